What follows belongs to an exercise in optimizing a design on an open flow for small area, a short achievable clock period and few clock cycles; a production flow would make more cautious choices. Function was checked by simulation only, so behaviour that the tests miss may differ from the original. The runs stand in the order in which they began. Some may have run side by side, so a run need not build on the results above it, and the first need not be the original design. Not every run is shown, and edits may drop behaviour that the tests do not exercise. Power and IR drop assume default switching activity.

==> design.v <==
module MUX2(
	input [15:0] Ain,  
	input [15:0] Bin,
	input Select,  
	output [15:0] Output  
	);
	assign Output = (Select == 1'b0)? Ain : Bin;
endmodule
module MUX3(
	input [15:0] Ain,  
	input [15:0] Bin,
	input [15:0] Cin,
	input [1:0] Select,  
	output reg [15:0] Output
	);
	always @(*)
	begin
		case (Select)
		2'b00: Output = Ain;
		2'b01: Output = Bin;
		2'b10: Output = Cin;
		2'b11: Output = 16'd0;  
		endcase
	end
endmodule
module MUX4(
	input [15:0] Ain,  
	input [15:0] Bin,
	input [15:0] Cin,
	input [15:0] Din,
	input [1:0] Select,  
	output reg [15:0] Output
	);
	always @(*)
	begin
		case (Select)
		2'b00: Output = Ain;
		2'b01: Output = Bin;
		2'b10: Output = Cin;
		2'b11: Output = Din;
		endcase
	end
endmodule
module ALU(
	input [15:0] Ain,  
	input [15:0] Bin,  
	input [3:0] MODE,  
	output reg [15:0] ALUout,  
	output FLAGzero  
	);
	always @(*)  
	begin
		case (MODE)  
			4'b0000: ALUout = 16'd0;		 
			4'b0001: ALUout = Ain + Bin;	 
			4'b0010: ALUout = Ain - Bin;	 
			4'b0011: ALUout = Ain & Bin;	 
			4'b0100: ALUout = Ain | Bin;	 
			4'b0101: ALUout = Ain ^ Bin;	 
			4'b0110: ALUout = ~Ain;			 
			4'b0111: ALUout = Ain * Bin;	 
			4'b1000: ALUout = (Bin == 16'd0) ? 16'hFFFF : Ain / Bin;	 
			4'b1001: ALUout = (Bin == 16'd0) ? Ain : Ain % Bin;	 
			4'b1010: ALUout = Ain<<Bin;	 
			4'b1011: ALUout = Ain>>Bin;	 
			4'b1100: ALUout = Ain;			 
			4'b1101: ALUout = Bin;			 
			4'b1110: begin if (Ain != Bin) ALUout = 16'd1;	 
							else ALUout = 16'd0;
							end
			4'b1111: begin if (Ain < Bin) ALUout = 16'd1;		 
							else ALUout = 16'd0;
							end
		endcase
	end
	assign FLAGzero = (ALUout == 16'd0) ? 1'b1: 1'b0;	 
endmodule
module CTRLUNIT(
	input [15:0] Instruction,  
	input ZFlag,  
	output reg JFlag,  
	output reg RamWriteEN,  
	output reg [9:0] RamAddr,
	output reg [3:0] ALUCtrl,  
	output reg RegWriteEN,
	output reg [4:0] RegWriteAddr,
	output reg [4:0] RegAddrA,  
	output reg [4:0] RegAddrB,
	output reg [9:0] Immediate,  
	output reg [1:0] MuxA,  
	output reg [1:0] MuxB,
	output reg [1:0] MuxC
	);
	wire [5:0] Opcode;
	wire [9:0] Address;
	wire [4:0] AddressA, AddressB;
	assign Opcode = Instruction[15:10];  
	assign Address = Instruction[9:0];  
	assign AddressA = Address[9:5];  
	assign AddressB = Address[4:0];  
	always @(*)
	begin
		case (Opcode)
		6'b000000: begin  
					RamWriteEN 		= 1'b0;
					RegWriteEN 		= 1'b0;
					MuxA 				= 1'b00;
					MuxB 				= 2'b00;
					MuxC				= 2'b00;
					RamAddr 			= 10'b0000000000;
					RegWriteAddr 	= 5'b00000;
					RegAddrA 		= 5'b00000;
					RegAddrB 		= 5'b00000;
					JFlag				= 1'b0;
					ALUCtrl			= 4'b0000;
					Immediate		= 10'b0000000000;
					end
		6'b000001: begin  
					RamWriteEN 		= 1'b0;
					RegWriteEN 		= 1'b1;
					MuxA 				= 1'b00;
					MuxB 				= 2'b01;
					MuxC				= 2'b01;
					RamAddr 			= Address;
					RegWriteAddr 	= 5'b00001;
					RegAddrA 		= 5'b00000;
					RegAddrB 		= 5'b00000;
					JFlag				= 1'b0;
					ALUCtrl			= 4'b1101;
					Immediate		= 10'b0000000000;
					end
		6'b000010: begin  
					RamWriteEN 		= 1'b1;
					RegWriteEN 		= 1'b0;
					MuxA 				= 1'b00;
					MuxB 				= 2'b00;
					MuxC				= 2'b01;
					RamAddr 			= Address;
					RegWriteAddr 	= 5'b00000;
					RegAddrA 		= 5'b00000;
					RegAddrB 		= 5'b00001;
					JFlag				= 1'b0;
					ALUCtrl			= 4'b0000;
					Immediate		= 10'b0000000000;
					end
		6'b000011: begin  
					RamWriteEN 		= 1'b0;
					RegWriteEN 		= 1'b1;
					MuxA 				= 1'b00;
					MuxB 				= 2'b00;
					MuxC				= 2'b00;
					RamAddr 			= 10'b0000000000;
					RegWriteAddr 	= AddressB;
					RegAddrA 		= AddressA;
					RegAddrB 		= 5'b00000;
					JFlag				= 1'b0;
					ALUCtrl			= 4'b1100;
					Immediate		= 10'b0000000000;
					end
		6'b000100: begin  
					RamWriteEN 		= 1'b0;
					RegWriteEN 		= 1'b0;
					MuxA 				= 1'b00;
					MuxB 				= 2'b10;  
					MuxC				= 2'b00;
					RamAddr 			= 10'b0000000000;
					RegWriteAddr 	= 5'b00000;
					RegAddrA 		= 5'b00001;  
					RegAddrB 		= 5'b00000;
					JFlag				= ~ZFlag;  
					ALUCtrl			= 4'b1100;  
					Immediate		= Address;  
					end
		6'b000101: begin  
					RamWriteEN 		= 1'b0;
					RegWriteEN 		= 1'b0;
					MuxA 				= 1'b00;
					MuxB 				= 2'b10;
					MuxC				= 2'b00;
					RamAddr 			= 10'b0000000000;
					RegWriteAddr 	= 5'b00000;
					RegAddrA 		= 5'b00001;
					RegAddrB 		= 5'b00000;
					JFlag				= ZFlag;
					ALUCtrl			= 4'b1100;
					Immediate		= Address;
					end
		6'b000110: begin  
					RamWriteEN 		= 1'b0;
					RegWriteEN 		= 1'b0;
					MuxA 				= 1'b00;
					MuxB 				= 2'b10;
					MuxC				= 2'b00;
					RamAddr 			= 10'b0000000000;
					RegWriteAddr 	= 5'b00000;
					RegAddrA 		= 5'b00000;
					RegAddrB 		= 5'b00000;
					JFlag				= 1'b1;
					ALUCtrl			= 4'b0000;
					Immediate		= Address;
					end
		6'b000111: begin  
					RamWriteEN 		= 1'b0;
					RegWriteEN 		= 1'b1;	 
					MuxA 				= 1'b01;	 
					MuxB 				= 2'b10;  
					MuxC				= 2'b00;
					RamAddr 			= 10'b0000000000;
					RegWriteAddr 	= AddressA;
					RegAddrA 		= 5'b00000;
					RegAddrB 		= 5'b00000;
					JFlag				= 1'b0;  
					ALUCtrl			= 4'b1100;	 
					Immediate		= 10'b0000000000;
					end
		6'b001000: begin  
					RamWriteEN 		= 1'b0;
					RegWriteEN 		= 1'b0;
					MuxA 				= 1'b00;
					MuxB 				= 2'b00;  
					MuxC				= 2'b00;
					RamAddr 			= 10'b0000000000;
					RegWriteAddr 	= 5'b00000;
					RegAddrA 		= 5'b00000;
					RegAddrB 		= AddressA;  
					JFlag				= 1'b1;  
					ALUCtrl			= 4'b0000;
					Immediate		= 10'b0000000000;
					end
		6'b001001: begin  
					RamWriteEN 		= 1'b0;
					RegWriteEN 		= 1'b1;  
					MuxA 				= 1'b00;
					MuxB 				= 2'b00;
					MuxC				= 2'b00;
					RamAddr 			= 10'b0000000000;
					RegWriteAddr 	= 5'b00001;  
					RegAddrA 		= AddressA;  
					RegAddrB 		= AddressB;  
					JFlag				= 1'b0;
					ALUCtrl			= 4'b1111;  
					Immediate		= 10'b0000000000;
					end
		6'b001010: begin  
					RamWriteEN 		= 1'b0;
					RegWriteEN 		= 1'b1;  
					MuxA 				= 1'b00;
					MuxB 				= 2'b10;  
					MuxC				= 2'b00;
					RamAddr 			= 10'b0000000000;
					RegWriteAddr 	= 5'b00001;  
					RegAddrA 		= AddressA;  
					RegAddrB 		= 5'b00000;
					JFlag				= 1'b0;
					ALUCtrl			= 4'b1111;  
					Immediate		= {5'b00000, AddressB};
					end
		6'b001011: begin  
					RamWriteEN 		= 1'b0;
					RegWriteEN 		= 1'b1;  
					MuxA 				= 1'b00;
					MuxB 				= 2'b00;
					MuxC				= 2'b00;
					RamAddr 			= 10'b0000000000;
					RegWriteAddr 	= 5'b00001;  
					RegAddrA 		= AddressA;  
					RegAddrB 		= AddressB;  
					JFlag				= 1'b0;
					ALUCtrl			= 4'b1110;  
					Immediate		= 10'b0000000000;
					end
		6'b001100: begin  
					RamWriteEN 		= 1'b0;
					RegWriteEN 		= 1'b1;  
					MuxA 				= 1'b00;
					MuxB 				= 2'b10;  
					MuxC				= 2'b00;
					RamAddr 			= 10'b0000000000;
					RegWriteAddr 	= 5'b00001;  
					RegAddrA 		= AddressA;  
					RegAddrB 		= 5'b00000;
					JFlag				= 1'b0;
					ALUCtrl			= 4'b1110;  
					Immediate		= {5'b00000, AddressB};
					end
		6'b001101: begin  
					RamWriteEN 		= 1'b0;
					RegWriteEN 		= 1'b1;  
					MuxA 				= 1'b00;
					MuxB 				= 2'b10;  
					MuxC				= 2'b00;
					RamAddr 			= 10'b0000000000;
					RegWriteAddr 	= 5'b00001;  
					RegAddrA 		= 5'b00000;
					RegAddrB 		= 5'b00000;
					JFlag				= 1'b0;
					ALUCtrl			= 4'b1101;
					Immediate		= Address;  
					end
		6'b001110: begin  
					RamWriteEN 		= 1'b0;
					RegWriteEN 		= 1'b1;
					MuxA 				= 1'b00;
					MuxB 				= 2'b00;
					MuxC				= 2'b00;
					RamAddr 			= 10'b0000000000;
					RegWriteAddr 	= 5'b00001;
					RegAddrA 		= AddressA;
					RegAddrB 		= AddressB;
					JFlag				= 1'b0;
					ALUCtrl			= 4'b1010;  
					Immediate		= 10'b0000000000;
					end
		6'b001111: begin  
					RamWriteEN 		= 1'b0;
					RegWriteEN 		= 1'b1;
					MuxA 				= 1'b00;
					MuxB 				= 2'b00;
					MuxC				= 2'b00;
					RamAddr 			= 10'b0000000000;
					RegWriteAddr 	= 5'b00001;
					RegAddrA 		= AddressA;
					RegAddrB 		= AddressB;
					JFlag				= 1'b0;
					ALUCtrl			= 4'b1011;  
					Immediate		= 10'b0000000000;
					end
		6'b010000: begin  
					RamWriteEN 		= 1'b0;
					RegWriteEN 		= 1'b1;
					MuxA 				= 1'b00;
					MuxB 				= 2'b00;
					MuxC				= 2'b00;
					RamAddr 			= 10'b0000000000;
					RegWriteAddr 	= 5'b00001;
					RegAddrA 		= AddressA;
					RegAddrB 		= AddressB;
					JFlag				= 1'b0;
					ALUCtrl			= 4'b0001;
					Immediate		= 10'b0000000000;
					end
		6'b010001: begin  
					RamWriteEN 		= 1'b0;
					RegWriteEN 		= 1'b1;
					MuxA 				= 1'b00;
					MuxB 				= 2'b00;
					MuxC				= 2'b00;
					RamAddr 			= 10'b0000000000;
					RegWriteAddr 	= 5'b00001;
					RegAddrA 		= AddressA;
					RegAddrB 		= AddressB;
					JFlag				= 1'b0;
					ALUCtrl			= 4'b0010;
					Immediate		= 10'b0000000000;
					end
		6'b010010: begin  
					RamWriteEN 		= 1'b0;
					RegWriteEN 		= 1'b1;
					MuxA 				= 1'b00;
					MuxB 				= 2'b00;
					MuxC				= 2'b00;
					RamAddr 			= 10'b0000000000;
					RegWriteAddr 	= 5'b00001;
					RegAddrA 		= AddressA;
					RegAddrB 		= AddressB;
					JFlag				= 1'b0;
					ALUCtrl			= 4'b0111;
					Immediate		= 10'b0000000000;
					end
		6'b010011: begin  
					RamWriteEN 		= 1'b0;
					RegWriteEN 		= 1'b1;
					MuxA 				= 1'b00;
					MuxB 				= 2'b00;
					MuxC				= 2'b00;
					RamAddr 			= 10'b0000000000;
					RegWriteAddr 	= 5'b00001;
					RegAddrA 		= AddressA;
					RegAddrB 		= AddressB;
					JFlag				= 1'b0;
					ALUCtrl			= 4'b1000;
					Immediate		= 10'b0000000000;
					end
		6'b010100: begin  
					RamWriteEN 		= 1'b0;
					RegWriteEN 		= 1'b1;
					MuxA 				= 1'b00;
					MuxB 				= 2'b00;
					MuxC				= 2'b00;
					RamAddr 			= 10'b0000000000;
					RegWriteAddr 	= 5'b00001;
					RegAddrA 		= AddressA;
					RegAddrB 		= AddressB;
					JFlag				= 1'b0;
					ALUCtrl			= 4'b1001;
					Immediate		= 10'b0000000000;
					end
		6'b010101: begin  
					RamWriteEN 		= 1'b0;
					RegWriteEN 		= 1'b1;
					MuxA 				= 1'b00;
					MuxB 				= 2'b10;
					MuxC				= 2'b00;
					RamAddr 			= 10'b0000000000;
					RegWriteAddr 	= 5'b00001;
					RegAddrA 		= AddressA;
					RegAddrB 		= 5'b00000;
					JFlag				= 1'b0;
					ALUCtrl			= 4'b0001;
					Immediate		= {5'b00000, AddressB};
					end
		6'b010110: begin  
					RamWriteEN 		= 1'b0;
					RegWriteEN 		= 1'b1;
					MuxA 				= 1'b00;
					MuxB 				= 2'b10;
					MuxC				= 2'b00;
					RamAddr 			= 10'b0000000000;
					RegWriteAddr 	= 5'b00001;
					RegAddrA 		= AddressA;
					RegAddrB 		= 5'b00000;
					JFlag				= 1'b0;
					ALUCtrl			= 4'b0010;
					Immediate		= {5'b00000, AddressB};
					end
		6'b010111: begin  
					RamWriteEN 		= 1'b0;
					RegWriteEN 		= 1'b1;
					MuxA 				= 1'b00;
					MuxB 				= 2'b10;
					MuxC				= 2'b00;
					RamAddr 			= 10'b0000000000;
					RegWriteAddr 	= 5'b00001;
					RegAddrA 		= AddressA;
					RegAddrB 		= 5'b00000;
					JFlag				= 1'b0;
					ALUCtrl			= 4'b0111;
					Immediate		= {5'b00000, AddressB};
					end
		6'b011000: begin  
					RamWriteEN 		= 1'b0;
					RegWriteEN 		= 1'b1;
					MuxA 				= 1'b00;
					MuxB 				= 2'b10;
					MuxC				= 2'b00;
					RamAddr 			= 10'b0000000000;
					RegWriteAddr 	= 5'b00001;
					RegAddrA 		= AddressA;
					RegAddrB 		= 5'b00000;
					JFlag				= 1'b0;
					ALUCtrl			= 4'b1000;
					Immediate		= {5'b00000, AddressB};
					end
		6'b011001: begin  
					RamWriteEN 		= 1'b0;
					RegWriteEN 		= 1'b1;
					MuxA 				= 1'b00;
					MuxB 				= 2'b10;
					MuxC				= 2'b00;
					RamAddr 			= 10'b0000000000;
					RegWriteAddr 	= 5'b00001;
					RegAddrA 		= AddressA;
					RegAddrB 		= 5'b00000;
					JFlag				= 1'b0;
					ALUCtrl			= 4'b1001;
					Immediate		= {5'b00000, AddressB};
					end
		6'b011010: begin  
					RamWriteEN 		= 1'b0;
					RegWriteEN 		= 1'b1;
					MuxA 				= 1'b00;
					MuxB 				= 2'b00;
					MuxC				= 2'b00;
					RamAddr 			= 10'b0000000000;
					RegWriteAddr 	= AddressB;
					RegAddrA 		= AddressA;
					RegAddrB 		= 5'b00000;
					JFlag				= 1'b0;
					ALUCtrl			= 4'b0110;
					Immediate		= 10'b0000000000;
					end
		6'b011011: begin  
					RamWriteEN 		= 1'b0;
					RegWriteEN 		= 1'b1;
					MuxA 				= 1'b00;
					MuxB 				= 2'b00;
					MuxC				= 2'b00;
					RamAddr 			= 10'b0000000000;
					RegWriteAddr 	= 5'b00001;
					RegAddrA 		= AddressA;
					RegAddrB 		= AddressB;
					JFlag				= 1'b0;
					ALUCtrl			= 4'b0101;
					Immediate		= 10'b0000000000;
					end
		6'b011100: begin  
					RamWriteEN 		= 1'b0;
					RegWriteEN 		= 1'b1;
					MuxA 				= 1'b00;
					MuxB 				= 2'b00;
					MuxC				= 2'b00;
					RamAddr 			= 10'b0000000000;
					RegWriteAddr 	= 5'b00001;
					RegAddrA 		= AddressA;
					RegAddrB 		= AddressB;
					JFlag				= 1'b0;
					ALUCtrl			= 4'b0100;
					Immediate		= 10'b0000000000;
					end
		6'b011101: begin  
					RamWriteEN 		= 1'b0;
					RegWriteEN 		= 1'b1;
					MuxA 				= 1'b00;
					MuxB 				= 2'b00;
					MuxC				= 2'b00;
					RamAddr 			= 10'b0000000000;
					RegWriteAddr 	= 5'b00001;
					RegAddrA 		= AddressA;
					RegAddrB 		= AddressB;
					JFlag				= 1'b0;
					ALUCtrl			= 4'b0011;
					Immediate		= 10'b0000000000;
					end
		6'b011110: begin  
					RamWriteEN 		= 1'b0;
					RegWriteEN 		= 1'b1;
					MuxA 				= 1'b00;
					MuxB 				= 2'b01;  
					MuxC				= 2'b10;  
					RamAddr 			= 10'b0000000000;
					RegWriteAddr 	= AddressB;
					RegAddrA 		= AddressA;  
					RegAddrB 		= 5'b00000;
					JFlag				= 1'b0;
					ALUCtrl			= 4'b1101;  
					Immediate		= 10'b0000000000;
					end
		6'b011111: begin  
					RamWriteEN 		= 1'b1;  
					RegWriteEN 		= 1'b0;
					MuxA 				= 1'b00;  
					MuxB 				= 2'b00;
					MuxC				= 2'b10;  
					RamAddr 			= 10'b0000000000;
					RegWriteAddr 	= 5'b00000;
					RegAddrA 		= AddressB;  
					RegAddrB 		= AddressA;  
					JFlag				= 1'b0;
					ALUCtrl			= 4'b0000;
					Immediate		= 10'b0000000000;
					end
		6'b100000: begin  
					RamWriteEN 		= 1'b0;  
					RegWriteEN 		= 1'b1;
					MuxA 				= 2'b10;  
					MuxB 				= 2'b00;
					MuxC				= 2'b10;  
					RamAddr 			= 10'b0000000000;
					RegWriteAddr 	= AddressA;
					RegAddrA 		= 5'b00000;  
					RegAddrB 		= 5'b00000;  
					JFlag				= 1'b0;
					ALUCtrl			= 4'b1100;
					Immediate		= 10'b0000000000;
					end
		6'b100001: begin  
					RamWriteEN 		= 1'b0;
					RegWriteEN 		= 1'b1;
					MuxA 				= 1'b00;
					MuxB 				= 2'b10;
					MuxC				= 2'b00;
					RamAddr 			= 10'b0000000000;
					RegWriteAddr 	= 5'b00001;
					RegAddrA 		= AddressA;
					RegAddrB 		= 5'b00000;
					JFlag				= 1'b0;
					ALUCtrl			= 4'b1010;  
					Immediate		= AddressB;
				end
		6'b100010: begin  
					RamWriteEN 		= 1'b0;
					RegWriteEN 		= 1'b1;
					MuxA 				= 1'b00;
					MuxB 				= 2'b10;
					MuxC				= 2'b00;
					RamAddr 			= 10'b0000000000;
					RegWriteAddr 	= 5'b00001;
					RegAddrA 		= AddressA;
					RegAddrB 		= 5'b00000;
					JFlag				= 1'b0;
					ALUCtrl			= 4'b1011;  
					Immediate		= AddressB;
				end
		default: begin  
					RamWriteEN 		= 1'b0;
					RegWriteEN 		= 1'b0;
					MuxA 				= 1'b00;
					MuxB 				= 2'b00;
					MuxC				= 2'b00;
					RamAddr 			= 10'b0000000000;
					RegWriteAddr 	= 5'b00000;
					RegAddrA 		= 5'b00000;
					RegAddrB 		= 5'b00000;
					JFlag				= 1'b0;
					ALUCtrl			= 4'b0000;
					Immediate		= 10'b0000000000;
					end
		endcase
	end
endmodule
module REGFILE(
	input clk,  
	input En,  
	input Reset,  
	input Write,  
	input [4:0] Waddr,  
	input [15:0] Wdata,  
	input [4:0] Aaddr,  
	output [15:0] Adata,  
	input [4:0] Baddr,
	output [15:0] Bdata
	);
	integer i;
	reg [15:0] register[31:0];
	always @(posedge clk)
	begin
		if (Reset == 1'b1) begin
			for(i = 0; i < 32; i = i + 1) begin  
				register[i] <= 16'd0;
			end
		end
		else if (En == 1'b1 && Write == 1'b1) begin
			register[Waddr] <= Wdata;  
		end
	end
	assign Adata = (Aaddr == 0)? 16'd0 : register[Aaddr];
	assign Bdata = (Baddr == 0)? 16'd0 : register[Baddr];
endmodule
module PCOUNTER(
	input clk,  
	input En,  
	input [9:0] Jaddr,  
	input Jflag,  
	output reg [9:0] Caddr,  
	input Clear  
	);
	always @(posedge clk)
	begin
		if (Clear == 1'b1) begin  
			Caddr <= 10'd0;
		end
		else if (En == 1'b1) begin
			if(Jflag == 1'b1) begin  
				Caddr <= Jaddr;
			end
			else begin
				Caddr <= Caddr + 1'b1;  
			end
		end
	end
endmodule
module microcounter(
	input clk,  
	input Clear,  
	output reg [1:0] count  
	);
	always @(posedge clk)
	begin
		if (Clear == 1'b1) begin
			count <= 2'b00;
		end
		else if (count == 2'b11) begin
			count <= 2'b00;
		end
		else begin
			count <= count + 1'b1;
		end
	end
endmodule
module mips16_core(
	input clk,
	input rst,  
	output [9:0] imem_addr,
	input [15:0] imem_rdata,
	output [9:0] dmem_addr,
	output dmem_we,
	output [15:0] dmem_wdata,
	input [15:0] dmem_rdata,
	input [15:0] in_data,
	output rf_we,
	output [4:0] rf_waddr,
	output [15:0] rf_wdata
	);
	wire ramWriteEN, regWriteEN, ZFlag, JFlag;
	wire [1:0] selA, selB, selC;
	wire [15:0] muxAout, muxBout, muxCout;
	wire [9:0] Caddr, ramAddress;
	wire [15:0] Instruction;
	wire [15:0] regAdata, regBdata;
	wire [3:0] ALUop;
	wire [15:0] ALUout;
	wire [9:0] Immediate;
	wire [15:0] ramBdata;
	wire [4:0] regAread, regBread, regwrite;
	wire [1:0] microcount;
	microcounter micro(.clk(clk), .Clear(rst), .count(microcount));
	wire ramclk = (microcount == 2'b00);  
	wire regclk = (microcount == 2'b01);  
	wire instrclk = (microcount == 2'b10);  
	PCOUNTER programcounter(
		.clk(clk),
		.En(instrclk),
		.Jaddr(muxBout[9:0]),  
		.Jflag(JFlag),
		.Caddr(Caddr),
		.Clear(rst)
		);
	assign imem_addr = Caddr;
	assign Instruction = imem_rdata;
	CTRLUNIT controlunit(
		.Instruction(Instruction),  
		.ZFlag(ZFlag),  
		.JFlag(JFlag),
		.RamWriteEN(ramWriteEN),
		.RamAddr(ramAddress),
		.ALUCtrl(ALUop),
		.RegWriteEN(regWriteEN),
		.RegWriteAddr(regwrite),
		.RegAddrA(regAread),
		.RegAddrB(regBread),
		.Immediate(Immediate),
		.MuxA(selA),
		.MuxB(selB),
		.MuxC(selC)
		);
	MUX3 muxA(
		.Ain(regAdata),
		.Bin({6'd0, Caddr}),
		.Cin(in_data),
		.Select(selA),
		.Output(muxAout)
		);
	MUX3 muxB(
		.Ain(regBdata),
		.Bin(ramBdata),
		.Cin({6'd0, Immediate}),
		.Select(selB),
		.Output(muxBout)
		);
	MUX3 muxC(
		.Ain({6'd0, Caddr}),
		.Bin({6'd0, ramAddress}),
		.Cin(muxAout),
		.Select(selC),
		.Output(muxCout)
		);
	ALU arithmaticlogic(
		.Ain(muxAout),  
		.Bin(muxBout),  
		.MODE(ALUop),  
		.ALUout(ALUout),
		.FLAGzero(ZFlag)
		);
	REGFILE registers(
		.clk(clk),
		.En(regclk),
		.Reset(rst),
		.Write(regWriteEN),
		.Waddr(regwrite),
		.Wdata(ALUout),
		.Aaddr(regAread),
		.Adata(regAdata),  
		.Baddr(regBread),
		.Bdata(regBdata)  
		);
	assign dmem_addr = muxCout[9:0];
	assign dmem_we = ramclk & ramWriteEN;
	assign dmem_wdata = regBdata;
	assign ramBdata = dmem_rdata;
	reg rf_we_q;
	reg [4:0] rf_waddr_q;
	reg [15:0] rf_wdata_q;
	always @(posedge clk)
	begin
		if (rst == 1'b1) begin
			rf_we_q <= 1'b0;
		end
		else begin
			rf_we_q <= regclk & regWriteEN;
		end
		if (regclk == 1'b1) begin
			rf_waddr_q <= regwrite;
			rf_wdata_q <= ALUout;
		end
	end
	assign rf_we = rf_we_q;
	assign rf_waddr = rf_waddr_q;
	assign rf_wdata = rf_wdata_q;
endmodule
==> run.sh <==
#!/bin/bash
# synth_recipe.tcl (not shown) runs the flow's synth.tcl, then flattens the netlist and writes it again
# the make line also repeats each setting of config.mk as NAME=value (left out here)
make -C /OpenROAD-flow-scripts/flow DESIGN_CONFIG=/design/flow/config.mk WORK_HOME=/design/flow/orfs CLKGATE_MAP_FILE= SYNTH_SCRIPT=/design/flow/synth_recipe.tcl finish
==> config.mk <==
export PLATFORM = sky130hd
export DESIGN_NAME = mips16_core
export DESIGN_NICKNAME = mips16_core
export VERILOG_FILES = /design/flow/design.v
export SDC_FILE = /design/flow/constraint.sdc
export NUM_CORES = 4
export LEC_CHECK = 0
export CAP_MARGIN = 20
export CORE_MARGIN = 2
export CORE_UTILIZATION = 40
export SLEW_MARGIN = 20
==> constraint.sdc <==
create_clock -name core_clock -period 44.0 [get_ports {clk}]
set_input_delay 8.8000 -clock core_clock [delete_from_list [all_inputs] [get_ports {clk}]]
set_output_delay 8.8000 -clock core_clock [all_outputs]
set_load 0.01 [all_outputs]
==> results of run 1 <==
cell usage after synthesis, drive strengths merged, types with 59 or more instances:
cell and count:
mux2i 227, a22oi 59, and3 91, xnor2 67, a31oi 71, o21ai 209, nor3 140, nand2b 66
ha 242, nand3 158, clkbuf 246, fa 83, edfxtp 533, buf 165, a21oi 292, nor2 842
nand2 703, a211oi 95, inv 244
per-layer routing:
metal	share of wire (%)	GRT usage [%]	vias up
li1	-	-	22010
met1	39	57.5	25232
met2	38	56.9	4060
met3	16	18.3	755
met4	5.7	19.2	20
met5	0.052	0	-
area by class of cell:
| class | instances | share of cell area, % |
|---|---|---|
| Antenna cell | 2 | 0.00824 |
| Clock buffer | 68 | 2.49 |
| Clock inverter | 38 | 0.929 |
| Inverter | 250 | 1.55 |
| Multi-Input combinational cell | 4337 | 48.7 |
| Sequential cell | 546 | 26.8 |
| Tap cell | 1536 | 3.16 |
| Timing Repair Buffer | 1220 | 16.4 |
metrics by stage:
stage	hold WS (ps)	setup slack, ps	TNS, ps
2_1_floorplan	457	18.8	0
3_3_place_gp	476	-751	-6440
3_5_place_dp	485	-1690	-249270
4_1_cts	498	11.4	0
5_1_grt	514	-261	-1860
6_report	502	1210	0
worst register-to-register path: cells and delay by family, from the launching register on:
| family | cells | cell delay (ps) |
|---|---|---|
| buffers and inverters | 21 | 2480 |
| AO/OA/AOI/OAI | 85 | 15610 |
| adder cells (fa/ha/maj) | 15 | 4090 |
| AND/OR/NAND/NOR | 53 | 9810 |
| multiplexers | 4 | 910 |
| flip-flops | 1 | 420 |
cell families after synthesis:
family | count (synthesis) | synth area share, %
multiplexers | 259 | 5.57
flip-flops | 546 | 34.4
AO/OA/AOI/OAI | 1361 | 20.2
XOR/XNOR | 110 | 2.10
adder cells (fa/ha/maj) | 325 | 9.93
AND/OR/NAND/NOR | 2282 | 21.8
buffers and inverters | 661 | 5.98
worst paths after layout:
kind                            cells past startpoint                 endpoint  slack (ps)                  startpoint
worst max-delay path                              187  programcounter.Caddr[3]        1210              imem_rdata[14]
worst min-delay path                                1           micro.count[0]         500              micro.count[0]
worst max register to register                    178  programcounter.Caddr[3]       10550  registers.register[25][12]
worst min register to register                      1           micro.count[0]         500              micro.count[0]
timing repair:
action | in CTS | in global routing
setup buffers | 4 | 53
cloned | 0 | 4
hold buffers | 0 | 0
resized for setup | 39 | 217
pin swaps | 8 | 110
endpoints found under the setup margin | 236 | 538
state kept, by name, summed over array words and instances, names as in the netlist:
name and flops:
micro.count 2, rf_wdata_q 16, rf_waddr_q 5, registers.register 512, rf_we_q 1, programcounter.Caddr 10
==> impl_metrics.py, run 1 <==
metrics = {
    "timing": {
        "finClkSkew_ps": 45.2,
        "setup_violations": 0,
        "fmax_ghz": 0.0234,
        "tightest_slew_ps": 1300,
        "final_hold_viol_count": 0,
        "layout_min_cycle_time_ps": 42790,
        "maxSlewHeadroom_pct": 13.3,
        "drv_slew": 0,
        "fin_crit_sh_pct": 97.3,
    },
    "synthesis": {
        "ys_async_sr_fraction_pct": 0,
        "synth_edf_count": 533,
        "synth_area_mm2": 0.0472,
        "synth_flop_cell": "edfxtp_1",
        "synth_top_cell_area_share_pct": 33.9,
        "synth_warnings": 7,
        "synth_seq_cells": 546,
        "ys_types": 109,
        "ys_seq_area_share_pct": 34.4,
        "syn_nets": 5919,
        "avgSynthCellArea_um2": 8.52,
        "synth.largest_area_cell": "edfxtp_1",
        "yosys-top-cells-area": "edfxtp_1, nor2_1, ha_1, nand2_1, mux2i_1",
        "postSynthCellCount": 5544,
    },
    "cts": {
        "clock_path_buffers": 3,
        "cts_buffers": 58,
        "htree_levels": 2,
        "clkTransAtPathRegs_ps": 70,
        "cts-root-buf": "clkbuf_16",
        "cts.sinks": 546,
        "cts_tree": "yes",
        "insertion_delay_ps": 680,
    },
    "hold_path": {
        "hp-class": "reg2reg",
    },
    "final_layout": {
        "nNetsFinal": 6788,
        "multi_input_area_mm2": 0.0296,
        "stdcell_count": 7997,
        "fillCellCount": 11109,
        "final_cell_mix": "buf_4, nor2_1, nand2_1, edfxtp_1, a21oi_1",
        "regArea_mm2": 0.0163,
        "syn2layout_area_growth_pct": 28.5,
        "final_core_util_pct": 51.6,
        "drive_gt1_share_pct": 23.8,
        "final_area_mm2": 0.0607,
        "mostFrequentLayoutCell": "buf_4",
    },
    "run_status": {
        "status": "finished clean",
    },
    "route": {
        "drt-wirelength-per-cell_um": 33.1,
        "drt_iter0_markers": 8943,
        "ant_nets": 0,
        "vias_per_cell": 6.51,
        "totalWireLength_um": 265000,
        "drtPass1Iterations": 7,
        "vias": 52077,
        "drc": 0,
    },
    "floorplanning": {
        "initial_utilization_pct": 40.2,
        "core.rowCount": 126,
        "die_w_um": 348,
        "dieArea_mm2": 0.121,
        "die_h_um": 348,
        "num_io_pins": 109,
        "design.core.area_mm2": 0.118,
    },
    "worst_setup_path": {
        "end_kind": "flop",
        "slowest_delay_ps": 600,
        "required_ps": 44570,
        "crit_family": "compound AO/OA/AOI/OAI gates",
        "crit_path_max_fanout": 16,
        "arrival_ps": 43360,
        "path_class": "in2reg",
        "path_buf_inv": 28,
        "cp_slowest_cell": "or4b_2",
        "critPathLaunchType": "primary input",
        "crit_top_cell": "o21a_1",
    },
    "grt": {
        "grt_usage_pct": 42.2,
        "grt_pass1_wl_um": 366000,
        "grt_max_degree": 55,
        "grt_pass1_vias": 48362,
        "antenna_found_initial": 24,
        "gr-total-overflow": 0,
    },
    "run": {
        "cap_violations": 0,
    },
    "placed_design": {
        "placed_cell_area_mm2": 0.0570,
        "hpwl_um": 197000,
        "dp.cells": 7828,
        "port-buffer-count": 108,
        "place_congestion": 1.09,
    },
}
Testbench counts, summed over its fixed seeds: cycles 89,440.
Power of run 1 is not shown: default switching activity piles up to over one toggle a cycle in this logic, so the estimate is an artifact.
==> run 2: changes to the inputs <==
==> design.v (replaced) <==
module ALU(
	input [15:0] a,
	input [15:0] b,
	input [15:0] shl_x,   
	input [15:0] shl_n,   
	output [15:0] sum,
	output [15:0] diff,
	output lt,            
	output [15:0] shl,
	output [15:0] shr,
	output [15:0] mul,
	output [3:0] dshift   
	);
	wire [16:0] d17 = {1'b0, a} - {1'b0, b};
	assign sum = a + b;
	assign diff = d17[15:0];
	assign lt = d17[16];
	assign shl = (shl_n[15:4] != 12'd0) ? 16'd0 : (shl_x << shl_n[3:0]);
	assign shr = (b[15:4] != 12'd0) ? 16'd0 : (a >> b[3:0]);
	assign mul = a * b;
	function [3:0] msb;
		input [15:0] x;
		integer k;
		begin
			msb = 4'd0;
			for (k = 0; k < 16; k = k + 1)
				if (x[k]) msb = k;
		end
	endfunction
	assign dshift = msb(a) - msb(b);
endmodule
module REGFILE(
	input clk,
	input rst,
	input we,
	input [4:0] waddr,
	input [15:0] wdata,
	input [4:0] aaddr,
	output [15:0] adata,
	input [4:0] baddr,
	output [15:0] bdata,
	output r1nz  
	);
	reg [15:0] r [1:31];
	integer i;
	always @(posedge clk) begin
		for (i = 1; i < 32; i = i + 1) begin
			if (rst) r[i] <= 16'd0;
			else if (we && waddr == i) r[i] <= wdata;
		end
	end
	assign adata = (aaddr == 5'd0) ? 16'd0 : r[aaddr];
	assign bdata = (baddr == 5'd0) ? 16'd0 : r[baddr];
	assign r1nz = |r[1];
endmodule
module mips16_core(
	input clk,
	input rst,  
	output [9:0] imem_addr,
	input [15:0] imem_rdata,
	output [9:0] dmem_addr,
	output dmem_we,
	output [15:0] dmem_wdata,
	input [15:0] dmem_rdata,
	input [15:0] in_data,
	output rf_we,
	output [4:0] rf_waddr,
	output [15:0] rf_wdata
	);
	localparam [5:0] OP_NOP = 6'h00, OP_LW = 6'h01, OP_SW = 6'h02, OP_MV = 6'h03,
		OP_BGZ = 6'h04, OP_BEZ = 6'h05, OP_JMP = 6'h06, OP_JAL = 6'h07, OP_JR = 6'h08,
		OP_SLT = 6'h09, OP_SLTI = 6'h0A, OP_SEQ = 6'h0B, OP_SEQI = 6'h0C, OP_LIM = 6'h0D,
		OP_SL = 6'h0E, OP_SR = 6'h0F, OP_ADD = 6'h10, OP_SUB = 6'h11, OP_MULT = 6'h12,
		OP_DIV = 6'h13, OP_MOD = 6'h14, OP_ADDI = 6'h15, OP_SUBI = 6'h16, OP_MULTI = 6'h17,
		OP_DIVI = 6'h18, OP_MODI = 6'h19, OP_NOT = 6'h1A, OP_XOR = 6'h1B, OP_OR = 6'h1C,
		OP_AND = 6'h1D, OP_LWR = 6'h1E, OP_SWR = 6'h1F, OP_SI = 6'h20, OP_SLI = 6'h21,
		OP_SRI = 6'h22;
	reg [9:0] fpc, dpc, npc;
	reg [15:0] ir;
	reg ev;             
	reg e_wr1;          
	reg e_sw;           
	reg [1:0] ph;       
	reg [3:0] cnt;      
	reg ld_iss;         
	reg [9:0] dm_addr;
	reg dm_we;
	reg [15:0] dm_wdata;  
	reg rfw_we;
	reg [4:0] rfw_addr;
	reg [15:0] rfw_data;  
	assign imem_addr = fpc;
	assign dmem_addr = dm_addr;
	assign dmem_we = dm_we;
	assign dmem_wdata = dm_wdata;
	assign rf_we = rfw_we;
	assign rf_waddr = rfw_addr;
	assign rf_wdata = rfw_data;
	wire [5:0] op = ir[15:10];
	wire [4:0] fa = ir[9:5];
	wire [4:0] fb = ir[4:0];
	wire [4:0] ra = e_sw ? 5'd1 : fa;
	wire [15:0] rA, rB;
	wire r1nz;
	reg wen;
	reg [4:0] waddr;
	reg [15:0] wdata;
	REGFILE regs(.clk(clk), .rst(rst), .we(wen), .waddr(waddr), .wdata(wdata),
		.aaddr(ra), .adata(rA), .baddr(fb), .bdata(rB), .r1nz(r1nz));
	wire use_imm = (op == OP_SLTI) | (op == OP_SEQI) | (op == OP_ADDI) | (op == OP_SUBI) |
		(op == OP_MULTI) | (op == OP_DIVI) | (op == OP_MODI) | (op == OP_SLI) | (op == OP_SRI);
	wire [15:0] opA = rA;
	wire [15:0] opB = use_imm ? {11'd0, fb} : rB;
	wire is_div = (op == OP_DIV) | (op == OP_DIVI);
	wire is_mod = (op == OP_MOD) | (op == OP_MODI);
	wire is_dm = is_div | is_mod;
	wire div_it = is_dm & (ph != 2'd0);    
	wire [15:0] alu_sum, alu_diff, alu_shl, alu_shr, alu_mul;
	wire alu_lt;
	wire [3:0] div_s;
	ALU alu(.a(opA), .b(opB), .shl_x(div_it ? opB : opA), .shl_n(div_it ? {12'd0, cnt} : opB),
		.sum(alu_sum), .diff(alu_diff), .lt(alu_lt), .shl(alu_shl), .shr(alu_shr),
		.mul(alu_mul), .dshift(div_s));
	wire [16:0] dsub = {1'b0, rfw_data} - {1'b0, alu_shl};
	wire dge = ~dsub[16];
	wire [15:0] rem_n = dge ? dsub[15:0] : rfw_data;
	wire [15:0] quo_n = {dm_wdata[14:0], dge};
	wire b_zero = (opB == 16'd0);
	wire div_triv = b_zero | alu_lt;
	wire [15:0] div_triv_res = is_div ? (b_zero ? 16'hFFFF : 16'd0) : opA;
	wire is_lw = (op == OP_LW), is_lwr = (op == OP_LWR);
	reg e_last;
	always @(*) begin
		if (!ev) e_last = 1'b1;
		else if (is_lw) e_last = ld_iss ? (ph == 2'd1) : (ph == 2'd2);
		else if (is_lwr) e_last = (ph == 2'd2);
		else if (is_dm) e_last = (ph == 2'd0) ? div_triv : (cnt == 4'd0);
		else e_last = 1'b1;
	end
	reg e_last_next;
	always @(*) begin
		if (is_lw) e_last_next = ld_iss ? 1'b1 : (ph == 2'd1);
		else if (is_lwr) e_last_next = (ph == 2'd1);
		else if (is_dm) e_last_next = (ph == 2'd0) ? (div_s == 4'd0) : (cnt == 4'd1);
		else e_last_next = 1'b1;
	end
	wire [9:0] epc = npc - 10'd1;  
	always @(*) begin
		wen = 1'b0;
		waddr = 5'd1;
		wdata = 16'd0;
		if (ev) begin
			case (op)
			OP_LW: begin wen = e_last; wdata = dmem_rdata; end
			OP_MV: begin wen = 1'b1; waddr = fb; wdata = opA; end
			OP_JAL: begin wen = 1'b1; waddr = fa; wdata = {6'd0, epc}; end
			OP_SLT, OP_SLTI: begin wen = 1'b1; wdata = {15'd0, alu_lt}; end
			OP_SEQ, OP_SEQI: begin wen = 1'b1; wdata = {15'd0, opA != opB}; end
			OP_LIM: begin wen = 1'b1; wdata = {6'd0, ir[9:0]}; end
			OP_SL, OP_SLI: begin wen = 1'b1; wdata = alu_shl; end
			OP_SR, OP_SRI: begin wen = 1'b1; wdata = alu_shr; end
			OP_ADD, OP_ADDI: begin wen = 1'b1; wdata = alu_sum; end
			OP_SUB, OP_SUBI: begin wen = 1'b1; wdata = alu_diff; end
			OP_MULT, OP_MULTI: begin wen = 1'b1; wdata = alu_mul; end
			OP_DIV, OP_DIVI, OP_MOD, OP_MODI: begin
				wen = e_last;
				wdata = (ph == 2'd0) ? div_triv_res : (is_div ? quo_n : rem_n);
			end
			OP_NOT: begin wen = 1'b1; waddr = fb; wdata = ~opA; end
			OP_XOR: begin wen = 1'b1; wdata = opA ^ opB; end
			OP_OR: begin wen = 1'b1; wdata = opA | opB; end
			OP_AND: begin wen = 1'b1; wdata = opA & opB; end
			OP_LWR: begin wen = e_last; waddr = fb; wdata = dmem_rdata; end
			OP_SI: begin wen = 1'b1; waddr = fa; wdata = in_data; end
			default: ;
			endcase
		end
	end
	wire e_br = ev & ((op == OP_JR) | ((op == OP_BGZ) & r1nz) | ((op == OP_BEZ) & ~r1nz));
	wire [9:0] e_tgt = (op == OP_JR) ? rA[9:0] : ir[9:0];
	wire [5:0] dop = imem_rdata[15:10];
	wire ir_free = e_last;
	wire acc = (dpc == npc) & ir_free & ~e_br;
	wire r1_known = ~(ev & e_wr1);
	wire d_jmp = (dop == OP_JMP);
	wire d_cbr = ((dop == OP_BGZ) | (dop == OP_BEZ)) & r1_known;
	wire d_taken = d_jmp | ((dop == OP_BGZ) & r1_known & r1nz) | ((dop == OP_BEZ) & r1_known & ~r1nz);
	wire d_drop = d_jmp | d_cbr;  
	wire d_multi = (dop == OP_LW) | (dop == OP_LWR);
	wire [4:0] dfa = imem_rdata[9:5], dfb = imem_rdata[4:0];
	wire d_wr1 = (dop == OP_LW) | (dop == OP_SLT) | (dop == OP_SLTI) | (dop == OP_SEQ) |
		(dop == OP_SEQI) | (dop == OP_LIM) | (dop == OP_SL) | (dop == OP_SR) |
		((dop >= OP_ADD) & (dop <= OP_MODI)) | (dop == OP_XOR) | (dop == OP_OR) |
		(dop == OP_AND) | (dop == OP_SLI) | (dop == OP_SRI) |
		(((dop == OP_MV) | (dop == OP_NOT) | (dop == OP_LWR)) & (dfb == 5'd1)) |
		(((dop == OP_JAL) | (dop == OP_SI)) & (dfa == 5'd1));
	wire e_store = ev & ((op == OP_SW) | (op == OP_SWR));
	wire e_lwr_iss = ev & is_lwr & (ph == 2'd0);
	wire e_lw_iss = ev & is_lw & ~ld_iss & (ph == 2'd0);
	wire d_lw_iss = acc & (dop == OP_LW) & ~e_store & ~e_lwr_iss;
	wire seq_ok = (fpc == npc + 10'd1);
	always @(posedge clk) begin
		dpc <= fpc;
		if (rst) begin
			fpc <= 10'd0;
			npc <= 10'd0;
			ev <= 1'b0;
			ph <= 2'd0;
			ld_iss <= 1'b0;
			dm_we <= 1'b0;
			rfw_we <= 1'b0;
		end else begin
			if (e_br) begin
				npc <= e_tgt;
				fpc <= e_tgt;
			end else if (acc) begin
				if (d_taken) begin
					npc <= imem_rdata[9:0];
					fpc <= imem_rdata[9:0];
				end else begin
					npc <= npc + 10'd1;
					if (!seq_ok) fpc <= npc + 10'd1;
					else if (d_multi & ~d_drop) fpc <= fpc;
					else fpc <= fpc + 10'd1;
				end
			end else begin
				if ((fpc == npc) & (e_last | e_last_next)) fpc <= fpc + 10'd1;
				else fpc <= npc;
			end
			if (acc) begin
				ir <= imem_rdata;
				ev <= ~d_drop;
				e_wr1 <= d_wr1;
				e_sw <= (dop == OP_SW);
				ld_iss <= d_lw_iss;
			end else if (e_last) begin
				ev <= 1'b0;
			end
			if (e_last) ph <= 2'd0;
			else if (div_it) ph <= 2'd1;
			else ph <= ph + 2'd1;
			if (ev & is_dm) begin
				if (ph == 2'd0) cnt <= div_s;
				else cnt <= cnt - 4'd1;
			end
			dm_we <= e_store;
			if (e_store) begin
				dm_addr <= (op == OP_SW) ? ir[9:0] : rB[9:0];
				dm_wdata <= rA;
			end else if (e_lwr_iss) begin
				dm_addr <= rA[9:0];
			end else if (e_lw_iss) begin
				dm_addr <= ir[9:0];
			end else if (d_lw_iss) begin
				dm_addr <= imem_rdata[9:0];
			end
			rfw_we <= wen;
			if (wen) begin
				rfw_addr <= waddr;
				rfw_data <= wdata;
			end else if (ev & is_dm) begin
				rfw_data <= (ph == 2'd0) ? opA : rem_n;
			end
			if (ev & is_dm & ~e_store) begin
				dm_wdata <= (ph == 2'd0) ? 16'd0 : quo_n;
			end
		end
	end
endmodule
==> run 2 against run 1 <==
Net effect:
- critical path type unchanged
- global-route usage up 0.99 points
- still clean
- highest routed layer unchanged
- synthesized cell count down 0.56%
- flip-flop and latch count up 55
- area after synthesis down 11%
==> impl_metrics.py, run 2 <==
metrics = {
    "final_layout": {
        "mostFrequentLayoutCell": "nor2_1",
        "multi_input_area_mm2": 0.0270,
        "stdcell_count": 6859,
        "largest_reg_flops": 496,
        "drive_gt1_share_pct": 8.87,
        "fillCellCount": 10725,
        "final_core_util_pct": 45.2,
        "regMostFlops": "regs.r",
        "regArea_mm2": 0.0127,
        "syn2layout_area_growth_pct": 12.5,
        "final_area_mm2": 0.0474,
        "final_cell_mix": "nor2_1, dfxtp_1, nand3_1, nand2_1, and3_1",
        "nNetsFinal": 5662,
    },
    "worst_setup_path": {
        "rrSetupSlack_ps": 31490,
        "required_ps": 44490,
        "path_class": "in2reg",
        "critPathLaunchType": "primary input",
        "worstPathCellList": "clkdlybuf4s50_1 > a222oi_1 > o2111ai_1 > a2111oi_0 > o21ai_0 > nor3b_1 > nand2b_1 > o21ai_0",
        "end_kind": "flop",
        "arrival_ps": 13030,
        "path_buf_inv": 1,
        "r2r_start": "ir[0]",
        "slowest_delay_ps": 910,
        "crit_top_cell": "o21ai_0",
        "crit_family": "compound AO/OA/AOI/OAI gates",
        "reg2regPathDepth": 30,
        "cp_slowest_cell": "nand2b_1",
        "r2r-end": "regs.r[3][3]",
        "crit_path_max_fanout": 30,
    },
    "power_and_ir_drop": {
        "p_comb_share_pct": 61.2,
        "p_leak_nw": 18.5,
        "power.internal_mw": 1.52,
        "irDropWorstVdd_mv": 0.0428,
        "switching_share_pct": 53.9,
        "p_clk_share_pct": 19.4,
        "pwr_density_cell_mw_per_mm2": 69.7,
        "power.switching_mw": 1.78,
        "pwr-share-seq_pct": 19.4,
        "total_power_mw": 3.30,
    },
    "synthesis": {
        "synth_edf_count": 69,
        "synth_flop_cell": "dfxtp_1",
        "avgSynthCellArea_um2": 7.64,
        "syn_nets": 5771,
        "ys_seq_area_share_pct": 30.2,
        "ys_async_sr_fraction_pct": 0,
        "synth.largest_area_cell": "dfxtp_1",
        "synthTopCellsByCount": "nor2_1, dfxtp_1, nand3_1, nand2_1, clkbuf_1",
        "ys_types": 110,
        "synth_top_cell_area_share_pct": 25.3,
        "synth_seq_cells": 601,
        "synth_area_mm2": 0.0421,
        "yosys-top-cells-area": "dfxtp_1, nor2_1, and3_1, edfxtp_1, nand3_1",
        "postSynthCellCount": 5513,
        "synth_warnings": 20,
        "yosys.cell_count.top_type": "nor2_1",
    },
    "run": {
        "cap_violations": 0,
    },
    "cts": {
        "clkTransAtPathRegs_ps": 60,
        "cts_tree": "yes",
        "htree_levels": 3,
        "cts-root-buf": "clkbuf_16",
        "post_cts_resized": 0,
        "cts.sinks": 601,
        "insertion_delay_ps": 680,
        "clock_path_buffers": 3,
        "cts_buffers": 71,
        "post_cts_buffers": 0,
        "hold_buffers": 0,
    },
    "floorplanning": {
        "num_io_pins": 109,
        "core.rowCount": 119,
        "design.core.area_mm2": 0.105,
        "die_h_um": 329,
        "die_w_um": 329,
        "dieArea_mm2": 0.108,
        "initial_utilization_pct": 40.2,
    },
    "timing": {
        "fin_crit_sh_pct": 28.5,
        "holdWs_ps": 472,
        "tightest_slew_ps": 1280,
        "layout_min_cycle_time_ps": 12540,
        "tns_ps": 0,
        "drv_slew": 0,
        "rsz0062_at_grt": "false",
        "maxSlewHeadroom_pct": 14.2,
        "fin_ws_ps": 31460,
        "setup_violations": 0,
        "fmax_ghz": 0.0798,
        "finClkSkew_ps": 28.9,
        "final_hold_viol_count": 0,
    },
    "placed_design": {
        "placed_cell_area_mm2": 0.0448,
        "dp.cells": 6718,
        "dp_slack_ps": 31050,
        "place_congestion": 1.05,
        "port-buffer-count": 108,
        "hpwl_um": 157000,
    },
    "route": {
        "totalWireLength_um": 241000,
        "ant_nets": 0,
        "drt-wirelength-per-cell_um": 35.2,
        "drc": 0,
        "vias": 47641,
        "drtPass1Iterations": 8,
        "vias_per_cell": 6.95,
        "drt_iter0_markers": 7959,
    },
    "run_status": {
        "status": "finished clean",
    },
    "grt": {
        "antenna_found_initial": 28,
        "use_met2_pct": 61.4,
        "gr-total-overflow": 0,
        "use_met1_pct": 51.6,
        "grt_pass1_vias": 44139,
        "grt_pass1_wl_um": 335000,
        "grt_max_degree": 89,
        "grt_usage_pct": 43.2,
        "met3_usage_pct": 16.7,
        "grt_busiest_layer": "met2",
    },
    "hold_path": {
        "whs_path_depth": 0,
        "whs_endpoint": "dpc[6]",
        "hp-start": "fpc[6]",
        "hp-class": "reg2reg",
    },
}
## run 2: changes by cell type after synthesis, moves of 137 or more
cell	change
nand3_1	+258
edfxtp_1	-464
clkbuf_1	+137
and3_1	+265
nand2_1	-312
dfxtp_1	+519
## run 2: cell type report
| type | count | share of cell area [%] |
|---|---|---|
| Clock buffer | 105 | 4.58 |
| Sequential cell | 601 | 26.8 |
| Antenna cell | 14 | 0.0739 |
| Multi-Input combinational cell | 4213 | 57.1 |
| Inverter | 210 | 1.67 |
| Tap cell | 1391 | 3.67 |
| Timing Repair Buffer | 307 | 5.53 |
| Clock inverter | 18 | 0.562 |
## run 2: logic make-up after synthesis
logic type,share of synthesized area [%]
buf+inv,6.61
simple gates,29.2
compound gates,21.0
mux,3.06
fa+ha+maj,7.67
xor+xnor,2.25
flops,30.2
## run 2: worst max-delay path by stage
stage | startpoint | to | depth (start not counted)
floorplan | imem_rdata[10] | fpc[0] | 11
global placement | dmem_rdata[3] | regs.r[6][3] | 8
detailed placement | dmem_rdata[3] | regs.r[19][3] | 8
CTS | dmem_rdata[3] | regs.r[3][3] | 8
global route | dmem_rdata[3] | regs.r[5][3] | 8
finish | dmem_rdata[3] | regs.r[3][3] | 8
## run 2: metal layers
metal	part of all wire, %	wire length, um
met5	0.13	307
met4	9.6	23200
met3	14	34100
met2	40	97600
met1	36	86000
## run 2: power groups by stage
stage	combinational (mW)	sequential, mW	clock [mW]
4_1_cts	1.91	0.638	0.637
3_3_place_gp	1.90	0.649	0
2_1_floorplan	1.16	0.616	0
5_1_grt	2.08	0.642	0.661
3_5_place_dp	1.90	0.650	0
6_report	2.02	0.641	0.640
Testbench counts for the RTL of run 2, summed over its fixed seeds: cycles 27,874.
==> run 3: changes to the inputs <==
--- a/design.v
+++ b/design.v
@@ -33,3 +33,3 @@
 	input clk,
-	input rst,
+	input clr,
 	input we,
@@ -44,11 +44,20 @@
 	reg [15:0] r [1:31];
+	wire [15:0] wd = clr ? 16'd0 : wdata;
+	genvar g;
+	generate for (g = 1; g < 32; g = g + 1) begin : W
+		wire en = clr | (we & (waddr == g));
+		always @(posedge clk) if (en) r[g] <= wd;
+	end endgenerate
+	reg [15:0] a, b;
 	integer i;
-	always @(posedge clk) begin
+	always @(*) begin
+		a = 16'd0;
+		b = 16'd0;
 		for (i = 1; i < 32; i = i + 1) begin
-			if (rst) r[i] <= 16'd0;
-			else if (we && waddr == i) r[i] <= wdata;
+			a = a | (r[i] & {16{aaddr == i}});
+			b = b | (r[i] & {16{baddr == i}});
 		end
 	end
-	assign adata = (aaddr == 5'd0) ? 16'd0 : r[aaddr];
-	assign bdata = (baddr == 5'd0) ? 16'd0 : r[baddr];
+	assign adata = a;
+	assign bdata = b;
 	assign r1nz = |r[1];
@@ -77,3 +86,5 @@
 		OP_SRI = 6'h22;
-	reg [9:0] fpc, dpc, npc;
+	reg [9:0] fpc, npc;
+	reg ahead;          
+	reg dv;             
 	reg [15:0] ir;
@@ -101,2 +112,3 @@
 	wire [4:0] fb = ir[4:0];
+	wire is_lw = (op == OP_LW), is_lwr = (op == OP_LWR);
 	wire [4:0] ra = e_sw ? 5'd1 : fa;
@@ -106,4 +118,9 @@
 	reg [4:0] waddr;
-	reg [15:0] wdata;
-	REGFILE regs(.clk(clk), .rst(rst), .we(wen), .waddr(waddr), .wdata(wdata),
+	reg [15:0] wdata_alu;
+	wire sel_ld = is_lw | is_lwr;
+	wire sel_si = (op == OP_SI);
+	wire [15:0] wdata = sel_ld ? dmem_rdata : sel_si ? in_data : wdata_alu;
+	reg clr;  
+	always @(posedge clk) clr <= rst;
+	REGFILE regs(.clk(clk), .clr(clr), .we(wen), .waddr(waddr), .wdata(wdata),
 		.aaddr(ra), .adata(rA), .baddr(fb), .bdata(rB), .r1nz(r1nz));
@@ -130,3 +147,2 @@
 	wire [15:0] div_triv_res = is_div ? (b_zero ? 16'hFFFF : 16'd0) : opA;
-	wire is_lw = (op == OP_LW), is_lwr = (op == OP_LWR);
 	reg e_last;
@@ -150,26 +166,26 @@
 		waddr = 5'd1;
-		wdata = 16'd0;
+		wdata_alu = 16'd0;
 		if (ev) begin
 			case (op)
-			OP_LW: begin wen = e_last; wdata = dmem_rdata; end
-			OP_MV: begin wen = 1'b1; waddr = fb; wdata = opA; end
-			OP_JAL: begin wen = 1'b1; waddr = fa; wdata = {6'd0, epc}; end
-			OP_SLT, OP_SLTI: begin wen = 1'b1; wdata = {15'd0, alu_lt}; end
-			OP_SEQ, OP_SEQI: begin wen = 1'b1; wdata = {15'd0, opA != opB}; end
-			OP_LIM: begin wen = 1'b1; wdata = {6'd0, ir[9:0]}; end
-			OP_SL, OP_SLI: begin wen = 1'b1; wdata = alu_shl; end
-			OP_SR, OP_SRI: begin wen = 1'b1; wdata = alu_shr; end
-			OP_ADD, OP_ADDI: begin wen = 1'b1; wdata = alu_sum; end
-			OP_SUB, OP_SUBI: begin wen = 1'b1; wdata = alu_diff; end
-			OP_MULT, OP_MULTI: begin wen = 1'b1; wdata = alu_mul; end
+			OP_LW: begin wen = e_last; end
+			OP_MV: begin wen = 1'b1; waddr = fb; wdata_alu = opA; end
+			OP_JAL: begin wen = 1'b1; waddr = fa; wdata_alu = {6'd0, epc}; end
+			OP_SLT, OP_SLTI: begin wen = 1'b1; wdata_alu = {15'd0, alu_lt}; end
+			OP_SEQ, OP_SEQI: begin wen = 1'b1; wdata_alu = {15'd0, opA != opB}; end
+			OP_LIM: begin wen = 1'b1; wdata_alu = {6'd0, ir[9:0]}; end
+			OP_SL, OP_SLI: begin wen = 1'b1; wdata_alu = alu_shl; end
+			OP_SR, OP_SRI: begin wen = 1'b1; wdata_alu = alu_shr; end
+			OP_ADD, OP_ADDI: begin wen = 1'b1; wdata_alu = alu_sum; end
+			OP_SUB, OP_SUBI: begin wen = 1'b1; wdata_alu = alu_diff; end
+			OP_MULT, OP_MULTI: begin wen = 1'b1; wdata_alu = alu_mul; end
 			OP_DIV, OP_DIVI, OP_MOD, OP_MODI: begin
 				wen = e_last;
-				wdata = (ph == 2'd0) ? div_triv_res : (is_div ? quo_n : rem_n);
-			end
-			OP_NOT: begin wen = 1'b1; waddr = fb; wdata = ~opA; end
-			OP_XOR: begin wen = 1'b1; wdata = opA ^ opB; end
-			OP_OR: begin wen = 1'b1; wdata = opA | opB; end
-			OP_AND: begin wen = 1'b1; wdata = opA & opB; end
-			OP_LWR: begin wen = e_last; waddr = fb; wdata = dmem_rdata; end
-			OP_SI: begin wen = 1'b1; waddr = fa; wdata = in_data; end
+				wdata_alu = (ph == 2'd0) ? div_triv_res : (is_div ? quo_n : rem_n);
+			end
+			OP_NOT: begin wen = 1'b1; waddr = fb; wdata_alu = ~opA; end
+			OP_XOR: begin wen = 1'b1; wdata_alu = opA ^ opB; end
+			OP_OR: begin wen = 1'b1; wdata_alu = opA | opB; end
+			OP_AND: begin wen = 1'b1; wdata_alu = opA & opB; end
+			OP_LWR: begin wen = e_last; waddr = fb; end
+			OP_SI: begin wen = 1'b1; waddr = fa; end
 			default: ;
@@ -182,3 +198,3 @@
 	wire ir_free = e_last;
-	wire acc = (dpc == npc) & ir_free & ~e_br;
+	wire acc = dv & ir_free & ~e_br;
 	wire r1_known = ~(ev & e_wr1);
@@ -200,5 +216,3 @@
 	wire d_lw_iss = acc & (dop == OP_LW) & ~e_store & ~e_lwr_iss;
-	wire seq_ok = (fpc == npc + 10'd1);
 	always @(posedge clk) begin
-		dpc <= fpc;
 		if (rst) begin
@@ -206,2 +220,4 @@
 			npc <= 10'd0;
+			ahead <= 1'b0;
+			dv <= (fpc == 10'd0);
 			ev <= 1'b0;
@@ -215,2 +231,4 @@
 				fpc <= e_tgt;
+				ahead <= 1'b0;
+				dv <= 1'b0;
 			end else if (acc) begin
@@ -219,11 +237,26 @@
 					fpc <= imem_rdata[9:0];
+					ahead <= 1'b0;
+					dv <= 1'b0;
 				end else begin
 					npc <= npc + 10'd1;
-					if (!seq_ok) fpc <= npc + 10'd1;
-					else if (d_multi & ~d_drop) fpc <= fpc;
-					else fpc <= fpc + 10'd1;
+					dv <= ahead;
+					if (!ahead) begin
+						fpc <= npc + 10'd1;
+						ahead <= 1'b0;
+					end else if (d_multi & ~d_drop) begin
+						ahead <= 1'b0;
+					end else begin
+						fpc <= fpc + 10'd1;
+						ahead <= 1'b1;
+					end
 				end
 			end else begin
-				if ((fpc == npc) & (e_last | e_last_next)) fpc <= fpc + 10'd1;
-				else fpc <= npc;
+				dv <= ~ahead;
+				if (!ahead & (e_last | e_last_next)) begin
+					fpc <= fpc + 10'd1;
+					ahead <= 1'b1;
+				end else begin
+					fpc <= npc;
+					ahead <= 1'b0;
+				end
 			end
==> flow/run.sh (new file) <==
#!/bin/bash
set -euo pipefail
MARGIN=34.2
bash standard.sh SETUP_SLACK_MARGIN=$MARGIN "BUFFER_PORTS_ARGS=-buffer_cell sky130_fd_sc_hd__buf_4" finish > standard_flow.log 2>&1
==> standard.sh (new file) <==
#!/bin/bash
# synth_recipe.tcl (not shown) runs the flow's synth.tcl, then flattens the netlist and writes it again
# the make line also repeats each setting of config.mk as NAME=value (left out here)
make -C /OpenROAD-flow-scripts/flow DESIGN_CONFIG=/design/flow/config.mk WORK_HOME=/design/flow/orfs CLKGATE_MAP_FILE= SYNTH_SCRIPT=/design/flow/synth_recipe.tcl "${@:-finish}"
removed: run.sh
==> run 3 against run 2 <==
Net effect:
- still clean
- routed wire length is 17% lower
- flip-flop and latch count is 7 lower
- final cell count is 19% lower
- core utilization is 3.3 points higher
- global-route usage is 5.7 points lower
- via count is 16% lower
- setup slack better by 2200 ps
- clock power is 6.1% lower
- total power is 9.6% lower
- critical endpoint is now regs.r[31][6]
==> impl_metrics.py, run 3 <==
metrics = {
    "run_status": {
        "status": "finished clean",
    },
    "route": {
        "vias_per_cell": 7.18,
        "drc": 0,
        "vias": 39878,
        "ant_nets": 0,
        "totalWireLength_um": 200000,
        "drt_iter0_markers": 8252,
        "drt-wirelength-per-cell_um": 36.0,
        "drtPass1Iterations": 12,
    },
    "synthesis": {
        "ys_types": 102,
        "synth_warnings": 4,
        "yosys.area_share.xor_xnor_pct": 1.92,
        "synth_compound_area_share_pct": 17.8,
        "postSynthCellCount": 4034,
        "synth_seq_cells": 594,
        "synth_fa_ha_area_share_pct": 8.20,
        "synth_top_family_by_area": "simple AND/OR/NAND/NOR gates",
        "synth_flop_cell": "edfxtp_1",
        "synth_edf_count": 565,
        "syn_nets": 4295,
        "ys_async_sr_fraction_pct": 0,
        "synth.largest_area_cell": "edfxtp_1",
        "ys_seq_area_share_pct": 44.1,
        "synthTopCellsByCount": "edfxtp_1, nand3_1, nor2_1, nand2_1, clkbuf_1",
        "yosys.area_share.simple_pct": 19.1,
        "avgSynthCellArea_um2": 9.86,
        "yosys.cell_count.top_type": "edfxtp_1",
        "synth_top_cell_area_share_pct": 42.6,
        "muxShareOfSynthArea_pct": 3.31,
        "yosys-top-cells-area": "edfxtp_1, nand3_1, fa_1, ha_1, nor2_1",
        "synth_area_mm2": 0.0398,
    },
    "timing": {
        "fin_crit_sh_pct": 23.5,
        "layout_min_cycle_time_ps": 10320,
        "drv_slew": 0,
        "fmax_ghz": 0.0969,
        "final_hold_viol_count": 0,
        "tightest_slew_ps": 1220,
        "maxSlewHeadroom_pct": 19.0,
        "rsz0062_at_grt": "true",
        "holdWs_ps": 486,
        "tns_ps": 0,
        "finClkSkew_ps": 35.6,
        "fin_ws_ps": 33680,
        "setup_violations": 0,
    },
    "worst_setup_path": {
        "critPathLaunchType": "primary input",
        "path_class": "in2reg",
        "r2r_start": "ir[5]",
        "reg2regPathDepth": 31,
        "crit_path_max_fanout": 6,
        "cp_slowest_cell": "a221oi_1",
        "arrival_ps": 10720,
        "slowest_delay_ps": 1000,
        "rrSetupSlack_ps": 34150,
        "worstPathCellList": "buf_8 > buf_4 > a221oi_1 > nor3_4 > buf_4 > buf_8",
        "required_ps": 44400,
        "r2r-end": "regs.r[14][14]",
        "end_kind": "flop",
    },
    "cts": {
        "htree_levels": 3,
        "insertion_delay_ps": 660,
        "clkTransAtPathRegs_ps": 60,
        "hold_buffers": 0,
        "cts_buffers": 69,
        "cts-root-buf": "clkbuf_16",
        "cts_tree": "yes",
        "clock_path_buffers": 3,
        "cts.sinks": 594,
    },
    "hold_path": {
        "whs_endpoint": "ph[0]",
        "hp-start": "ph[0]",
        "hp-class": "reg2reg",
        "whs_path_depth": 1,
    },
    "final_layout": {
        "final_area_mm2": 0.0478,
        "stdcell_count": 5556,
        "fillCellCount": 8994,
        "multi_input_area_mm2": 0.0215,
        "regMostFlops": "regs.r",
        "final_cell_mix": "edfxtp_1, nand3_1, buf_4, nor2_1, nand2_1",
        "syn2layout_area_growth_pct": 20.1,
        "largest_reg_flops": 496,
        "mostFrequentLayoutCell": "edfxtp_1",
        "nNetsFinal": 4471,
        "drive_gt1_share_pct": 19.3,
        "regArea_mm2": 0.0176,
    },
    "grt": {
        "gr-total-overflow": 0,
        "grt_pass1_vias": 37157,
        "grt_usage_pct": 37.4,
        "antenna_found_initial": 5,
        "grt_max_degree": 63,
        "grt_pass1_wl_um": 275000,
    },
    "placed_design": {
        "hpwl_um": 126000,
        "dp_slack_ps": 32830,
        "dp.cells": 5253,
        "port-buffer-count": 108,
        "place_congestion": 1.06,
        "placed_cell_area_mm2": 0.0426,
    },
    "floorplanning": {
        "design.core.area_mm2": 0.0984,
        "dieArea_mm2": 0.102,
        "core.rowCount": 115,
        "num_io_pins": 109,
        "initial_utilization_pct": 40.4,
        "die_w_um": 319,
        "die_h_um": 319,
    },
    "power_and_ir_drop": {
        "p_leak_nw": 18.4,
        "pwr_density_cell_mw_per_mm2": 62.5,
        "irDropWorstVdd_mv": 0.166,
    },
    "run": {
        "cap_violations": 0,
    },
}
run 3: changes by cell type after synthesis, moves of 130 or more:
cell      before  now
clkbuf_1     383  235
edfxtp_1      69  565
a211oi_1     221   30
nand2_1      389  259
dfxtp_1      532   29
o21ai_0      278  128
nor2_1       774  302
and3_1       356  123
run 3: kinds of logic after synthesis:
logic type | after synthesis
multiplexers | 126
buffers and inverters | 544
flip-flops | 594
XOR/XNOR | 81
AND/OR/NAND/NOR | 1491
adder cells (fa/ha/maj) | 211
AO/OA/AOI/OAI | 987
run 3: area by class of cell:
class                      instances  area share, %
clock buffer                      79           3.80
inverter                         206           1.69
antenna                            4         0.0209
tap                             1287           3.37
multi-input combinational       2916           45.1
clock inverter                    47           1.07
timing repair buffer             423           8.18
sequential                       594           36.8
run 3: metal layers:
metal / vias to the layer above / global-route usage (%) / part of all wire [%]
met1: 19118 / 46.4 / 35
met2: 3880 / 54.6 / 42
li1: 15839 / - / -
met4: 10 / 26.1 / 8.6
met3: 1031 / 12.8 / 15
met5: - / 0 / 0.096
run 3: what timing repair did:
| action | in CTS | in global routing |
|---|---|---|
| gates resized for setup | 206 | 136 |
| setup buffers | 84 | 61 |
| cloned | 20 | 7 |
| setup endpoints to repair | 595 | 588 |
| pin swaps | 35 | 53 |
run 3: stage by stage:
| stage | power [mW] | util [%] |
|---|---|---|
| after floorplan | 1.68 | - |
| after global placement | 2.24 | 43.3 |
| after detailed placement | 2.24 | 43.3 |
| after CTS | 2.90 | 47.4 |
| after global routing | 3.10 | 48.5 |
| final | 2.99 | 48.6 |
run 3: power by group:
group	leakage (nW)	switching, mW	internal [mW]
Combinational	11.3	1.10	0.558
Sequential	5.99	0.0420	0.683
Clock	1.13	0.255	0.347
Total	18.4	1.40	1.59
run 3: critical path: cells and delay by family:
family	cells	cell delay, ps
AO/OA/AOI/OAI	1	1000
buffers and inverters	4	590
AND/OR/NAND/NOR	1	310
run 3: worst max-delay path by stage:
stage | cells after the start | slack, ps | start | endpoint
detailed placement | 7 | 32830 | in_data[5] | regs.r[17][5]
global placement | 7 | 32760 | in_data[5] | regs.r[17][5]
CTS | 1 | 33800 | rfw_data[5] | rf_wdata[5]
global route | 11 | 33720 | in_data[6] | regs.r[23][6]
floorplan | 7 | 33650 | in_data[8] | regs.r[10][8]
finish | 6 | 33680 | in_data[6] | regs.r[31][6]
Testbench counts for the RTL of run 3, summed over its fixed seeds: cycles 27,902.
==> run 4: changes to the inputs <==
--- a/design.v
+++ b/design.v
@@ -86,5 +86,3 @@
 		OP_SRI = 6'h22;
-	reg [9:0] fpc, npc;
-	reg ahead;          
-	reg dv;             
+	reg [9:0] fpc, dpc, npc;
 	reg [15:0] ir;
@@ -198,3 +196,3 @@
 	wire ir_free = e_last;
-	wire acc = dv & ir_free & ~e_br;
+	wire acc = (dpc == npc) & ir_free & ~e_br;
 	wire r1_known = ~(ev & e_wr1);
@@ -216,3 +214,5 @@
 	wire d_lw_iss = acc & (dop == OP_LW) & ~e_store & ~e_lwr_iss;
+	wire seq_ok = (fpc == npc + 10'd1);
 	always @(posedge clk) begin
+		dpc <= fpc;
 		if (rst) begin
@@ -220,4 +220,2 @@
 			npc <= 10'd0;
-			ahead <= 1'b0;
-			dv <= (fpc == 10'd0);
 			ev <= 1'b0;
@@ -231,4 +229,2 @@
 				fpc <= e_tgt;
-				ahead <= 1'b0;
-				dv <= 1'b0;
 			end else if (acc) begin
@@ -237,26 +233,11 @@
 					fpc <= imem_rdata[9:0];
-					ahead <= 1'b0;
-					dv <= 1'b0;
 				end else begin
 					npc <= npc + 10'd1;
-					dv <= ahead;
-					if (!ahead) begin
-						fpc <= npc + 10'd1;
-						ahead <= 1'b0;
-					end else if (d_multi & ~d_drop) begin
-						ahead <= 1'b0;
-					end else begin
-						fpc <= fpc + 10'd1;
-						ahead <= 1'b1;
-					end
+					if (!seq_ok) fpc <= npc + 10'd1;
+					else if (d_multi & ~d_drop) fpc <= fpc;
+					else fpc <= fpc + 10'd1;
 				end
 			end else begin
-				dv <= ~ahead;
-				if (!ahead & (e_last | e_last_next)) begin
-					fpc <= fpc + 10'd1;
-					ahead <= 1'b1;
-				end else begin
-					fpc <= npc;
-					ahead <= 1'b0;
-				end
+				if ((fpc == npc) & (e_last | e_last_next)) fpc <= fpc + 10'd1;
+				else fpc <= npc;
 			end
==> flow/run.sh (replaced) <==
#!/bin/bash
set -euo pipefail
MARGIN=33.5
bash standard.sh SETUP_SLACK_MARGIN=$MARGIN finish > standard_flow.log 2>&1
==> run 4 against run 3 <==
Net effect:
- still clean
- routed wire length up 3.3%
- clock skew rose by 12 ps
- synthesized cell count up 4.1%
- cell area down 1.8%
- non-clock buffer count shrank 125
- first-iteration DRC count shrank 6.4%
- area after synthesis up 2.7%
- sequential share of layout area rose by 0.97 points
- largest cell class unchanged
==> impl_metrics.py, run 4 <==
metrics = {
    "worst_setup_path": {
        "crit_start": "in_data[8]",
        "end_kind": "flop",
        "r2r_start": "ir[1]",
        "arrival_ps": 10870,
        "crit_path_max_fanout": 31,
        "required_ps": 44310,
        "critPathLaunchType": "primary input",
        "path_class": "in2reg",
    },
    "route": {
        "drtPass1Iterations": 8,
        "drt-wirelength-per-cell_um": 36.5,
        "met1_length_um": 71600,
        "drt_iter0_markers": 7727,
        "ant_nets": 0,
        "vias": 40360,
        "top_layer": "met5",
        "wl_met3_um": 30500,
        "vias_per_cell": 7.14,
        "met2_length_um": 85400,
        "drc": 0,
        "totalWireLength_um": 207000,
    },
    "placed_design": {
        "place_congestion": 1.06,
        "dp_slack_ps": 31980,
        "hpwl_um": 134000,
        "port-buffer-count": 108,
    },
    "timing": {
        "finClkSkew_ps": 47.8,
        "fmax_ghz": 0.0947,
        "tns_ps": 0,
        "final_hold_viol_count": 0,
        "fin_crit_sh_pct": 24.0,
        "maxSlewHeadroom_pct": 18.5,
        "tightest_slew_ps": 1210,
        "fin_ws_ps": 33440,
        "setup_violations": 0,
        "rsz0062_at_grt": "true",
        "layout_min_cycle_time_ps": 10560,
        "drv_slew": 0,
    },
    "floorplanning": {
        "die_h_um": 324,
        "num_io_pins": 109,
        "initial_utilization_pct": 40.2,
        "die_w_um": 324,
        "core.rowCount": 117,
        "design.core.area_mm2": 0.102,
        "dieArea_mm2": 0.105,
    },
    "final_layout": {
        "fillCellCount": 9626,
        "nNetsFinal": 4475,
        "regMostFlops": "regs.r",
        "drive_gt1_share_pct": 12.1,
        "mostFrequentLayoutCell": "edfxtp_1",
        "syn2layout_area_growth_pct": 14.9,
        "largest_reg_flops": 496,
        "final_cell_mix": "edfxtp_1, nand3_1, nor2_1, nand2_1, a21oi_1",
    },
    "cts": {
        "hold_buffers": 0,
        "cts_tree": "yes",
        "clkTransAtPathRegs_ps": 60,
        "htree_levels": 3,
        "cts.sinks": 602,
        "cts-root-buf": "clkbuf_16",
        "clock_path_buffers": 3,
        "insertion_delay_ps": 680,
        "cts_buffers": 70,
    },
    "grt": {
        "grt_pass1_wl_um": 283000,
        "grt_max_degree": 88,
        "gr-total-overflow": 0,
        "grt_pass1_vias": 37628,
        "antenna_found_initial": 17,
        "grt_usage_pct": 38.2,
    },
    "run_status": {
        "status": "finished clean",
    },
    "synthesis": {
        "synth_area_mm2": 0.0409,
        "synth_edf_count": 565,
        "avgSynthCellArea_um2": 9.73,
        "synthTopCellsByCount": "edfxtp_1, nand3_1, nor2_1, nand2_1, clkbuf_1",
        "synth_warnings": 4,
        "ys_seq_area_share_pct": 43.3,
        "yosys.cell_count.top_type": "edfxtp_1",
        "postSynthCellCount": 4199,
        "ys_types": 96,
        "yosys-top-cells-area": "edfxtp_1, nand3_1, fa_1, ha_1, and3_1",
        "ys_async_sr_fraction_pct": 0,
        "synth.largest_area_cell": "edfxtp_1",
        "synth_seq_cells": 602,
        "synth_flop_cell": "edfxtp_1",
        "syn_nets": 4458,
        "synth_top_cell_area_share_pct": 41.5,
    },
    "hold_path": {
        "hp-start": "fpc[3]",
        "hp-class": "reg2reg",
    },
    "run": {
        "cap_violations": 0,
    },
}
run 4: cell types whose count changed after synthesis, sizes merged, moves of 16 or more:
| cell | change |
|---|---|
| a32o | -21 |
| nor3 | -29 |
| nand3 | +26 |
| a31oi | -19 |
| a32oi | -36 |
| nor4 | +16 |
| clkbuf | +32 |
| and3 | +61 |
| a21oi | +26 |
| xor2 | +27 |
run 4: kinds of logic (layout without fill, tap and decap cells):
logic type	count (synthesis)	in the layout	share of synthesized area (%)
AOI/OAI and AO/OA	977	977	16.9
muxes	140	140	3.59
other	0	12	0
DFF	602	602	43.3
adders and majority gates	209	209	7.92
xor gates and xnor gates	108	108	2.49
buffers and inverters	559	629	5.43
and+or+nand+nor	1604	1607	20.4
run 4: critical path, stage by stage:
cell,delay [ps]
clkdlybuf4s50_1,490
a2111oi_2,340
o211ai_1,150
a221oi_2,270
o221ai_2,190
a21oi_1,170
a21o_2,270
nor2_4,160
run 4: layer usage:
metal | vias up | track usage, %
met5 | - | 0.278
met4 | 12 | 28.6
met3 | 1159 | 12.9
met2 | 3884 | 55.6
met1 | 19265 | 46.8
li1 | 16040 | -
run 4: worst paths after layout:
kind / endpoint / slack (ps) / cells past startpoint
setup / recovery: regs.r[12][8] / 33440 / 8
hold / removal: dpc[3] / 430 / 0
setup reg to reg: regs.r[5][15] / 33670 / 33
hold reg to reg: dpc[3] / 430 / 0
run 4: layout make-up:
type                       count  area, um^2  area share [%]
multi-input combinational   3041       21600            46.1
clock inverter                55         634            1.35
sequential                   602       17700            37.8
antenna                       12        30.0          0.0640
timing repair inverter         1        5.00          0.0107
clock buffer                  73        1790            3.82
timing repair buffer         298        2630            5.61
inverter                     202         778            1.66
tap                         1368        1710            3.65
run 4: timing repair:
action,CTS,global route
setup buffers,11,13
hold endpoints to repair,0,0
pin swaps,6,5
cloned,2,5
setup endpoints to repair,518,618
gates resized for setup,65,80
run 4: metrics by stage:
stage | utilization [%] | std cells | area, um^2 | hold slack, ps
final | 46.2 | 5652 | 46900 | 435
after global routing | 46.2 | 5643 | 46900 | 441
after CTS | 45.7 | 5621 | 46500 | 434
after detailed placement | 43.1 | 5480 | 43700 | 467
after global placement | 43.0 | 5479 | 43700 | 453
after floorplan | - | 4199 | 40900 | 392
Testbench counts for the RTL of run 4, summed over its fixed seeds: cycles 27,874.
Power of run 4 is left out: the tool's default activity adds up to more than one toggle a clock period on the data nets, which glitch-free logic cannot reach.
==> run 5: changes to the inputs <==
--- a/design.v
+++ b/design.v
@@ -3,9 +3,10 @@
 	input [15:0] b,
-	input [15:0] shl_x,   
-	input [15:0] shl_n,   
-	output [15:0] sum,
-	output [15:0] diff,
+	input sub,            
+	input [15:0] sh_x,    
+	input [3:0] sh_n,     
+	input sh_zero,        
+	input sh_right,       
+	output [15:0] addsub,
 	output lt,            
-	output [15:0] shl,
-	output [15:0] shr,
+	output [15:0] sh,
 	output [15:0] mul,
@@ -13,9 +14,16 @@
 	);
-	wire [16:0] d17 = {1'b0, a} - {1'b0, b};
-	assign sum = a + b;
-	assign diff = d17[15:0];
-	assign lt = d17[16];
-	assign shl = (shl_n[15:4] != 12'd0) ? 16'd0 : (shl_x << shl_n[3:0]);
-	assign shr = (b[15:4] != 12'd0) ? 16'd0 : (a >> b[3:0]);
-	assign mul = a * b;
+	wire [16:0] s17 = {1'b0, a} + {1'b0, b ^ {16{sub}}} + {16'd0, sub};
+	assign addsub = s17[15:0];
+	assign lt = ~s17[16];
+	function [15:0] rev;
+		input [15:0] x;
+		integer k;
+		begin
+			for (k = 0; k < 16; k = k + 1) rev[k] = x[15 - k];
+		end
+	endfunction
+	wire [15:0] shi = sh_right ? rev(sh_x) : sh_x;
+	wire [15:0] sho = shi << sh_n;
+	assign sh = sh_zero ? 16'd0 : (sh_right ? rev(sho) : sho);
+	MUL16 m(.a(a), .b(b), .p(mul));
 	function [3:0] msb;
@@ -31,2 +39,203 @@
 endmodule
+module MUL16(input [15:0] a, input [15:0] b, output [15:0] p);
+	wire t1 = (a[13] & b[0]) ^ (a[12] & b[1]);
+	wire t2 = (a[13] & b[0]) & (a[12] & b[1]);
+	wire t3 = (a[14] & b[0]) ^ (a[13] & b[1]) ^ (a[12] & b[2]);
+	wire t4 = ((a[14] & b[0]) & (a[13] & b[1])) | ((a[12] & b[2]) & ((a[14] & b[0]) ^ (a[13] & b[1])));
+	wire t5 = (a[11] & b[3]) ^ (a[10] & b[4]);
+	wire t6 = (a[11] & b[3]) & (a[10] & b[4]);
+	wire t7 = (a[15] & b[0]) ^ (a[14] & b[1]) ^ (a[13] & b[2]);
+	wire t9 = (a[12] & b[3]) ^ (a[11] & b[4]) ^ (a[10] & b[5]);
+	wire t11 = (a[9] & b[6]) ^ (a[8] & b[7]);
+	wire t13 = (a[9] & b[0]) ^ (a[8] & b[1]);
+	wire t14 = (a[9] & b[0]) & (a[8] & b[1]);
+	wire t15 = (a[10] & b[0]) ^ (a[9] & b[1]) ^ (a[8] & b[2]);
+	wire t16 = ((a[10] & b[0]) & (a[9] & b[1])) | ((a[8] & b[2]) & ((a[10] & b[0]) ^ (a[9] & b[1])));
+	wire t17 = (a[7] & b[3]) ^ (a[6] & b[4]);
+	wire t18 = (a[7] & b[3]) & (a[6] & b[4]);
+	wire t19 = (a[11] & b[0]) ^ (a[10] & b[1]) ^ (a[9] & b[2]);
+	wire t20 = ((a[11] & b[0]) & (a[10] & b[1])) | ((a[9] & b[2]) & ((a[11] & b[0]) ^ (a[10] & b[1])));
+	wire t21 = (a[8] & b[3]) ^ (a[7] & b[4]) ^ (a[6] & b[5]);
+	wire t22 = ((a[8] & b[3]) & (a[7] & b[4])) | ((a[6] & b[5]) & ((a[8] & b[3]) ^ (a[7] & b[4])));
+	wire t23 = (a[5] & b[6]) ^ (a[4] & b[7]);
+	wire t24 = (a[5] & b[6]) & (a[4] & b[7]);
+	wire t25 = (a[12] & b[0]) ^ (a[11] & b[1]) ^ (a[10] & b[2]);
+	wire t26 = ((a[12] & b[0]) & (a[11] & b[1])) | ((a[10] & b[2]) & ((a[12] & b[0]) ^ (a[11] & b[1])));
+	wire t27 = (a[9] & b[3]) ^ (a[8] & b[4]) ^ (a[7] & b[5]);
+	wire t28 = ((a[9] & b[3]) & (a[8] & b[4])) | ((a[7] & b[5]) & ((a[9] & b[3]) ^ (a[8] & b[4])));
+	wire t29 = (a[6] & b[6]) ^ (a[5] & b[7]) ^ (a[4] & b[8]);
+	wire t30 = ((a[6] & b[6]) & (a[5] & b[7])) | ((a[4] & b[8]) & ((a[6] & b[6]) ^ (a[5] & b[7])));
+	wire t31 = (a[3] & b[9]) ^ (a[2] & b[10]);
+	wire t32 = (a[3] & b[9]) & (a[2] & b[10]);
+	wire t33 = (a[11] & b[2]) ^ (a[10] & b[3]) ^ (a[9] & b[4]);
+	wire t34 = ((a[11] & b[2]) & (a[10] & b[3])) | ((a[9] & b[4]) & ((a[11] & b[2]) ^ (a[10] & b[3])));
+	wire t35 = (a[8] & b[5]) ^ (a[7] & b[6]) ^ (a[6] & b[7]);
+	wire t36 = ((a[8] & b[5]) & (a[7] & b[6])) | ((a[6] & b[7]) & ((a[8] & b[5]) ^ (a[7] & b[6])));
+	wire t37 = (a[5] & b[8]) ^ (a[4] & b[9]) ^ (a[3] & b[10]);
+	wire t38 = ((a[5] & b[8]) & (a[4] & b[9])) | ((a[3] & b[10]) & ((a[5] & b[8]) ^ (a[4] & b[9])));
+	wire t39 = (a[2] & b[11]) ^ (a[1] & b[12]) ^ (a[0] & b[13]);
+	wire t40 = ((a[2] & b[11]) & (a[1] & b[12])) | ((a[0] & b[13]) & ((a[2] & b[11]) ^ (a[1] & b[12])));
+	wire t41 = (a[9] & b[5]) ^ (a[8] & b[6]) ^ (a[7] & b[7]);
+	wire t42 = ((a[9] & b[5]) & (a[8] & b[6])) | ((a[7] & b[7]) & ((a[9] & b[5]) ^ (a[8] & b[6])));
+	wire t43 = (a[6] & b[8]) ^ (a[5] & b[9]) ^ (a[4] & b[10]);
+	wire t44 = ((a[6] & b[8]) & (a[5] & b[9])) | ((a[4] & b[10]) & ((a[6] & b[8]) ^ (a[5] & b[9])));
+	wire t45 = (a[3] & b[11]) ^ (a[2] & b[12]) ^ (a[1] & b[13]);
+	wire t46 = ((a[3] & b[11]) & (a[2] & b[12])) | ((a[1] & b[13]) & ((a[3] & b[11]) ^ (a[2] & b[12])));
+	wire t47 = (a[0] & b[14]) ^ t2 ^ t3;
+	wire t48 = ((a[0] & b[14]) & t2) | (t3 & ((a[0] & b[14]) ^ t2));
+	wire t49 = (a[7] & b[8]) ^ (a[6] & b[9]) ^ (a[5] & b[10]);
+	wire t51 = (a[4] & b[11]) ^ (a[3] & b[12]) ^ (a[2] & b[13]);
+	wire t53 = (a[1] & b[14]) ^ (a[0] & b[15]) ^ t4;
+	wire t55 = t6 ^ t7 ^ t9;
+	wire t57 = (a[6] & b[0]) ^ (a[5] & b[1]);
+	wire t58 = (a[6] & b[0]) & (a[5] & b[1]);
+	wire t59 = (a[7] & b[0]) ^ (a[6] & b[1]) ^ (a[5] & b[2]);
+	wire t60 = ((a[7] & b[0]) & (a[6] & b[1])) | ((a[5] & b[2]) & ((a[7] & b[0]) ^ (a[6] & b[1])));
+	wire t61 = (a[4] & b[3]) ^ (a[3] & b[4]);
+	wire t62 = (a[4] & b[3]) & (a[3] & b[4]);
+	wire t63 = (a[8] & b[0]) ^ (a[7] & b[1]) ^ (a[6] & b[2]);
+	wire t64 = ((a[8] & b[0]) & (a[7] & b[1])) | ((a[6] & b[2]) & ((a[8] & b[0]) ^ (a[7] & b[1])));
+	wire t65 = (a[5] & b[3]) ^ (a[4] & b[4]) ^ (a[3] & b[5]);
+	wire t66 = ((a[5] & b[3]) & (a[4] & b[4])) | ((a[3] & b[5]) & ((a[5] & b[3]) ^ (a[4] & b[4])));
+	wire t67 = (a[2] & b[6]) ^ (a[1] & b[7]);
+	wire t68 = (a[2] & b[6]) & (a[1] & b[7]);
+	wire t69 = (a[7] & b[2]) ^ (a[6] & b[3]) ^ (a[5] & b[4]);
+	wire t70 = ((a[7] & b[2]) & (a[6] & b[3])) | ((a[5] & b[4]) & ((a[7] & b[2]) ^ (a[6] & b[3])));
+	wire t71 = (a[4] & b[5]) ^ (a[3] & b[6]) ^ (a[2] & b[7]);
+	wire t72 = ((a[4] & b[5]) & (a[3] & b[6])) | ((a[2] & b[7]) & ((a[4] & b[5]) ^ (a[3] & b[6])));
+	wire t73 = (a[1] & b[8]) ^ (a[0] & b[9]) ^ t13;
+	wire t74 = ((a[1] & b[8]) & (a[0] & b[9])) | (t13 & ((a[1] & b[8]) ^ (a[0] & b[9])));
+	wire t75 = (a[5] & b[5]) ^ (a[4] & b[6]) ^ (a[3] & b[7]);
+	wire t76 = ((a[5] & b[5]) & (a[4] & b[6])) | ((a[3] & b[7]) & ((a[5] & b[5]) ^ (a[4] & b[6])));
+	wire t77 = (a[2] & b[8]) ^ (a[1] & b[9]) ^ (a[0] & b[10]);
+	wire t78 = ((a[2] & b[8]) & (a[1] & b[9])) | ((a[0] & b[10]) & ((a[2] & b[8]) ^ (a[1] & b[9])));
+	wire t79 = t14 ^ t15 ^ t17;
+	wire t80 = (t14 & t15) | (t17 & (t14 ^ t15));
+	wire t81 = (a[3] & b[8]) ^ (a[2] & b[9]) ^ (a[1] & b[10]);
+	wire t82 = ((a[3] & b[8]) & (a[2] & b[9])) | ((a[1] & b[10]) & ((a[3] & b[8]) ^ (a[2] & b[9])));
+	wire t83 = (a[0] & b[11]) ^ t16 ^ t18;
+	wire t84 = ((a[0] & b[11]) & t16) | (t18 & ((a[0] & b[11]) ^ t16));
+	wire t85 = t19 ^ t21 ^ t23;
+	wire t86 = (t19 & t21) | (t23 & (t19 ^ t21));
+	wire t87 = (a[1] & b[11]) ^ (a[0] & b[12]) ^ t20;
+	wire t88 = ((a[1] & b[11]) & (a[0] & b[12])) | (t20 & ((a[1] & b[11]) ^ (a[0] & b[12])));
+	wire t89 = t22 ^ t24 ^ t25;
+	wire t90 = (t22 & t24) | (t25 & (t22 ^ t24));
+	wire t91 = t27 ^ t29 ^ t31;
+	wire t92 = (t27 & t29) | (t31 & (t27 ^ t29));
+	wire t93 = t1 ^ t26 ^ t28;
+	wire t94 = (t1 & t26) | (t28 & (t1 ^ t26));
+	wire t95 = t30 ^ t32 ^ t33;
+	wire t96 = (t30 & t32) | (t33 & (t30 ^ t32));
+	wire t97 = t35 ^ t37 ^ t39;
+	wire t98 = (t35 & t37) | (t39 & (t35 ^ t37));
+	wire t99 = t5 ^ t34 ^ t36;
+	wire t100 = (t5 & t34) | (t36 & (t5 ^ t34));
+	wire t101 = t38 ^ t40 ^ t41;
+	wire t102 = (t38 & t40) | (t41 & (t38 ^ t40));
+	wire t103 = t43 ^ t45 ^ t47;
+	wire t104 = (t43 & t45) | (t47 & (t43 ^ t45));
+	wire t105 = t11 ^ t42 ^ t44;
+	wire t107 = t46 ^ t48 ^ t49;
+	wire t109 = t51 ^ t53 ^ t55;
+	wire t111 = (a[4] & b[0]) ^ (a[3] & b[1]);
+	wire t112 = (a[4] & b[0]) & (a[3] & b[1]);
+	wire t113 = (a[5] & b[0]) ^ (a[4] & b[1]) ^ (a[3] & b[2]);
+	wire t114 = ((a[5] & b[0]) & (a[4] & b[1])) | ((a[3] & b[2]) & ((a[5] & b[0]) ^ (a[4] & b[1])));
+	wire t115 = (a[2] & b[3]) ^ (a[1] & b[4]);
+	wire t116 = (a[2] & b[3]) & (a[1] & b[4]);
+	wire t117 = (a[4] & b[2]) ^ (a[3] & b[3]) ^ (a[2] & b[4]);
+	wire t118 = ((a[4] & b[2]) & (a[3] & b[3])) | ((a[2] & b[4]) & ((a[4] & b[2]) ^ (a[3] & b[3])));
+	wire t119 = (a[1] & b[5]) ^ (a[0] & b[6]) ^ t57;
+	wire t120 = ((a[1] & b[5]) & (a[0] & b[6])) | (t57 & ((a[1] & b[5]) ^ (a[0] & b[6])));
+	wire t121 = (a[2] & b[5]) ^ (a[1] & b[6]) ^ (a[0] & b[7]);
+	wire t122 = ((a[2] & b[5]) & (a[1] & b[6])) | ((a[0] & b[7]) & ((a[2] & b[5]) ^ (a[1] & b[6])));
+	wire t123 = t58 ^ t59 ^ t61;
+	wire t124 = (t58 & t59) | (t61 & (t58 ^ t59));
+	wire t125 = (a[0] & b[8]) ^ t60 ^ t62;
+	wire t126 = ((a[0] & b[8]) & t60) | (t62 & ((a[0] & b[8]) ^ t60));
+	wire t127 = t63 ^ t65 ^ t67;
+	wire t128 = (t63 & t65) | (t67 & (t63 ^ t65));
+	wire t129 = t64 ^ t66 ^ t68;
+	wire t130 = (t64 & t66) | (t68 & (t64 ^ t66));
+	wire t131 = t69 ^ t71 ^ t73;
+	wire t132 = (t69 & t71) | (t73 & (t69 ^ t71));
+	wire t133 = t70 ^ t72 ^ t74;
+	wire t134 = (t70 & t72) | (t74 & (t70 ^ t72));
+	wire t135 = t75 ^ t77 ^ t79;
+	wire t136 = (t75 & t77) | (t79 & (t75 ^ t77));
+	wire t137 = t76 ^ t78 ^ t80;
+	wire t138 = (t76 & t78) | (t80 & (t76 ^ t78));
+	wire t139 = t81 ^ t83 ^ t85;
+	wire t140 = (t81 & t83) | (t85 & (t81 ^ t83));
+	wire t141 = t82 ^ t84 ^ t86;
+	wire t142 = (t82 & t84) | (t86 & (t82 ^ t84));
+	wire t143 = t87 ^ t89 ^ t91;
+	wire t144 = (t87 & t89) | (t91 & (t87 ^ t89));
+	wire t145 = t88 ^ t90 ^ t92;
+	wire t146 = (t88 & t90) | (t92 & (t88 ^ t90));
+	wire t147 = t93 ^ t95 ^ t97;
+	wire t148 = (t93 & t95) | (t97 & (t93 ^ t95));
+	wire t149 = t94 ^ t96 ^ t98;
+	wire t150 = (t94 & t96) | (t98 & (t94 ^ t96));
+	wire t151 = t99 ^ t101 ^ t103;
+	wire t152 = (t99 & t101) | (t103 & (t99 ^ t101));
+	wire t153 = t100 ^ t102 ^ t104;
+	wire t155 = t105 ^ t107 ^ t109;
+	wire t157 = (a[3] & b[0]) ^ (a[2] & b[1]);
+	wire t158 = (a[3] & b[0]) & (a[2] & b[1]);
+	wire t159 = (a[2] & b[2]) ^ (a[1] & b[3]) ^ (a[0] & b[4]);
+	wire t160 = ((a[2] & b[2]) & (a[1] & b[3])) | ((a[0] & b[4]) & ((a[2] & b[2]) ^ (a[1] & b[3])));
+	wire t161 = (a[0] & b[5]) ^ t112 ^ t113;
+	wire t162 = ((a[0] & b[5]) & t112) | (t113 & ((a[0] & b[5]) ^ t112));
+	wire t163 = t114 ^ t116 ^ t117;
+	wire t164 = (t114 & t116) | (t117 & (t114 ^ t116));
+	wire t165 = t118 ^ t120 ^ t121;
+	wire t166 = (t118 & t120) | (t121 & (t118 ^ t120));
+	wire t167 = t122 ^ t124 ^ t125;
+	wire t168 = (t122 & t124) | (t125 & (t122 ^ t124));
+	wire t169 = t126 ^ t128 ^ t129;
+	wire t170 = (t126 & t128) | (t129 & (t126 ^ t128));
+	wire t171 = t130 ^ t132 ^ t133;
+	wire t172 = (t130 & t132) | (t133 & (t130 ^ t132));
+	wire t173 = t134 ^ t136 ^ t137;
+	wire t174 = (t134 & t136) | (t137 & (t134 ^ t136));
+	wire t175 = t138 ^ t140 ^ t141;
+	wire t176 = (t138 & t140) | (t141 & (t138 ^ t140));
+	wire t177 = t142 ^ t144 ^ t145;
+	wire t178 = (t142 & t144) | (t145 & (t142 ^ t144));
+	wire t179 = t146 ^ t148 ^ t149;
+	wire t180 = (t146 & t148) | (t149 & (t146 ^ t148));
+	wire t181 = t150 ^ t152 ^ t153;
+	wire t183 = (a[2] & b[0]) ^ (a[1] & b[1]);
+	wire t184 = (a[2] & b[0]) & (a[1] & b[1]);
+	wire t185 = (a[1] & b[2]) ^ (a[0] & b[3]) ^ t157;
+	wire t186 = ((a[1] & b[2]) & (a[0] & b[3])) | (t157 & ((a[1] & b[2]) ^ (a[0] & b[3])));
+	wire t187 = t111 ^ t158 ^ t159;
+	wire t188 = (t111 & t158) | (t159 & (t111 ^ t158));
+	wire t189 = t115 ^ t160 ^ t161;
+	wire t190 = (t115 & t160) | (t161 & (t115 ^ t160));
+	wire t191 = t119 ^ t162 ^ t163;
+	wire t192 = (t119 & t162) | (t163 & (t119 ^ t162));
+	wire t193 = t123 ^ t164 ^ t165;
+	wire t194 = (t123 & t164) | (t165 & (t123 ^ t164));
+	wire t195 = t127 ^ t166 ^ t167;
+	wire t196 = (t127 & t166) | (t167 & (t127 ^ t166));
+	wire t197 = t131 ^ t168 ^ t169;
+	wire t198 = (t131 & t168) | (t169 & (t131 ^ t168));
+	wire t199 = t135 ^ t170 ^ t171;
+	wire t200 = (t135 & t170) | (t171 & (t135 ^ t170));
+	wire t201 = t139 ^ t172 ^ t173;
+	wire t202 = (t139 & t172) | (t173 & (t139 ^ t172));
+	wire t203 = t143 ^ t174 ^ t175;
+	wire t204 = (t143 & t174) | (t175 & (t143 ^ t174));
+	wire t205 = t147 ^ t176 ^ t177;
+	wire t206 = (t147 & t176) | (t177 & (t147 ^ t176));
+	wire t207 = t151 ^ t178 ^ t179;
+	wire t208 = (t151 & t178) | (t179 & (t151 ^ t178));
+	wire t209 = t155 ^ t180 ^ t181;
+	wire [15:0] r0 = {t208, t206, t204, t202, t200, t198, t196, t194, t192, t190, t188, t186, t184, (a[0] & b[2]), (a[1] & b[0]), (a[0] & b[0])};
+	wire [15:0] r1 = {t209, t207, t205, t203, t201, t199, t197, t195, t193, t191, t189, t187, t185, t183, (a[0] & b[1]), 1'b0};
+	assign p = r0 + r1;
+endmodule
 module REGFILE(
@@ -36,3 +245,8 @@
 	input [4:0] waddr,
-	input [15:0] wdata,
+	input [15:0] wdata,   
+	input ld,             
+	input [15:0] ldata,
+	input si,             
+	input [15:0] sdata,
+	output [15:0] wd_o,   
 	input [4:0] aaddr,
@@ -44,3 +258,4 @@
 	reg [15:0] r [1:31];
-	wire [15:0] wd = clr ? 16'd0 : wdata;
+	assign wd_o = ld ? ldata : si ? sdata : wdata;
+	wire [15:0] wd = clr ? 16'd0 : wd_o;
 	genvar g;
@@ -86,3 +301,5 @@
 		OP_SRI = 6'h22;
-	reg [9:0] fpc, dpc, npc;
+	reg [9:0] fpc, npc;
+	reg ahead;          
+	reg dv;             
 	reg [15:0] ir;
@@ -119,6 +336,7 @@
 	wire sel_si = (op == OP_SI);
-	wire [15:0] wdata = sel_ld ? dmem_rdata : sel_si ? in_data : wdata_alu;
+	wire [15:0] wdata;
 	reg clr;  
 	always @(posedge clk) clr <= rst;
-	REGFILE regs(.clk(clk), .clr(clr), .we(wen), .waddr(waddr), .wdata(wdata),
+	REGFILE regs(.clk(clk), .clr(clr), .we(wen), .waddr(waddr), .wdata(wdata_alu),
+		.ld(sel_ld), .ldata(dmem_rdata), .si(sel_si), .sdata(in_data), .wd_o(wdata),
 		.aaddr(ra), .adata(rA), .baddr(fb), .bdata(rB), .r1nz(r1nz));
@@ -132,9 +350,12 @@
 	wire div_it = is_dm & (ph != 2'd0);    
-	wire [15:0] alu_sum, alu_diff, alu_shl, alu_shr, alu_mul;
+	wire is_add = (op == OP_ADD) | (op == OP_ADDI);
+	wire is_shr = (op == OP_SR) | (op == OP_SRI);
+	wire [15:0] alu_as, alu_sh, alu_mul;
 	wire alu_lt;
 	wire [3:0] div_s;
-	ALU alu(.a(opA), .b(opB), .shl_x(div_it ? opB : opA), .shl_n(div_it ? {12'd0, cnt} : opB),
-		.sum(alu_sum), .diff(alu_diff), .lt(alu_lt), .shl(alu_shl), .shr(alu_shr),
-		.mul(alu_mul), .dshift(div_s));
-	wire [16:0] dsub = {1'b0, rfw_data} - {1'b0, alu_shl};
+	ALU alu(.a(opA), .b(opB), .sub(~is_add),
+		.sh_x(div_it ? opB : opA), .sh_n(div_it ? cnt : opB[3:0]),
+		.sh_zero(~div_it & (opB[15:4] != 12'd0)), .sh_right(~div_it & is_shr),
+		.addsub(alu_as), .lt(alu_lt), .sh(alu_sh), .mul(alu_mul), .dshift(div_s));
+	wire [16:0] dsub = {1'b0, rfw_data} - {1'b0, alu_sh};
 	wire dge = ~dsub[16];
@@ -171,8 +392,6 @@
 			OP_SLT, OP_SLTI: begin wen = 1'b1; wdata_alu = {15'd0, alu_lt}; end
-			OP_SEQ, OP_SEQI: begin wen = 1'b1; wdata_alu = {15'd0, opA != opB}; end
+			OP_SEQ, OP_SEQI: begin wen = 1'b1; wdata_alu = {15'd0, alu_as != 16'd0}; end
 			OP_LIM: begin wen = 1'b1; wdata_alu = {6'd0, ir[9:0]}; end
-			OP_SL, OP_SLI: begin wen = 1'b1; wdata_alu = alu_shl; end
-			OP_SR, OP_SRI: begin wen = 1'b1; wdata_alu = alu_shr; end
-			OP_ADD, OP_ADDI: begin wen = 1'b1; wdata_alu = alu_sum; end
-			OP_SUB, OP_SUBI: begin wen = 1'b1; wdata_alu = alu_diff; end
+			OP_SL, OP_SLI, OP_SR, OP_SRI: begin wen = 1'b1; wdata_alu = alu_sh; end
+			OP_ADD, OP_ADDI, OP_SUB, OP_SUBI: begin wen = 1'b1; wdata_alu = alu_as; end
 			OP_MULT, OP_MULTI: begin wen = 1'b1; wdata_alu = alu_mul; end
@@ -196,3 +415,3 @@
 	wire ir_free = e_last;
-	wire acc = (dpc == npc) & ir_free & ~e_br;
+	wire acc = dv & ir_free & ~e_br;
 	wire r1_known = ~(ev & e_wr1);
@@ -214,5 +433,3 @@
 	wire d_lw_iss = acc & (dop == OP_LW) & ~e_store & ~e_lwr_iss;
-	wire seq_ok = (fpc == npc + 10'd1);
 	always @(posedge clk) begin
-		dpc <= fpc;
 		if (rst) begin
@@ -220,2 +437,4 @@
 			npc <= 10'd0;
+			ahead <= 1'b0;
+			dv <= (fpc == 10'd0);
 			ev <= 1'b0;
@@ -229,2 +448,4 @@
 				fpc <= e_tgt;
+				ahead <= 1'b0;
+				dv <= 1'b0;
 			end else if (acc) begin
@@ -233,11 +454,26 @@
 					fpc <= imem_rdata[9:0];
+					ahead <= 1'b0;
+					dv <= 1'b0;
 				end else begin
 					npc <= npc + 10'd1;
-					if (!seq_ok) fpc <= npc + 10'd1;
-					else if (d_multi & ~d_drop) fpc <= fpc;
-					else fpc <= fpc + 10'd1;
+					dv <= ahead;
+					if (!ahead) begin
+						fpc <= npc + 10'd1;
+						ahead <= 1'b0;
+					end else if (d_multi & ~d_drop) begin
+						ahead <= 1'b0;
+					end else begin
+						fpc <= fpc + 10'd1;
+						ahead <= 1'b1;
+					end
 				end
 			end else begin
-				if ((fpc == npc) & (e_last | e_last_next)) fpc <= fpc + 10'd1;
-				else fpc <= npc;
+				dv <= ~ahead;
+				if (!ahead & (e_last | e_last_next)) begin
+					fpc <= fpc + 10'd1;
+					ahead <= 1'b1;
+				end else begin
+					fpc <= npc;
+					ahead <= 1'b0;
+				end
 			end
==> flow/run.sh (replaced) <==
#!/bin/bash
set -euo pipefail
MARGIN=34.0
bash standard.sh SETUP_SLACK_MARGIN=$MARGIN "BUFFER_PORTS_ARGS=-buffer_cell sky130_fd_sc_hd__buf_4" finish > standard_flow.log 2>&1
--- a/config.mk
+++ b/config.mk
@@ -11 +11,3 @@
 export SLEW_MARGIN = 20
+export SYNTH_HIERARCHICAL = 1
+export SYNTH_MINIMUM_KEEP_SIZE = 0
==> run 5 against run 4 <==
Net effect:
- critical path type is now reg2out
- first-iteration DRC count decreased by 9.6%
- setup slack improved by 410 ps
- critical endpoint is now rf_waddr[4]
- sequential share of layout area is 1.3 points higher
- highest routed layer unchanged
- largest cell class unchanged
==> impl_metrics.py, run 5 <==
metrics = {
    "cts": {
        "hold_buffers": 0,
        "clkTransAtPathRegs_ps": 60,
        "cts-root-buf": "clkbuf_16",
        "cts.sinks": 594,
        "clock_path_buffers": 3,
        "cts_buffers": 69,
        "insertion_delay_ps": 670,
        "htree_levels": 3,
        "cts_tree": "yes",
    },
    "timing": {
        "drv_slew": 0,
        "setup_violations": 0,
        "final_hold_viol_count": 0,
        "fmax_ghz": 0.0985,
        "rsz0062_at_grt": "true",
        "tightest_slew_ps": 1310,
        "fin_ws_ps": 33850,
        "tns_ps": 0,
        "fin_crit_sh_pct": 23.1,
        "layout_min_cycle_time_ps": 10150,
        "finClkSkew_ps": 39.9,
        "maxSlewHeadroom_pct": 11.8,
    },
    "floorplanning": {
        "initial_utilization_pct": 40.4,
        "core.rowCount": 114,
        "num_io_pins": 109,
        "dieArea_mm2": 0.100,
        "die_w_um": 317,
        "die_h_um": 317,
        "design.core.area_mm2": 0.0969,
    },
    "run": {
        "cap_violations": 0,
    },
    "synthesis": {
        "synth_edf_count": 565,
        "ys_types": 104,
        "ys_seq_area_share_pct": 44.9,
        "synth_top_cell_area_share_pct": 43.4,
        "synth_seq_cells": 594,
        "syn_nets": 4086,
        "synth_flop_cell": "edfxtp_1",
        "synth.largest_area_cell": "edfxtp_1",
        "synth_warnings": 10,
        "postSynthCellCount": 3851,
        "synth_area_mm2": 0.0391,
        "yosys-top-cells-area": "edfxtp_1, a22oi_1, fa_1, nand3_1, ha_1",
        "synthTopCellsByCount": "edfxtp_1, nand2_1, nand3_1, a22oi_1, clkbuf_1",
        "ys_async_sr_fraction_pct": 0,
        "yosys.cell_count.top_type": "edfxtp_1",
        "avgSynthCellArea_um2": 10.2,
    },
    "worst_setup_path": {
        "cp_slowest_cell": "edfxtp_1",
        "critPathLaunchType": "flop",
        "slowest_delay_ps": 530,
        "end_kind": "primary output",
        "rrSetupSlack_ps": 34150,
        "worstPathCellList": "buf_6",
        "crit_family": "flip-flops",
        "path_class": "reg2out",
        "path_buf_inv": 1,
        "crit_path_max_fanout": 1,
        "required_ps": 35200,
        "arrival_ps": 1350,
    },
    "route": {
        "drc": 0,
        "totalWireLength_um": 177000,
        "drt_iter0_markers": 6985,
        "drtPass1Iterations": 10,
        "ant_nets": 0,
        "drt-wirelength-per-cell_um": 33.4,
        "vias_per_cell": 6.94,
        "vias": 36720,
    },
    "final_layout": {
        "final_cell_mix": "edfxtp_1, nand2_1, nand3_1, buf_4, a22oi_1",
        "multi_input_area_mm2": 0.0201,
        "fillCellCount": 8926,
        "regArea_mm2": 0.0176,
        "drive_gt1_share_pct": 15.4,
        "largest_reg_flops": 496,
        "regMostFlops": "regs.r",
        "syn2layout_area_growth_pct": 15.0,
        "mostFrequentLayoutCell": "edfxtp_1",
        "nNetsFinal": 4194,
    },
    "placed_design": {
        "hpwl_um": 116000,
        "port-buffer-count": 108,
        "place_congestion": 1.03,
        "dp_slack_ps": 32930,
    },
    "grt": {
        "use_met1_pct": 42.9,
        "grt_busiest_layer": "met2",
        "grt_pass1_vias": 34076,
        "gr-total-overflow": 0,
        "grt_max_degree": 62,
        "grt_pass1_wl_um": 246000,
        "met3_usage_pct": 9.94,
        "antenna_found_initial": 3,
        "grt_usage_pct": 34.1,
        "use_met2_pct": 51.1,
    },
    "power_and_ir_drop": {
        "power.switching_mw": 1.14,
        "p_leak_nw": 17.0,
        "switching_share_pct": 43.2,
        "power.internal_mw": 1.49,
        "p_comb_share_pct": 49.2,
        "pwr_density_cell_mw_per_mm2": 58.5,
        "irDropWorstVdd_mv": 0.0566,
        "p_clk_share_pct": 23.6,
        "pwr-share-seq_pct": 27.2,
    },
    "run_status": {
        "status": "finished clean",
    },
    "hold_path": {
        "hp-class": "reg2reg",
    },
}
run 5: cell types whose count changed after synthesis, moves of 54 or more:
cell | before | now
a22oi_1 | 72 | 257
nand3_1 | 394 | 308
and3_1 | 183 | 109
nor2_1 | 299 | 170
clkbuf_1 | 267 | 213
and2_1 | 36 | 122
a21oi_1 | 225 | 142
nand2_1 | 269 | 336
run 5: cell type report:
class	count	area share, %
clock inverters	48	1.47
repair buffers	319	5.66
multi-input cells	2798	44.8
inverters	177	1.53
clock buffers	79	3.92
diodes	3	0.0167
well taps	1276	3.55
flip-flops and latches	594	39.1
run 5: worst paths after layout:
check,endpoint,cells past startpoint,startpoint
max,rf_waddr[4],1,rfw_addr[4]
min,ph[0],1,ph[0]
max reg2reg,regs.r[17][9],28,ir[6]
min reg2reg,ph[0],1,ph[0]
run 5: repair_timing:
action,in CTS,in global routing
setup buffers,39,20
setup endpoints to repair,448,570
pin swaps,2,1
gates resized for setup,69,63
gates cloned,1,4
run 5: cell families after synthesis:
family / after synthesis / share of synthesized area, %
simple gates: 1432 / 19.0
compound gates: 932 / 17.0
flops: 594 / 44.9
buf+inv: 464 / 4.97
fa+ha+maj: 186 / 7.52
mux: 133 / 4.19
xor+xnor: 110 / 2.50
run 5: modules after synthesis, one instance, submodules excluded:
module,area [um^2],flip-flops and latches,times used
MUL16,3590,0,1
ALU,2680,0,1
REGFILE,23000,496,1
mips16_core,9860,98,1
run 5: layer usage:
layer	vias up	wire [um]
li1	14921	-
met1	17580	61800
met2	3379	75200
met3	838	25800
met4	2	14000
met5	-	46
run 5: power by group through the flow:
stage	logic [mW]	clock network, mW	registers [mW]
after global placement	1.22	0	0.724
after global routing	1.38	0.643	0.718
after floorplan	0.827	0	0.704
after CTS	1.24	0.620	0.713
after detailed placement	1.22	0	0.723
final	1.29	0.620	0.716
run 5: per-stage QoR:
| step | total power [mW] | hold slack [ps] | std cells | cell area, um^2 | util, % |
|---|---|---|---|---|---|
| 3_5_place_dp | 1.95 | 476 | 5099 | 41700 | 43.1 |
| 5_1_grt | 2.74 | 505 | 5292 | 45000 | 46.4 |
| 4_1_cts | 2.58 | 488 | 5266 | 44600 | 46.1 |
| 2_1_floorplan | 1.53 | 449 | 3851 | 39200 | - |
| 6_report | 2.63 | 490 | 5294 | 45000 | 46.4 |
| 3_3_place_gp | 1.94 | 468 | 5099 | 41700 | 43.1 |
Testbench counts for the RTL of run 5, summed over its fixed seeds: cycles 27,902.
==> run 6: changes to the inputs <==
--- a/config.mk
+++ b/config.mk
@@ -7,6 +7,6 @@
 export LEC_CHECK = 0
-export CAP_MARGIN = 20
+export CAP_MARGIN = 10
 export CORE_MARGIN = 2
-export CORE_UTILIZATION = 40
-export SLEW_MARGIN = 20
+export CORE_UTILIZATION = 55
+export SLEW_MARGIN = 10
 export SYNTH_HIERARCHICAL = 1
==> run 6 against run 5 <==
Net effect:
- critical path depth unchanged
- synthesized cell count unchanged
- total power increased by 0.22%
- sequential share of layout area increased by 0.30 points
- die area decreased by 27%
- flip-flop and latch count unchanged
- non-clock buffer count increased by 16
- critical endpoint is now rf_wdata[1]
- largest power group unchanged
==> impl_metrics.py, run 6 <==
metrics = {
    "run_status": {
        "status": "finished clean",
    },
    "synthesis": {
        "ys_seq_area_share_pct": 44.9,
        "synth_area_mm2": 0.0391,
        "synth_edf_count": 565,
        "synth_warnings": 10,
        "postSynthCellCount": 3851,
        "synth.largest_area_cell": "edfxtp_1",
        "ys_types": 104,
        "synthTopCellsByCount": "edfxtp_1, nand2_1, nand3_1, a22oi_1, clkbuf_1",
        "avgSynthCellArea_um2": 10.2,
        "ys_async_sr_fraction_pct": 0,
        "syn_nets": 4086,
        "synth_top_cell_area_share_pct": 43.4,
        "yosys-top-cells-area": "edfxtp_1, a22oi_1, fa_1, nand3_1, ha_1",
        "synth_flop_cell": "edfxtp_1",
        "synth_seq_cells": 594,
        "yosys.cell_count.top_type": "edfxtp_1",
    },
    "worst_setup_path": {
        "required_ps": 35200,
        "critPathLaunchType": "flop",
        "arrival_ps": 1350,
        "cp_slowest_cell": "edfxtp_1",
        "slowest_delay_ps": 500,
        "worstPathCellList": "buf_6",
        "crit_family": "flip-flops",
        "crit_path_max_fanout": 4,
        "path_buf_inv": 1,
        "path_class": "reg2out",
        "end_kind": "primary output",
    },
    "timing": {
        "tns_ps": 0,
        "final_hold_viol_count": 0,
        "layout_min_cycle_time_ps": 10150,
        "setup_violations": 0,
        "maxSlewHeadroom_pct": 5.98,
        "finClkSkew_ps": 66.5,
        "holdWs_ps": 498,
        "fin_crit_sh_pct": 23.1,
        "fmax_ghz": 0.0985,
        "tightest_slew_ps": 1410,
        "drv_slew": 0,
        "rsz0062_at_grt": "true",
    },
    "route": {
        "drt-wirelength-per-cell_um": 37.0,
        "vias_per_cell": 7.66,
        "drt_iter0_markers": 7704,
        "ant_nets": 0,
        "drtPass1Iterations": 17,
        "vias": 38016,
        "totalWireLength_um": 183000,
        "drc": 0,
    },
    "final_layout": {
        "nNetsFinal": 4198,
        "final_core_util_pct": 63.6,
        "syn2layout_area_growth_pct": 14.2,
        "regMostFlops": "regs.r",
        "final_cell_mix": "edfxtp_1, nand2_1, nand3_1, buf_4, a22oi_1",
        "mostFrequentLayoutCell": "edfxtp_1",
        "drive_gt1_share_pct": 16.0,
        "largest_reg_flops": 496,
        "final_area_mm2": 0.0446,
    },
    "power_and_ir_drop": {
        "p_comb_share_pct": 50.7,
        "pwr-share-seq_pct": 27.2,
        "p_leak_nw": 17.0,
        "p_clk_share_pct": 22.1,
        "power.switching_mw": 1.16,
        "pwr_density_cell_mw_per_mm2": 59.1,
        "switching_share_pct": 44.1,
        "power.internal_mw": 1.47,
        "irDropWorstVdd_mv": 0.0467,
        "total_power_mw": 2.64,
    },
    "placed_design": {
        "port-buffer-count": 108,
        "hpwl_um": 119000,
        "placed_cell_area_mm2": 0.0413,
        "place_congestion": 1.07,
    },
    "grt": {
        "grt_pass1_wl_um": 256000,
        "grt_max_degree": 59,
        "antenna_found_initial": 9,
        "gr-total-overflow": 0,
        "grt_pass1_vias": 35773,
        "grt_usage_pct": 48.4,
    },
    "floorplanning": {
        "num_io_pins": 109,
        "die_h_um": 271,
        "design.core.area_mm2": 0.0701,
        "dieArea_mm2": 0.0732,
        "initial_utilization_pct": 55.7,
        "core.rowCount": 97,
        "die_w_um": 271,
    },
    "cts": {
        "insertion_delay_ps": 700,
        "cts.sinks": 594,
        "cts_tree": "yes",
        "cts_buffers": 61,
        "cts-root-buf": "clkbuf_16",
        "hold_buffers": 0,
        "clock_path_buffers": 3,
        "htree_levels": 2,
        "clkTransAtPathRegs_ps": 70,
    },
    "hold_path": {
        "hp-class": "reg2reg",
    },
    "run": {
        "cap_violations": 0,
    },
}
run 6: cell families (layout without fill, tap and decap cells):
| family | after synthesis | in the layout | synth area share (%) |
|---|---|---|---|
| other | 0 | 7 | 0 |
| adder cells (fa/ha/maj) | 186 | 186 | 7.52 |
| AO/OA/AOI/OAI | 932 | 932 | 17.0 |
| buffers and inverters | 464 | 627 | 4.97 |
| XOR/XNOR | 110 | 110 | 2.50 |
| flip-flops | 594 | 594 | 44.9 |
| AND/OR/NAND/NOR | 1432 | 1433 | 19.0 |
| multiplexers | 133 | 133 | 4.19 |
run 6: metal layers:
layer  routed length, um  up-vias  track usage [%]  share of wire (%)
li1                    -    14951                -                  -
met1               59800    18108             57.7                 33
met2               77000     3814             71.6                 42
met3               28100     1137             17.0                 15
met4               18400        6             37.4                 10
met5                 155        -             1.32              0.084
run 6: cell type report:
| cell class | instances | area (um^2) |
|---|---|---|
| fill | 5612 | 25500 |
| multi-input combinational | 2794 | 20200 |
| sequential | 594 | 17600 |
| timing repair buffer | 335 | 2750 |
| clock buffer | 66 | 1550 |
| tap | 940 | 1180 |
| inverter | 177 | 698 |
| clock inverter | 49 | 689 |
| antenna | 7 | 17.5 |
run 6: through the flow:
stage               setup WS, ps  cells
finish                     33850   4962
global route               33820   4957
CTS                        33830   4922
detailed placement         32780   4762
global placement           32920   4762
floorplan                  33760   3851
run 6: path summary, 6_finish.rpt:
check	endpoint	depth (start not counted)	slack (ps)	start
setup / recovery	rf_wdata[1]	1	33850	rfw_data[1]
hold / removal	ph[0]	1	500	ph[0]
setup reg to reg	regs.r[12][15]	29	34070	ir[7]
hold reg to reg	ph[0]	1	500	ph[0]
run 6: timing repair:
action                                  4_1_cts  5_1_grt
hold endpoints to repair                      0        0
pin swaps                                     2        2
endpoints found under the setup margin      645      595
setup buffers                                44       31
cloned                                        1        2
gates resized for setup                     106       66
run 6: power groups by stage:
stage / Clock, mW / Sequential (mW) / Combinational [mW]
after detailed placement: 0 / 0.724 / 1.24
after global placement: 0 / 0.724 / 1.21
after CTS: 0.578 / 0.713 / 1.26
after global routing: 0.601 / 0.718 / 1.41
final: 0.582 / 0.716 / 1.34
after floorplan: 0 / 0.704 / 0.827
run 6: Yosys stat by module, one instance, submodules excluded:
module       area [um^2]  cells inside
ALU                 2680           340
mips16_core         9860          1268
REGFILE            23000          1815
MUL16               3590           428
==> run 7: changes to the inputs <==
--- a/design.v
+++ b/design.v
@@ -260,3 +260,3 @@
 	wire [15:0] wd = clr ? 16'd0 : wd_o;
-	genvar g;
+	genvar g, k;
 	generate for (g = 1; g < 32; g = g + 1) begin : W
@@ -265,16 +265,32 @@
 	end endgenerate
-	reg [15:0] a, b;
-	integer i;
-	always @(*) begin
-		a = 16'd0;
-		b = 16'd0;
-		for (i = 1; i < 32; i = i + 1) begin
-			a = a | (r[i] & {16{aaddr == i}});
-			b = b | (r[i] & {16{baddr == i}});
+	wire [31:1] sa, sb;
+	generate for (g = 1; g < 32; g = g + 1) begin : D
+		assign sa[g] = (aaddr == g);
+		assign sb[g] = (baddr == g);
+	end endgenerate
+	generate for (k = 0; k < 16; k = k + 1) begin : B
+		wire [9:0] ya, yb;
+		for (g = 0; g < 10; g = g + 1) begin : G
+			AOI222 ua(.d({r[3*g+3][k], r[3*g+2][k], r[3*g+1][k]}), .s(sa[3*g+3:3*g+1]), .y(ya[g]));
+			AOI222 ub(.d({r[3*g+3][k], r[3*g+2][k], r[3*g+1][k]}), .s(sb[3*g+3:3*g+1]), .y(yb[g]));
 		end
-	end
-	assign adata = a;
-	assign bdata = b;
+		assign adata[k] = ~(&ya) | (r[31][k] & sa[31]);
+		assign bdata[k] = ~(&yb) | (r[31][k] & sb[31]);
+	end endgenerate
 	assign r1nz = |r[1];
 endmodule
+module AOI222(
+	input [2:0] d,
+	input [2:0] s,
+	output y
+	);
+	assign y = ~(|(d & s));
+endmodule
+module AOI22(
+	input [1:0] d,
+	input [1:0] s,
+	output y
+	);
+	assign y = ~(|(d & s));
+endmodule
 module mips16_core(
@@ -333,3 +349,3 @@
 	reg [4:0] waddr;
-	reg [15:0] wdata_alu;
+	wire [15:0] wdata_alu;
 	wire sel_ld = is_lw | is_lwr;
@@ -382,2 +398,30 @@
 	wire [9:0] epc = npc - 10'd1;  
+	wire s_mv = (op == OP_MV), s_not = (op == OP_NOT), s_xor = (op == OP_XOR);
+	wire s_or = (op == OP_OR), s_and = (op == OP_AND);
+	wire s_sh = (op == OP_SL) | (op == OP_SLI) | (op == OP_SR) | (op == OP_SRI);
+	wire s_as = (op == OP_ADD) | (op == OP_ADDI) | (op == OP_SUB) | (op == OP_SUBI);
+	wire s_mul = (op == OP_MULT) | (op == OP_MULTI);
+	wire s_jal = (op == OP_JAL), s_lim = (op == OP_LIM);
+	wire s_lt = (op == OP_SLT) | (op == OP_SLTI), s_ne = (op == OP_SEQ) | (op == OP_SEQI);
+	wire [15:0] dres = (ph == 2'd0) ? div_triv_res : (is_div ? quo_n : rem_n);
+	wire alu_ne = (alu_as != 16'd0);
+	wire [15:0] lg_or = opA | opB, lg_and = opA & opB, lg_xor = opA ^ opB;
+	genvar k;
+	generate for (k = 0; k < 16; k = k + 1) begin : RES
+		wire y1, y2, y3, y4;
+		AOI222 g1(.d({lg_xor[k], ~opA[k], opA[k]}), .s({s_xor, s_not, s_mv}), .y(y1));
+		AOI222 g2(.d({alu_sh[k], lg_and[k], lg_or[k]}), .s({s_sh, s_and, s_or}), .y(y2));
+		AOI222 g3(.d({dres[k], alu_mul[k], alu_as[k]}), .s({is_dm, s_mul, s_as}), .y(y3));
+		if (k == 0) begin : B0
+			wire y5;
+			AOI222 g4(.d({alu_lt, ir[k], epc[k]}), .s({s_lt, s_lim, s_jal}), .y(y4));
+			assign y5 = ~(alu_ne & s_ne);
+			assign wdata_alu[k] = ~(y1 & y2 & y3 & y4 & y5);
+		end else if (k < 10) begin : BL
+			AOI22 g4(.d({ir[k], epc[k]}), .s({s_lim, s_jal}), .y(y4));
+			assign wdata_alu[k] = ~(y1 & y2 & y3 & y4);
+		end else begin : BH
+			assign wdata_alu[k] = ~(y1 & y2 & y3);
+		end
+	end endgenerate
 	always @(*) begin
@@ -385,3 +429,2 @@
 		waddr = 5'd1;
-		wdata_alu = 16'd0;
 		if (ev) begin
@@ -389,18 +432,17 @@
 			OP_LW: begin wen = e_last; end
-			OP_MV: begin wen = 1'b1; waddr = fb; wdata_alu = opA; end
-			OP_JAL: begin wen = 1'b1; waddr = fa; wdata_alu = {6'd0, epc}; end
-			OP_SLT, OP_SLTI: begin wen = 1'b1; wdata_alu = {15'd0, alu_lt}; end
-			OP_SEQ, OP_SEQI: begin wen = 1'b1; wdata_alu = {15'd0, alu_as != 16'd0}; end
-			OP_LIM: begin wen = 1'b1; wdata_alu = {6'd0, ir[9:0]}; end
-			OP_SL, OP_SLI, OP_SR, OP_SRI: begin wen = 1'b1; wdata_alu = alu_sh; end
-			OP_ADD, OP_ADDI, OP_SUB, OP_SUBI: begin wen = 1'b1; wdata_alu = alu_as; end
-			OP_MULT, OP_MULTI: begin wen = 1'b1; wdata_alu = alu_mul; end
+			OP_MV: begin wen = 1'b1; waddr = fb; end
+			OP_JAL: begin wen = 1'b1; waddr = fa; end
+			OP_SLT, OP_SLTI: begin wen = 1'b1; end
+			OP_SEQ, OP_SEQI: begin wen = 1'b1; end
+			OP_LIM: begin wen = 1'b1; end
+			OP_SL, OP_SLI, OP_SR, OP_SRI: begin wen = 1'b1; end
+			OP_ADD, OP_ADDI, OP_SUB, OP_SUBI: begin wen = 1'b1; end
+			OP_MULT, OP_MULTI: begin wen = 1'b1; end
 			OP_DIV, OP_DIVI, OP_MOD, OP_MODI: begin
 				wen = e_last;
-				wdata_alu = (ph == 2'd0) ? div_triv_res : (is_div ? quo_n : rem_n);
 			end
-			OP_NOT: begin wen = 1'b1; waddr = fb; wdata_alu = ~opA; end
-			OP_XOR: begin wen = 1'b1; wdata_alu = opA ^ opB; end
-			OP_OR: begin wen = 1'b1; wdata_alu = opA | opB; end
-			OP_AND: begin wen = 1'b1; wdata_alu = opA & opB; end
+			OP_NOT: begin wen = 1'b1; waddr = fb; end
+			OP_XOR: begin wen = 1'b1; end
+			OP_OR: begin wen = 1'b1; end
+			OP_AND: begin wen = 1'b1; end
 			OP_LWR: begin wen = e_last; waddr = fb; end
==> flow/run.sh (replaced) <==
#!/bin/bash
set -euo pipefail
MARGIN=33.85
bash standard.sh SETUP_SLACK_MARGIN=$MARGIN "BUFFER_PORTS_ARGS=-buffer_cell sky130_fd_sc_hd__buf_4" finish > standard_flow.log 2>&1
--- a/config.mk
+++ b/config.mk
@@ -7,6 +7,6 @@
 export LEC_CHECK = 0
-export CAP_MARGIN = 10
+export CAP_MARGIN = 20
 export CORE_MARGIN = 2
-export CORE_UTILIZATION = 55
-export SLEW_MARGIN = 10
+export CORE_UTILIZATION = 40
+export SLEW_MARGIN = 20
 export SYNTH_HIERARCHICAL = 1
==> run 7 against run 6 <==
Net effect:
- core utilization is 17 points lower
- largest power group unchanged
- largest cell class unchanged
- critical endpoint is now dmem_addr[5]
- final cell count is 8.9% lower
- combinational power is 14% higher
- clock power is 7.4% lower
- non-clock buffer count is 88 lower
==> impl_metrics.py, run 7 <==
metrics = {
    "route": {
        "drc": 0,
        "drt_iter0_markers": 6190,
        "vias": 30664,
        "vias_per_cell": 6.79,
        "drt-wirelength-per-cell_um": 31.0,
        "drtPass1Iterations": 12,
        "ant_nets": 0,
        "totalWireLength_um": 140000,
    },
    "worst_setup_path": {
        "cp-endpoint": "dmem_addr[5]",
        "required_ps": 35200,
        "reg2regPathDepth": 33,
        "cp_slowest_cell": "edfxtp_1",
        "end_kind": "primary output",
        "crit_start": "dm_addr[5]",
        "arrival_ps": 1370,
        "r2r_start": "e_sw",
        "r2r-end": "regs.r[14][3]",
        "path_buf_inv": 1,
        "critPathLaunchType": "flop",
        "crit_cells": 1,
        "slowest_delay_ps": 540,
        "crit_path_max_fanout": 1,
        "crit_family": "flip-flops",
        "path_class": "reg2out",
        "rrSetupSlack_ps": 33890,
        "worstPathCellList": "buf_6",
    },
    "timing": {
        "maxSlewHeadroom_pct": 18.3,
        "setup_violations": 0,
        "rsz0062_at_grt": "true",
        "fin_crit_sh_pct": 23.1,
        "tns_ps": 0,
        "layout_min_cycle_time_ps": 10170,
        "holdWs_ps": 475,
        "final_hold_viol_count": 0,
        "tightest_slew_ps": 1220,
        "drv_slew": 0,
        "finClkSkew_ps": 42.1,
        "fmax_ghz": 0.0983,
    },
    "grt": {
        "grt_pass1_wl_um": 200000,
        "grt_pass1_vias": 29243,
        "antenna_found_initial": 1,
        "grt_usage_pct": 29.0,
        "grt_max_degree": 48,
        "gr-total-overflow": 0,
    },
    "synthesis": {
        "synth_seq_cells": 594,
        "ys_types": 113,
        "synth_area_mm2": 0.0362,
        "ys_seq_area_share_pct": 48.5,
        "postSynthCellCount": 3099,
        "synth_warnings": 10,
        "synthTopCellsByCount": "edfxtp_1, a222oi_1, nand2_1, nor2_1, inv_1",
        "synth_flop_cell": "edfxtp_1",
        "synth_top_cell_area_share_pct": 46.9,
        "ys_async_sr_fraction_pct": 0,
        "synth_edf_count": 565,
        "avgSynthCellArea_um2": 11.7,
        "synth.largest_area_cell": "edfxtp_1",
        "syn_nets": 3334,
        "yosys.cell_count.top_type": "edfxtp_1",
        "yosys-top-cells-area": "edfxtp_1, a222oi_1, fa_1, ha_1, nand2_1",
    },
    "cts": {
        "cts_tree": "yes",
        "htree_levels": 3,
        "hold_buffers": 0,
        "cts_buffers": 67,
        "cts-root-buf": "clkbuf_16",
        "insertion_delay_ps": 630,
        "cts.sinks": 594,
        "clock_path_buffers": 3,
        "clkTransAtPathRegs_ps": 60,
    },
    "placed_design": {
        "place_congestion": 0.991,
        "placed_cell_area_mm2": 0.0391,
        "hpwl_um": 93600,
        "port-buffer-count": 108,
    },
    "power_and_ir_drop": {
        "power.switching_mw": 1.30,
        "power.internal_mw": 1.62,
        "pwr-share-seq_pct": 29.0,
        "pwr_density_cell_mw_per_mm2": 70.3,
        "p_comb_share_pct": 52.6,
        "p_clk_share_pct": 18.5,
        "p_leak_nw": 15.3,
        "irDropWorstVdd_mv": 0.0833,
        "switching_share_pct": 44.5,
    },
    "run_status": {
        "status": "finished clean",
    },
    "final_layout": {
        "drive_gt1_share_pct": 16.5,
        "final_area_mm2": 0.0415,
        "mostFrequentLayoutCell": "edfxtp_1",
        "regMostFlops": "regs.r",
        "final_cell_mix": "edfxtp_1, a222oi_1, nand2_1, buf_4, inv_1",
        "syn2layout_area_growth_pct": 14.6,
        "diodes": 0,
        "largest_reg_flops": 496,
        "nNetsFinal": 3525,
    },
    "run": {
        "cap_violations": 0,
    },
    "floorplanning": {
        "die_w_um": 305,
        "num_io_pins": 109,
        "die_h_um": 305,
        "design.core.area_mm2": 0.0899,
        "initial_utilization_pct": 40.3,
        "dieArea_mm2": 0.0930,
        "core.rowCount": 110,
    },
    "hold_path": {
        "hp-class": "reg2reg",
        "whs_path_depth": 1,
    },
}
==> run 7: changes by cell type after synthesis, moves of 31 or more <==
cell       change
nand3_1      -281
nand2_1       -41
a21oi_1       -55
a22oi_1      -251
clkbuf_1     -130
and3_1       -104
a222oi_1     +347
a2111oi_0     -35
a2111o_1      +32
nor2_1        +31
and2_1        -56
a221oi_1      -31
o21ai_0       -51
or4_1         -38
==> run 7: worst min-delay path by stage <==
stage | start | to | slack, ps
detailed placement | ph[0] | ph[0] | 460
global route | ph[0] | ph[0] | 510
floorplan | ph[0] | ph[0] | 440
CTS | ph[0] | ph[0] | 470
finish | ph[0] | ph[0] | 470
global placement | ph[0] | ph[0] | 460
==> run 7: final cells by class <==
cell class                 count  area [um^2]
clock buffer                  89         1780
clock inverter                32          308
fill                        8222        48400
inverter                     197          739
multi-input combinational   2183        17800
sequential                   594        17500
tap                         1176         1470
timing repair buffer         247         1890
==> run 7: cells by family after synthesis <==
family / Yosys count / synth area share [%]
xor gates and xnor gates: 111 / 2.72
muxes: 137 / 4.82
DFF: 594 / 48.5
and+or+nand+nor: 904 / 12.4
buffers and inverters: 324 / 3.77
adders and majority gates: 185 / 8.09
AOI/OAI and AO/OA: 844 / 19.7
==> run 7: power by group through the flow <==
stage | clock, mW | sequential [mW] | combinational [mW]
floorplan | 0 | 0.823 | 1.00
global placement | 0 | 0.852 | 1.48
detailed placement | 0 | 0.856 | 1.49
CTS | 0.544 | 0.845 | 1.50
global route | 0.566 | 0.855 | 1.65
finish | 0.539 | 0.845 | 1.53
==> run 7: routing by layer <==
metal	routed length (um)	global-route usage (%)	vias to the layer above
met5	9	0	-
met4	8500	16.0	2
met3	17800	6.92	432
met2	62500	45.0	2259
met1	51300	37.5	14979
li1	-	-	12992
==> run 7: worst reg2reg max path, delay by kind of cell (launching register included) <==
family | cells | cell delay (ps)
muxes | 3 | 660
AOI/OAI and AO/OA | 13 | 3670
and+or+nand+nor | 11 | 3160
buffers and inverters | 5 | 1360
DFF | 1 | 550
adders and majority gates | 1 | 370
==> run 7: Yosys stat by module, one instance, submodules excluded <==
| module | cells | times used | flip-flops and latches | cell area [um^2] |
|---|---|---|---|---|
| REGFILE | 849 | 1 | 496 | 17100 |
| ALU | 340 | 1 | 0 | 2680 |
| MUL16 | 428 | 1 | 0 | 3590 |
| AOI222 | 1 | 369 | 0 | 10.0 |
| mips16_core | 1104 | 1 | 98 | 9020 |
| AOI22 | 1 | 9 | 0 | 12.5 |
==> run 7: stage by stage <==
| step | utilization, % | std cells | total power [mW] | setup WS, ps |
|---|---|---|---|---|
| 6_report | 46.2 | 4518 | 2.92 | 33830 |
| 5_1_grt | 46.2 | 4518 | 3.07 | 33830 |
| 4_1_cts | 45.9 | 4501 | 2.89 | 33840 |
| 3_5_place_dp | 43.5 | 4380 | 2.34 | 33010 |
| 3_3_place_gp | 43.5 | 4380 | 2.33 | 33050 |
| 2_1_floorplan | - | 3099 | 1.83 | 33630 |
==> run 7: what timing repair did <==
item                                    in CTS  in global routing
buffers inserted                             0                 14
pin swaps                                    0                  6
resized for setup                           12                 32
endpoints found under the setup margin     146                497
gates cloned                                 0                  2
Testbench counts for the RTL of run 7, summed over its fixed seeds: cycles 27,902.
==> run 8: changes to the inputs <==
--- a/config.mk
+++ b/config.mk
@@ -10,2 +10,4 @@
 export CORE_UTILIZATION = 40
+export CTS_CLUSTER_DIAMETER = 100
+export CTS_CLUSTER_SIZE = 30
 export SLEW_MARGIN = 20
==> run 8 against run 7 <==
Net effect:
- global-route usage is 0.45 points lower
- setup slack lost 31 ps
- sequential power about the same
- hold slack better by 5.9 ps
- largest cell class unchanged
==> impl_metrics.py, run 8 <==
metrics = {
    "final_layout": {
        "final_area_mm2": 0.0404,
        "stdcell_count": 4449,
        "fillCellCount": 8309,
        "regMostFlops": "regs.r",
        "final_cell_mix": "edfxtp_1, a222oi_1, nand2_1, buf_4, inv_1",
        "diodes": 0,
        "nNetsFinal": 3497,
        "final_core_util_pct": 45.0,
        "largest_reg_flops": 496,
        "drive_gt1_share_pct": 15.8,
        "mostFrequentLayoutCell": "edfxtp_1",
        "syn2layout_area_growth_pct": 11.6,
    },
    "cts": {
        "cts-root-buf": "clkbuf_16",
        "cts_buffers": 28,
        "cts.sinks": 594,
        "hold_buffers": 0,
        "insertion_delay_ps": 670,
        "clkTransAtPathRegs_ps": 110,
        "htree_levels": 1,
        "cts_tree": "yes",
        "clock_path_buffers": 3,
    },
    "worst_setup_path": {
        "crit_path_max_fanout": 1,
        "r2r-end": "regs.r[6][3]",
        "r2r_start": "ir[9]",
        "slowest_delay_ps": 560,
        "end_kind": "primary output",
        "path_class": "reg2out",
        "rrSetupSlack_ps": 33870,
        "arrival_ps": 1400,
        "cp_slowest_cell": "edfxtp_1",
        "reg2regPathDepth": 31,
        "path_buf_inv": 1,
        "crit_family": "flip-flops",
        "required_ps": 35200,
        "critPathLaunchType": "flop",
        "worstPathCellList": "buf_6",
    },
    "hold_path": {
        "whs_path_depth": 1,
        "hp-start": "ph[0]",
        "hp-class": "reg2reg",
        "whs_endpoint": "ph[0]",
    },
    "placed_design": {
        "port-buffer-count": 108,
        "dp.cells": 4380,
        "dp_slack_ps": 33010,
        "hpwl_um": 93600,
        "place_congestion": 0.991,
        "placed_cell_area_mm2": 0.0391,
    },
    "run_status": {
        "status": "finished clean",
    },
    "synthesis": {
        "synth_top_cell_area_share_pct": 46.9,
        "avgSynthCellArea_um2": 11.7,
        "synth_flop_cell": "edfxtp_1",
        "synth_edf_count": 565,
        "ys_types": 113,
        "syn_nets": 3334,
        "synth.largest_area_cell": "edfxtp_1",
        "yosys.cell_count.top_type": "edfxtp_1",
        "synth_area_mm2": 0.0362,
        "yosys-top-cells-area": "edfxtp_1, a222oi_1, fa_1, ha_1, nand2_1",
        "ys_seq_area_share_pct": 48.5,
        "synth_seq_cells": 594,
        "ys_async_sr_fraction_pct": 0,
        "synth_warnings": 10,
        "postSynthCellCount": 3099,
        "synthTopCellsByCount": "edfxtp_1, a222oi_1, nand2_1, nor2_1, inv_1",
    },
    "timing": {
        "tns_ps": 0,
        "maxSlewHeadroom_pct": 14.1,
        "finClkSkew_ps": 62.4,
        "final_hold_viol_count": 0,
        "tightest_slew_ps": 1290,
        "drv_slew": 0,
        "setup_violations": 0,
        "holdWs_ps": 481,
        "fin_ws_ps": 33800,
        "layout_min_cycle_time_ps": 10200,
        "fin_crit_sh_pct": 23.2,
        "rsz0062_at_grt": "true",
        "fmax_ghz": 0.0981,
    },
    "route": {
        "vias_per_cell": 6.83,
        "ant_nets": 0,
        "drtPass1Iterations": 13,
        "vias": 30386,
        "drt-wirelength-per-cell_um": 31.2,
        "drc": 0,
        "totalWireLength_um": 139000,
        "drt_iter0_markers": 5895,
    },
    "power_and_ir_drop": {
        "irDropWorstVdd_mv": 0.0834,
        "pwr_density_cell_mw_per_mm2": 66.8,
        "p_leak_nw": 14.8,
        "total_power_mw": 2.70,
    },
    "floorplanning": {
        "core.rowCount": 110,
        "design.core.area_mm2": 0.0899,
        "dieArea_mm2": 0.0930,
        "die_h_um": 305,
        "num_io_pins": 109,
        "initial_utilization_pct": 40.3,
        "die_w_um": 305,
    },
    "grt": {
        "antenna_found_initial": 0,
        "gr-total-overflow": 0,
        "grt_max_degree": 48,
        "grt_pass1_wl_um": 198000,
        "grt_pass1_vias": 28685,
        "grt_usage_pct": 28.6,
    },
    "run": {
        "cap_violations": 0,
    },
}
run 8: cell counts after synthesis:
Identical to the previous run, type by type.
run 8: routing by layer:
metal  vias up  track usage (%)  wire (um)
li1      12870                -          -
met1     14918             37.4      50800
met2      2206             44.9      62500
met3       392             6.18      17400
met4         0             14.2       8220
met5         -                0          0
run 8: logic make-up (layout without fill, tap and decap cells):
family,after synthesis,in the layout,synth area share [%]
simple gates,904,904,12.4
compound gates,844,846,19.7
flops,594,594,48.5
buf+inv,324,496,3.77
fa+ha+maj,185,185,8.09
mux,137,137,4.82
xor+xnor,111,111,2.72
run 8: worst max path at each step:
stage / from / to / slack (ps) / depth (start not counted)
floorplan: imem_rdata[14] / fpc[9] / 33630 / 10
global placement: imem_rdata[14] / fpc[9] / 33050 / 8
detailed placement: imem_rdata[14] / fpc[9] / 33010 / 8
CTS: dm_addr[2] / dmem_addr[2] / 33820 / 1
global route: dm_addr[2] / dmem_addr[2] / 33810 / 1
finish: dm_addr[2] / dmem_addr[2] / 33800 / 1
run 8: where the power goes:
group	switching, mW	leakage (nW)	internal, mW	total [mW]
combinational	0.989	8.39	0.545	1.53
sequential	0.0756	5.97	0.768	0.843
clock	0.195	0.441	0.127	0.322
run 8: final cells by class:
type,instances,area [um^2],area share (%)
Multi-Input combinational cell,2183,17700,43.9
Clock inverter,11,220,0.545
Inverter,197,739,1.83
Sequential cell,594,17500,43.4
Tap cell,1176,1470,3.64
Timing Repair Buffer,258,1960,4.86
Clock buffer,30,718,1.78
run 8: timing repair:
item	4_1_cts	5_1_grt
cloned	0	2
setup buffers	2	24
endpoints found under the setup margin	138	523
pin swaps	0	9
gates resized for setup	13	32
run 8: per-module statistics from Yosys, one instance, submodules excluded:
module       flops+latches  cells inside
MUL16                    0           428
ALU                      0           340
mips16_core             98          1104
AOI222                   0             1
AOI22                    0             1
REGFILE                496           849
==> run 9: changes to the inputs <==
--- a/design.v
+++ b/design.v
@@ -538,24 +538,12 @@
 			dm_we <= e_store;
-			if (e_store) begin
-				dm_addr <= (op == OP_SW) ? ir[9:0] : rB[9:0];
-				dm_wdata <= rA;
-			end else if (e_lwr_iss) begin
-				dm_addr <= rA[9:0];
-			end else if (e_lw_iss) begin
-				dm_addr <= ir[9:0];
-			end else if (d_lw_iss) begin
-				dm_addr <= imem_rdata[9:0];
-			end
 			rfw_we <= wen;
-			if (wen) begin
-				rfw_addr <= waddr;
-				rfw_data <= wdata;
-			end else if (ev & is_dm) begin
-				rfw_data <= (ph == 2'd0) ? opA : rem_n;
-			end
-			if (ev & is_dm & ~e_store) begin
-				dm_wdata <= (ph == 2'd0) ? 16'd0 : quo_n;
-			end
 		end
 	end
+	always @(posedge clk) begin
+		dm_addr <= e_store ? ((op == OP_SW) ? ir[9:0] : rB[9:0]) :
+			e_lwr_iss ? rA[9:0] : e_lw_iss ? ir[9:0] : imem_rdata[9:0];
+		dm_wdata <= (ev & is_dm) ? ((ph == 2'd0) ? 16'd0 : quo_n) : rA;
+		rfw_addr <= waddr;
+		rfw_data <= wen ? wdata : (ph == 2'd0) ? opA : rem_n;
+	end
 endmodule
==> flow/run.sh (replaced) <==
#!/bin/bash
set -euo pipefail
MARGIN=34.05
bash standard.sh SETUP_SLACK_MARGIN=$MARGIN "BUFFER_PORTS_ARGS=-buffer_cell sky130_fd_sc_hd__buf_4" finish > standard_flow.log 2>&1
==> run 9 against run 8 <==
Net effect:
- clock-buffer cell count up 1
- setup slack better by 260 ps
- cell area is 0.14% lower
- sequential share of layout area decreased by 0.85 points
- routed wire length decreased by 3.5%
- synthesized cell count is 0.52% lower
- via count is 1.2% lower
- hold slack gained 25 ps
- critical path depth unchanged
- non-clock buffer count is 37 higher
- highest routed layer is now met5
==> impl_metrics.py, run 9 <==
metrics = {
    "run_status": {
        "status": "finished clean",
    },
    "worst_setup_path": {
        "end_kind": "primary output",
        "arrival_ps": 1140,
        "worstPathCellList": "buf_4",
        "crit_start": "fpc[9]",
        "path_class": "reg2out",
        "required_ps": 35200,
        "path_buf_inv": 1,
        "critPathLaunchType": "flop",
        "cp_slowest_cell": "dfxtp_4",
        "crit_family": "flip-flops",
        "r2r_start": "e_sw",
        "crit_path_max_fanout": 2,
        "slowest_delay_ps": 370,
    },
    "final_layout": {
        "final_cell_mix": "edfxtp_1, a222oi_1, buf_4, nand2_1, inv_1",
        "final_area_mm2": 0.0403,
        "nNetsFinal": 3518,
        "multi_input_area_mm2": 0.0177,
        "mostFrequentLayoutCell": "edfxtp_1",
        "drive_gt1_share_pct": 17.5,
        "final_core_util_pct": 45.6,
        "regArea_mm2": 0.0172,
        "regMostFlops": "regs.r",
        "largest_reg_flops": 496,
        "syn2layout_area_growth_pct": 13.2,
        "fillCellCount": 8194,
    },
    "hold_path": {
        "hp-start": "ph[0]",
        "hp-class": "reg2reg",
    },
    "placed_design": {
        "place_congestion": 0.990,
        "hpwl_um": 90100,
        "dp_slack_ps": 32590,
        "placed_cell_area_mm2": 0.0386,
        "port-buffer-count": 108,
    },
    "floorplanning": {
        "dieArea_mm2": 0.0915,
        "num_io_pins": 109,
        "initial_utilization_pct": 40.3,
        "die_h_um": 302,
        "die_w_um": 302,
        "core.rowCount": 109,
        "design.core.area_mm2": 0.0884,
    },
    "synthesis": {
        "avgSynthCellArea_um2": 11.6,
        "syn_nets": 3318,
        "ys_async_sr_fraction_pct": 0,
        "synthTopCellsByCount": "edfxtp_1, a222oi_1, nand2_1, inv_1, nor2_1",
        "synth_seq_cells": 594,
        "synth.largest_area_cell": "edfxtp_1",
        "synth_warnings": 10,
        "synth_edf_count": 518,
        "yosys.cell_count.top_type": "edfxtp_1",
        "ys_types": 103,
        "synth_top_cell_area_share_pct": 43.7,
        "postSynthCellCount": 3083,
        "synth_flop_cell": "edfxtp_1",
        "yosys-top-cells-area": "edfxtp_1, a222oi_1, fa_1, dfxtp_1, ha_1",
        "ys_seq_area_share_pct": 47.9,
        "synth_area_mm2": 0.0356,
    },
    "timing": {
        "holdWs_ps": 506,
        "tns_ps": 0,
        "finClkSkew_ps": 51.4,
        "rsz0062_at_grt": "true",
        "maxSlewHeadroom_pct": 27.9,
        "fin_ws_ps": 34060,
        "fin_crit_sh_pct": 22.6,
        "layout_min_cycle_time_ps": 9940,
        "tightest_slew_ps": 1080,
        "setup_violations": 0,
        "fmax_ghz": 0.101,
        "drv_slew": 0,
        "final_hold_viol_count": 0,
    },
    "grt": {
        "gr-total-overflow": 0,
        "grt_pass1_vias": 28328,
        "grt_pass1_wl_um": 191000,
        "antenna_found_initial": 4,
        "grt_max_degree": 48,
        "grt_usage_pct": 28.3,
    },
    "run": {
        "cap_violations": 0,
    },
    "route": {
        "drt_iter0_markers": 5631,
        "drt-wirelength-per-cell_um": 30.1,
        "vias": 30034,
        "drtPass1Iterations": 13,
        "drc": 0,
        "vias_per_cell": 6.73,
        "ant_nets": 0,
        "totalWireLength_um": 134000,
    },
    "power_and_ir_drop": {
        "p_leak_nw": 15.0,
        "pwr_density_cell_mw_per_mm2": 71.0,
        "irDropWorstVdd_mv": 0.0702,
    },
    "cts": {
        "clock_path_buffers": 3,
        "hold_buffers": 0,
        "cts_tree": "yes",
        "cts-root-buf": "clkbuf_16",
        "insertion_delay_ps": 650,
        "htree_levels": 1,
        "clkTransAtPathRegs_ps": 100,
        "cts_buffers": 29,
        "cts.sinks": 594,
    },
}
[run 9: cell types whose count changed after synthesis, moves of 7 or more]
cell and delta:
a21oi_1 +10, a22o_1 +14, dfxtp_1 +47, edfxtp_1 -47
mux2i_1 +17, nand2_1 -33, nand2b_1 +7, nor2_1 -11
o211ai_1 -9, o21ai_0 +16
[run 9: per-stage QoR]
stage	instances	power, mW
3_5_place_dp	4361	2.46
4_1_cts	4437	2.82
5_1_grt	4459	3.03
2_1_floorplan	3083	1.93
6_report	4463	2.86
3_3_place_gp	4360	2.45
[run 9: what timing repair did]
item	CTS	global route
setup endpoints to repair	497	487
pin swaps	1	10
resized for setup	85	28
cloned	2	1
setup buffers	32	20
[run 9: path summary, 6_finish.rpt]
path | endpoint | slack (ps) | cells after the start
max | imem_addr[9] | 34060 | 1
min | ph[0] | 510 | 1
max reg2reg | regs.r[8][8] | 34100 | 33
min reg2reg | ph[0] | 510 | 1
[run 9: modules after synthesis (local to each module, per instance)]
module / cells / area, um^2
MUL16: 428 / 3590
AOI222: 1 / 10.0
AOI22: 1 / 12.5
ALU: 340 / 2680
mips16_core: 1088 / 8440
REGFILE: 849 / 17100
[run 9: power by group]
part	internal, mW	switching, mW	leakage, nW
registers	0.772	0.0722	5.96
logic	0.633	1.06	8.56
clock network	0.131	0.198	0.456
total	1.54	1.33	15.0
[run 9: final cells by class]
cell class / count / area share (%)
Multi-Input combinational cell: 2169 / 44.0
Sequential cell: 594 / 42.6
Timing Repair Buffer: 295 / 5.60
Tap cell: 1165 / 3.61
Inverter: 194 / 1.82
Clock buffer: 31 / 1.82
Clock inverter: 11 / 0.555
Antenna cell: 4 / 0.0248
[run 9: per-layer routing]
| metal | vias to the layer above | track usage (%) | part of all wire [%] |
|---|---|---|---|
| li1 | 12899 | - | - |
| met1 | 14905 | 38.9 | 39 |
| met2 | 1930 | 43.5 | 44 |
| met3 | 298 | 4.92 | 11 |
| met4 | 2 | 13.6 | 5.4 |
| met5 | - | 0 | 0.010 |
[run 9: cells by family after synthesis]
logic type / synth area share [%]
and+or+nand+nor: 12.1
DFF: 47.9
AOI/OAI and AO/OA: 20.4
muxes: 4.92
xor gates and xnor gates: 2.72
adders and majority gates: 8.22
buffers and inverters: 3.73
Testbench counts for the RTL of run 9, summed over its fixed seeds: cycles 27,902.
==> run 10: changes to the inputs <==
==> flow/run.sh (replaced) <==
#!/bin/bash
set -euo pipefail
MARGIN=34.05
CTS="-sink_clustering_enable -repair_clock_nets -sink_clustering_size 24 -sink_clustering_max_diameter 80 -dont_use_dummy_load"
bash standard.sh SETUP_SLACK_MARGIN=$MARGIN "BUFFER_PORTS_ARGS=-buffer_cell sky130_fd_sc_hd__buf_4" "CTS_ARGS=$CTS" finish > standard_flow.log 2>&1
--- a/config.mk
+++ b/config.mk
@@ -10,4 +10,2 @@
 export CORE_UTILIZATION = 40
-export CTS_CLUSTER_DIAMETER = 100
-export CTS_CLUSTER_SIZE = 30
 export SLEW_MARGIN = 20
==> run 10 against run 9 <==
Net effect:
- still clean
- maximum frequency barely moved
- global-route usage up 0.070 points
- synthesized cell count unchanged
- first-iteration DRC count up 2.0%
- cell area decreased by 0.70%
- sequential share of layout area increased by 0.14 points
- setup slack gained 2.3 ps
- critical path depth stayed put
- via count about the same
- register-to-register slack improved by 30 ps
- clock skew rose by 6.6 ps
- critical endpoint is now dmem_wdata[3]
==> impl_metrics.py, run 10 <==
metrics = {
    "placed_design": {
        "place_congestion": 0.990,
        "dp.cells": 4361,
        "port-buffer-count": 108,
        "hpwl_um": 90100,
    },
    "route": {
        "vias": 30043,
        "drt_iter0_markers": 5744,
        "drtPass1Iterations": 15,
        "top_layer": "met5",
        "drc": 0,
        "ant_nets": 0,
        "met2_length_um": 59900,
        "totalWireLength_um": 134000,
        "drt-wirelength-per-cell_um": 30.2,
        "met1_length_um": 52400,
        "vias_per_cell": 6.78,
        "wl_met3_um": 15000,
    },
    "run_status": {
        "status": "finished clean",
    },
    "final_layout": {
        "final_cell_mix": "edfxtp_1, a222oi_1, buf_4, nand2_1, inv_1",
        "nNetsFinal": 3504,
        "regMostFlops": "regs.r",
        "syn2layout_area_growth_pct": 12.4,
        "fillCellCount": 8221,
        "stdcell_count": 4434,
        "drive_gt1_share_pct": 16.6,
        "largest_reg_flops": 496,
        "mostFrequentLayoutCell": "edfxtp_1",
    },
    "timing": {
        "maxSlewHeadroom_pct": 27.0,
        "tns_ps": 0,
        "tightest_slew_ps": 1090,
        "layout_min_cycle_time_ps": 9940,
        "fin_crit_sh_pct": 22.6,
        "final_hold_viol_count": 0,
        "holdWs_ps": 493,
        "fmax_ghz": 0.101,
        "finClkSkew_ps": 58.0,
        "drv_slew": 0,
        "setup_violations": 0,
        "rsz0062_at_grt": "true",
    },
    "synthesis": {
        "ys_seq_area_share_pct": 47.9,
        "ys_types": 103,
        "synth_seq_cells": 594,
        "synth_top_cell_area_share_pct": 43.7,
        "synth_flop_cell": "edfxtp_1",
        "yosys-top-cells-area": "edfxtp_1, a222oi_1, fa_1, dfxtp_1, ha_1",
        "postSynthCellCount": 3083,
        "syn_nets": 3318,
        "synth_edf_count": 518,
        "avgSynthCellArea_um2": 11.6,
        "synth_warnings": 10,
        "synth_area_mm2": 0.0356,
        "synth.largest_area_cell": "edfxtp_1",
        "yosys.cell_count.top_type": "edfxtp_1",
        "synthTopCellsByCount": "edfxtp_1, a222oi_1, nand2_1, inv_1, nor2_1",
        "ys_async_sr_fraction_pct": 0,
    },
    "worst_setup_path": {
        "critPathLaunchType": "flop",
        "end_kind": "primary output",
        "crit_path_max_fanout": 3,
        "crit_family": "flip-flops",
        "arrival_ps": 1140,
        "slowest_delay_ps": 400,
        "path_buf_inv": 1,
        "worstPathCellList": "buf_4",
        "cp_slowest_cell": "dfxtp_2",
        "required_ps": 35200,
        "path_class": "reg2out",
    },
    "grt": {
        "grt_usage_pct": 28.4,
        "gr-total-overflow": 0,
        "antenna_found_initial": 4,
        "grt_pass1_vias": 28243,
        "grt_max_degree": 48,
        "grt_pass1_wl_um": 191000,
    },
    "cts": {
        "cts-root-buf": "clkbuf_16",
        "cts_tree": "yes",
        "cts_buffers": 37,
        "insertion_delay_ps": 600,
        "clock_path_buffers": 3,
        "cts.sinks": 594,
        "clkTransAtPathRegs_ps": 80,
        "htree_levels": 2,
    },
    "floorplanning": {
        "die_w_um": 302,
        "core.rowCount": 109,
        "die_h_um": 302,
        "initial_utilization_pct": 40.3,
        "num_io_pins": 109,
        "design.core.area_mm2": 0.0884,
        "dieArea_mm2": 0.0915,
    },
    "power_and_ir_drop": {
        "irDropWorstVdd_mv": 0.0699,
        "p_leak_nw": 14.9,
        "pwr_density_cell_mw_per_mm2": 71.1,
        "total_power_mw": 2.85,
    },
    "hold_path": {
        "hp-class": "reg2reg",
    },
    "run": {
        "cap_violations": 0,
    },
}
## run 10: cell families (layout without fill, tap and decap cells)
family	count (synthesis)	after routing	share of synthesized area, %
other	0	2	0
AND/OR/NAND/NOR	859	861	12.1
flip-flops	594	594	47.9
buffers and inverters	323	504	3.73
AO/OA/AOI/OAI	869	870	20.4
XOR/XNOR	109	109	2.72
adder cells (fa/ha/maj)	185	185	8.22
multiplexers	144	144	4.92
## run 10: worst register-to-register path, delay by kind of cell (launching register included)
| kind | cells | cell delay, ps |
|---|---|---|
| compound gates | 10 | 3020 |
| mux | 5 | 1830 |
| flops | 1 | 530 |
| buf+inv | 5 | 980 |
| simple gates | 12 | 2900 |
| fa+ha+maj | 1 | 270 |
## run 10: power breakdown
group	switching (mW)	total (mW)	leakage, nW	internal [mW]
clock	0.181	0.330	0.456	0.150
combinational	1.05	1.67	8.45	0.621
sequential	0.0770	0.847	5.95	0.770
## run 10: final cells by class
cell class	instances	area, um^2	share of cell area [%]
well taps	1165	1460	3.64
inverters	194	734	1.83
multi-input cells	2169	17800	44.3
clock buffers	37	926	2.31
flip-flops and latches	594	17100	42.7
repair buffers	273	2070	5.16
diodes	2	5.00	0.0125
## run 10: layer usage
| metal | vias to the layer above | track usage [%] |
|---|---|---|
| li1 | 12848 | - |
| met1 | 14949 | 38.6 |
| met2 | 1962 | 43.5 |
| met3 | 280 | 5.61 |
| met4 | 4 | 13.8 |
| met5 | - | 0 |
## run 10: timing repair
action / in CTS / in global routing
cloned: 3 / 1
setup buffers: 4 / 25
resized for setup: 47 / 29
pin swaps: 1 / 14
hold buffers: 0 / 0
setup endpoints to repair: 485 / 475
## run 10: final timing paths
path / start / to / slack [ps] / depth (start not counted)
worst max-delay path: dm_wdata[3] / dmem_wdata[3] / 34060 / 1
worst min-delay path: ph[0] / ph[0] / 490 / 1
worst max register to register: e_sw / regs.r[18][8] / 34130 / 33
worst min register to register: ph[0] / ph[0] / 490 / 1
## run 10: per-module statistics from Yosys, one instance, submodules excluded
module | cells | times used | cell area (um^2)
mips16_core | 1088 | 1 | 8440
AOI22 | 1 | 9 | 12.5
REGFILE | 849 | 1 | 17100
ALU | 340 | 1 | 2680
MUL16 | 428 | 1 | 3590
AOI222 | 1 | 369 | 10.0
## run 10: through the flow
stage	worst slack, ps	utilization [%]	area [um^2]
global route	34000	45.3	40100
global placement	32620	43.6	38600
finish	34060	45.3	40100
floorplan	33730	-	35800
CTS	34050	45.0	39700
detailed placement	32590	43.7	38600
==> run 11: changes to the inputs <==
--- a/design.v
+++ b/design.v
@@ -323,3 +323,3 @@
 	reg e_wr1;          
-	reg e_sw;           
+	reg [4:0] e_ra;     
 	reg [1:0] ph;       
@@ -344,3 +344,3 @@
 	wire is_lw = (op == OP_LW), is_lwr = (op == OP_LWR);
-	wire [4:0] ra = e_sw ? 5'd1 : fa;
+	wire [4:0] ra = e_ra;
 	wire [15:0] rA, rB;
@@ -525,3 +525,3 @@
 				e_wr1 <= d_wr1;
-				e_sw <= (dop == OP_SW);
+				e_ra <= (dop == OP_SW) ? 5'd1 : dfa;
 				ld_iss <= d_lw_iss;
==> run 11 against run 10 <==
Net effect:
- critical path depth is 10 higher
- register-to-register slack about the same
- combinational power is 3% higher
- clock-buffer cell count shrank 2
- routed wire length up 2.8%
- clock skew up 25 ps
- sequential share of layout area grew 0.35 points
- maximum frequency fell by 0.25%
- clock power down 2%
- setup slack worse by 25 ps
- still clean on timing, DRC and antenna
- via count rose by 1.0%
==> impl_metrics.py, run 11 <==
metrics = {
    "power_and_ir_drop": {
        "p_leak_nw": 15.0,
        "p_clk_share_pct": 11.2,
        "power.switching_mw": 1.38,
        "p_comb_share_pct": 59.3,
        "irDropWorstVdd_mv": 0.0718,
        "power.internal_mw": 1.52,
        "switching_share_pct": 47.5,
        "pwr_density_cell_mw_per_mm2": 72.5,
        "pwr-share-seq_pct": 29.6,
    },
    "worst_setup_path": {
        "arrival_ps": 10420,
        "crit_cells": 11,
        "r2r-end": "regs.r[26][1]",
        "crit_start": "imem_rdata[11]",
        "cp-endpoint": "npc[6]",
        "crit_path_max_fanout": 6,
        "slowest_delay_ps": 360,
        "r2r_start": "ir[0]",
        "crit_family": "compound AO/OA/AOI/OAI gates",
        "required_ps": 44460,
        "rrSetupSlack_ps": 34120,
        "critPathLaunchType": "primary input",
        "reg2regPathDepth": 30,
        "end_kind": "flop",
        "cp_slowest_cell": "or3b_4",
        "path_buf_inv": 4,
        "path_class": "in2reg",
        "crit_top_cell": "buf_12",
        "worstPathCellList": "buf_12 > or3b_4 > a21oi_2 > o21a_1 > buf_12 > clkinvlp_4 > buf_6 > nor2_4 > a31oi_1 > o221ai_1 > a21oi_1",
    },
    "timing": {
        "layout_min_cycle_time_ps": 9960,
        "maxSlewHeadroom_pct": 21.2,
        "drv_slew": 0,
        "setup_violations": 0,
        "tns_ps": 0,
        "final_hold_viol_count": 0,
        "fin_crit_sh_pct": 22.6,
        "holdWs_ps": 496,
        "finClkSkew_ps": 83.4,
        "tightest_slew_ps": 1180,
        "fmax_ghz": 0.100,
        "rsz0062_at_grt": "true",
    },
    "synthesis": {
        "postSynthCellCount": 3087,
        "ys_async_sr_fraction_pct": 0,
        "yosys.area_share.xor_xnor_pct": 2.61,
        "synth_top_cell_area_share_pct": 43.8,
        "synth_top_family_by_area": "compound AO/OA/AOI/OAI gates",
        "synth.largest_area_cell": "edfxtp_1",
        "yosys-top-cells-area": "edfxtp_1, a222oi_1, fa_1, dfxtp_1, ha_1",
        "ys_seq_area_share_pct": 48.0,
        "synth_area_mm2": 0.0358,
        "ys_types": 107,
        "synth_fa_ha_area_share_pct": 8.19,
        "muxShareOfSynthArea_pct": 4.88,
        "synth_seq_cells": 598,
        "avgSynthCellArea_um2": 11.6,
        "synthTopCellsByCount": "edfxtp_1, a222oi_1, nand2_1, nor2_1, inv_1",
        "synth_warnings": 10,
        "yosys.cell_count.top_type": "edfxtp_1",
        "synth_edf_count": 522,
        "synth_flop_cell": "edfxtp_1",
        "yosys.area_share.simple_pct": 12.1,
        "synth_compound_area_share_pct": 20.6,
        "syn_nets": 3322,
    },
    "floorplanning": {
        "num_io_pins": 109,
        "dieArea_mm2": 0.0919,
        "initial_utilization_pct": 40.4,
        "design.core.area_mm2": 0.0885,
        "die_h_um": 303,
        "core.rowCount": 109,
        "die_w_um": 303,
    },
    "route": {
        "drt-wirelength-per-cell_um": 31.1,
        "vias_per_cell": 6.84,
        "totalWireLength_um": 138000,
        "drc": 0,
        "vias": 30342,
        "drtPass1Iterations": 17,
        "ant_nets": 0,
        "drt_iter0_markers": 6097,
    },
    "final_layout": {
        "syn2layout_area_growth_pct": 11.8,
        "drive_gt1_share_pct": 15.7,
        "final_area_mm2": 0.0400,
        "largest_reg_flops": 496,
        "mostFrequentLayoutCell": "edfxtp_1",
        "regMostFlops": "regs.r",
        "nNetsFinal": 3508,
        "final_cell_mix": "edfxtp_1, a222oi_1, nand2_1, buf_4, inv_1",
    },
    "placed_design": {
        "place_congestion": 1.00,
        "hpwl_um": 94000,
        "port-buffer-count": 108,
        "placed_cell_area_mm2": 0.0386,
    },
    "run_status": {
        "status": "finished clean",
    },
    "grt": {
        "grt_max_degree": 58,
        "gr-total-overflow": 0,
        "grt_pass1_vias": 28145,
        "grt_usage_pct": 29.0,
        "antenna_found_initial": 9,
        "grt_pass1_wl_um": 195000,
    },
    "cts": {
        "cts_tree": "yes",
        "cts_buffers": 35,
        "clkTransAtPathRegs_ps": 90,
        "htree_levels": 2,
        "clock_path_buffers": 3,
        "insertion_delay_ps": 590,
        "cts-root-buf": "clkbuf_16",
        "hold_buffers": 0,
        "cts.sinks": 598,
    },
    "hold_path": {
        "hp-class": "reg2reg",
        "hp-start": "ph[0]",
    },
    "run": {
        "cap_violations": 0,
    },
}
## run 11: cell types whose count changed after synthesis, sizes merged, moves of 7 or more
cell / change
a21oi: +17
a311oi: -7
and2: +8
clkbuf: -9
mux2i: -12
o22ai: +7
## run 11: layer usage
layer / routed length [um] / GRT usage [%] / vias to the layer above
met4: 7300 / 13.3 / 0
met3: 16000 / 6.00 / 353
met5: 0 / 0 / -
met1: 53200 / 39.6 / 15025
li1: - / - / 12870
met2: 61300 / 44.3 / 2094
## run 11: what timing repair did
action                                  in CTS  in global routing
buffers inserted                            11                 21
endpoints found under the setup margin     275                432
gates resized for setup                     45                 29
hold endpoints to repair                     0                  0
cloned                                       1                  1
pin swaps                                   11                 22
## run 11: through the flow
step | worst slack (ps) | power (mW) | utilization [%] | instances
finish | 34040 | 2.90 | 45.2 | 4439
global route | 33950 | 3.04 | 45.2 | 4436
CTS | 34030 | 2.85 | 44.9 | 4413
detailed placement | 33160 | 2.51 | 43.6 | 4366
global placement | 33190 | 2.51 | 43.6 | 4363
floorplan | 33640 | 1.92 | - | 3087
## run 11: worst min-delay path by stage
stage | to | slack (ps) | depth (start not counted)
after floorplan | ph[0] | 440 | 1
after global placement | ph[0] | 460 | 1
after detailed placement | ph[0] | 480 | 1
after CTS | ph[0] | 490 | 1
after global routing | ph[0] | 530 | 1
final | ph[0] | 500 | 1
## run 11: cells by family (layout without fill, tap and decap cells)
| group | Yosys count | after routing |
|---|---|---|
| buf+inv | 311 | 495 |
| fa+ha+maj | 185 | 185 |
| other cells | 0 | 3 |
| compound gates | 889 | 889 |
| simple gates | 859 | 859 |
| mux | 140 | 140 |
| flops | 598 | 598 |
| xor+xnor | 105 | 105 |
## run 11: area by class of cell
| cell class | count | area (um^2) |
|---|---|---|
| Fill cell | 8118 | 48500 |
| Multi-Input combinational cell | 2178 | 17600 |
| Sequential cell | 598 | 17200 |
| Timing Repair Buffer | 270 | 2110 |
| Tap cell | 1165 | 1460 |
| Clock buffer | 35 | 876 |
| Inverter | 190 | 717 |
| Antenna cell | 3 | 7.51 |
## run 11: power by group through the flow
| stage | Clock [mW] | Sequential (mW) | Combinational [mW] |
|---|---|---|---|
| 2_1_floorplan | 0 | 0.841 | 1.08 |
| 3_3_place_gp | 0 | 0.865 | 1.64 |
| 3_5_place_dp | 0 | 0.868 | 1.65 |
| 4_1_cts | 0.327 | 0.857 | 1.66 |
| 5_1_grt | 0.345 | 0.869 | 1.83 |
| 6_report | 0.324 | 0.858 | 1.72 |
## run 11: modules after synthesis (local to each module, per instance)
module	copies in the design	cells	flip-flops and latches	cell area [um^2]
MUL16	1	428	0	3590
AOI22	9	1	0	12.5
AOI222	369	1	0	10.0
mips16_core	1	1092	102	8600
REGFILE	1	849	496	17100
ALU	1	340	0	2680
Testbench counts for the RTL of run 11, summed over its fixed seeds: cycles 27,902.
==> run 12: changes to the inputs <==
--- a/config.mk
+++ b/config.mk
@@ -10,2 +10,3 @@
 export CORE_UTILIZATION = 40
+export GPL_TIMING_DRIVEN = 0
 export SLEW_MARGIN = 20
==> run 12 against run 11 <==
Net effect:
- core utilization up 1.1 points
- non-clock buffer count up 54
- clock-buffer cell count is 1 higher
- hold slack got worse by 12 ps
- die area is the same
- clock power up 1%
- routed wire length up 0.33%
- first-iteration DRC count increased by 4.9%
- area after synthesis unchanged
- sequential share of layout area down 0.99 points
- cell area rose by 2.4%
- highest routed layer is now met5
==> impl_metrics.py, run 12 <==
metrics = {
    "run_status": {
        "status": "finished clean",
    },
    "timing": {
        "fmax_ghz": 0.0995,
        "fin_ws_ps": 33950,
        "final_hold_viol_count": 0,
        "drv_slew": 0,
        "rsz0062_at_grt": "true",
        "finClkSkew_ps": 75.7,
        "setup_violations": 0,
        "fin_crit_sh_pct": 22.8,
        "tightest_slew_ps": 1260,
        "tns_ps": 0,
        "layout_min_cycle_time_ps": 10050,
        "maxSlewHeadroom_pct": 15.4,
    },
    "route": {
        "drt_iter0_markers": 6393,
        "drtPass1Iterations": 21,
        "drt-wirelength-per-cell_um": 30.8,
        "drc": 0,
        "totalWireLength_um": 138000,
        "ant_nets": 0,
        "vias_per_cell": 6.83,
        "vias": 30694,
    },
    "grt": {
        "grt_usage_pct": 28.9,
        "grt_pass1_vias": 28407,
        "grt_pass1_wl_um": 194000,
        "antenna_found_initial": 12,
        "grt_max_degree": 32,
        "gr-total-overflow": 0,
    },
    "placed_design": {
        "hpwl_um": 100000,
        "port-buffer-count": 108,
        "dp_slack_ps": 33100,
        "place_congestion": 0.991,
    },
    "worst_setup_path": {
        "reg2regPathDepth": 29,
        "crit_start": "in_data[1]",
        "path_class": "in2reg",
        "rrSetupSlack_ps": 34040,
        "end_kind": "flop",
        "crit_path_max_fanout": 17,
        "r2r_start": "e_ra[0]",
        "cp-endpoint": "regs.r[5][1]",
        "arrival_ps": 10490,
        "critPathLaunchType": "primary input",
        "required_ps": 44430,
        "r2r-end": "regs.r[5][1]",
    },
    "floorplanning": {
        "initial_utilization_pct": 40.4,
        "dieArea_mm2": 0.0919,
        "die_h_um": 303,
        "core.rowCount": 109,
        "die_w_um": 303,
        "design.core.area_mm2": 0.0885,
        "num_io_pins": 109,
    },
    "final_layout": {
        "final_cell_mix": "edfxtp_1, a222oi_1, nand2_1, inv_1, buf_4",
        "drive_gt1_share_pct": 17.8,
        "nNetsFinal": 3564,
        "syn2layout_area_growth_pct": 14.5,
        "mostFrequentLayoutCell": "edfxtp_1",
        "largest_reg_flops": 496,
        "regMostFlops": "regs.r",
    },
    "synthesis": {
        "synthTopCellsByCount": "edfxtp_1, a222oi_1, nand2_1, nor2_1, inv_1",
        "synth_edf_count": 522,
        "ys_types": 107,
        "avgSynthCellArea_um2": 11.6,
        "synth_flop_cell": "edfxtp_1",
        "synth_seq_cells": 598,
        "synth_top_cell_area_share_pct": 43.8,
        "synth.largest_area_cell": "edfxtp_1",
        "syn_nets": 3322,
        "synth_area_mm2": 0.0358,
        "ys_seq_area_share_pct": 48.0,
        "ys_async_sr_fraction_pct": 0,
        "synth_warnings": 10,
        "yosys.cell_count.top_type": "edfxtp_1",
        "postSynthCellCount": 3087,
        "yosys-top-cells-area": "edfxtp_1, a222oi_1, fa_1, dfxtp_1, ha_1",
    },
    "cts": {
        "cts_tree": "yes",
        "htree_levels": 2,
        "cts.sinks": 598,
        "insertion_delay_ps": 610,
        "hold_buffers": 0,
        "clock_path_buffers": 3,
        "clkTransAtPathRegs_ps": 80,
        "cts-root-buf": "clkbuf_16",
        "cts_buffers": 36,
    },
    "power_and_ir_drop": {
        "pwr_density_cell_mw_per_mm2": 71.5,
        "total_power_mw": 2.93,
        "irDropWorstVdd_mv": 0.0622,
        "switching_share_pct": 46.8,
        "power.switching_mw": 1.37,
        "p_clk_share_pct": 11.2,
        "p_leak_nw": 15.2,
        "p_comb_share_pct": 59.9,
        "power.internal_mw": 1.56,
        "pwr-share-seq_pct": 28.9,
    },
    "run": {
        "cap_violations": 0,
    },
    "hold_path": {
        "hp-start": "ph[0]",
        "hp-class": "reg2reg",
    },
}
[run 12: cell types whose count changed in the layout (fill, tap and decap cells not counted), sizes merged]
cell	change
diode	-2
inv	+1
a2111o	+1
buf	-21
clkinvlp	-1
clkbuf	+76
[run 12: worst max-delay path, stage by stage]
cell and delay, ps:
buf_4 80, mux2i_1 50, o21ai_0 570, nor2b_4 750, buf_16 230
[run 12: per-module statistics from Yosys (local to each module, per instance)]
module	copies in the design	flops+latches	area, um^2	cells
ALU	1	0	2680	340
AOI22	9	0	12.5	1
AOI222	369	0	10.0	1
MUL16	1	0	3590	428
REGFILE	1	496	17100	849
mips16_core	1	102	8600	1092
[run 12: kinds of logic (layout without fill, tap and decap cells)]
| group | after synthesis | after routing | synth area share, % |
|---|---|---|---|
| AO/OA/AOI/OAI | 889 | 890 | 20.6 |
| AND/OR/NAND/NOR | 859 | 859 | 12.1 |
| flip-flops | 598 | 598 | 48.0 |
| buffers and inverters | 311 | 550 | 3.66 |
| adder cells (fa/ha/maj) | 185 | 185 | 8.19 |
| multiplexers | 140 | 140 | 4.88 |
| XOR/XNOR | 105 | 105 | 2.61 |
| other | 0 | 1 | 0 |
[run 12: metrics by stage]
stage / hold slack, ps / instances / util, % / cell area, um^2
3_5_place_dp: 471 / 4403 / 44.2 / 39200
2_1_floorplan: 441 / 3087 / - / 35900
5_1_grt: 498 / 4492 / 46.3 / 41000
3_3_place_gp: 471 / 4360 / 43.2 / 38200
4_1_cts: 483 / 4451 / 45.5 / 40300
6_report: 484 / 4493 / 46.3 / 41000
[run 12: area by class of cell]
cell class	instances	area, um^2
Antenna cell	1	2.50
Buffer	121	697
Clock buffer	36	901
Fill cell	8114	47500
Inverter	190	713
Multi-Input combinational cell	2179	18000
Sequential cell	598	17200
Tap cell	1165	1460
Timing Repair Buffer	203	1950
[run 12: worst min-delay path by stage]
| stage | to | slack (ps) | cells past startpoint |
|---|---|---|---|
| global route | ph[0] | 500 | 1 |
| detailed placement | ph[0] | 470 | 1 |
| CTS | ph[0] | 480 | 1 |
| global placement | ph[0] | 470 | 1 |
| finish | ph[0] | 480 | 1 |
| floorplan | ph[0] | 440 | 1 |
[run 12: what timing repair did]
action,CTS,global route
pin swaps,7,51
setup buffers,10,38
cloned,2,3
endpoints found under the setup margin,547,539
gates resized for setup,68,100
[run 12: power groups by stage]
stage	combinational [mW]	sequential [mW]	clock [mW]
4_1_cts	1.68	0.846	0.330
3_3_place_gp	1.62	0.858	0
6_report	1.75	0.848	0.328
3_5_place_dp	1.66	0.858	0
5_1_grt	1.88	0.860	0.348
2_1_floorplan	1.08	0.841	0
[run 12: routing by layer]
layer	GRT usage, %	up-vias	wire length (um)
li1	-	12984	-
met1	40.4	15208	54200
met2	43.7	2136	60400
met3	5.88	360	16600
met4	11.9	6	7050
met5	0	-	80
==> run 13: changes to the inputs <==
==> run.sh (new file) <==
#!/bin/bash
# synth_recipe.tcl (not shown) runs the flow's synth.tcl, then flattens the netlist and writes it again
# the make line also repeats each setting of config.mk as NAME=value (left out here)
make -C /OpenROAD-flow-scripts/flow DESIGN_CONFIG=/design/flow/config.mk WORK_HOME=/design/flow/orfs CLKGATE_MAP_FILE= SYNTH_SCRIPT=/design/flow/synth_recipe.tcl finish
--- a/config.mk
+++ b/config.mk
@@ -10,3 +10,4 @@
 export CORE_UTILIZATION = 40
-export GPL_TIMING_DRIVEN = 0
+export CTS_CLUSTER_DIAMETER = 80
+export CTS_CLUSTER_SIZE = 24
 export SLEW_MARGIN = 20
removed: flow/run.sh
removed: standard.sh
==> run 13 against run 12 <==
Net effect:
- first-iteration DRC count decreased by 12%
- clock skew decreased by 17 ps
- combinational power decreased by 6%
- total power decreased by 2.1%
- synthesized cell count unchanged
- routed wire length decreased by 3.3%
- register-to-register slack got worse by 890 ps
- cell area decreased by 2.3%
- setup slack got worse by 950 ps
- die area unchanged
- critical path depth increased by 3
- critical path type unchanged
- largest power group unchanged
==> impl_metrics.py, run 13 <==
metrics = {
    "floorplanning": {
        "design.core.area_mm2": 0.0885,
        "num_io_pins": 109,
        "die_h_um": 303,
        "initial_utilization_pct": 40.4,
        "dieArea_mm2": 0.0919,
        "core.rowCount": 109,
        "die_w_um": 303,
    },
    "synthesis": {
        "synth_warnings": 10,
        "synth_area_mm2": 0.0358,
        "synth_top_cell_area_share_pct": 43.8,
        "yosys-top-cells-area": "edfxtp_1, a222oi_1, fa_1, dfxtp_1, ha_1",
        "postSynthCellCount": 3087,
        "synth.largest_area_cell": "edfxtp_1",
        "syn_nets": 3322,
        "ys_async_sr_fraction_pct": 0,
        "synth_flop_cell": "edfxtp_1",
        "synth_seq_cells": 598,
        "avgSynthCellArea_um2": 11.6,
        "ys_seq_area_share_pct": 48.0,
        "synthTopCellsByCount": "edfxtp_1, a222oi_1, nand2_1, nor2_1, inv_1",
        "synth_edf_count": 522,
        "yosys.cell_count.top_type": "edfxtp_1",
        "ys_types": 107,
    },
    "timing": {
        "fmax_ghz": 0.0909,
        "tightest_slew_ps": 1270,
        "final_hold_viol_count": 0,
        "layout_min_cycle_time_ps": 11000,
        "fin_crit_sh_pct": 25.0,
        "rsz0062_at_grt": "false",
        "setup_violations": 0,
        "drv_slew": 0,
        "finClkSkew_ps": 58.3,
        "holdWs_ps": 489,
        "maxSlewHeadroom_pct": 15.6,
        "tns_ps": 0,
    },
    "final_layout": {
        "nNetsFinal": 3472,
        "syn2layout_area_growth_pct": 11.8,
        "regMostFlops": "regs.r",
        "final_cell_mix": "edfxtp_1, a222oi_1, nand2_1, inv_1, nor2_1",
        "mostFrequentLayoutCell": "edfxtp_1",
        "drive_gt1_share_pct": 10.9,
        "final_core_util_pct": 45.2,
        "stdcell_count": 4415,
        "largest_reg_flops": 496,
    },
    "cts": {
        "insertion_delay_ps": 640,
        "cts_buffers": 36,
        "cts_tree": "yes",
        "clkTransAtPathRegs_ps": 90,
        "cts.sinks": 598,
        "post_cts_buffers": 0,
        "clock_path_buffers": 3,
        "hold_buffers": 0,
        "htree_levels": 2,
        "cts-root-buf": "clkbuf_16",
        "post_cts_resized": 0,
    },
    "route": {
        "totalWireLength_um": 134000,
        "ant_nets": 0,
        "drt-wirelength-per-cell_um": 30.3,
        "drtPass1Iterations": 15,
        "drt_iter0_markers": 5603,
        "vias_per_cell": 6.73,
        "drc": 0,
        "vias": 29707,
    },
    "power_and_ir_drop": {
        "pwr_density_cell_mw_per_mm2": 71.7,
        "p_leak_nw": 14.7,
        "irDropWorstVdd_mv": 0.0799,
        "total_power_mw": 2.87,
    },
    "worst_setup_path": {
        "crit_path_max_fanout": 15,
        "r2r_start": "ir[4]",
        "r2r-end": "regs.r[17][1]",
        "critPathLaunchType": "primary input",
        "end_kind": "flop",
        "path_class": "in2reg",
        "reg2regPathDepth": 28,
        "required_ps": 44490,
        "rrSetupSlack_ps": 33150,
        "arrival_ps": 11490,
    },
    "hold_path": {
        "whs_path_depth": 1,
        "hp-class": "reg2reg",
        "whs_endpoint": "ph[0]",
        "hp-start": "ph[0]",
    },
    "grt": {
        "grt_pass1_wl_um": 191000,
        "grt_pass1_vias": 27749,
        "gr-total-overflow": 0,
        "antenna_found_initial": 7,
        "grt_max_degree": 58,
        "grt_usage_pct": 28.4,
    },
    "placed_design": {
        "port-buffer-count": 108,
        "hpwl_um": 90700,
        "dp.cells": 4363,
        "place_congestion": 0.971,
    },
    "run": {
        "cap_violations": 0,
    },
    "run_status": {
        "status": "finished clean",
    },
}
==> run 13: cell types whose count changed in the layout (fill, tap and decap cells not counted), moves of 20 or more <==
cell | before | now
o21ai_0 | 90 | 112
clkbuf_1 | 62 | 1
buf_4 | 163 | 124
buf_6 | 35 | 1
buf_2 | 20 | 0
nor2_1 | 131 | 165
dfxtp_1 | 53 | 75
clkdlybuf4s50_1 | 0 | 108
==> run 13: through the flow <==
stage               cell area [um^2]  setup WS [ps]
floorplan                      35800          33350
global placement               38800          32500
detailed placement             38900          32430
CTS                            40000          33080
global route                   40000          32850
finish                         40000          33000
==> run 13: logic make-up after synthesis <==
family,count (synthesis),synth area share (%)
flops,598,48.0
mux,140,4.88
buf+inv,311,3.66
simple gates,859,12.1
compound gates,889,20.6
fa+ha+maj,185,8.19
xor+xnor,105,2.61
==> run 13: worst max-delay path by stage <==
stage | from | end | slack, ps | cells after the start
final | imem_rdata[11] | fpc[1] | 33000 | 8
after detailed placement | imem_rdata[11] | fpc[1] | 32430 | 8
after global routing | imem_rdata[11] | fpc[6] | 32850 | 9
after CTS | imem_rdata[11] | fpc[1] | 33080 | 8
after global placement | imem_rdata[11] | fpc[1] | 32500 | 8
after floorplan | imem_rdata[11] | npc[3] | 33350 | 9
==> run 13: cell type report <==
type | count | area (um^2)
Tap cell | 1165 | 1460
Timing Repair Buffer | 233 | 2020
Fill cell | 8132 | 48500
Multi-Input combinational cell | 2178 | 17500
Clock inverter | 13 | 225
Sequential cell | 598 | 17200
Inverter | 190 | 713
Antenna cell | 1 | 2.50
Clock buffer | 37 | 905
==> run 13: routing by layer <==
metal  vias up  share of wire (%)  GRT usage, %
li1      12815                  -             -
met1     14669                 40          40.0
met4         6                4.1          10.8
met2      1940                 43          42.1
met3       277                 13          7.11
met5         -              0.031             0
==> run 13: modules after synthesis, one instance, submodules excluded <==
module,cell area (um^2),cells,flops+latches
REGFILE,17100,849,496
mips16_core,8600,1092,102
MUL16,3590,428,0
ALU,2680,340,0
AOI22,12.5,1,0
AOI222,10.0,1,0
==> run 13: critical path, cell delays in order <==
cell             delay, ps
clkdlybuf4s50_1        730
nor2b_1                300
nand4_1                120
a21oi_1                220
and3_1                 190
nand4_1                590
o22ai_1                410
o22ai_1                120
==> run 13: power by group <==
group / switching, mW / internal (mW) / leakage (nW)
combinational: 1.05 / 0.604 / 8.17
clock: 0.208 / 0.158 / 0.543
sequential: 0.0824 / 0.772 / 5.98
total: 1.34 / 1.53 / 14.7

## what the ideal ports hide
In the flow no input, the clock included, has a driving cell. The finished layouts below were timed again as built, in two steps.
Step 1 assumes that a clkbuf_16 drives the clock port and a buf_2 every other input.
Step 2 times the ports against the registers' clock, not the clock port: input delays grow and output delays shrink by t, the midpoint of the rising clock arrivals with the driver on.
Three values: ideal, step 1, step 2; two values: the first two.
| run | t, ns | setup WS [ns] | hold slack, ns | slew at the worst register clock pin (ns) | pins driven straight from the clock port |
|---|---|---|---|---|---|
| run 1 | 0.746 | 1.207 / 1.276 / 0.530 | 0.502 / 0.502 / 0.502 | 0.07 / 0.07 | 1 |
| run 2 | 0.736 | 31.464 / 31.495 / 30.779 | 0.472 / 0.472 / 0.472 | 0.07 / 0.07 | 1 |
| run 3 | 0.715 | 33.677 / 33.705 / 32.990 | 0.486 / 0.486 / 0.486 | 0.07 / 0.07 | 1 |
| run 4 | 0.728 | 33.440 / 33.462 / 32.754 | 0.435 / 0.435 / 0.435 | 0.08 / 0.08 | 1 |
| run 5 | 0.717 | 33.849 / 33.783 / 33.438 | 0.490 / 0.490 / 0.490 | 0.07 / 0.07 | 1 |
| run 6 | 0.737 | 33.845 / 33.778 / 33.341 | 0.498 / 0.498 / 0.498 | 0.07 / 0.07 | 1 |
| run 7 | 0.678 | 33.832 / 33.767 / 33.282 | 0.475 / 0.475 / 0.475 | 0.06 / 0.06 | 1 |
| run 8 | 0.706 | 33.801 / 33.738 / 33.297 | 0.481 / 0.481 / 0.481 | 0.12 / 0.12 | 1 |
| run 9 | 0.699 | 34.061 / 33.988 / 33.442 | 0.506 / 0.506 / 0.506 | 0.12 / 0.12 | 1 |
| run 10 | 0.639 | 34.063 / 34.000 / 33.497 | 0.493 / 0.493 / 0.493 | 0.10 / 0.10 | 1 |
| run 11 | 0.617 | 34.038 / 33.994 / 33.444 | 0.496 / 0.496 / 0.496 | 0.10 / 0.10 | 1 |
| run 12 | 0.647 | 33.948 / 33.986 / 33.338 | 0.484 / 0.484 / 0.484 | 0.11 / 0.11 | 1 |
| run 13 | 0.671 | 32.997 / 32.929 / 32.258 | 0.489 / 0.489 / 0.489 | 0.10 / 0.10 | 1 |
After both steps setup and hold are still met in every run listed. The setup slack of run 13, which loses most, moves by -0.068 ns with the drivers and by -0.739 ns with both steps.
